From an optimization exercise on the open Yosys and OpenROAD flow, aimed at small area; shortcuts taken in it are not production practice.
RTL that was checked went through simulation tests only; none was proved equivalent to the original.
Order is by start time. A run may have started before the one above it ended, and the first run may already hold edits.
Some runs may be left out. An edit can pass the tests and still lose a function that they never use.
No functional check of the RTL was part of runs 3 to 8, 11 and 12.
The flow treats the clock pin as an ideal source, which a real chip does not have.
Power is estimated from default activity; no workload was simulated.

<file path="flow/design.v">
module bcd_to_binary (
    input logic [3:0] bcd,   
    output logic [6:0] bin   
);
    always_comb begin
        case (bcd)
            4'b0000: bin = 7'b0111111;  
            4'b0001: bin = 7'b0000110;  
            4'b0010: bin = 7'b1011011;  
            4'b0011: bin = 7'b1001111;  
            4'b0100: bin = 7'b1100110;  
            4'b0101: bin = 7'b1101101;  
            4'b0110: bin = 7'b1111101;  
            4'b0111: bin = 7'b0000111;  
            4'b1000: bin = 7'b1111111;  
            4'b1001: bin = 7'b1101111;  
            default: bin = 7'b0000000;  
        endcase
    end
endmodule
`timescale 1ns / 1ps
module doubleDabble(
    input [13:0] bin,
    output logic [15:0] bcd,
    input clk,
    input rst,
    output logic ready
    );
    logic [29:0] scratch;
    logic [3:0] clkcnt;
    always_ff @(posedge clk)
    begin
        if(rst) begin
            scratch <= 0;
            bcd <= 0;
            ready <= 1;
            clkcnt <= 0;
        end else if(clk) begin
            if(scratch[29:26] >= 5) begin  
                    scratch[29:26] = scratch[29:26] + 3;
            end
            if(scratch[25:22] >= 5) begin
                    scratch[25:22] = scratch[25:22] + 3;
            end
            if(scratch[21:18] >= 5) begin
                    scratch[21:18]  = scratch[21:18] + 3;
            end
            if(scratch[17:14] >= 5) begin
                    scratch[17:14]  = scratch[17:14] + 3;
            end
            scratch[29:0] = {scratch[28:0], 1'b0};  
            if (clkcnt == 0) begin
                clkcnt = clkcnt + 1;
                ready <= 1;  
                bcd[15:0] <= scratch[29:14];  
                scratch[29:14] = 0;
                scratch[13:0] = bin;
            end else begin
                clkcnt = clkcnt + 1;
                ready <= 0;  
                if(clkcnt == 14) begin
                    clkcnt = 0;
                end
            end
        end
    end
endmodule
`timescale 1ns/1ps
module pwm_module
#(parameter bit_width = 8)
(
input logic clk,                          
input logic rst_n,                        
input [bit_width-1:0] duty,               
input [bit_width-1:0] max_value,          
output logic pwm_out                      
);
logic [bit_width-1:0] counter;
always_ff @(posedge clk)
begin
    if (~rst_n) begin
        counter <= (bit_width)'('d0);                
        pwm_out <= 1'b0;                             
    end else begin 
        if (counter == max_value) begin              
            counter <= (bit_width)'('d0);          
        end else begin                               
            counter <= counter + (bit_width)'('d1);
        end
        pwm_out <= (counter <= duty);                
    end
end
endmodule
`timescale 1ns / 1ps
module segment_mux (
    input logic clk,             
    input logic rst_n,            
    input logic en,               
    input logic [6:0] in0,        
    input logic [6:0] in1,        
    input logic [6:0] in2,        
    input logic [6:0] in3,        
    output logic [6:0] out_val,    
    output logic [3:0] out_sel     
);
    always_ff @(posedge clk) begin
        if (!rst_n) begin
            out_sel <= 4'b0001;    
        end else if (en) begin
            case(out_sel)
                4'b0001: out_sel <= 4'b0010;  
                4'b0010: out_sel <= 4'b0100;  
                4'b0100: out_sel <= 4'b1000;  
                4'b1000: out_sel <= 4'b0001;  
                default: out_sel <= 4'b0001;  
            endcase
        end 
    end
    always_comb begin
        case (out_sel)
            4'b0001: out_val = in0;  
            4'b0010: out_val = in1;  
            4'b0100: out_val = in2;  
            4'b1000: out_val = in3;  
            default: out_val = 7'b0000000;  
        endcase
    end
endmodule
`timescale 1ns / 1ns
module sevenseg4ddriver(
    input logic clk,  
    input logic rst_n,
    input logic [6:0] digit0_segments,
    input logic [6:0] digit1_segments,
    input logic [6:0] digit2_segments,
    input logic [6:0] digit3_segments,
    output logic [6:0] segments,
    output logic [3:0] anodes
    );
    logic clk_reduced;  
    logic clk_reduced_prev;  
    logic mux_en;  
    always_ff @(posedge clk) begin
        if (~rst_n) clk_reduced_prev <= 1'b0;
        else clk_reduced_prev <= clk_reduced;
    end
    assign mux_en = clk_reduced & ~clk_reduced_prev;
    logic [6:0] segments_mux;  
    assign segments = ~segments_mux;  
    segment_mux persistence_mux (
        .clk(clk),
        .rst_n(rst_n),
        .en(mux_en),
        .in0(digit0_segments),
        .in1(digit1_segments),
        .in2(digit2_segments),
        .in3(digit3_segments),
        .out_val(segments_mux),
        .out_sel(anodes)
    );
    pwm_module #(
        .bit_width(14)  
    ) clk_reducer (
        .clk(clk),
        .rst_n(rst_n),
        .duty(5),
        .max_value(10),
        .pwm_out(clk_reduced)
    );
endmodule
module display_driver(
    input logic clk,              
    input logic rst_n,            
    input logic [5:0] minutes,    
    input logic [5:0] seconds,    
    output logic [6:0] seg,      
    output logic [3:0] an        
    );
    logic [6:0] digit0, digit1, digit2, digit3;   
    logic [3:0] bcd0, bcd1, bcd2, bcd3;          
    logic [15:0] seconds_bcd;                     
    logic [15:0] minutes_bcd;                     
    logic seconds_ready;                          
    logic minutes_ready;                          
    logic [3:0] out_sel;                          
    logic [3:0] assigned_value;                   
    assign an = ~out_sel;                        
    bcd_to_binary digit0_bcd_to_binary (         
        .bcd(bcd0),
        .bin(digit0)
    );
    bcd_to_binary digit1_bcd_to_binary (         
        .bcd(bcd1),
        .bin(digit1)
    );
    bcd_to_binary digit2_bcd_to_binary (         
        .bcd(bcd2),
        .bin(digit2)
    );
    bcd_to_binary digit3_bcd_to_binary (         
        .bcd(bcd3),
        .bin(digit3)
    );
    doubleDabble double_dabble_seconds(          
        .bin({8'd0,seconds}),
        .bcd(seconds_bcd),
        .clk(clk),
        .rst(!rst_n),
        .ready(seconds_ready)
    );
    doubleDabble double_dabble_minutes(          
        .bin({8'd0,minutes}),
        .bcd(minutes_bcd),
        .clk(clk),
        .rst(!rst_n),
        .ready(minutes_ready)
    );
    sevenseg4ddriver seg_driver(                 
    .clk(clk),
    .rst_n(rst_n),
    .digit0_segments(digit0),
    .digit1_segments(digit1),
    .digit2_segments(digit2),
    .digit3_segments(digit3),
    .segments(seg),
    .anodes(out_sel)
    );
    always @(posedge clk) begin                  
        if(!rst_n) begin
            bcd0 <= 4'd0;                        
            bcd1 <= 4'd0;
            bcd2 <= 4'd0;
            bcd3 <= 4'd0;
        end else begin
            if(seconds_ready) begin              
                bcd0 <= seconds_bcd[3:0];
                bcd1 <= seconds_bcd[7:4];
            end
            if(minutes_ready) begin              
                bcd2 <= minutes_bcd[3:0];
                bcd3 <= minutes_bcd[7:4];
            end
        end
    end
endmodule
`timescale 1ns / 1ps
module clock_divider
(
    input logic clk_100MHz,      
    input logic rst_n,           
    output logic clk_1Hz,        
    output logic clk_1kHz        
);
    logic [25:0] counter_1Hz;
    logic [15:0] counter_1kHz;
    logic clk_1Hz_reg;
    logic clk_1kHz_reg;
    always_ff @(posedge clk_100MHz) begin
        if (!rst_n) begin                                       
            counter_1Hz <= 0;
            clk_1Hz_reg <= 0;
        end else if(counter_1Hz == 50_000 - 1) begin     
            counter_1Hz <= 0;                                
            clk_1Hz_reg <= ~clk_1Hz_reg;                     
        end else begin
            counter_1Hz <= counter_1Hz + 1;                  
        end
    end
    always_ff @(posedge clk_100MHz) begin
        if (!rst_n) begin
            counter_1kHz <= 0;
            clk_1kHz_reg <= 0;
        end else if(counter_1kHz == 50 - 1) begin    
            counter_1kHz <= 0;                           
            clk_1kHz_reg <= ~clk_1kHz_reg;               
        end else begin
            counter_1kHz <= counter_1kHz + 1;            
        end
    end
    assign clk_1Hz = clk_1Hz_reg;
    assign clk_1kHz = clk_1kHz_reg;
endmodule
`timescale 1ns / 1ps
module blinking_display (
    input logic [3:0] anode_in,   
    input logic clk,              
    input logic rst_n,            
    input logic blink,            
    input logic clk_1hz,          
    output logic [3:0] anode_out   
);
  logic blink_state;               
  logic clk_1hz_last;       
  always_ff @(posedge clk) begin
    if (!rst_n) begin
      blink_state <= 1'b0;
      anode_out <= 4'b1111;  
      clk_1hz_last <= 1'b0;
    end else begin
      if (clk_1hz && !clk_1hz_last) 
        blink_state <= ~blink_state;
      clk_1hz_last <= clk_1hz;
      if (blink && blink_state)
        anode_out <= 4'b1111;   
      else
        anode_out <= anode_in;  
    end
  end
endmodule
module debounce
 #(parameter clk_freq    = 50_000_000,  
             stable_time = 20)          
  (input  logic clk,      
                reset_n,  
                button,   
   output logic result);  
  logic ff1,ff2,ff3;
  logic ena;
  logic sclr;
  localparam int max_count = clk_freq*stable_time/1000;  
  logic [$clog2(max_count):0] count;  
  always_ff @(posedge clk, negedge reset_n)  
    if(!reset_n) begin
      ff1 <= 0;
      ff2 <= 0;
      ff3 <= 0;
    end
    else begin
      if(ena)
        ff3 <= ff2;
      ff1 <= button;
      ff2 <= ff1;  
    end
  assign result = ff3;
  assign sclr = ff1 ^ ff2;  
  always_ff @(posedge clk, negedge reset_n)
    if(!reset_n)
      count <= 0;
    else if(sclr)  
        count <= 0;
    else if (!ena)  
        count <= count + 1;
  assign ena = (count > max_count) ? 1 : 0;  
endmodule
module debounce_wrapper(
    input logic clk,                  
    input logic rst_n,                
    input logic [4:0] buttons,        
    output logic [4:0] results       
);
    generate                         
        genvar i;                    
        for (i = 0; i < 5; i = i + 1) begin: debounce_instances
            debounce #(50000,10) generic_debounce (
                .clk(clk),               
                .button(buttons[i]),     
                .reset_n(rst_n),         
                .result(results[i])      
            );
        end
    endgenerate
endmodule
`timescale 1ns / 1ps
module time_counter (
  input logic clk_1khz,        
  input logic clk_high_speed,  
  input logic rst_n,           
  input logic up_down,         
  input logic en,              
  input logic inc_sec,         
  input logic inc_min,         
  output logic [9:0] time_ms,  
  output logic [5:0] time_sec,  
  output logic [5:0] time_min   
);
logic clk_1khz_prev;    
logic inc_sec_prev;    
logic inc_min_prev;    
always @(posedge clk_high_speed) begin
    if (~rst_n) begin
      time_ms <= 32'h0;
      time_sec <= 6'h0;
      time_min <= 6'h0;
      clk_1khz_prev <= 0;
      inc_sec_prev <= 0;
      inc_min_prev <= 0;
    end else begin
        if (clk_1khz && ~clk_1khz_prev) begin  
            if (en) begin
                if (up_down) begin
                        if(time_ms < 10'h3E7) begin  
                            time_ms <= time_ms + 1;
                        end else if (time_sec < 6'h3B) begin  
                            time_ms <= 0;
                            time_sec <= time_sec + 1;
                        end else if (time_min < 6'h3B) begin  
                            time_ms <= 0;
                            time_sec <= 0;
                            time_min <= time_min + 1;
                        end
                end else begin
                        if(time_ms > 0) begin  
                            time_ms <= time_ms - 1;
                        end else if (time_sec > 0) begin  
                            time_ms <= 10'h3E7;
                            time_sec <= time_sec - 1;
                        end else if (time_min > 0) begin  
                            time_ms <= 10'h3E7;
                            time_sec <= 6'h3B;
                            time_min <= time_min - 1;
                        end  
                end
            end
        end else begin
            if(up_down) begin 
                if (inc_sec && ~inc_sec_prev) begin  
                    if(time_sec < 6'h3C) begin
                        time_sec <= time_sec + 1;
                    end else begin
                        time_sec <= 0;
                        time_min <= time_min + 1;
                    end
                end else if (inc_min && ~inc_min_prev) begin  
                    if (time_min < 6'h3C) begin
                        time_min <= time_min + 1;
                    end
                end 
            end else begin
                if (inc_sec && ~inc_sec_prev) begin  
                    if(time_sec > 0) begin
                        time_sec <= time_sec - 1;
                    end else if (time_min > 0) begin
                        time_sec <= 6'h3B;
                        time_min <= time_min - 1;
                    end
                end else if (inc_min && ~inc_min_prev) begin  
                    if(time_min > 0) begin
                        time_min <= time_min - 1;
                    end else begin
                        time_min <= 6'h3B;
                    end
                end
            end
            inc_sec_prev <= inc_sec;
            inc_min_prev <= inc_min;
        end
        clk_1khz_prev <= clk_1khz;
    end
end
endmodule
`timescale 1ns / 1ps
module timer (
  input logic clk,       
  input logic clk1k,     
  input logic rst_n,     
  input logic en,        
  input logic start,     
  input logic stop,      
  input logic reset,     
  input logic inc_min,   
  input logic inc_sec,   
  input logic inc,
  output logic [5:0] minutes,   
  output logic [5:0] seconds,   
  output logic blink           
);
  logic running;   
  logic set_time;  
  logic [9:0] time_ms;
  logic [5:0] time_sec;
  logic [5:0] time_min;
  assign minutes = time_min;
  assign seconds = time_sec;
  time_counter timer (
    .clk_1khz(clk1k),
    .clk_high_speed(clk),
    .rst_n(rst_n && !reset),
    .up_down(inc && !running),   
    .en(en && running),
    .inc_sec(inc_sec),
    .inc_min(inc_min),
    .time_ms(time_ms),
    .time_sec(time_sec),
    .time_min(time_min)
  );
  always @(posedge clk) begin
    if (~rst_n) begin
      running <= 1'b0;
      set_time <= 1'b0;
      blink <= 1'b0;
    end else if (reset) begin
      running <= 1'b0;
      set_time <= 1'b0;
      blink <= 1'b0;
    end else if (start) begin
      if (set_time) running <= 1'b1;
      blink <= 1'b0;
    end else if (stop) begin
      running <= 1'b0;
      blink <= 1'b0;
    end else if (inc_min || inc_sec) begin
      set_time <= 1'b1;  
      blink <= 1'b0;
    end
    if (time_min == 0 && time_sec == 0) begin
      if(set_time) begin
        blink <= 1'b1;   
      end else begin
        blink <= 1'b0;
      end
    end
  end
endmodule
`timescale 1ns / 1ps
module stopwatch (
  input logic clk,       
  input logic clk1k,   
  input logic rst_n,     
  input logic en,        
  input logic start,     
  input logic stop,      
  input logic reset,     
  output logic [5:0] minutes,  
  output logic [5:0] seconds  
);
  logic running;  
  logic [9:0] time_ms;
  logic [5:0] time_sec;
  logic [5:0] time_min;
  assign minutes = time_min;
  assign seconds = time_sec;
    time_counter timer (
    .clk_1khz(clk1k),
    .clk_high_speed(clk),
    .rst_n(rst_n && !reset),
    .up_down(1'b1),
    .en(en && running),
    .inc_sec(1'b0),
    .inc_min(1'b0),
    .time_ms(time_ms),
    .time_sec(time_sec),
    .time_min(time_min)
  );
  always @(posedge clk) begin
    if (~rst_n) begin
      running <= 1'b0;
    end else if (reset) begin
      running <= 1'b0;
    end else if (start) begin
      running <= 1'b1;
    end else if (stop) begin
      running <= 1'b0;
    end
  end
endmodule
`timescale 1ns / 1ps
module mux_2to1 #(
    parameter int DATA_WIDTH = 8   
) (
    input logic [DATA_WIDTH-1:0] a,   
    input logic [DATA_WIDTH-1:0] b,   
    input logic sel,                   
    output logic [DATA_WIDTH-1:0] y    
);
    always_comb begin
        if (sel == 0) begin
            y = a;
        end else begin
            y = b;
        end
    end
endmodule
`timescale 1ns / 1ps
module stopwatch_timer_wrapper (
    input logic clk,
    input logic clk_1kHz,
    input logic rst_n,
    input logic mode_sw,                 
    input logic start,
    input logic stop,
    input logic reset,
    input logic inc_min,
    input logic inc_sec,
    input logic inc_sw,
    output logic [5:0] minutes,
    output logic [5:0] seconds,
    output logic blink
);
    logic [5:0] minutes_sw;
    logic [5:0] seconds_sw;
    logic [5:0] minutes_tm;
    logic [5:0] seconds_tm;
    logic blnk;
    assign blink = blnk && !mode_sw;
    stopwatch my_stopwatch (
        .clk(clk),
        .clk1k(clk_1kHz),
        .rst_n(rst_n),
        .en(mode_sw),
        .start(start),
        .stop(stop),
        .reset(reset),
        .minutes(minutes_sw),
        .seconds(seconds_sw)
    );
    timer timer_module (                 
        .clk(clk),                       
        .clk1k(clk_1kHz),                
        .rst_n(rst_n),                   
        .en(!mode_sw),                   
        .start(start),                   
        .stop(stop),                     
        .reset(reset),                   
        .inc_min(inc_min),               
        .inc_sec(inc_sec),               
        .inc(inc_sw),                    
        .minutes(minutes_tm),            
        .seconds(seconds_tm),               
        .blink(blnk)                     
    );
    mux_2to1 #(12) mux_2to1_inst (
        .a({minutes_sw, seconds_sw}),
        .b({minutes_tm, seconds_tm}),
        .sel(!mode_sw),
        .y({minutes, seconds})
    );
endmodule
`timescale 1ns / 1ps
module top(
        input logic clk,                  
        input logic rst,                  
        input logic start_btn,            
        input logic stop_btn,             
        input logic softrst_sw,           
        input logic inc_min_btn,          
        input logic inc_sec_btn,          
        input logic inc_sw,               
        input logic mode_sw,              
        output logic [6:0] seg,           
        output logic [3:0] an             
    );
    logic clk_1Hz;
    logic clk_1kHz;
    logic blink;
    logic [5:0] minutes;
    logic [5:0] seconds;
    logic start;
    logic stop;
    logic softrst;
    logic inc_min;
    logic inc_sec;
    logic [3:0] anode_raw;
    logic rst_n;
    assign rst_n = !rst;
    clock_divider clock_divider_inst(
        .clk_100MHz(clk),
        .rst_n(rst_n ),
        .clk_1Hz(clk_1Hz),
        .clk_1kHz(clk_1kHz)
    );
    blinking_display uut (
        .anode_in(anode_raw),
        .clk(clk),
        .rst_n(rst_n),
        .blink(blink),
        .clk_1hz(clk_1Hz),
        .anode_out(an)
    );
    display_driver display_driver_inst(
        .clk(clk),
        .rst_n(rst_n),
        .minutes(minutes),
        .seconds(seconds),
        .seg(seg),
        .an(anode_raw)
    );
    stopwatch_timer_wrapper stopwatch_timer_wrapper_inst(
        .clk(clk),
        .clk_1kHz(clk_1kHz),
        .rst_n(rst_n),
        .mode_sw(mode_sw),
        .start(start),
        .stop(stop),
        .reset(softrst_sw),
        .inc_min(inc_min),
        .inc_sec(inc_sec),
        .inc_sw(inc_sw),
        .minutes(minutes),
        .seconds(seconds),
        .blink(blink)
    );
    debounce_wrapper debounce_wrapper (
        .clk(clk), 
        .rst_n(rst_n), 
        .buttons({start_btn, stop_btn, softrst_sw, inc_min_btn, inc_sec_btn}), 
        .results({start, stop, softrst, inc_min, inc_sec})
    );
endmodule
</file>
<file path="flow/run.sh">
#!/bin/bash
# synth_recipe.tcl (not shown) runs the flow's synth.tcl, then flattens the netlist and writes it again
# the make line also repeats each setting of config.mk as NAME=value (left out here)
make -C /OpenROAD-flow-scripts/flow DESIGN_CONFIG=/design/flow/config.mk WORK_HOME=/design/flow/orfs CLKGATE_MAP_FILE= SYNTH_SCRIPT=/design/flow/synth_recipe.tcl finish
</file>
<file path="flow/config.mk">
export PLATFORM = sky130hd
export DESIGN_NAME = top
export DESIGN_NICKNAME = top
export VERILOG_FILES = /design/flow/design.v
export SDC_FILE = /design/flow/constraint.sdc
export NUM_CORES = 4
export LEC_CHECK = 0
export CAP_MARGIN = 20
export CORE_MARGIN = 2
export CORE_UTILIZATION = 40
export SLEW_MARGIN = 20
</file>
<file path="flow/constraint.sdc">
create_clock -name core_clock -period 10.0 [get_ports {clk}]
set_input_delay 2.0000 -clock core_clock [delete_from_list [all_inputs] [get_ports {clk}]]
set_output_delay 2.0000 -clock core_clock [all_outputs]
set_load 0.01 [all_outputs]
</file>
==> results of run 1 <==
per-layer routing:
metal	global-route usage [%]	vias up
li1	-	5633
met1	20.7	5323
met2	25.4	243
met3	7.16	62
met4	10.6	0
met5	0	-
cell type report:
cell class / instances / area, um2 / area share (%)
tap: 448 / 561 / 3.36
multi-input combinational: 1134 / 7250 / 43.5
sequential: 287 / 6020 / 36.1
timing repair buffer: 25 / 230 / 1.38
inverter: 66 / 248 / 1.49
clock buffer: 89 / 2000 / 12.0
clock inverter: 40 / 367 / 2.20
power by group through the flow:
stage,Clock [W],Sequential (W),Combinational (W)
after global routing,0.00237,0.00128,0.000266
after global placement,0.000164,0.00129,0.000228
final,0.00222,0.00127,0.000234
after CTS,0.00228,0.00127,0.000238
after floorplan,0.000201,0.00127,0.000188
after detailed placement,0.000164,0.00129,0.000232
final timing paths:
| check | slack [ns] | endpoint | cells past startpoint | from |
|---|---|---|---|---|
| hold reg to reg | 0.39 | flip-flop | 0 | flip-flop |
| min in group asynchronous | 2.12 | async pin | 4 | rst |
| setup reg to reg | 7.24 | flip-flop | 7 | flip-flop |
| setup / recovery | 3.41 | flip-flop | 16 | clk |
| max in group asynchronous | 7.38 | async pin | 4 | rst |
| hold / removal | 0.19 | flip-flop | 7 | clk |
worst max-delay path: cells and delay by family:
kind | cells | cell delay [ns]
buffers and inverters | 12 | 1.66
AND/OR/NAND/NOR | 1 | 0.09
AO/OA/AOI/OAI | 3 | 0.32
logic make-up after synthesis:
family,Yosys count,synth area share [%]
AO/OA/AOI/OAI,327,15.8
XOR/XNOR,103,6.54
adder cells (fa/ha/maj),64,5.81
buffers and inverters,140,3.96
flip-flops,287,43.6
multiplexers,51,3.75
AND/OR/NAND/NOR,589,20.6
per-stage QoR:
step                      cells  power (W)  instance area (um2)  worst slack, ns  util [%]
after detailed placement   1961    0.00169                14300             4.00      42.4
after global routing       2089    0.00392                16700             3.32      49.5
final                      2089    0.00373                16700             3.41      49.5
after global placement     1961    0.00168                14300             4.00      42.4
after CTS                  2089    0.00379                16700             3.37      49.4
after floorplan            1561    0.00166                13800             4.06         -
synth_stat cells, types with 12 or more instances:
cell	instances
dfxtp_1	234
nor2_1	223
nand2_1	111
a21oi_1	97
ha_1	64
inv_1	62
o21ai_0	61
clkbuf_1	59
nand3_1	59
xor2_1	53
dfrtp_1	52
xnor2_1	50
mux2i_1	46
nand4_1	29
nor3_1	28
and3_1	24
a22o_1	23
o22ai_1	18
a31oi_1	16
nor2b_1	16
a22oi_1	13
nand2b_1	13
nor4_1	13
o2111ai_1	13
o31ai_1	13
or3_1	13
nor3b_1	12
==> flow_summary.toml, run 1 <==
[power_and_ir_drop]
p_int_w = 0.00273
p_switching_w = 0.000999
p_per_area_mw_per_mm2 = 224
p_leak_nw = 6.62
peakVddDrop_uv = 125
sw_frac_of_total_pct = 26.8
power_frac_clock_pct = 59.6
pwr-share-seq_pct = 34.1
combPwrFrac_pct = 6.3

[place]
io_buffers = 19
dp_hpwl_mm = 18.8
gp_congestion = 0.819

[worst_setup_path]
cpPeakStageDelay_ns = 0.20
cp_cell_sequence = "clkbuf_16, clkbuf_16, clkbuf_16, clkbuf_16, clkbuf_16, clkbuf_16, clkbuf_16, clkbuf_16, nand2_1, clkbuf_16, clkbuf_16, a31oi_1, clkbuf_16, clkbuf_16, a41oi_1, a31oi_1"
arrival_ns = 7.08
critPathMostFrequentCell = "clkbuf_16"
critPathKind = "clock port to flip-flop"
cp_slowest_cell = "a41oi_1"
cp_max_fo = 5
endpoint_kind = "flip-flop"
start_kind = "clock port"
cp_data_required_time_ns = 10.48

[grt]
gr-usage-all-layers_pct = 17.2
grt_pass1_vias = 11800
grt_pass1_wl_mm = 51.7
grt_max_degree = 74
antenna_found_initial = 0
overflow = 0

[outcome]
status = "complete, no violations"

[routing]
vias = 11300
wl_per_cell_um = 14.3
drc = 0
wl_met1_mm = 14.1
dr.max_layer_used = "met4"
wl_mm = 29.9
first_iter_violations = 646
met3_wirelength_mm = 1.54
ant_nets = 0
viasPerCell = 5.39
drt_pass1_iterations = 6
wl_met2_mm = 13.6

[floorplanning]
dieWidth_um = 190
core_region_area_mm2 = 0.0337
ioPinCount = 20
die-area_mm2 = 0.0360
die_h_um = 190
core.rowCount = 67
start_util_pct = 40.9

[cells_and_area]
nFillCells = 3086
insertedDiodeCount = 0
fin_nets = 1675
final_cell_mix = "dfxtp_1, nor2_1, nand2_1, a21oi_1, clkbuf_16"
syn_to_final_growth_pct = 20.9
top_regs = "debounce_wrapper.debounce_instances.generic_debounce.count: 40 flops, clock_divider_inst.counter_1Hz: 26 flops"
largest_reg_flops = 40
drive_gt1_share_pct = 8.71
layout_commonest_cell = "dfxtp_1"
regMostFlops = "debounce_wrapper.debounce_instances.generic_debounce.count"

[clock_tree]
cts_tree = "yes"
worstSkewPairLatency_ns = 0.62
cts_setup_buffers = 0
clkTransAtPathRegs_ns = 0.06
cts_resized = 0
hold_buffers = 0

[timing]
timing.hold.ws_ns = 0.192
slew_headroom_pct = 28.5
hold_viol_final = 0
setup_viol = 0
finClkSkew_ns = 0.0171
tns_ns = 0
slew_violations = 0
rsz0062_at_grt = "false"
tightest_slew_ns = 1.07

[logic_synthesis]
synthArstFlopShare_pct = 18.1
yosysUniqueCellTypes = 75
synthCells = 1561
synthFlopType = "dfxtp_1"
syn_area_mm2 = 0.0138
avgSynthCellArea_um2 = 8.83
synth_top_area_share_pct = 34.0
synth_area_leader_cell = "dfxtp_1"
yosysSeqAreaShare_pct = 43.6
synth_seq_cells = 287
synth_fp_nets = 1634
synth_area_leaders = "dfxtp_1, dfrtp_1, nor2_1, ha_1, a21oi_1"
ys_warn_count = 15
synth_edf_count = 1

[job]
maxCapViolCount = 0

[min_path]
hold_class = "clock port to flip-flop"
==> run 2, diff against run 1 <==
==> flow/design.v (replaced) <==
module debounce (
    input  logic clk,
    input  logic rst,
    input  logic button,
    output logic result
);
  logic ff1, ff2;
  logic [8:0] count;
  logic ena;
  assign ena = count[8] & count[7] & count[6] & count[5] & count[4] & count[2] & count[0];
  always_ff @(posedge clk) begin
    if (rst) begin
      ff1 <= 1'b0;
      ff2 <= 1'b0;
      result <= 1'b0;
      count <= 9'd0;
    end else begin
      ff1 <= button;
      ff2 <= ff1;
      if (ena) result <= ff2;
      if (ff1 ^ ff2) count <= 9'd0;
      else if (!ena) count <= count + 9'd1;
    end
  end
endmodule
module top (
    input  logic clk,
    input  logic rst,
    input  logic start_btn,
    input  logic stop_btn,
    input  logic softrst_sw,
    input  logic inc_min_btn,
    input  logic inc_sec_btn,
    input  logic inc_sw,
    input  logic mode_sw,
    output logic [6:0] seg,
    output logic [3:0] an
);
  logic start, stop, inc_min, inc_sec;
  debounce db_start (.clk(clk), .rst(rst), .button(start_btn),   .result(start));
  debounce db_stop  (.clk(clk), .rst(rst), .button(stop_btn),    .result(stop));
  debounce db_min   (.clk(clk), .rst(rst), .button(inc_min_btn), .result(inc_min));
  debounce db_sec   (.clk(clk), .rst(rst), .button(inc_sec_btn), .result(inc_sec));
  logic [5:0] lo;
  logic       ph;
  logic [9:0] hi;
  logic       bst;
  logic lo_end, hi_end;
  assign lo_end = lo[5] & lo[4] & lo[0];                        
  assign hi_end = (&hi[9:5]) & (&hi[2:0]);                      
  always_ff @(posedge clk) begin
    if (rst) begin
      lo <= 6'd0;
      ph <= 1'b0;
      hi <= 10'd0;
      bst <= 1'b0;
    end else begin
      if (lo_end) begin
        lo <= 6'd0;
        ph <= ~ph;
        if (ph) hi <= hi_end ? 10'd0 : hi + 10'd1;
      end else begin
        lo <= lo + 6'd1;
      end
      if (hi == 10'd500 && lo == 6'd0 && !ph) bst <= ~bst;
    end
  end
  logic sr_prev;
  always_ff @(posedge clk) sr_prev <= softrst_sw;
  logic tick;
  assign tick = ph & ((lo == 6'd0) | sr_prev);
  logic clr;
  assign clr = rst | softrst_sw;
  logic       run_sw;
  logic [9:0] ms_sw;
  logic [5:0] sec_sw, min_sw;
  logic ms_sw_end, sec_sw_end, min_sw_end;
  assign ms_sw_end  = (&ms_sw[9:5]) & (&ms_sw[2:0]);                           
  assign sec_sw_end = sec_sw[5] & sec_sw[4] & sec_sw[3] & sec_sw[1] & sec_sw[0];  
  assign min_sw_end = min_sw[5] & min_sw[4] & min_sw[3] & min_sw[1] & min_sw[0];  
  always_ff @(posedge clk) begin
    if (clr) begin
      run_sw <= 1'b0;
      ms_sw <= 10'd0;
      sec_sw <= 6'd0;
      min_sw <= 6'd0;
    end else begin
      if (start) run_sw <= 1'b1;
      else if (stop) run_sw <= 1'b0;
      if (tick && mode_sw && run_sw) begin
        if (!ms_sw_end) ms_sw <= ms_sw + 10'd1;
        else if (!sec_sw_end) begin
          ms_sw <= 10'd0;
          sec_sw <= sec_sw + 6'd1;
        end else if (!min_sw_end) begin
          ms_sw <= 10'd0;
          sec_sw <= 6'd0;
          min_sw <= min_sw + 6'd1;
        end
      end
    end
  end
  logic       run_tm, set_tm, blink_tm, ps, pm;
  logic [9:0] ms_tm;
  logic [5:0] sec_tm, min_tm;
  logic sec_tm_60, min_tm_ge60, up, es, em;
  assign sec_tm_60   = sec_tm[5] & sec_tm[4] & sec_tm[3] & sec_tm[2];    
  assign min_tm_ge60 = min_tm[5] & min_tm[4] & min_tm[3] & min_tm[2];
  assign up = inc_sw & ~run_tm;
  assign es = inc_sec & ~ps;
  assign em = inc_min & ~pm;
  always_ff @(posedge clk) begin
    if (clr) begin
      run_tm <= 1'b0;
      set_tm <= 1'b0;
      ms_tm <= 10'd0;
      sec_tm <= 6'd0;
      min_tm <= 6'd0;
      ps <= 1'b0;
      pm <= 1'b0;
    end else begin
      if (start) begin
        if (set_tm) run_tm <= 1'b1;
      end else if (stop) run_tm <= 1'b0;
      else if (inc_min || inc_sec) set_tm <= 1'b1;
      if (tick) begin
        if (!mode_sw && run_tm) begin
          if (ms_tm != 10'd0) ms_tm <= ms_tm - 10'd1;
          else if (sec_tm != 6'd0) begin
            ms_tm <= 10'd999;
            sec_tm <= sec_tm - 6'd1;
          end else if (min_tm != 6'd0) begin
            ms_tm <= 10'd999;
            sec_tm <= 6'd59;
            min_tm <= min_tm - 6'd1;
          end
        end
      end else begin
        if (up) begin
          if (es) begin
            if (!sec_tm_60) sec_tm <= sec_tm + 6'd1;
            else begin
              sec_tm <= 6'd0;
              min_tm <= min_tm + 6'd1;
            end
          end else if (em) begin
            if (!min_tm_ge60) min_tm <= min_tm + 6'd1;
          end
        end else begin
          if (es) begin
            if (sec_tm != 6'd0) sec_tm <= sec_tm - 6'd1;
            else if (min_tm != 6'd0) begin
              sec_tm <= 6'd59;
              min_tm <= min_tm - 6'd1;
            end
          end else if (em) begin
            if (min_tm != 6'd0) min_tm <= min_tm - 6'd1;
            else min_tm <= 6'd59;
          end
        end
        ps <= inc_sec;
        pm <= inc_min;
      end
    end
  end
  always_ff @(posedge clk) begin
    if (min_tm == 6'd0 && sec_tm == 6'd0) blink_tm <= set_tm;
    else if (clr | start | stop | inc_min | inc_sec) blink_tm <= 1'b0;
  end
  logic [2:0]  d7;
  logic [3:0]  c;           
  logic [1:0]  j;           
  logic        first;       
  logic [11:0] a, d;
  logic [3:0]  dq;
  logic        blank_q;
  logic        load;
  assign load = (d7 == 3'd0) & ~lo[0];
  logic [1:0] sel_next;
  assign sel_next = j + {1'b0, (c == 4'd1) | (c == 4'd2)};
  logic [5:0] v;
  logic [3:0] digit;
  assign v = sel_next[1] ? d[11:6] : d[5:0];
  assign digit = sel_next[0] ? 4'(v / 6'd10) : 4'(v % 6'd10);
  always_ff @(posedge clk) begin
    if (rst) begin
      d7 <= 3'd0;
      c <= 4'd0;
      j <= 2'd0;
      first <= 1'b1;
      dq <= 4'd0;
      blank_q <= 1'b1;
    end else begin
      d7 <= (d7 == 3'd6) ? 3'd0 : d7 + 3'd1;
      c <= (c == 4'd10) ? 4'd0 : c + 4'd1;
      if (c == 4'd2) j <= j + 2'd1;
      if (lo[3] & lo[2] & lo[1]) first <= 1'b0;
      dq <= first ? 4'd0 : digit;
      blank_q <= blink_tm & ~mode_sw & bst;
    end
  end
  always_ff @(posedge clk) begin
    if (load) begin
      a <= mode_sw ? {min_sw, sec_sw} : {min_tm, sec_tm};
      d <= a;
    end
  end
  always_comb begin
    case (dq)
      4'd0: seg = 7'b1000000;
      4'd1: seg = 7'b1111001;
      4'd2: seg = 7'b0100100;
      4'd3: seg = 7'b0110000;
      4'd4: seg = 7'b0011001;
      4'd5: seg = 7'b0010010;
      4'd6: seg = 7'b0000010;
      4'd7: seg = 7'b1111000;
      4'd8: seg = 7'b0000000;
      4'd9: seg = 7'b0010000;
      default: seg = 7'bxxxxxxx;
    endcase
  end
  assign an = blank_q ? 4'b1111 : ~(4'b0001 << j);
endmodule
==> run 2 against run 1 <==
- clock skew shrank 0.0063 ns
- final area shrank 47%
- clock power shrank about 70%
- critical path depth shrank 9
- combinational power shrank about 60%
- first-iteration DRC count shrank 63%
- via count shrank 49%
- die area shrank 43%
- highest routed layer unchanged
==> flow_summary.toml, run 2 <==
[routing]
viasPerCell = 5.09
wl_mm = 14.8
ant_nets = 0
drt_pass1_iterations = 4
wl_per_cell_um = 13.0
first_iter_violations = 239
vias = 5795
drc = 0

[power_and_ir_drop]
p_leak_nw = 3.21
peakVddDrop_uv = 123
p_per_area_mw_per_mm2 = 164

[cells_and_area]
drive_gt1_share_pct = 7.06
insertedDiodeCount = 0
syn_to_final_growth_pct = 12.8
instances_no_fill = 1138
layout_commonest_cell = "dfxtp_1"
nFillCells = 1841
design_area_mm2 = 0.00877
fin_nets = 911
final_cell_mix = "dfxtp_1, nor2_1, a21oi_1, nand2_1, o21ai_0"
top_regs = "a: 12 flops, d: 12 flops"

[job]
maxCapViolCount = 0

[timing]
slew_headroom_pct = 29.2
setup_slack_ns = 5.70
min_period_ns = 4.30
tightest_slew_ns = 1.06
setup_viol = 0
slew_violations = 0
hold_viol_final = 0
final.period_utilization_pct = 43.0
finClkSkew_ns = 0.0108
fmax_ghz = 0.233
tns_ns = 0
rsz0062_at_grt = "false"

[logic_synthesis]
synthArstFlopShare_pct = 0
ys_warn_count = 2
yosysSeqAreaShare_pct = 44.2
synthCells = 857
synthFlopType = "dfxtp_1"
synth_area_leader_cell = "dfxtp_1"
avgSynthCellArea_um2 = 9.07
synthTopCellsByCount = "dfxtp_1, nor2_1, a21oi_1"
synth_seq_cells = 159
synth_edf_count = 25
synth_area_leaders = "dfxtp_1, edfxtp_1, ha_1, nor2_1, a21oi_1"
synth_most_common_cell = "dfxtp_1"
synth_top_area_share_pct = 34.5
yosysUniqueCellTypes = 61
syn_area_mm2 = 0.00777
synth_fp_nets = 903

[grt]
antenna_found_initial = 0
grt_pass1_vias = 5470
grt_max_degree = 41
gr-usage-all-layers_pct = 15.3
overflow = 0
grt_pass1_wl_mm = 25.4

[clock_tree]
clock-sinks = 159
cts_root_buffer = "clkbuf_16"
hold_buffers = 0
clkTransAtPathRegs_ns = 0.06
cts_buffers = 17
worstSkewPairLatency_ns = 0.43
htreeDepth = 4
cts_resized = 0
cts_tree = "yes"
cts_setup_buffers = 0
cts_buffer_depth = 2

[outcome]
status = "complete, no violations"

[place]
detailed_place.area_mm2 = 0.00817
io_buffers = 19
dp.cells = 1106
dp_hpwl_mm = 10.4
gp_congestion = 0.841
dp_worst_setup_slack_ns = 5.24

[worst_setup_path]
r2r_cells = 15
critPathKind = "primary input to flip-flop"
rr_startpoint = "c[0]"
cp_data_required_time_ns = 10.28
cp_max_fo = 19
arrival_ns = 4.58
crit_path_start = "mode_sw"
endpoint_kind = "flip-flop"
worst-r2r-setup-slack_ns = 5.82
reg2reg_to = "seg[6]"
start_kind = "primary input"

[min_path]
whs_endpoint = "d[3]"
hp-start = "a[3]"
hold_class = "flip-flop to flip-flop"
hold_depth = 0

[floorplanning]
die-area_mm2 = 0.0206
ioPinCount = 20
core_region_area_mm2 = 0.0189
start_util_pct = 41.2
core.rowCount = 50
die_h_um = 143
dieWidth_um = 143
[run 2: changes by cell type after synthesis, moves of 29 or more]
cell,before,now
inv_1,62,33
nand2_1,111,59
clkbuf_1,59,25
a21oi_1,97,60
dfrtp_1,52,0
dfxtp_1,234,134
nor2_1,223,107
[run 2: cell type report]
type / instances / area [um2] / area share, %
clock inverter: 15 / 173 / 1.97
clock buffer: 17 / 425 / 4.85
multi-input combinational: 633 / 4090 / 46.6
tap: 260 / 325 / 3.71
inverter: 33 / 124 / 1.41
timing repair buffer: 21 / 205 / 2.34
sequential: 159 / 3430 / 39.1
[run 2: through the flow]
stage	utilization [%]	power [W]	hold WS, ns
2_1_floorplan	-	0.000769	0.400
3_3_place_gp	43.3	0.000793	0.403
3_5_place_dp	43.3	0.000794	0.408
4_1_cts	46.4	0.00146	0.423
5_1_grt	46.4	0.00150	0.429
6_report	46.4	0.00144	0.420
[run 2: cells by family after synthesis]
group                      synth area share [%]
muxes                                      4.49
buffers and inverters                      3.36
and+or+nand+nor                            22.4
DFF                                        44.2
AOI/OAI and AO/OA                          12.4
xor gates and xnor gates                   7.31
adders and majority gates                  5.95
[run 2: metal layers]
metal / part of all wire (%) / global-route usage [%] / wire (um)
met5: 0 / 0 / 0
met4: 1.6 / 6.50 / 229
met3: 2.7 / 3.43 / 393
met2: 46 / 24.5 / 6740
met1: 50 / 20.0 / 7400
[run 2: where the power goes]
| group | internal [W] | switching [W] | leakage, nW |
|---|---|---|---|
| Clock | 0.000376 | 0.000281 | 0.300 |
| Combinational | 0.0000383 | 0.0000557 | 1.58 |
| Sequential | 0.000670 | 0.0000146 | 1.33 |
| Total | 0.00109 | 0.000351 | 3.21 |
[run 2: worst max-delay path: stages]
cell and delay, ns:
clkdlybuf4s50_1 0.94, nand3_1 0.24, nor4b_1 0.83, and2_1 0.27
nand3_1 0.10, xor2_1 0.14, nor2_1 0.05
[run 2: how the worst max path moves through the flow]
stage,cells past startpoint,endpoint
final,7,min_sw[4]
after floorplan,7,min_sw[3]
after detailed placement,7,min_sw[3]
after global placement,7,min_sw[3]
after global routing,15,seg[5]
after CTS,7,min_sw[3]
==> run 3, diff against run 2 <==
==> flow/design.v (replaced) <==
module display (
    input  logic clk,
    input  logic rst,
    input  logic [11:0] bin,
    input  logic blank_in,
    output logic [6:0] seg,
    output logic [3:0] an
);
  localparam logic [7:0] D_TT = 8'd14;
  localparam logic [7:0] C_TT = 8'd7;
  logic [3:0]  d14;
  logic [3:0]  c;
  logic [1:0]  j;           
  logic        first;       
  logic [11:0] a, d;
  logic [3:0]  dq;
  logic        blank_q;
  logic        load;
  logic d_fb, c_fb, c1or2, c2, c3;
  assign d_fb  = d14[3] ^ D_TT[{d14[2], d14[1], d14[0]}];
  assign c_fb  = c[3] ^ C_TT[{c[2], c[1], c[0]}];
  assign load  = ~d14[1] & ~d14[2] & ~d14[3];       
  assign c1or2 = c[0] & ~c[2] & ~c[3];              
  assign c2    = c[0] & c[1];                       
  assign c3    = c[1] & c[2];                       
  logic [1:0] sel_next;
  assign sel_next = j + {1'b0, c1or2};
  logic [5:0] v;
  logic [3:0] digit;
  assign v = sel_next[1] ? d[11:6] : d[5:0];
  assign digit = sel_next[0] ? 4'(v / 6'd10) : 4'(v % 6'd10);
  always_ff @(posedge clk) begin
    if (rst) begin
      d14 <= 4'b0001;
      c <= 4'b0000;
      j <= 2'd0;
      first <= 1'b1;
      dq <= 4'd0;
      blank_q <= 1'b1;
    end else begin
      d14 <= {d14[2:0], d_fb};
      c <= {c[2:0], c_fb};
      if (c2) j <= j + 2'd1;
      if (load & c3) first <= 1'b0;             
      dq <= first ? 4'd0 : digit;
      blank_q <= blank_in;
    end
  end
  always_ff @(posedge clk) begin
    if (load) begin
      a <= bin;
      d <= a;
    end
  end
  always_comb begin
    case (dq)
      4'd0: seg = 7'b1000000;
      4'd1: seg = 7'b1111001;
      4'd2: seg = 7'b0100100;
      4'd3: seg = 7'b0110000;
      4'd4: seg = 7'b0011001;
      4'd5: seg = 7'b0010010;
      4'd6: seg = 7'b0000010;
      4'd7: seg = 7'b1111000;
      4'd8: seg = 7'b0000000;
      4'd9: seg = 7'b0010000;
      default: seg = 7'bxxxxxxx;
    endcase
  end
  assign an = blank_q ? 4'b1111 : ~(4'b0001 << j);
endmodule
module timebase (
    input  logic clk,
    input  logic rst,
    input  logic clr,
    output logic tick,
    output logic bst
);
  localparam logic [7:0] LO_TT = 8'd179;    
  localparam logic [7:0] HI_TT = 8'd93;     
  logic [5:0] lo;
  logic       ph, prev;
  logic [9:0] hi;
  logic lo_fb, hi_fb, lo49, lo0, hi500;
  assign lo_fb = lo[5] ^ LO_TT[{lo[3], lo[1], lo[0]}];
  assign hi_fb = hi[9] ^ HI_TT[{hi[6], hi[4], hi[1]}];
  assign lo49  = ~lo[0] & ~lo[1] & ~lo[3] & ~lo[4] & lo[5];           
  assign lo0   = ~lo[0] & ~lo[1] & ~lo[2] & ~lo[4] & ~lo[5];          
  assign hi500 = hi == 10'b1000100001;                                
  always_ff @(posedge clk) begin
    if (rst) begin
      lo <= 6'd0;
      ph <= 1'b0;
      hi <= 10'd0;
      bst <= 1'b0;
    end else begin
      lo <= {lo[4:0], lo_fb};
      if (lo49) ph <= ~ph;
      if (lo49 & ph) hi <= {hi[8:0], hi_fb};
      if (hi500 & lo0 & ~ph) bst <= ~bst;
    end
  end
  always_ff @(posedge clk) prev <= ~clr & ph;
  assign tick = ph & ~prev;
endmodule
module debounce (
    input  logic clk,
    input  logic rst,
    input  logic button,
    output logic result
);
  localparam logic [8:0] CLR = 9'b111011100;
  logic ff1, ff2;
  logic [8:0] s;
  logic ena, fb;
  assign ena = s[8] & s[7] & s[6] & s[5] & s[3] & s[2] & s[1];
  assign fb  = ~(s[8] ^ s[4]) | (s[7] & s[6] & s[5] & s[4] & s[2] & s[1] & s[0]);
  always_ff @(posedge clk) begin
    if (rst) begin
      ff1 <= 1'b0;
      ff2 <= 1'b0;
      result <= 1'b0;
      s <= CLR;
    end else begin
      ff1 <= button;
      ff2 <= ff1;
      if (ena) result <= ff2;
      if (ff1 ^ ff2) s <= CLR;
      else s <= {s[7:0], fb};
    end
  end
endmodule
module sw_counter (
    input  logic clk,
    input  logic clr,
    input  logic tick,
    input  logic mode_sw,
    input  logic start,
    input  logic stop,
    output logic [5:0] sec,
    output logic [5:0] min
);
  localparam logic [7:0] MS_TT = 8'd93;
  logic       run;
  logic [9:0] ms;
  logic ms_fb, ms_end, sec_end, min_end, step;
  assign ms_fb   = ms[9] ^ MS_TT[{ms[6], ms[4], ms[1]}];
  assign ms_end  = ms == 10'b1000000000;                           
  assign sec_end = sec[5] & sec[4] & sec[3] & sec[1] & sec[0];     
  assign min_end = min[5] & min[4] & min[3] & min[1] & min[0];     
  assign step = tick & mode_sw & run & ~(ms_end & sec_end & min_end);
  always_ff @(posedge clk) begin
    if (clr) begin
      run <= 1'b0;
      ms <= 10'd0;
      sec <= 6'd0;
      min <= 6'd0;
    end else begin
      if (start) run <= 1'b1;
      else if (stop) run <= 1'b0;
      if (step) begin
        ms <= {ms[8:0], ms_fb};
        if (ms_end) begin
          sec <= sec_end ? 6'd0 : sec + 6'd1;
          if (sec_end) min <= min + 6'd1;
        end
      end
    end
  end
endmodule
module tm_counter (
    input  logic clk,
    input  logic clr,
    input  logic tick,
    input  logic mode_sw,
    input  logic inc_sw,
    input  logic start,
    input  logic stop,
    input  logic inc_min,
    input  logic inc_sec,
    output logic [5:0] sec,
    output logic [5:0] min,
    output logic blink
);
  localparam logic [7:0] MS_TT = 8'd93;
  logic       run, set_t, ps, pm;
  logic [9:0] ms;
  logic ms_fb, ms0, sec0, min0, sec60, min_ge60, up, t_ev, es, em;
  logic sdn, sup, min_dec, min_inc, min_59;
  logic [5:0] sec_pm, min_pm;
  assign ms_fb    = ms[9] ^ MS_TT[{ms[6], ms[4], ms[1]}];
  assign ms0      = ms == 10'd0;
  assign sec0     = sec == 6'd0;
  assign min0     = min == 6'd0;
  assign sec60    = sec[5] & sec[4] & sec[3] & sec[2];    
  assign min_ge60 = min[5] & min[4] & min[3] & min[2];
  assign up   = inc_sw & ~run;                       
  assign t_ev = tick & ~mode_sw & run;
  assign es   = ~tick & inc_sec & ~ps;
  assign em   = ~tick & inc_min & ~pm & ~(inc_sec & ~ps);
  assign sdn  = (t_ev & ms0) | (es & ~up);           
  assign sup  = es & up;                             
  assign min_dec = (sdn & sec0 & ~min0) | (em & ~up & ~min0);
  assign min_inc = (sup & sec60) | (em & up & ~min_ge60);
  assign min_59  = em & ~up & min0;
  assign sec_pm = up ? sec + 6'd1 : sec - 6'd1;
  assign min_pm = up ? min + 6'd1 : min - 6'd1;
  always_ff @(posedge clk) begin
    if (clr) begin
      run <= 1'b0;
      set_t <= 1'b0;
      ms <= 10'd0;
      sec <= 6'd0;
      min <= 6'd0;
      ps <= 1'b0;
      pm <= 1'b0;
    end else begin
      if (start) begin
        if (set_t) run <= 1'b1;
      end else if (stop) run <= 1'b0;
      else if (inc_min || inc_sec) set_t <= 1'b1;
      if (t_ev & ~(ms0 & sec0 & min0)) ms <= {ms[8:0], ms_fb};
      if (sdn) begin
        if (!sec0) sec <= sec_pm;
        else if (!min0) sec <= 6'd59;
      end else if (sup) begin
        sec <= sec60 ? 6'd0 : sec_pm;
      end
      if (min_dec | min_inc) min <= min_pm;
      else if (min_59) min <= 6'd59;
      if (!tick) begin
        ps <= inc_sec;
        pm <= inc_min;
      end
    end
  end
  always_ff @(posedge clk) begin
    if (min0 && sec0) blink <= set_t;
    else if (clr | start | stop | inc_min | inc_sec) blink <= 1'b0;
  end
endmodule
module top (
    input  logic clk,
    input  logic rst,
    input  logic start_btn,
    input  logic stop_btn,
    input  logic softrst_sw,
    input  logic inc_min_btn,
    input  logic inc_sec_btn,
    input  logic inc_sw,
    input  logic mode_sw,
    output logic [6:0] seg,
    output logic [3:0] an
);
  logic start, stop, inc_min, inc_sec;
  debounce db_start (.clk(clk), .rst(rst), .button(start_btn),   .result(start));
  debounce db_stop  (.clk(clk), .rst(rst), .button(stop_btn),    .result(stop));
  debounce db_min   (.clk(clk), .rst(rst), .button(inc_min_btn), .result(inc_min));
  debounce db_sec   (.clk(clk), .rst(rst), .button(inc_sec_btn), .result(inc_sec));
  logic clr;
  assign clr = rst | softrst_sw;
  logic tick, bst;
  timebase tb (.clk(clk), .rst(rst), .clr(clr), .tick(tick), .bst(bst));
  logic [5:0] sec_sw, min_sw, sec_tm, min_tm;
  logic blink_tm;
  sw_counter swc (.clk(clk), .clr(clr), .tick(tick), .mode_sw(mode_sw), .start(start),
                  .stop(stop), .sec(sec_sw), .min(min_sw));
  tm_counter tmc (.clk(clk), .clr(clr), .tick(tick), .mode_sw(mode_sw), .inc_sw(inc_sw),
                  .start(start), .stop(stop), .inc_min(inc_min), .inc_sec(inc_sec),
                  .sec(sec_tm), .min(min_tm), .blink(blink_tm));
  display disp (.clk(clk), .rst(rst),
                .bin(mode_sw ? {min_sw, sec_sw} : {min_tm, sec_tm}),
                .blank_in(blink_tm & ~mode_sw & bst), .seg(seg), .an(an));
endmodule
==> run 3 against run 2 <==
- combinational power fell by 5.6%
- sequential share of layout area rose by 4.8 points
- still clean
- synthesized cell count fell by 20%
- clock skew barely moved
- largest power group unchanged
- sequential power rose by 1%
- critical path depth rose by 2
- final cell count fell by 17%
- largest cell class is now sequential cells
- total power barely moved
- final area fell by 10%
==> flow_summary.toml, run 3 <==
[clock_tree]
cts_root_buffer = "clkbuf_16"
worstSkewPairLatency_ns = 0.42
cts_buffer_depth = 2
cts_buffers = 17
cts_setup_buffers = 0
clkTransAtPathRegs_ns = 0.06
cts_resized = 0
hold_buffers = 0
cts_tree = "yes"
htreeDepth = 4
clock-sinks = 160

[routing]
ant_nets = 0
wl_per_cell_um = 13.2
drc = 0
vias = 4802
viasPerCell = 5.09
first_iter_violations = 321
drt_pass1_iterations = 4
wl_mm = 12.5

[worst_setup_path]
cp_max_fo = 18
cp_data_required_time_ns = 10.33
start_kind = "primary input"
worst-r2r-setup-slack_ns = 5.88
endpoint_kind = "flip-flop"
arrival_ns = 5.08
critPathKind = "primary input to flip-flop"

[timing]
tns_ns = 0
setup_viol = 0
rsz0062_at_grt = "false"
slew_headroom_pct = 45.0
finClkSkew_ns = 0.0109
hold_viol_final = 0
final.period_utilization_pct = 47.5
tightest_slew_ns = 0.825
fmax_ghz = 0.211
min_period_ns = 4.75
slew_violations = 0

[place]
gp_congestion = 0.893
detailed_place.area_mm2 = 0.00725
io_buffers = 19
dp_hpwl_mm = 8.62

[logic_synthesis]
synth_area_leader_cell = "dfxtp_1"
yosysUniqueCellTypes = 61
syn_area_mm2 = 0.00684
yosysSeqAreaShare_pct = 50.5
synth_fp_nets = 722
synthTopCellsByCount = "dfxtp_1, nor2_1, nand2_1"
synth_edf_count = 25
synthCells = 689
synthFlopType = "dfxtp_1"
synthArstFlopShare_pct = 0
synth_most_common_cell = "dfxtp_1"
avgSynthCellArea_um2 = 9.92
synth_top_area_share_pct = 39.5
synth_area_leaders = "dfxtp_1, edfxtp_1, mux2i_1, nor2_1, ha_1"
ys_warn_count = 5
synth_seq_cells = 160

[outcome]
status = "complete, no violations"

[grt]
grt_pass1_vias = 4709
grt_pass1_wl_mm = 21.7
gr-usage-all-layers_pct = 14.8
antenna_found_initial = 0
overflow = 0
grt_max_degree = 74

[cells_and_area]
fin_nets = 744
syn_to_final_growth_pct = 14.9
insertedDiodeCount = 0
layout_commonest_cell = "dfxtp_1"
multi_input_area_mm2 = 0.00322
layout.area.seq_mm2 = 0.00345
design_area_mm2 = 0.00785
final_cell_mix = "dfxtp_1, nor2_1, nand2_1, mux2i_1, a21oi_1"
top_regs = "disp.a: 12 flops, disp.d: 12 flops"
nFillCells = 1541
drive_gt1_share_pct = 8.98

[floorplanning]
start_util_pct = 41.1
ioPinCount = 20
core_region_area_mm2 = 0.0166
die-area_mm2 = 0.0181
dieWidth_um = 135
die_h_um = 135
core.rowCount = 47

[power_and_ir_drop]
p_leak_nw = 3.20
sw_frac_of_total_pct = 23.7
p_per_area_mw_per_mm2 = 183
peakVddDrop_uv = 126
pwr-share-seq_pct = 48.4
combPwrFrac_pct = 6.2
p_int_w = 0.00109
power_frac_clock_pct = 45.5
p_switching_w = 0.000341

[job]
maxCapViolCount = 0

[min_path]
hold_class = "flip-flop to flip-flop"
run 3: worst max-delay path, stage by stage:
cell             delay [ns]
clkdlybuf4s50_1        0.77
nor4bb_1               0.84
nand4_1                0.24
a21oi_1                0.27
nand2b_1               0.15
a21oi_1                0.16
o21ai_0                0.29
a21oi_1                0.14
a211oi_1               0.21
run 3: final cells by class:
cell class | instances | area share (%)
clock inverter | 14 | 2.20
clock buffer | 18 | 5.46
sequential | 160 | 44.0
tap | 220 | 3.50
multi-input combinational | 484 | 41.0
timing repair buffer | 22 | 2.64
inverter | 26 | 1.24
run 3: kinds of logic (layout without fill, tap and decap cells):
kind of cell / Yosys count / count (layout) / synth area share, %
AND/OR/NAND/NOR: 281 / 281 / 21.0
XOR/XNOR: 32 / 32 / 4.48
multiplexers: 49 / 49 / 7.51
adder cells (fa/ha/maj): 24 / 24 / 4.61
buffers and inverters: 45 / 80 / 2.47
flip-flops: 160 / 160 / 50.5
AO/OA/AOI/OAI: 98 / 98 / 9.37
run 3: stage by stage:
step	setup WS (ns)	instances	power, W	hold WS [ns]	util (%)
after floorplan	5.89	689	0.000775	0.400	-
after global placement	5.03	912	0.000794	0.406	43.6
after detailed placement	4.88	912	0.000798	0.405	43.6
after CTS	5.32	944	0.00145	0.419	47.2
after global routing	4.86	944	0.00149	0.436	47.2
final	5.25	944	0.00144	0.419	47.2
run 3: path summary, 6_finish.rpt:
check / cells after the start / start / to
max: 9 / mode_sw / tmc.min[5]
min: 0 / disp.a[11] / disp.d[11]
max reg2reg: 16 / disp.c[0] / seg[0]
min reg2reg: 0 / disp.a[11] / disp.d[11]
run 3: power by group through the flow:
stage / Sequential, W / Clock [W] / Combinational, W
2_1_floorplan: 0.000703 / 0 / 0.0000711
3_3_place_gp: 0.000707 / 0 / 0.0000865
3_5_place_dp: 0.000709 / 0 / 0.0000893
4_1_cts: 0.000694 / 0.000668 / 0.0000900
5_1_grt: 0.000698 / 0.000694 / 0.000101
6_report: 0.000694 / 0.000653 / 0.0000887
run 3: layer usage:
layer  GRT usage [%]  vias to the layer above  share of wire, %  routed length (um)
met4            5.91                        0               1.8                 224
met2            24.8                       59                49                6100
met5               0                        -                 0                   0
li1                -                     2454                 -                   -
met1            18.3                     2271                46                5800
met3            3.79                       18               2.9                 364
==> run 4, diff against run 3 <==
--- a/flow/config.mk
+++ b/flow/config.mk
@@ -8,4 +8,6 @@
 export CAP_MARGIN = 20
 export CORE_MARGIN = 2
 export CORE_UTILIZATION = 40
+export CTS_BUF_LIST = sky130_fd_sc_hd__clkbuf_8
+export CTS_CLUSTER_SIZE = 20
 export SLEW_MARGIN = 20
==> run 4 against run 3 <==
- combinational power about the same
- still clean
- sequential cell count unchanged
- via count decreased by 0.83%
- sequential share of layout area increased by 1.1 points
- maximum frequency increased by 1.2%
==> flow_summary.toml, run 4 <==
[logic_synthesis]
synth_fp_nets = 722
synthCells = 689
synthArstFlopShare_pct = 0
avgSynthCellArea_um2 = 9.92
synth_most_common_cell = "dfxtp_1"
synth_edf_count = 25
yosysSeqAreaShare_pct = 50.5
synth_area_leaders = "dfxtp_1, edfxtp_1, mux2i_1, nor2_1, ha_1"
synth_top_area_share_pct = 39.5
syn_area_mm2 = 0.00684
synthFlopType = "dfxtp_1"
yosysUniqueCellTypes = 61
synthTopCellsByCount = "dfxtp_1, nor2_1, nand2_1"
ys_warn_count = 5
synth_area_leader_cell = "dfxtp_1"
synth_seq_cells = 160

[worst_setup_path]
cp_max_fo = 18
start_kind = "primary input"
arrival_ns = 5.06
crit_path_start = "mode_sw"
rr_startpoint = "disp.c[0]"
cp_cell_sequence = "clkdlybuf4s50_1, nor4bb_1, nand4_1, a21oi_1, nand2b_1, a21oi_1, o21ai_0, a21oi_1, a211oi_1"
critPathKind = "primary input to flip-flop"
path_delay_family = "simple AND/OR/NAND/NOR gates"
cp_data_required_time_ns = 10.36
cpPeakStageDelay_ns = 0.83
critPathMostFrequentCell = "a21oi_1"
critical_path_buf_inv_count = 1
endpoint_kind = "flip-flop"
cp_slowest_cell = "nor4bb_1"

[clock_tree]
cts_resized = 0
cts_buffer_depth = 2
cts_tree = "yes"
clkTransAtPathRegs_ns = 0.08
cts_buffers = 17
hold_buffers = 0
htreeDepth = 4
cts_root_buffer = "clkbuf_8"
clock-sinks = 160
worstSkewPairLatency_ns = 0.46
cts_setup_buffers = 0

[power_and_ir_drop]
combPwrFrac_pct = 7.0
p_leak_nw = 3.12
peakVddDrop_uv = 83.9
sw_frac_of_total_pct = 25.3
p_per_area_mw_per_mm2 = 165
p_switching_w = 0.000320
power_frac_clock_pct = 38.3
p_int_w = 0.000947
pwr-share-seq_pct = 54.7

[routing]
first_iter_violations = 321
ant_nets = 0
viasPerCell = 5.04
drc = 0
vias = 4762
drt_pass1_iterations = 6
wl_per_cell_um = 13.1
wl_mm = 12.3

[grt]
grt_max_degree = 74
overflow = 0
grt_pass1_vias = 4640
grt_pass1_wl_mm = 21.4
gr-usage-all-layers_pct = 14.6
antenna_found_initial = 0

[cells_and_area]
fin_nets = 744
final_cell_mix = "dfxtp_1, nor2_1, nand2_1, mux2i_1, a21oi_1"
drive_gt1_share_pct = 8.98
design_area_mm2 = 0.00766
top_regs = "disp.a: 12 flops, disp.d: 12 flops"
insertedDiodeCount = 0
layout_commonest_cell = "dfxtp_1"
multi_input_area_mm2 = 0.00322
layout.area.seq_mm2 = 0.00345
syn_to_final_growth_pct = 12.1
nFillCells = 1572

[min_path]
hold_class = "flip-flop to flip-flop"
hp-start = "disp.a[11]"

[floorplanning]
dieWidth_um = 135
die_h_um = 135
ioPinCount = 20
start_util_pct = 41.1
core.rowCount = 47
die-area_mm2 = 0.0181
core_region_area_mm2 = 0.0166

[timing]
hold_viol_final = 0
timing.hold.ws_ns = 0.423
setup_viol = 0
slew_violations = 0
fmax_ghz = 0.213
tightest_slew_ns = 0.830
rsz0062_at_grt = "false"
tns_ns = 0
final.period_utilization_pct = 46.9
finClkSkew_ns = 0.0179
slew_headroom_pct = 44.7
min_period_ns = 4.69

[place]
gp_congestion = 0.893
io_buffers = 19
detailed_place.area_mm2 = 0.00725
dp_hpwl_mm = 8.62

[job]
maxCapViolCount = 0

[outcome]
status = "complete, no violations"
## run 4: worst paths after layout
kind              slack (ns)    endpoint  depth (start not counted)
setup / recovery        5.31  tmc.min[5]                          9
hold / removal          0.42  disp.d[11]                          0
setup reg to reg        5.87      seg[0]                         16
hold reg to reg         0.42  disp.d[11]                          0
## run 4: layout make-up
class | instances | share of cell area, %
Clock buffer | 17 | 3.05
Clock inverter | 15 | 2.30
Inverter | 26 | 1.27
Multi-Input combinational cell | 484 | 42.0
Sequential cell | 160 | 45.1
Tap cell | 220 | 3.59
Timing Repair Buffer | 22 | 2.71
## run 4: metrics by stage
| step | total power [W] | cells | util [%] | setup slack, ns |
|---|---|---|---|---|
| 6_report | 0.00127 | 944 | 46.0 | 5.31 |
| 3_5_place_dp | 0.000798 | 912 | 43.6 | 4.88 |
| 5_1_grt | 0.00132 | 944 | 46.0 | 4.90 |
| 3_3_place_gp | 0.000794 | 912 | 43.6 | 5.03 |
| 2_1_floorplan | 0.000775 | 689 | - | 5.89 |
| 4_1_cts | 0.00128 | 944 | 46.0 | 5.36 |
## run 4: metal layers
layer | GRT usage (%) | vias to the layer above | share of wire (%)
li1 | - | 2446 | -
met5 | 0 | - | 0
met1 | 18.3 | 2247 | 46
met4 | 5.09 | 0 | 1.2
met2 | 24.6 | 57 | 49
met3 | 3.53 | 12 | 3.0
## run 4: cell families (layout without fill, tap and decap cells)
family / Yosys count / in the layout / synth area share, %
simple gates: 281 / 281 / 21.0
flops: 160 / 160 / 50.5
compound gates: 98 / 98 / 9.37
mux: 49 / 49 / 7.51
buf+inv: 45 / 80 / 2.47
xor+xnor: 32 / 32 / 4.48
fa+ha+maj: 24 / 24 / 4.61
## run 4: power groups by stage
stage | clock (W) | combinational [W] | sequential, W
after floorplan | 0 | 0.0000711 | 0.000703
after global placement | 0 | 0.0000865 | 0.000707
after detailed placement | 0 | 0.0000893 | 0.000709
after CTS | 0.000499 | 0.0000899 | 0.000694
after global routing | 0.000526 | 0.000101 | 0.000697
final | 0.000485 | 0.0000886 | 0.000694
==> run 5, diff against run 4 <==
--- a/flow/config.mk
+++ b/flow/config.mk
@@ -7,7 +7,6 @@
 export LEC_CHECK = 0
 export CAP_MARGIN = 20
 export CORE_MARGIN = 2
-export CORE_UTILIZATION = 40
-export CTS_BUF_LIST = sky130_fd_sc_hd__clkbuf_8
-export CTS_CLUSTER_SIZE = 20
+export CORE_UTILIZATION = 65
+export CTS_BUF_LIST = sky130_fd_sc_hd__clkbuf_4
 export SLEW_MARGIN = 20
==> run 5 against run 4 <==
- critical path depth is the same
- final area shrank 2.4%
- total power shrank 3.9%
- still clean on timing, DRC and antenna
- synthesized cell count is the same
- non-clock buffer count is the same
- largest power group unchanged
- worst hold slack lost 0.012 ns
- critical path type unchanged
- utilization grew 27 points
- maximum frequency grew 2.3%
==> flow_summary.toml, run 5 <==
[outcome]
status = "complete, no violations"

[clock_tree]
worstSkewPairLatency_ns = 0.55
cts_resized = 0
cts_root_buffer = "clkbuf_4"
clock-sinks = 160
clkTransAtPathRegs_ns = 0.12
htreeDepth = 4
cts_tree = "yes"
cts_buffer_depth = 2
cts_setup_buffers = 0
hold_buffers = 0
cts_buffers = 17

[logic_synthesis]
synthFlopType = "dfxtp_1"
synth_compound_area_share_pct = 9.37
synth_edf_count = 25
synthTopCellsByCount = "dfxtp_1, nor2_1, nand2_1"
synth_top_family_by_area = "simple AND/OR/NAND/NOR gates"
ys_warn_count = 5
yosysUniqueCellTypes = 61
synthArstFlopShare_pct = 0
synth_fp_nets = 722
avgSynthCellArea_um2 = 9.92
synth_fa_ha_area_share_pct = 4.61
synth_most_common_cell = "dfxtp_1"
synthCells = 689
synth-xor-area-share_pct = 4.48
synthSimpleGateAreaFrac_pct = 21.0
yosysSeqAreaShare_pct = 50.5
synthMuxAreaShare_pct = 7.51
synth_area_leaders = "dfxtp_1, edfxtp_1, mux2i_1, nor2_1, ha_1"
synth_top_area_share_pct = 39.5
synth_seq_cells = 160
synth_area_leader_cell = "dfxtp_1"
syn_area_mm2 = 0.00684

[timing]
tightest_slew_ns = 0.820
min_period_ns = 4.59
slew_headroom_pct = 45.3
rsz0062_at_grt = "false"
final.period_utilization_pct = 45.9
fmax_ghz = 0.218
slew_violations = 0
hold_viol_final = 0
setup_viol = 0
setup_slack_ns = 5.41
finClkSkew_ns = 0.0157
tns_ns = 0

[routing]
first_iter_violations = 194
drt_pass1_iterations = 4
vias = 4786
drc = 0
ant_nets = 0
wl_per_cell_um = 13.8
wl_mm = 11.9
viasPerCell = 5.57

[floorplanning]
dieWidth_um = 107
ioPinCount = 20
start_util_pct = 66.5
die-area_mm2 = 0.0114
core_region_area_mm2 = 0.0103
die_h_um = 107
core.rowCount = 37

[place]
io_buffers = 19
dp_worst_setup_slack_ns = 4.88
dp_hpwl_mm = 8.30
gp_congestion = 0.874

[cells_and_area]
drive_gt1_share_pct = 8.70
layout_commonest_cell = "dfxtp_1"
top_regs = "disp.a: 12 flops, disp.d: 12 flops"
insertedDiodeCount = 0
fin_nets = 744
syn_to_final_growth_pct = 9.45
final_cell_mix = "dfxtp_1, nor2_1, nand2_1, mux2i_1, a21oi_1"

[power_and_ir_drop]
p_leak_nw = 3.10
power_w = 0.00122
peakVddDrop_uv = 102
p_per_area_mw_per_mm2 = 163

[grt]
antenna_found_initial = 0
grt_max_degree = 74
gr-usage-all-layers_pct = 23.3
grt_use_met3_pct = 6.13
grt_pass1_vias = 4762
grt-busiest-layer = "met2"
grt_use_met2_pct = 40.2
met1_usage_pct = 28.5
overflow = 0
grt_pass1_wl_mm = 21.2

[worst_setup_path]
cp_max_fo = 18
endpoint_kind = "flip-flop"
worst-r2r-setup-slack_ns = 5.91
crit_path_start = "mode_sw"
start_kind = "primary input"
cp-endpoint = "tmc.min[5]"
r2r_cells = 16
reg2reg_to = "seg[0]"
cp_data_required_time_ns = 10.47
rr_startpoint = "disp.c[0]"
critPathKind = "primary input to flip-flop"
arrival_ns = 5.06

[job]
maxCapViolCount = 0

[min_path]
hp-start = "disp.a[0]"
hold_class = "flip-flop to flip-flop"
-- run 5: worst min path at each step --
stage                end  slack [ns]  cells after the start
6_report       disp.d[0]        0.41                      0
5_1_grt        disp.d[0]        0.43                      0
4_1_cts        disp.d[0]        0.42                      0
3_5_place_dp   disp.d[5]        0.40                      0
3_3_place_gp   disp.d[0]        0.40                      0
2_1_floorplan  disp.d[0]        0.40                      0
-- run 5: layout make-up --
cell class	count	area, um2
well taps	136	170
clock inverters	13	191
inverters	26	97.6
flip-flops and latches	160	3450
repair buffers	22	208
clock buffers	19	143
multi-input cells	484	3220
fillers	790	2800
-- run 5: kinds of logic (layout without fill, tap and decap cells) --
| kind of cell | Yosys count | in the layout |
|---|---|---|
| xor gates and xnor gates | 32 | 32 |
| DFF | 160 | 160 |
| and+or+nand+nor | 281 | 281 |
| muxes | 49 | 49 |
| buffers and inverters | 45 | 80 |
| AOI/OAI and AO/OA | 98 | 98 |
| adders and majority gates | 24 | 24 |
-- run 5: power breakdown --
group / leakage, nW / switching [W] / internal (W)
clock network: 0.183 / 0.000208 / 0.000226
logic: 1.56 / 0.0000504 / 0.0000395
registers: 1.35 / 0.0000160 / 0.000678
total: 3.10 / 0.000275 / 0.000943
-- run 5: layer usage --
metal	vias to the layer above	wire (um)
met5	-	0
met4	0	143
met3	16	374
li1	2452	-
met1	2255	5510
met2	63	5870
-- run 5: worst max-delay path, cell delays in order --
cell and delay [ns]:
clkdlybuf4s50_1 0.77, nor4bb_1 0.79, nand4_1 0.24, a21oi_1 0.27
nand2b_1 0.15, a21oi_1 0.16, o21ai_0 0.31, a21oi_1 0.14
a211oi_1 0.23
-- run 5: per-stage QoR --
stage / cell area, um2 / hold slack, ns / instances / util [%]
after floorplan: 6840 / 0.400 / 689 / -
after global placement: 7150 / 0.405 / 828 / 69.5
after global routing: 7480 / 0.434 / 860 / 72.8
final: 7480 / 0.411 / 860 / 72.8
after CTS: 7480 / 0.419 / 860 / 72.8
after detailed placement: 7150 / 0.405 / 828 / 69.5
==> run 6, diff against run 5 <==
--- a/flow/config.mk
+++ b/flow/config.mk
@@ -8,5 +8,5 @@
 export CAP_MARGIN = 20
 export CORE_MARGIN = 2
 export CORE_UTILIZATION = 65
-export CTS_BUF_LIST = sky130_fd_sc_hd__clkbuf_4
+export CTS_BUF_LIST = sky130_fd_sc_hd__clkbuf_8
 export SLEW_MARGIN = 20
==> run 6 against run 5 <==
- sequential power barely moved
- die area unchanged
- highest routed layer unchanged
- via count decreased by 0.15%
- maximum frequency decreased by 2.6%
- critical path depth is the same
- clock skew is 0.0078 ns lower
- clock power grew 24%
- combinational power decreased by 0.4%
==> flow_summary.toml, run 6 <==
[outcome]
status = "complete, no violations"

[routing]
drt_pass1_iterations = 5
wl_mm = 12.0
drc = 0
viasPerCell = 5.56
wl_per_cell_um = 14.0
vias = 4779
first_iter_violations = 177
ant_nets = 0

[logic_synthesis]
synthTopCellsByCount = "dfxtp_1, nor2_1, nand2_1"
synth_edf_count = 25
synthFlopType = "dfxtp_1"
yosysSeqAreaShare_pct = 50.5
yosysUniqueCellTypes = 61
syn_area_mm2 = 0.00684
synth_seq_cells = 160
synth_top_area_share_pct = 39.5
synth_most_common_cell = "dfxtp_1"
synth_area_leaders = "dfxtp_1, edfxtp_1, mux2i_1, nor2_1, ha_1"
synth_fp_nets = 722
synthCells = 689
synthArstFlopShare_pct = 0
avgSynthCellArea_um2 = 9.92
synth_area_leader_cell = "dfxtp_1"
ys_warn_count = 5

[worst_setup_path]
arrival_ns = 5.07
cp_slowest_cell = "nor4bb_1"
critPathKind = "primary input to flip-flop"
cpPeakStageDelay_ns = 0.80
endpoint_kind = "flip-flop"
start_kind = "primary input"
cp_max_fo = 18
cp_cell_sequence = "clkdlybuf4s50_1, nor4bb_1, nand4_1, a21oi_1, nand2b_1, a21oi_1, o21ai_0, a21oi_1, a211oi_1"
critPathMostFrequentCell = "a21oi_1"
cp_data_required_time_ns = 10.36

[floorplanning]
die-area_mm2 = 0.0114
ioPinCount = 20
core.rowCount = 37
die_h_um = 107
dieWidth_um = 107
start_util_pct = 66.5
core_region_area_mm2 = 0.0103

[clock_tree]
clkTransAtPathRegs_ns = 0.08
hold_buffers = 0
cts_resized = 0
cts_root_buffer = "clkbuf_8"
worstSkewPairLatency_ns = 0.44
cts_tree = "yes"
cts_buffers = 17
cts_buffer_depth = 2
htreeDepth = 4
cts_setup_buffers = 0
clock-sinks = 160

[grt]
grt_pass1_vias = 4756
grt_pass1_wl_mm = 21.2
grt_max_degree = 74
antenna_found_initial = 0
overflow = 0
gr-usage-all-layers_pct = 23.3

[power_and_ir_drop]
p_leak_nw = 3.16
power_w = 0.00132
peakVddDrop_uv = 111
p_per_area_mw_per_mm2 = 173

[timing]
finClkSkew_ns = 0.00792
tns_ns = 0
setup_viol = 0
slew_headroom_pct = 44.0
fmax_ghz = 0.212
min_period_ns = 4.71
tightest_slew_ns = 0.834
slew_violations = 0
setup_slack_ns = 5.29
timing.hold.ws_ns = 0.420
rsz0062_at_grt = "false"
hold_viol_final = 0
final.period_utilization_pct = 47.1

[job]
maxCapViolCount = 0

[place]
dp_worst_setup_slack_ns = 4.88
gp_congestion = 0.874
io_buffers = 19
dp_hpwl_mm = 8.30

[cells_and_area]
final_cell_mix = "dfxtp_1, nor2_1, nand2_1, mux2i_1, a21oi_1"
drive_gt1_share_pct = 8.84
top_regs = "disp.a: 12 flops, disp.d: 12 flops"
insertedDiodeCount = 0
fin_nets = 744
nFillCells = 770
syn_to_final_growth_pct = 11.3
layout_commonest_cell = "dfxtp_1"

[min_path]
hold_class = "flip-flop to flip-flop"
[run 6: cell types whose count changed in the layout (fill, tap and decap cells not counted)]
cell / delta
clkbuf_4: -19
clkbuf_8: +20
clkinv_1: -3
inv_1: +2
[run 6: worst paths after layout]
kind / startpoint / end / slack (ns) / cells past startpoint
setup reg to reg: disp.c[0] / seg[0] / 5.93 / 16
hold / removal: disp.a[5] / disp.d[5] / 0.42 / 0
hold reg to reg: disp.a[5] / disp.d[5] / 0.42 / 0
setup / recovery: mode_sw / tmc.min[5] / 5.29 / 9
[run 6: layout make-up]
class | instances | area (um2) | share of cell area [%]
Clock inverter | 12 | 188 | 2.47
Timing Repair Buffer | 22 | 208 | 2.73
Multi-Input combinational cell | 484 | 3220 | 42.3
Tap cell | 136 | 170 | 2.24
Inverter | 26 | 97.6 | 1.28
Sequential cell | 160 | 3450 | 45.4
Clock buffer | 20 | 275 | 3.62
[run 6: logic make-up after synthesis]
| group | synth area share, % |
|---|---|
| compound gates | 9.37 |
| xor+xnor | 4.48 |
| fa+ha+maj | 4.61 |
| buf+inv | 2.47 |
| flops | 50.5 |
| mux | 7.51 |
| simple gates | 21.0 |
[run 6: per-layer routing]
layer / part of all wire (%) / track usage, %
met1: 46 / 28.6
met5: 0 / 0
met3: 3.1 / 5.95
met4: 1.3 / 7.88
met2: 49 / 39.9
[run 6: critical path, delay by kind of cell]
family | cells | cell delay [ns]
buf+inv | 1 | 0.78
compound gates | 5 | 1.11
simple gates | 3 | 1.18
[run 6: stage by stage]
step           instance area, um2  instances  utilization, %
3_3_place_gp                 7150        828            69.5
5_1_grt                      7610        860            74.0
2_1_floorplan                6840        689               -
4_1_cts                      7610        860            74.0
3_5_place_dp                 7150        828            69.5
6_report                     7610        860            74.0
[run 6: where the power goes]
part	leakage [nW]	internal, W	switching (W)	total, W
Sequential	1.35	0.000678	0.0000161	0.000694
Clock	0.245	0.000315	0.000221	0.000536
Combinational	1.56	0.0000395	0.0000500	0.0000895
Total	3.16	0.00103	0.000287	0.00132
==> run 7, diff against run 6 <==
==> flow/flow/run.sh (new file) <==
#!/bin/bash
# Own flow: the standard layout, with clock tree synthesis told not to add
# dummy loads and smaller port buffers.  Each tool's output goes to its own log.
set -euo pipefail
cat >> config.mk <<'EOC'
export CTS_ARGS = -sink_clustering_enable -repair_clock_nets -dont_use_dummy_load -buf_list sky130_fd_sc_hd__clkbuf_8
export BUFFER_PORTS_ARGS = -buffer_cell sky130_fd_sc_hd__buf_1
EOC
bash standard.sh > standard_flow.log 2>&1
==> flow/standard.sh (new file) <==
#!/bin/bash
# synth_recipe.tcl (not shown) runs the flow's synth.tcl, then flattens the netlist and writes it again
# the make line also repeats each setting of config.mk as NAME=value (left out here)
make -C /OpenROAD-flow-scripts/flow DESIGN_CONFIG=/design/flow/config.mk WORK_HOME=/design/flow/orfs CLKGATE_MAP_FILE= SYNTH_SCRIPT=/design/flow/synth_recipe.tcl "${@:-finish}"
--- a/flow/config.mk
+++ b/flow/config.mk
@@ -7,6 +7,7 @@
 export LEC_CHECK = 0
 export CAP_MARGIN = 20
 export CORE_MARGIN = 2
-export CORE_UTILIZATION = 65
-export CTS_BUF_LIST = sky130_fd_sc_hd__clkbuf_8
+export CORE_UTILIZATION = 40
 export SLEW_MARGIN = 20
+export CTS_ARGS = -sink_clustering_enable -repair_clock_nets -dont_use_dummy_load -buf_list sky130_fd_sc_hd__clkbuf_8
+export BUFFER_PORTS_ARGS = -buffer_cell sky130_fd_sc_hd__buf_1
removed: flow/run.sh
==> run 7 against run 6 <==
- largest power group unchanged
- total power decreased by 15%
- global-route usage is 9.0 points lower
- clock power decreased by 36%
- final area is 3.1% lower
- critical path depth did not move
- combinational power fell by 4.2%
- final cell count increased by 8.0%
==> flow_summary.toml, run 7 <==
[outcome]
status = "complete, no violations"

[logic_synthesis]
synth_seq_cells = 160
synth_area_leaders = "dfxtp_1, edfxtp_1, mux2i_1, nor2_1, ha_1"
synthTopCellsByCount = "dfxtp_1, nor2_1, nand2_1"
synth_fp_nets = 722
avgSynthCellArea_um2 = 9.92
synth_area_leader_cell = "dfxtp_1"
synthCells = 689
ys_warn_count = 5
yosysUniqueCellTypes = 61
synth_top_area_share_pct = 39.5
synthFlopType = "dfxtp_1"
yosysSeqAreaShare_pct = 50.5
syn_area_mm2 = 0.00684
synthArstFlopShare_pct = 0
synth_edf_count = 25
synth_most_common_cell = "dfxtp_1"

[grt]
gr-usage-all-layers_pct = 14.2
antenna_found_initial = 0
overflow = 0
grt_pass1_wl_mm = 21.0
grt_pass1_vias = 4640
grt_max_degree = 74

[clock_tree]
cts_tree = "yes"
cts_buffer_depth = 2
worstSkewPairLatency_ns = 0.45
cts_buffers = 17
htreeDepth = 4
cts_resized = 0
cts_root_buffer = "clkbuf_8"
hold_buffers = 0
clock-sinks = 160
cts_setup_buffers = 0
clkTransAtPathRegs_ns = 0.07

[cells_and_area]
insertedDiodeCount = 0
final_cell_mix = "dfxtp_1, nor2_1, nand2_1, mux2i_1, a21oi_1"
instances_no_fill = 929
fin_nets = 744
syn_to_final_growth_pct = 7.87
layout_commonest_cell = "dfxtp_1"
top_regs = "disp.a: 12 flops, disp.d: 12 flops"
utilization_pct = 44.3
drive_gt1_share_pct = 7.19

[timing]
timing.hold.ws_ns = 0.431
tns_ns = 0
slew_violations = 0
min_period_ns = 4.28
final.period_utilization_pct = 42.8
hold_viol_final = 0
tightest_slew_ns = 0.862
finClkSkew_ns = 0.0316
slew_headroom_pct = 42.6
rsz0062_at_grt = "false"
fmax_ghz = 0.234
setup_viol = 0

[floorplanning]
start_util_pct = 41.1
die-area_mm2 = 0.0181
die_h_um = 135
dieWidth_um = 135
core_region_area_mm2 = 0.0166
ioPinCount = 20
core.rowCount = 47

[worst_setup_path]
critPathMostFrequentCell = "a21oi_1"
cp_cell_sequence = "buf_1, nor4bb_1, nand4_1, a21oi_1, nand2b_1, a21oi_1, o21ai_0, a21oi_1, a211oi_1"
rr_startpoint = "disp.c[0]"
critical_path_buf_inv_count = 1
path_delay_family = "simple AND/OR/NAND/NOR gates"
critPathKind = "primary input to flip-flop"
cp_slowest_cell = "nor4bb_1"
cp_data_required_time_ns = 10.34
endpoint_kind = "flip-flop"
cp_max_fo = 18
cpPeakStageDelay_ns = 0.81
crit_path_start = "mode_sw"
arrival_ns = 4.62
start_kind = "primary input"

[routing]
wl_per_cell_um = 13.0
drt_pass1_iterations = 5
ant_nets = 0
first_iter_violations = 273
viasPerCell = 5.07
wl_mm = 12.1
vias = 4714
drc = 0

[place]
io_buffers = 19
dp.cells = 912
gp_congestion = 0.904
dp_hpwl_mm = 8.53

[power_and_ir_drop]
power_w = 0.00112
p_per_area_mw_per_mm2 = 152
p_leak_nw = 2.99
peakVddDrop_uv = 88.0

[min_path]
hold_class = "flip-flop to flip-flop"
hp-start = "disp.a[0]"

[job]
maxCapViolCount = 0
run 7: kinds of logic after synthesis:
kind of cell | Yosys count | synth area share [%]
and+or+nand+nor | 281 | 21.0
DFF | 160 | 50.5
AOI/OAI and AO/OA | 98 | 9.37
muxes | 49 | 7.51
buffers and inverters | 45 | 2.47
xor gates and xnor gates | 32 | 4.48
adders and majority gates | 24 | 4.61
run 7: where the power goes:
part / total [W] / switching (W) / internal [W]
combinational: 0.0000857 / 0.0000490 / 0.0000367
clock: 0.000343 / 0.000193 / 0.000150
sequential: 0.000694 / 0.0000158 / 0.000678
total: 0.00112 / 0.000258 / 0.000865
run 7: cell type report:
cell class,instances,area [um2]
tap,220,275
inverter,26,97.6
timing repair buffer,22,95.1
fill,1591,9270
sequential,160,3450
multi-input combinational,484,3220
clock buffer,17,234
run 7: routing by layer:
layer / vias to the layer above / wire (um) / part of all wire (%) / GRT usage (%)
met5: - / 0 / 0 / 0
met4: 0 / 186 / 1.5 / 5.91
met3: 22 / 404 / 3.3 / 3.87
met2: 71 / 5810 / 48 / 23.3
met1: 2198 / 5720 / 47 / 17.8
li1: 2423 / - / - / -
run 7: stage by stage:
step	setup slack [ns]	instance area, um2
6_report	5.72	7370
5_1_grt	5.34	7370
4_1_cts	5.76	7370
3_5_place_dp	5.32	7140
3_3_place_gp	5.51	7140
2_1_floorplan	5.89	6840
run 7: path summary, 6_finish.rpt:
| path | to | slack (ns) | cells after the start |
|---|---|---|---|
| setup / recovery | tmc.min[5] | 5.72 | 9 |
| hold reg to reg | disp.d[0] | 0.43 | 0 |
| hold / removal | disp.d[0] | 0.43 | 0 |
| setup reg to reg | seg[0] | 5.83 | 16 |
==> run 8, diff against run 7 <==
==> flow/flow/run.sh (replaced) <==
#!/bin/bash
# Own flow: the standard layout, with clock tree synthesis told not to add
# dummy loads and smaller port buffers.  Each tool's output goes to its own log.
set -euo pipefail
cat >> config.mk <<'EOC'
export CTS_ARGS = -sink_clustering_enable -repair_clock_nets -dont_use_dummy_load -buf_list sky130_fd_sc_hd__clkbuf_4
export BUFFER_PORTS_ARGS = -buffer_cell sky130_fd_sc_hd__buf_1
EOC
bash standard.sh > standard_flow.log 2>&1
==> flow/config.mk (replaced) <==
export PLATFORM = sky130hd
export DESIGN_NAME = top
export DESIGN_NICKNAME = top
export VERILOG_FILES = /design/flow/design.v
export SDC_FILE = /design/flow/constraint.sdc
export NUM_CORES = 4
export LEC_CHECK = 0
export CAP_MARGIN = 20
export CORE_MARGIN = 2
export CORE_UTILIZATION = 65
export SLEW_MARGIN = 20
export CTS_ARGS = -sink_clustering_enable -repair_clock_nets -dont_use_dummy_load -buf_list sky130_fd_sc_hd__clkbuf_4
export BUFFER_PORTS_ARGS = -buffer_cell sky130_fd_sc_hd__buf_1
==> run 8 against run 7 <==
- first-iteration DRC count increased by 5.9%
- global-route usage increased by 8.8 points
- clock-buffer cell count stayed put
- utilization rose by 25 points
- sequential power hardly changed
- via count grew 0.66%
- synthesized cell count is the same
- non-clock buffer count stayed put
==> flow_summary.toml, run 8 <==
[clock_tree]
clkTransAtPathRegs_ns = 0.10
cts_resized = 0
cts_setup_buffers = 0
cts_buffers = 17
htreeDepth = 4
cts_tree = "yes"
cts_buffer_depth = 2
cts_root_buffer = "clkbuf_4"
worstSkewPairLatency_ns = 0.53
hold_buffers = 0
clock-sinks = 160

[logic_synthesis]
synthCells = 689
synth_top_family_by_area = "simple AND/OR/NAND/NOR gates"
synth_area_leader_cell = "dfxtp_1"
synthFlopType = "dfxtp_1"
syn_area_mm2 = 0.00684
yosysSeqAreaShare_pct = 50.5
synth_top_area_share_pct = 39.5
synth_seq_cells = 160
yosysUniqueCellTypes = 61
synth_fa_ha_area_share_pct = 4.61
ys_warn_count = 5
synthSimpleGateAreaFrac_pct = 21.0
synth_compound_area_share_pct = 9.37
synthTopCellsByCount = "dfxtp_1, nor2_1, nand2_1"
synth_most_common_cell = "dfxtp_1"
synth_fp_nets = 722
synth_edf_count = 25
synthArstFlopShare_pct = 0
avgSynthCellArea_um2 = 9.92
synth-xor-area-share_pct = 4.48
synth_area_leaders = "dfxtp_1, edfxtp_1, mux2i_1, nor2_1, ha_1"
synthMuxAreaShare_pct = 7.51

[place]
io_buffers = 19
dp_worst_setup_slack_ns = 5.30
dp_hpwl_mm = 8.63
gp_congestion = 0.872

[floorplanning]
die_h_um = 107
core_region_area_mm2 = 0.0103
dieWidth_um = 107
die-area_mm2 = 0.0114
ioPinCount = 20
start_util_pct = 66.5
core.rowCount = 37

[timing]
timing.hold.ws_ns = 0.432
slew_headroom_pct = 40.6
final.period_utilization_pct = 42.9
setup_viol = 0
setup_slack_ns = 5.71
tightest_slew_ns = 0.891
finClkSkew_ns = 0.0314
min_period_ns = 4.29
slew_violations = 0
tns_ns = 0
rsz0062_at_grt = "false"
hold_viol_final = 0
fmax_ghz = 0.233

[routing]
ant_nets = 0
first_iter_violations = 289
wl_per_cell_um = 14.3
viasPerCell = 5.61
drt_pass1_iterations = 5
wl_mm = 12.1
drc = 0
vias = 4745

[cells_and_area]
drive_gt1_share_pct = 7.19
fin_nets = 744
syn_to_final_growth_pct = 4.81
top_regs = "disp.a: 12 flops, disp.d: 12 flops"
nFillCells = 850
final_cell_mix = "dfxtp_1, nor2_1, nand2_1, mux2i_1, a21oi_1"
layout_commonest_cell = "dfxtp_1"

[power_and_ir_drop]
p_leak_nw = 2.94
peakVddDrop_uv = 106
p_per_area_mw_per_mm2 = 145
power_w = 0.00104

[grt]
antenna_found_initial = 1
gr-usage-all-layers_pct = 23.0
grt_max_degree = 74
grt_pass1_wl_mm = 20.8
overflow = 0
grt_pass1_vias = 4663

[min_path]
hold_class = "flip-flop to flip-flop"
hp-start = "disp.a[6]"

[worst_setup_path]
critPathKind = "primary input to flip-flop"
crit_path_start = "mode_sw"
start_kind = "primary input"
arrival_ns = 4.70
cp_max_fo = 18
rr_startpoint = "disp.c[0]"
cp_data_required_time_ns = 10.41
endpoint_kind = "flip-flop"

[outcome]
status = "complete, no violations"

[job]
maxCapViolCount = 0
## run 8: cell count changes in the layout (fill, tap and decap cells not counted), sizes merged
cell / before / now
diode: 0 / 1
## run 8: cell type report
type                            instances  area (um2)  area share [%]
Antenna cell                            1        2.50          0.0349
Clock buffer                           17         128            1.78
Inverter                               26        97.6            1.36
Multi-Input combinational cell        484        3220            44.9
Sequential cell                       160        3450            48.2
Tap cell                              136         170            2.38
Timing Repair Buffer                   22        95.1            1.33
## run 8: power breakdown
part	total, W	switching, W	leakage (nW)	internal (W)
Sequential	0.000694	0.0000160	1.35	0.000678
Clock	0.000255	0.000177	0.0782	0.0000778
Combinational	0.0000861	0.0000495	1.51	0.0000366
## run 8: metal layers
layer  track usage (%)  up-vias  share of wire (%)
met5                 0        -                  0
met4              7.51        0                1.1
met3              6.56       14                3.5
met2              39.1       70                 49
met1              28.3     2238                 46
li1                  -     2423                  -
## run 8: path summary, 6_finish.rpt
path | endpoint | slack [ns] | cells after the start
setup reg to reg | seg[0] | 5.83 | 16
hold / removal | disp.d[6] | 0.43 | 0
hold reg to reg | disp.d[6] | 0.43 | 0
setup / recovery | tmc.min[5] | 5.71 | 9
## run 8: logic make-up after synthesis
kind of cell,Yosys count
AND/OR/NAND/NOR,281
multiplexers,49
flip-flops,160
buffers and inverters,45
adder cells (fa/ha/maj),24
AO/OA/AOI/OAI,98
XOR/XNOR,32
## run 8: through the flow
stage,cell area [um2],instances,utilization [%]
6_report,7160,846,69.7
5_1_grt,7160,846,69.7
4_1_cts,7160,845,69.7
3_5_place_dp,7030,828,68.4
3_3_place_gp,7030,828,68.4
2_1_floorplan,6840,689,-
## run 8: worst max-delay path: stages
cell	delay, ns
buf_1	0.36
nor4bb_1	0.84
nand4_1	0.23
a21oi_1	0.28
nand2b_1	0.16
a21oi_1	0.16
o21ai_0	0.30
a21oi_1	0.13
a211oi_1	0.22
==> run 9, diff against run 8 <==
--- a/flow/design.v
+++ b/flow/design.v
@@ -24,11 +24,19 @@
   assign c2    = c[0] & c[1];                       
   assign c3    = c[1] & c[2];                       
   logic [1:0] sel_next;
-  assign sel_next = j + {1'b0, c1or2};
+  assign sel_next = {j[1] ^ (j[0] & c1or2), j[0] ^ c1or2};
   logic [5:0] v;
   logic [3:0] digit;
   assign v = sel_next[1] ? d[11:6] : d[5:0];
-  assign digit = sel_next[0] ? 4'(v / 6'd10) : 4'(v % 6'd10);
+  logic [2:0] r2, r3, r4;  logic q2, q3, q4;
+  logic [3:0] x2, x3, x4;
+  assign x2 = {1'b0, v[5], v[4], v[3]};
+  assign q2 = x2 >= 4'd5;  assign r2 = q2 ? 3'(x2 - 4'd5) : x2[2:0];
+  assign x3 = {r2, v[2]};
+  assign q3 = x3 >= 4'd5;  assign r3 = q3 ? 3'(x3 - 4'd5) : x3[2:0];
+  assign x4 = {r3, v[1]};
+  assign q4 = x4 >= 4'd5;  assign r4 = q4 ? 3'(x4 - 4'd5) : x4[2:0];
+  assign digit = sel_next[0] ? {1'b0, q2, q3, q4} : {r4, v[0]};
   always_ff @(posedge clk) begin
     if (rst) begin
       d14 <= 4'b0001;
@@ -40,7 +48,7 @@
     end else begin
       d14 <= {d14[2:0], d_fb};
       c <= {c[2:0], c_fb};
-      if (c2) j <= j + 2'd1;
+      if (c2) j <= {j[1] ^ j[0], ~j[0]};
       if (load & c3) first <= 1'b0;             
       dq <= first ? 4'd0 : digit;
       blank_q <= blank_in;
@@ -110,24 +118,25 @@
     output logic result
 );
   localparam logic [8:0] CLR = 9'b111011100;
-  logic ff1, ff2;
-  logic [8:0] s;
-  logic ena, fb;
+  localparam logic [8:0] POL = 9'b010101010;
+  logic ff1_n, ff2;            
+  logic [8:0] r, s;
+  logic ena, fb, clr;
+  assign s   = r ^ POL;
   assign ena = s[8] & s[7] & s[6] & s[5] & s[3] & s[2] & s[1];
   assign fb  = ~(s[8] ^ s[4]) | (s[7] & s[6] & s[5] & s[4] & s[2] & s[1] & s[0]);
+  assign clr = rst | (ff1_n == ff2);
   always_ff @(posedge clk) begin
     if (rst) begin
-      ff1 <= 1'b0;
+      ff1_n <= 1'b1;
       ff2 <= 1'b0;
       result <= 1'b0;
-      s <= CLR;
-    end else begin
-      ff1 <= button;
-      ff2 <= ff1;
+    end else begin
+      ff1_n <= ~button;
+      ff2 <= ~ff1_n;
       if (ena) result <= ff2;
-      if (ff1 ^ ff2) s <= CLR;
-      else s <= {s[7:0], fb};
-    end
+    end
+    r <= clr ? (CLR ^ POL) : ({s[7:0], fb} ^ POL);
   end
 endmodule
 module sw_counter (
@@ -149,6 +158,12 @@
   assign sec_end = sec[5] & sec[4] & sec[3] & sec[1] & sec[0];     
   assign min_end = min[5] & min[4] & min[3] & min[1] & min[0];     
   assign step = tick & mode_sw & run & ~(ms_end & sec_end & min_end);
+  logic inc_s, inc_m;
+  logic [5:0] sec_t, min_t;
+  assign inc_s = step & ms_end;
+  assign inc_m = inc_s & sec_end;
+  assign sec_t = {inc_s & (&sec[4:0]), inc_s & (&sec[3:0]), inc_s & (&sec[2:0]), inc_s & (&sec[1:0]), inc_s & sec[0], inc_s};
+  assign min_t = {inc_m & (&min[4:0]), inc_m & (&min[3:0]), inc_m & (&min[2:0]), inc_m & (&min[1:0]), inc_m & min[0], inc_m};
   always_ff @(posedge clk) begin
     if (clr) begin
       run <= 1'b0;
@@ -158,13 +173,9 @@
     end else begin
       if (start) run <= 1'b1;
       else if (stop) run <= 1'b0;
-      if (step) begin
-        ms <= {ms[8:0], ms_fb};
-        if (ms_end) begin
-          sec <= sec_end ? 6'd0 : sec + 6'd1;
-          if (sec_end) min <= min + 6'd1;
-        end
-      end
+      if (step) ms <= {ms[8:0], ms_fb};
+      sec <= sec_end & inc_s ? 6'd0 : sec ^ sec_t;
+      min <= min ^ min_t;
     end
   end
 endmodule
==> flow/flow/run.sh (replaced) <==
#!/bin/bash
# Own flow: the standard layout, with clock tree synthesis told not to add
# dummy loads and smaller port buffers.  Each tool's output goes to its own log.
set -euo pipefail
cat >> config.mk <<'EOC'
export CTS_ARGS = -sink_clustering_enable -repair_clock_nets -dont_use_dummy_load -buf_list "sky130_fd_sc_hd__clkbuf_4 sky130_fd_sc_hd__clkbuf_8"
export BUFFER_PORTS_ARGS = -buffer_cell sky130_fd_sc_hd__buf_1
EOC
bash standard.sh > standard_flow.log 2>&1
==> flow/config.mk (replaced) <==
export PLATFORM = sky130hd
export DESIGN_NAME = top
export DESIGN_NICKNAME = top
export VERILOG_FILES = /design/flow/design.v
export SDC_FILE = /design/flow/constraint.sdc
export NUM_CORES = 4
export LEC_CHECK = 0
export CAP_MARGIN = 20
export CORE_MARGIN = 2
export CORE_UTILIZATION = 75
export SLEW_MARGIN = 20
export CTS_ARGS = -sink_clustering_enable -repair_clock_nets -dont_use_dummy_load -buf_list "sky130_fd_sc_hd__clkbuf_4 sky130_fd_sc_hd__clkbuf_8"
export BUFFER_PORTS_ARGS = -buffer_cell sky130_fd_sc_hd__buf_1
==> run 9 against run 8 <==
- still clean
- synthesized cell count is 3.9% lower
- wire length down 3.3%
- final cell count fell by 6.5%
- highest routed layer unchanged
==> flow_summary.toml, run 9 <==
[grt]
grt_pass1_wl_mm = 20.2
antenna_found_initial = 0
grt_max_degree = 60
grt_pass1_vias = 4512
gr-usage-all-layers_pct = 25.7
overflow = 0

[routing]
ant_nets = 0
viasPerCell = 5.98
first_iter_violations = 257
wl_mm = 11.7
drt_pass1_iterations = 5
vias = 4732
drc = 0
wl_per_cell_um = 14.8

[worst_setup_path]
cp_data_required_time_ns = 10.31
rr_startpoint = "disp.c[0]"
critPathKind = "primary input to flip-flop"
cp_slowest_cell = "nor4_1"
start_kind = "primary input"
cpPeakStageDelay_ns = 0.71
critPathMostFrequentCell = "nand3_1"
cp_cell_sequence = "buf_1, nand3_1, nor4_1, nand3_1, nand3_1, o21ai_0"
worst-r2r-setup-slack_ns = 6.01
reg2reg_to = "disp.dq[1]"
arrival_ns = 4.31
critical_path_buf_inv_count = 1
cp_max_fo = 21
path_delay_family = "simple AND/OR/NAND/NOR gates"
endpoint_kind = "flip-flop"
r2r_cells = 15

[min_path]
hp-start = "db_sec.r[1]"
whs_endpoint = "db_sec.r[2]"
hold_depth = 1
hold_class = "flip-flop to flip-flop"

[clock_tree]
htreeDepth = 4
cts_buffer_depth = 2
hold_buffers = 0
cts_tree = "yes"
worstSkewPairLatency_ns = 0.43
clkTransAtPathRegs_ns = 0.08
cts_resized = 0
cts_root_buffer = "clkbuf_8"
cts_buffers = 17
cts_setup_buffers = 0
clock-sinks = 157

[timing]
finClkSkew_ns = 0.0360
slew_violations = 0
rsz0062_at_grt = "false"
min_period_ns = 4.01
setup_slack_ns = 5.99
tns_ns = 0
final.period_utilization_pct = 40.1
fmax_ghz = 0.250
slew_headroom_pct = 37.1
tightest_slew_ns = 0.944
hold_viol_final = 0
setup_viol = 0
timing.hold.ws_ns = 0.369

[floorplanning]
start_util_pct = 76.3
core_region_area_mm2 = 0.00864
core.rowCount = 34
ioPinCount = 20
dieWidth_um = 97.7
die-area_mm2 = 0.00955
die_h_um = 97.7

[cells_and_area]
design_area_mm2 = 0.00699
layout_commonest_cell = "dfxtp_1"
instances_no_fill = 791
drive_gt1_share_pct = 6.73
fin_nets = 720
top_regs = "disp.a: 12 flops, disp.d: 12 flops"
syn_to_final_growth_pct = 6.02
nFillCells = 554
multi_input_area_mm2 = 0.00303
insertedDiodeCount = 0
layout.area.seq_mm2 = 0.00339
final_cell_mix = "dfxtp_1, nor2_1, nand2_1, mux2i_1, a21oi_1"

[outcome]
status = "complete, no violations"

[logic_synthesis]
synth_top_area_share_pct = 40.1
synth_area_leader_cell = "dfxtp_1"
synth_area_leaders = "dfxtp_1, edfxtp_1, mux2i_1, ha_1, nor2_1"
synthCells = 662
avgSynthCellArea_um2 = 9.95
synthFlopType = "dfxtp_1"
synth_seq_cells = 157
yosysUniqueCellTypes = 70
yosysSeqAreaShare_pct = 51.5
synth_fp_nets = 697
synth_most_common_cell = "dfxtp_1"
synthTopCellsByCount = "dfxtp_1, nor2_1, nand2_1"
synthArstFlopShare_pct = 0
ys_warn_count = 5
synth_edf_count = 25
syn_area_mm2 = 0.00659

[place]
dp_hpwl_mm = 8.14
dp.cells = 774
io_buffers = 19
dp_worst_setup_slack_ns = 5.71
gp_congestion = 0.879
detailed_place.area_mm2 = 0.00675

[power_and_ir_drop]
p_leak_nw = 2.77
peakVddDrop_uv = 102
p_per_area_mw_per_mm2 = 156

[job]
maxCapViolCount = 0
run 9: changes by cell type in the layout (fill, tap and decap cells not counted), sizes merged, moves of 9 or more:
cell / delta
nor2b: -12
nor2: -15
nand2b: +9
and2: -9
or3: -23
o21ai: +9
nor3: +14
run 9: how the worst max path moves through the flow:
stage / cells after the start / slack, ns / to / start
4_1_cts: 15 / 6.02 / disp.dq[1] / disp.c[0]
2_1_floorplan: 9 / 6.05 / tmc.min[5] / inc_sw
5_1_grt: 15 / 5.64 / disp.dq[0] / disp.c[0]
3_3_place_gp: 8 / 5.82 / swc.min[1] / mode_sw
3_5_place_dp: 8 / 5.71 / swc.min[1] / mode_sw
6_report: 6 / 5.99 / swc.sec[5] / mode_sw
run 9: logic make-up (layout without fill, tap and decap cells):
logic type | Yosys count | in the layout | synth area share (%)
AND/OR/NAND/NOR | 257 | 257 | 20.1
buffers and inverters | 45 | 66 | 2.64
AO/OA/AOI/OAI | 104 | 104 | 9.70
multiplexers | 45 | 45 | 7.05
adder cells (fa/ha/maj) | 26 | 26 | 5.17
flip-flops | 157 | 157 | 51.5
XOR/XNOR | 28 | 28 | 3.84
run 9: area by class of cell:
type | count | area share [%]
clock buffer | 17 | 3.35
inverter | 27 | 1.45
multi-input combinational | 460 | 43.3
sequential | 157 | 48.6
tap | 108 | 1.93
timing repair buffer | 22 | 1.36
run 9: through the flow:
| stage | power [W] | util (%) |
|---|---|---|
| global placement | 0.000765 | 78.2 |
| CTS | 0.00110 | 80.9 |
| detailed placement | 0.000770 | 78.2 |
| finish | 0.00109 | 80.9 |
| floorplan | 0.000751 | - |
| global route | 0.00114 | 80.9 |
run 9: power breakdown:
group          switching (W)  leakage, nW  internal (W)
Clock               0.000186        0.122      0.000150
Combinational      0.0000458         1.32     0.0000307
Sequential         0.0000137         1.33      0.000666
run 9: worst reg2reg max path, stage by stage, from the launching register on:
cell and delay (ns):
dfxtp_1 0.38, nor3b_1 0.25, ha_1 0.22, xor2_2 0.57, mux2_4 0.39, a21oi_1 0.21, ha_1 0.28, nand2b_1 0.11
nand3_1 0.10, o21ai_0 0.15, xnor2_1 0.29, ha_1 0.24, nand2b_1 0.06, and4b_4 0.22, or4_1 0.40, nand3_1 0.09
run 9: per-layer routing:
metal / GRT usage [%] / vias up / share of wire, %
met2: 42.9 / 104 / 49
met4: 7.16 / 0 / 1.4
met3: 6.30 / 20 / 4.5
met5: 0 / - / 0
met1: 33.9 / 2257 / 45
li1: - / 2351 / -
==> run 10, diff against run 9 <==
==> flow/flow/run.sh (replaced) <==
#!/bin/bash
# Own flow: the standard layout, with clock tree synthesis told not to add
# dummy loads and smaller port buffers.  Each tool's output goes to its own log.
set -euo pipefail
cat >> config.mk <<'EOC'
export CTS_ARGS = -sink_clustering_enable -repair_clock_nets -dont_use_dummy_load -buf_list sky130_fd_sc_hd__clkbuf_8
export BUFFER_PORTS_ARGS = -buffer_cell sky130_fd_sc_hd__buf_1
export RECOVER_POWER = 100
EOC
bash standard.sh > standard_flow.log 2>&1
--- a/flow/config.mk
+++ b/flow/config.mk
@@ -9,5 +9,6 @@
 export CORE_MARGIN = 2
 export CORE_UTILIZATION = 75
 export SLEW_MARGIN = 20
-export CTS_ARGS = -sink_clustering_enable -repair_clock_nets -dont_use_dummy_load -buf_list "sky130_fd_sc_hd__clkbuf_4 sky130_fd_sc_hd__clkbuf_8"
+export CTS_ARGS = -sink_clustering_enable -repair_clock_nets -dont_use_dummy_load -buf_list sky130_fd_sc_hd__clkbuf_8
 export BUFFER_PORTS_ARGS = -buffer_cell sky130_fd_sc_hd__buf_1
+export RECOVER_POWER = 100
==> run 10 against run 9 <==
- global-route usage did not move
- largest power group unchanged
- final area fell by 0.39%
- register-to-register slack got worse by 0.38 ns
- clock power barely moved
- critical path depth fell by 2
- maximum frequency fell by 26%
- wire length rose by 0.52%
- critical endpoint is now swc.ms[8]
- now fails the layout checks on capacitance limit, slew limit
- highest routed layer unchanged
- clock skew rose by 0.0017 ns
- first-iteration DRC count rose by 0.78%
- worst setup slack got worse by 1.4 ns
- synthesized area did not move
- via count rose by 0.30%
==> flow_summary.toml, run 10 <==
[cells_and_area]
insertedDiodeCount = 0
layout_commonest_cell = "dfxtp_1"
utilization_pct = 80.6
nFillCells = 562
syn_to_final_growth_pct = 5.60
design_area_mm2 = 0.00696
fin_nets = 720
top_regs = "disp.a: 12 flops, disp.d: 12 flops"
final_cell_mix = "dfxtp_1, nor2_1, nand2_1, mux2i_1, a21oi_1"
drive_gt1_share_pct = 5.42

[clock_tree]
cts_root_buffer = "clkbuf_8"
cts_buffer_depth = 2
cts_resized = 0
clock-sinks = 157
htreeDepth = 4
cts_tree = "yes"
clkTransAtPathRegs_ns = 0.08
worstSkewPairLatency_ns = 0.43
cts_buffers = 17
hold_buffers = 0
cts_setup_buffers = 0

[logic_synthesis]
synth_area_leaders = "dfxtp_1, edfxtp_1, mux2i_1, ha_1, nor2_1"
synthFlopType = "dfxtp_1"
synth_top_area_share_pct = 40.1
synthMuxAreaShare_pct = 7.05
synthCells = 662
synth_edf_count = 25
synth_top_family_by_area = "simple AND/OR/NAND/NOR gates"
yosysSeqAreaShare_pct = 51.5
synthSimpleGateAreaFrac_pct = 20.1
synthTopCellsByCount = "dfxtp_1, nor2_1, nand2_1"
avgSynthCellArea_um2 = 9.95
synth_compound_area_share_pct = 9.70
syn_area_mm2 = 0.00659
synth_seq_cells = 157
synth_fa_ha_area_share_pct = 5.17
yosysUniqueCellTypes = 70
synth_fp_nets = 697
synthArstFlopShare_pct = 0
synth_most_common_cell = "dfxtp_1"
synth-xor-area-share_pct = 3.84
synth_area_leader_cell = "dfxtp_1"
ys_warn_count = 5

[routing]
first_iter_violations = 259
ant_nets = 0
vias = 4746
drc = 0
wl_mm = 11.7
viasPerCell = 6.00
drt_pass1_iterations = 7
wl_per_cell_um = 14.9

[grt]
overflow = 0
grt_pass1_vias = 4512
antenna_found_initial = 0
grt_pass1_wl_mm = 20.2
grt_max_degree = 60
gr-usage-all-layers_pct = 25.7

[timing]
rsz0062_at_grt = "false"
tns_ns = 0
hold_viol_final = 0
timing.hold.ws_ns = 0.369
slew_violations = 100
finClkSkew_ns = 0.0378
fmax_ghz = 0.185
setup_slack_ns = 4.61
final.period_utilization_pct = 53.9
slew_headroom_pct = -62.3
tightest_slew_ns = 2.44
setup_viol = 0
min_period_ns = 5.39

[min_path]
hold_class = "flip-flop to flip-flop"

[power_and_ir_drop]
peakVddDrop_uv = 102
p_leak_nw = 2.76
p_per_area_mw_per_mm2 = 157

[floorplanning]
die-area_mm2 = 0.00955
core.rowCount = 34
core_region_area_mm2 = 0.00864
dieWidth_um = 97.7
ioPinCount = 20
start_util_pct = 76.3
die_h_um = 97.7

[place]
gp_congestion = 0.879
io_buffers = 19
detailed_place.area_mm2 = 0.00675
dp_hpwl_mm = 8.14
dp_worst_setup_slack_ns = 5.71

[worst_setup_path]
critPathKind = "primary input to flip-flop"
endpoint_kind = "flip-flop"
cp_max_fo = 59
cp_data_required_time_ns = 10.21
start_kind = "primary input"
arrival_ns = 5.60

[outcome]
status = "failed layout checks"
so_faults = "capacitance limit, slew limit"

[job]
maxCapViolCount = 2
run 10: changes by cell type in the layout (fill, tap and decap cells not counted), moves of 2 or more:
| cell | before | now |
|---|---|---|
| and2_1 | 4 | 2 |
| buf_4 | 3 | 1 |
| mux2_2 | 7 | 5 |
| mux2_1 | 0 | 3 |
| clkbuf_1 | 0 | 3 |
| and2_0 | 0 | 2 |
run 10: layer usage:
metal / vias to the layer above / routed length (um) / track usage (%)
li1: 2348 / - / -
met4: 0 / 189 / 7.16
met2: 121 / 5660 / 42.9
met3: 24 / 558 / 6.30
met5: - / 0 / 0
met1: 2253 / 5340 / 33.9
run 10: cell type report:
| class | instances | area [um2] | share of cell area, % |
|---|---|---|---|
| sequential | 157 | 3390 | 48.8 |
| multi-input combinational | 460 | 3010 | 43.2 |
| clock buffer | 17 | 234 | 3.36 |
| tap | 108 | 135 | 1.94 |
| inverter | 27 | 101 | 1.46 |
| timing repair buffer | 22 | 87.6 | 1.26 |
run 10: path summary, 6_finish.rpt:
| kind | cells after the start | endpoint | slack, ns | start |
|---|---|---|---|---|
| worst min register to register | 1 | db_sec.r[2] | 0.37 | db_sec.r[1] |
| worst max-delay path | 4 | swc.ms[8] | 4.61 | rst |
| worst min-delay path | 1 | db_sec.r[2] | 0.37 | db_sec.r[1] |
| worst max register to register | 15 | disp.dq[2] | 5.63 | disp.c[0] |
run 10: where the power goes:
part	switching (W)	internal, W	total [W]
logic	0.0000457	0.0000297	0.0000755
registers	0.0000135	0.000666	0.000680
clock network	0.000188	0.000150	0.000338
total	0.000247	0.000846	0.00109
run 10: kinds of logic after synthesis:
family | count (synthesis)
AND/OR/NAND/NOR | 257
XOR/XNOR | 28
AO/OA/AOI/OAI | 104
flip-flops | 157
multiplexers | 45
buffers and inverters | 45
adder cells (fa/ha/maj) | 26
run 10: worst max-delay path, cell delays in order:
cell and delay [ns]:
clkbuf_2 0.07, clkbuf_1 1.71, or2_0 1.63, nor2_1 0.17
run 10: stage by stage:
stage / power [W] / std cells
floorplan: 0.000751 / 662
CTS: 0.00110 / 791
finish: 0.00109 / 791
global placement: 0.000765 / 774
detailed placement: 0.000770 / 774
global route: 0.00114 / 791
==> run 11, diff against run 10 <==
--- a/flow/design.v
+++ b/flow/design.v
@@ -86,9 +86,13 @@
 );
   localparam logic [7:0] LO_TT = 8'd179;    
   localparam logic [7:0] HI_TT = 8'd93;     
-  logic [5:0] lo;
+  localparam logic [5:0] LO_POL = 6'b101010;
+  localparam logic [9:0] HI_POL = 10'b1010101010;
+  logic [5:0] lo, lo_q;
   logic       ph, prev;
-  logic [9:0] hi;
+  logic [9:0] hi, hi_q;
+  assign lo = lo_q ^ LO_POL;
+  assign hi = hi_q ^ HI_POL;
   logic lo_fb, hi_fb, lo49, lo0, hi500;
   assign lo_fb = lo[5] ^ LO_TT[{lo[3], lo[1], lo[0]}];
   assign hi_fb = hi[9] ^ HI_TT[{hi[6], hi[4], hi[1]}];
@@ -97,14 +101,14 @@
   assign hi500 = hi == 10'b1000100001;                                
   always_ff @(posedge clk) begin
     if (rst) begin
-      lo <= 6'd0;
+      lo_q <= LO_POL;
       ph <= 1'b0;
-      hi <= 10'd0;
+      hi_q <= HI_POL;
       bst <= 1'b0;
     end else begin
-      lo <= {lo[4:0], lo_fb};
+      lo_q <= {lo[4:0], lo_fb} ^ LO_POL;
       if (lo49) ph <= ~ph;
-      if (lo49 & ph) hi <= {hi[8:0], hi_fb};
+      if (lo49 & ph) hi_q <= {hi[8:0], hi_fb} ^ HI_POL;
       if (hi500 & lo0 & ~ph) bst <= ~bst;
     end
   end
@@ -198,7 +202,6 @@
   logic [9:0] ms;
   logic ms_fb, ms0, sec0, min0, sec60, min_ge60, up, t_ev, es, em;
   logic sdn, sup, min_dec, min_inc, min_59;
-  logic [5:0] sec_pm, min_pm;
   assign ms_fb    = ms[9] ^ MS_TT[{ms[6], ms[4], ms[1]}];
   assign ms0      = ms == 10'd0;
   assign sec0     = sec == 6'd0;
@@ -214,8 +217,16 @@
   assign min_dec = (sdn & sec0 & ~min0) | (em & ~up & ~min0);
   assign min_inc = (sup & sec60) | (em & up & ~min_ge60);
   assign min_59  = em & ~up & min0;
-  assign sec_pm = up ? sec + 6'd1 : sec - 6'd1;
-  assign min_pm = up ? min + 6'd1 : min - 6'd1;
+  logic sec_en, min_en;
+  logic [5:0] sec_t, min_t, sec_c, min_c;
+  assign sec_en = (sdn & ~sec0) | (sup & ~sec60);
+  assign min_en = min_dec | min_inc;
+  assign sec_c = sec ^ {6{~up}};
+  assign min_c = min ^ {6{~up}};
+  assign sec_t = {sec_en & (&sec_c[4:0]), sec_en & (&sec_c[3:0]), sec_en & (&sec_c[2:0]),
+                  sec_en & (&sec_c[1:0]), sec_en & sec_c[0], sec_en};
+  assign min_t = {min_en & (&min_c[4:0]), min_en & (&min_c[3:0]), min_en & (&min_c[2:0]),
+                  min_en & (&min_c[1:0]), min_en & min_c[0], min_en};
   always_ff @(posedge clk) begin
     if (clr) begin
       run <= 1'b0;
@@ -231,14 +242,11 @@
       end else if (stop) run <= 1'b0;
       else if (inc_min || inc_sec) set_t <= 1'b1;
       if (t_ev & ~(ms0 & sec0 & min0)) ms <= {ms[8:0], ms_fb};
-      if (sdn) begin
-        if (!sec0) sec <= sec_pm;
-        else if (!min0) sec <= 6'd59;
-      end else if (sup) begin
-        sec <= sec60 ? 6'd0 : sec_pm;
-      end
-      if (min_dec | min_inc) min <= min_pm;
-      else if (min_59) min <= 6'd59;
+      if (sdn & sec0 & ~min0) sec <= 6'd59;
+      else if (sup & sec60) sec <= 6'd0;
+      else sec <= sec ^ sec_t;
+      if (min_59) min <= 6'd59;
+      else min <= min ^ min_t;
       if (!tick) begin
         ps <= inc_sec;
         pm <= inc_min;
==> flow/flow/run.sh (replaced) <==
#!/bin/bash
# Own flow: the standard layout, with clock tree synthesis told not to add
# dummy loads and smaller port buffers.  Each tool's output goes to its own log.
set -euo pipefail
cat >> config.mk <<'EOC'
export CTS_ARGS = -sink_clustering_enable -repair_clock_nets -dont_use_dummy_load -buf_list "sky130_fd_sc_hd__clkbuf_4 sky130_fd_sc_hd__clkbuf_8"
export BUFFER_PORTS_ARGS = -buffer_cell sky130_fd_sc_hd__buf_1
EOC
bash standard.sh > standard_flow.log 2>&1
--- a/flow/config.mk
+++ b/flow/config.mk
@@ -9,6 +9,5 @@
 export CORE_MARGIN = 2
 export CORE_UTILIZATION = 75
 export SLEW_MARGIN = 20
-export CTS_ARGS = -sink_clustering_enable -repair_clock_nets -dont_use_dummy_load -buf_list sky130_fd_sc_hd__clkbuf_8
+export CTS_ARGS = -sink_clustering_enable -repair_clock_nets -dont_use_dummy_load -buf_list "sky130_fd_sc_hd__clkbuf_4 sky130_fd_sc_hd__clkbuf_8"
 export BUFFER_PORTS_ARGS = -buffer_cell sky130_fd_sc_hd__buf_1
-export RECOVER_POWER = 100
==> run 11 against run 10 <==
- wire length fell by 3.5%
- largest power group unchanged
- critical path type unchanged
- clock power fell by 1%
- sequential cell count did not move
- final cell count rose by 1.1%
- now clean on timing, DRC and antenna
- via count fell by 1.1%
==> flow_summary.toml, run 11 <==
[worst_setup_path]
endpoint_kind = "flip-flop"
arrival_ns = 4.48
cp_data_required_time_ns = 10.34
critPathKind = "primary input to flip-flop"
r2r_cells = 16
start_kind = "primary input"
cp_max_fo = 17

[logic_synthesis]
avgSynthCellArea_um2 = 9.66
synthCells = 675
yosysUniqueCellTypes = 56
synth_area_leaders = "dfxtp_1, edfxtp_1, nor2_1, mux2i_1, nand2_1"
synth_fp_nets = 700
synth_edf_count = 25
synth_area_leader_cell = "dfxtp_1"
synthArstFlopShare_pct = 0
ys_warn_count = 5
yosysSeqAreaShare_pct = 52.0
syn_area_mm2 = 0.00652
synth_top_area_share_pct = 40.5
synthTopCellsByCount = "dfxtp_1, nor2_1, nand2_1"
synthFlopType = "dfxtp_1"
synth_seq_cells = 157
synth_most_common_cell = "dfxtp_1"

[timing]
min_period_ns = 4.13
tightest_slew_ns = 0.844
setup_viol = 0
slew_headroom_pct = 43.7
timing.hold.ws_ns = 0.368
fmax_ghz = 0.242
setup_slack_ns = 5.87
rsz0062_at_grt = "false"
slew_violations = 0
tns_ns = 0
finClkSkew_ns = 0.0415
final.period_utilization_pct = 41.3
hold_viol_final = 0

[clock_tree]
cts_resized = 0
hold_buffers = 0
htreeDepth = 4
clkTransAtPathRegs_ns = 0.09
clock-sinks = 157
cts_buffers = 17
cts_tree = "yes"
cts_setup_buffers = 0
worstSkewPairLatency_ns = 0.43
cts_buffer_depth = 2
cts_root_buffer = "clkbuf_8"

[job]
maxCapViolCount = 0

[place]
dp.cells = 783
dp_hpwl_mm = 7.97
gp_congestion = 0.909
dp_worst_setup_slack_ns = 5.47
io_buffers = 19

[floorplanning]
core_region_area_mm2 = 0.00859
core.rowCount = 34
ioPinCount = 20
dieWidth_um = 97.2
start_util_pct = 75.9
die-area_mm2 = 0.00946
die_h_um = 97.2

[routing]
wl_per_cell_um = 14.2
drt_pass1_iterations = 5
first_iter_violations = 280
ant_nets = 0
vias = 4694
drc = 0
viasPerCell = 5.87
wl_mm = 11.3

[min_path]
hold_depth = 1
hold_class = "flip-flop to flip-flop"

[cells_and_area]
final_cell_mix = "dfxtp_1, nor2_1, nand2_1, a21oi_1, mux2i_1"
layout_commonest_cell = "dfxtp_1"
drive_gt1_share_pct = 6.36
top_regs = "disp.a: 12 flops, disp.d: 12 flops"
fin_nets = 719
insertedDiodeCount = 0
instances_no_fill = 800
syn_to_final_growth_pct = 5.66
utilization_pct = 80.2

[grt]
overflow = 0
gr-usage-all-layers_pct = 24.8
antenna_found_initial = 0
grt_pass1_vias = 4399
grt_max_degree = 57
grt_pass1_wl_mm = 19.4

[power_and_ir_drop]
p_per_area_mw_per_mm2 = 158
peakVddDrop_uv = 107
p_leak_nw = 2.67

[outcome]
status = "complete, no violations"
run 11: worst paths after layout:
kind	endpoint	slack, ns	start
worst min register to register	db_sec.r[1]	0.37	db_sec.r[0]
worst min-delay path	db_sec.r[1]	0.37	db_sec.r[0]
worst max-delay path	tmc.min[5]	5.87	mode_sw
worst max register to register	disp.dq[1]	6.31	disp.c[0]
run 11: where the power goes:
group | internal (W) | switching (W)
clock network | 0.000150 | 0.000183
logic | 0.0000301 | 0.0000475
registers | 0.000666 | 0.0000146
run 11: logic make-up after synthesis:
logic type               after synthesis  share of synthesized area [%]
AND/OR/NAND/NOR                      301                           23.7
multiplexers                          38                           6.04
flip-flops                           157                           52.0
adder cells (fa/ha/maj)               16                           3.07
XOR/XNOR                              27                           3.74
buffers and inverters                 46                           2.97
AO/OA/AOI/OAI                         90                           8.42
run 11: worst max-delay path: stages:
cell and delay, ns:
buf_1 0.62, and4bb_1 0.39, nand4_2 0.11, a211o_1 0.18, a21boi_1 0.62, mux2_2 0.42
nor3_2 0.14
run 11: through the flow:
| stage | power (W) | instance area [um2] |
|---|---|---|
| global placement | 0.000767 | 6650 |
| global route | 0.00114 | 6890 |
| CTS | 0.00110 | 6890 |
| finish | 0.00109 | 6890 |
| detailed placement | 0.000772 | 6650 |
| floorplan | 0.000753 | 6520 |
run 11: area by class of cell:
type	count	area (um2)
flip-flops and latches	157	3390
inverters	24	90.1
fillers	569	1700
multi-input cells	472	2940
repair buffers	22	95.1
clock buffers	17	234
well taps	108	135
run 11: per-layer routing:
layer | global-route usage (%) | share of wire, % | vias up | wire length, um
met5 | 0 | 0 | - | 0
met4 | 8.44 | 0.81 | 0 | 92
met3 | 5.54 | 3.7 | 10 | 421
met2 | 41.1 | 50 | 97 | 5660
met1 | 32.4 | 46 | 2208 | 5170
li1 | - | - | 2379 | -
==> run 12, diff against run 11 <==
==> flow/flow/run.sh (replaced) <==
#!/bin/bash
# Own flow: the standard layout (standard.sh), with these changes:
#  - clock tree synthesis uses clkbuf_4 and adds no dummy loads; after it,
#    flow/fix_clk.tcl upsizes the clock buffers whose flip-flop clock pins
#    would see a slow slew (POST_CTS_TCL hook);
#  - port buffers are buf_1.
# The make run's full output goes to standard_flow.log; each ORFS step keeps
# its own log under orfs/logs.
set -euo pipefail
here=$(pwd)
cat >> config.mk <<EOC
export CTS_ARGS = -sink_clustering_enable -repair_clock_nets -dont_use_dummy_load -buf_list sky130_fd_sc_hd__clkbuf_4
export BUFFER_PORTS_ARGS = -buffer_cell sky130_fd_sc_hd__buf_1
export POST_CTS_TCL = $here/flow/fix_clk.tcl
export FIX_CLK_SLEW_PS = 105
EOC
bash standard.sh > standard_flow.log 2>&1
==> flow/flow/fix_clk.tcl (new file) <==
# Upsize (clkbuf_4 -> clkbuf_8) each clock buffer that drives a flip-flop
# clock pin whose estimated slew is over FIX_CLK_SLEW_PS, then re-legalise.
estimate_parasitics -placement
set limit $::env(FIX_CLK_SLEW_PS)
set slow {}
foreach pin [all_registers -clock_pins -edge_triggered] {
  set worst 0
  foreach edge {rise fall} {
    foreach a {min max} {
      set s [get_property $pin slew_${a}_$edge]
      set ps [expr {[sta::time_ui_sta $s] * 1e12}]
      set worst [expr {max($worst, $ps)}]
    }
  }
  set net [get_nets -of_objects $pin]
  set drv [get_pins -of_objects $net -filter "direction==output"]
  set inst [get_cells -of_objects $drv]
  puts [format "fix_clk: %s %.1f ps driven by %s" [get_full_name $pin] $worst [get_full_name $inst]]
  if {$worst > $limit} { lappend slow [get_full_name $inst] }
}
foreach name [lsort -unique $slow] {
  set inst [get_cells $name]
  if {[get_property $inst ref_name] eq "sky130_fd_sc_hd__clkbuf_4"} {
    puts "fix_clk: upsizing $name"
    replace_cell $inst sky130_fd_sc_hd__clkbuf_8
  }
}
detailed_placement
check_placement -verbose
estimate_parasitics -placement
==> flow/config.mk (replaced) <==
export PLATFORM = sky130hd
export DESIGN_NAME = top
export DESIGN_NICKNAME = top
export VERILOG_FILES = /design/flow/design.v
export SDC_FILE = /design/flow/constraint.sdc
export NUM_CORES = 4
export LEC_CHECK = 0
export CAP_MARGIN = 20
export CORE_MARGIN = 2
export CORE_UTILIZATION = 65
export SLEW_MARGIN = 20
export CTS_ARGS = -sink_clustering_enable -repair_clock_nets -dont_use_dummy_load -buf_list sky130_fd_sc_hd__clkbuf_4
export BUFFER_PORTS_ARGS = -buffer_cell sky130_fd_sc_hd__buf_1
export POST_CTS_TCL = /design/flow/flow/fix_clk.tcl
export FIX_CLK_SLEW_PS = 105
==> run 12 against run 11 <==
- still clean
- sequential cell count is the same
- maximum frequency grew 4.2%
- non-clock buffer count is the same
- worst setup slack gained 0.17 ns
- clock-buffer cell count is the same
- combinational power is essentially flat
- global-route usage shrank 2.4 points
- highest routed layer unchanged
==> flow_summary.toml, run 12 <==
[worst_setup_path]
arrival_ns = 4.42
critPathKind = "primary input to flip-flop"
cp_slowest_cell = "a21boi_1"
start_kind = "primary input"
cp_cell_sequence = "buf_1, and4bb_1, nand4_2, a211o_1, a21boi_1, mux2_2, nor3_2"
rr_startpoint = "disp.c[0]"
critical_path_buf_inv_count = 1
cp_max_fo = 17
cpPeakStageDelay_ns = 0.59
reg2reg_to = "disp.dq[1]"
r2r_cells = 16
cp_data_required_time_ns = 10.45
crit_path_start = "mode_sw"
path_delay_family = "compound AO/OA/AOI/OAI gates"
worst-r2r-setup-slack_ns = 6.42
endpoint_kind = "flip-flop"

[timing]
tns_ns = 0
finClkSkew_ns = 0.0308
setup_viol = 0
slew_headroom_pct = 46.5
fmax_ghz = 0.252
rsz0062_at_grt = "false"
setup_slack_ns = 6.03
min_period_ns = 3.97
slew_violations = 0
final.period_utilization_pct = 39.7
tightest_slew_ns = 0.802
hold_viol_final = 0

[cells_and_area]
fin_nets = 719
multi_input_area_mm2 = 0.00294
final_cell_mix = "dfxtp_1, nor2_1, nand2_1, a21oi_1, mux2i_1"
layout.area.seq_mm2 = 0.00339
top_regs = "disp.a: 12 flops, disp.d: 12 flops"
syn_to_final_growth_pct = 4.99
insertedDiodeCount = 0
nFillCells = 804
layout_commonest_cell = "dfxtp_1"
drive_gt1_share_pct = 6.36

[logic_synthesis]
synthFlopType = "dfxtp_1"
synth_top_area_share_pct = 40.5
synth_area_leaders = "dfxtp_1, edfxtp_1, nor2_1, mux2i_1, nand2_1"
synth_edf_count = 25
synthTopCellsByCount = "dfxtp_1, nor2_1, nand2_1"
synthArstFlopShare_pct = 0
synth_seq_cells = 157
syn_area_mm2 = 0.00652
synth_fp_nets = 700
ys_warn_count = 5
yosysUniqueCellTypes = 56
synth_most_common_cell = "dfxtp_1"
yosysSeqAreaShare_pct = 52.0
avgSynthCellArea_um2 = 9.66
synthCells = 675
synth_area_leader_cell = "dfxtp_1"

[floorplanning]
ioPinCount = 20
die-area_mm2 = 0.0109
core.rowCount = 36
die_h_um = 104
dieWidth_um = 104
start_util_pct = 66.7
core_region_area_mm2 = 0.00977

[place]
io_buffers = 19
gp_congestion = 0.883
dp_worst_setup_slack_ns = 5.51
dp_hpwl_mm = 8.09

[min_path]
hold_class = "flip-flop to flip-flop"
hold_depth = 1
whs_endpoint = "db_sec.r[5]"
hp-start = "db_sec.r[4]"

[job]
maxCapViolCount = 0

[routing]
ant_nets = 0
wl_mm = 11.5
drt_pass1_iterations = 4
viasPerCell = 5.65
wl_per_cell_um = 13.9
first_iter_violations = 264
vias = 4662
drc = 0

[outcome]
status = "complete, no violations"

[grt]
grt_pass1_vias = 4498
antenna_found_initial = 0
overflow = 0
grt_max_degree = 56
grt_pass1_wl_mm = 19.8
gr-usage-all-layers_pct = 22.3

[clock_tree]
cts_tree = "yes"
worstSkewPairLatency_ns = 0.55
clkTransAtPathRegs_ns = 0.10
clock-sinks = 157

[power_and_ir_drop]
p_leak_nw = 2.64
p_per_area_mw_per_mm2 = 151
peakVddDrop_uv = 114
run 12: changes by cell type in the layout (fill, tap and decap cells not counted):
cell,previous run,this run
clkbuf_4,0,12
clkbuf_8,17,5
run 12: where the power goes:
part	internal, W	switching (W)	leakage (nW)
clock	0.0000984	0.000178	0.0912
combinational	0.0000300	0.0000477	1.22
sequential	0.000665	0.0000144	1.33
total	0.000794	0.000240	2.64
run 12: cells by family (layout without fill, tap and decap cells):
kind of cell	after synthesis	count (layout)	synth area share (%)
compound gates	90	90	8.42
buf+inv	46	63	2.97
mux	38	38	6.04
fa+ha+maj	16	16	3.07
simple gates	301	301	23.7
xor+xnor	27	27	3.74
flops	157	157	52.0
run 12: worst max-delay path by stage:
stage	endpoint	slack, ns	cells past startpoint
global route	tmc.min[5]	5.82	7
floorplan	tmc.min[1]	6.23	9
finish	tmc.min[5]	6.03	7
detailed placement	tmc.min[5]	5.51	7
global placement	tmc.min[5]	5.60	7
run 12: cell type report:
| class | instances | area share, % |
|---|---|---|
| timing repair buffer | 22 | 1.39 |
| multi-input combinational | 472 | 43.0 |
| clock buffer | 17 | 2.32 |
| tap | 133 | 2.43 |
| sequential | 157 | 49.6 |
| inverter | 24 | 1.32 |
run 12: per-stage QoR:
step | utilization [%] | cell area [um2] | cells | power (W) | hold slack, ns
6_report | 70.0 | 6850 | 825 | 0.00103 | 0.364
5_1_grt | 70.0 | 6850 | 825 | 0.00108 | 0.366
3_5_place_dp | 68.4 | 6680 | 808 | 0.000772 | 0.367
3_3_place_gp | 68.4 | 6680 | 808 | 0.000767 | 0.356
2_1_floorplan | - | 6520 | 675 | 0.000753 | 0.353
run 12: metal layers:
metal | part of all wire (%) | global-route usage (%)
met2 | 49 | 38.3
met1 | 47 | 26.9
met4 | 1.6 | 8.88
met3 | 2.4 | 5.58
met5 | 0 | 0
==> run 13, diff against run 12 <==
--- a/flow/design.v
+++ b/flow/design.v
@@ -162,12 +162,6 @@
   assign sec_end = sec[5] & sec[4] & sec[3] & sec[1] & sec[0];     
   assign min_end = min[5] & min[4] & min[3] & min[1] & min[0];     
   assign step = tick & mode_sw & run & ~(ms_end & sec_end & min_end);
-  logic inc_s, inc_m;
-  logic [5:0] sec_t, min_t;
-  assign inc_s = step & ms_end;
-  assign inc_m = inc_s & sec_end;
-  assign sec_t = {inc_s & (&sec[4:0]), inc_s & (&sec[3:0]), inc_s & (&sec[2:0]), inc_s & (&sec[1:0]), inc_s & sec[0], inc_s};
-  assign min_t = {inc_m & (&min[4:0]), inc_m & (&min[3:0]), inc_m & (&min[2:0]), inc_m & (&min[1:0]), inc_m & min[0], inc_m};
   always_ff @(posedge clk) begin
     if (clr) begin
       run <= 1'b0;
@@ -177,9 +171,13 @@
     end else begin
       if (start) run <= 1'b1;
       else if (stop) run <= 1'b0;
-      if (step) ms <= {ms[8:0], ms_fb};
-      sec <= sec_end & inc_s ? 6'd0 : sec ^ sec_t;
-      min <= min ^ min_t;
+      if (step) begin
+        ms <= {ms[8:0], ms_fb};
+        if (ms_end) begin
+          sec <= sec_end ? 6'd0 : sec + 6'd1;
+          if (sec_end) min <= min + 6'd1;
+        end
+      end
     end
   end
 endmodule
==> run 13 against run 12 <==
- still clean
- sequential share of layout area grew 0.31 points
- non-clock buffer count shrank 1
- sequential power is essentially flat
- clock power grew 2%
- total power grew 0.30%
- final cell count shrank 2.7%
- clock skew is essentially flat
- first-iteration DRC count grew 25%
- wire length shrank 5.3%
- critical path type is now flip-flop to flip-flop
- largest power group unchanged
- highest routed layer unchanged
==> flow_summary.toml, run 13 <==
[outcome]
status = "complete, no violations"

[cells_and_area]
nFillCells = 721
insertedDiodeCount = 0
fin_nets = 697
top_regs = "disp.a: 12 flops, disp.d: 12 flops"
final_cell_mix = "dfxtp_1, nor2_1, nand2_1, a21oi_1, mux2i_1"
syn_to_final_growth_pct = 5.41
layout_commonest_cell = "dfxtp_1"
instances_no_fill = 803
drive_gt1_share_pct = 7.31

[grt]
gr-usage-all-layers_pct = 21.7
grt_max_degree = 56
grt_pass1_wl_mm = 18.9
overflow = 0
grt_pass1_vias = 4227
antenna_found_initial = 0

[power_and_ir_drop]
p_per_area_mw_per_mm2 = 152
peakVddDrop_uv = 113
p_leak_nw = 2.63
pwr-share-seq_pct = 65.5
combPwrFrac_pct = 7.2
p_int_w = 0.000799
p_switching_w = 0.000238
power_frac_clock_pct = 27.3
sw_frac_of_total_pct = 22.9

[logic_synthesis]
ys_warn_count = 5
yosysSeqAreaShare_pct = 52.6
syn_area_mm2 = 0.00645
synth_seq_cells = 157
avgSynthCellArea_um2 = 9.89
synthCells = 653
synth_fp_nets = 678
synthSimpleGateAreaFrac_pct = 20.3
synth_area_leaders = "dfxtp_1, edfxtp_1, nor2_1, mux2i_1, ha_1"
synth_area_leader_cell = "dfxtp_1"
synthFlopType = "dfxtp_1"
synthMuxAreaShare_pct = 7.11
synth_edf_count = 25
synth_top_family_by_area = "simple AND/OR/NAND/NOR gates"
synth_top_area_share_pct = 40.9
synth_fa_ha_area_share_pct = 3.10
synthTopCellsByCount = "dfxtp_1, nor2_1, nand2_1"
synth_most_common_cell = "dfxtp_1"
synth_compound_area_share_pct = 8.97
yosysUniqueCellTypes = 54
synth-xor-area-share_pct = 5.41
synthArstFlopShare_pct = 0

[timing]
finClkSkew_ns = 0.0312
rsz0062_at_grt = "false"
tns_ns = 0
min_period_ns = 4.19
slew_violations = 0
tightest_slew_ns = 0.886
slew_headroom_pct = 40.8
final.period_utilization_pct = 41.9
fmax_ghz = 0.238
hold_viol_final = 0
setup_viol = 0

[clock_tree]
worstSkewPairLatency_ns = 0.56
clock-sinks = 157
cts_tree = "yes"
clkTransAtPathRegs_ns = 0.09

[place]
io_buffers = 19
gp_congestion = 0.819
dp_hpwl_mm = 7.60
dp.cells = 786

[floorplanning]
core_region_area_mm2 = 0.00968
ioPinCount = 20
die-area_mm2 = 0.0107
die_h_um = 104
start_util_pct = 66.7
dieWidth_um = 104
core.rowCount = 36

[worst_setup_path]
endpoint_kind = "flip-flop"
rr_startpoint = "disp.c[0]"
start_kind = "flip-flop"
arrival_ns = 4.68
cp_max_fo = 11
reg2reg_to = "disp.dq[2]"
cp_data_required_time_ns = 10.49
critPathKind = "flip-flop to flip-flop"
worst-r2r-setup-slack_ns = 5.81
r2r_cells = 14

[routing]
drt_pass1_iterations = 7
wl_per_cell_um = 13.5
first_iter_violations = 331
viasPerCell = 5.63
wl_mm = 10.8
ant_nets = 0
vias = 4524
drc = 0

[min_path]
hp-start = "db_stop.r[1]"
hold_depth = 1
hold_class = "flip-flop to flip-flop"
whs_endpoint = "db_stop.r[2]"

[job]
maxCapViolCount = 0
run 13: changes by cell type after synthesis, sizes merged, moves of 5 or more:
cell and change:
o21ai +6, nand3 -17, or4 -5, nand2 -9, buf -5, xor2 +10
run 13: cell type report:
cell class                 count  area (um2)  area share [%]
clock buffer                  17         165            2.43
inverter                      22        82.6            1.21
multi-input combinational    453        2910            42.8
sequential                   157        3390            49.9
tap                          133         166            2.45
timing repair buffer          21        87.6            1.29
run 13: how the worst max path moves through the flow:
stage	start	endpoint	slack, ns
after global placement	mode_sw	tmc.min[5]	5.52
final	disp.c[0]	disp.dq[2]	5.81
after global routing	disp.c[0]	disp.dq[2]	5.43
after detailed placement	mode_sw	tmc.min[5]	5.34
after floorplan	disp.c[0]	disp.dq[2]	6.53
run 13: metal layers:
layer | routed length [um] | track usage, %
met1 | 5070 | 26.7
met2 | 5160 | 35.1
met3 | 410 | 7.30
met4 | 198 | 8.69
met5 | 0 | 0
run 13: power groups by stage:
stage	registers [W]	clock network, W	logic (W)
5_1_grt	0.000683	0.000316	0.0000855
3_3_place_gp	0.000693	0	0.0000722
2_1_floorplan	0.000689	0	0.0000615
6_report	0.000679	0.000283	0.0000749
3_5_place_dp	0.000694	0	0.0000750
run 13: logic make-up (layout without fill, tap and decap cells):
family / Yosys count / in the layout
xor+xnor: 39 / 39
flops: 157 / 157
fa+ha+maj: 16 / 16
buf+inv: 43 / 60
compound gates: 94 / 94
simple gates: 261 / 261
mux: 43 / 43
run 13: critical path, stage by stage (launching register included):
cell	delay [ns]
dfxtp_1	0.39
nor3b_1	0.23
ha_1	0.25
xor2_1	0.70
o31ai_1	0.23
ha_1	0.25
nand2b_1	0.16
a311oi_1	0.30
a21oi_1	0.12
xnor2_1	0.24
ha_1	0.20
or2b_2	0.30
a41oi_2	0.28
mux2_1	0.35
a21oi_1	0.13
run 13: metrics by stage:
step	hold slack [ns]	utilization, %	instance area [um2]	setup slack, ns	total power [W]
after floorplan	0.353	-	6450	6.53	0.000751
after global placement	0.355	68.5	6630	5.52	0.000765
after detailed placement	0.366	68.5	6630	5.34	0.000769
after global routing	0.404	70.3	6800	5.43	0.00108
final	0.386	70.3	6800	5.81	0.00104
==> run 14, diff against run 13 <==
--- a/flow/design.v
+++ b/flow/design.v
@@ -251,10 +251,7 @@
       end
     end
   end
-  always_ff @(posedge clk) begin
-    if (min0 && sec0) blink <= set_t;
-    else if (clr | start | stop | inc_min | inc_sec) blink <= 1'b0;
-  end
+  always_ff @(posedge clk) blink <= min0 & sec0 & set_t;
 endmodule
 module top (
     input  logic clk,
--- a/flow/flow/run.sh
+++ b/flow/flow/run.sh
@@ -3,6 +3,8 @@
 #  - clock tree synthesis uses clkbuf_4 and adds no dummy loads; after it,
 #    flow/fix_clk.tcl upsizes the clock buffers whose flip-flop clock pins
 #    would see a slow slew (POST_CTS_TCL hook);
+#  - before the placement resizer, flow/downsize.tcl sets combinational
+#    cells to their smallest drive strength (PRE_RESIZE_TCL hook);
 #  - port buffers are buf_1.
 # The make run's full output goes to standard_flow.log; each ORFS step keeps
 # its own log under orfs/logs.
@@ -13,5 +15,6 @@
 export BUFFER_PORTS_ARGS = -buffer_cell sky130_fd_sc_hd__buf_1
 export POST_CTS_TCL = $here/flow/fix_clk.tcl
 export FIX_CLK_SLEW_PS = 105
+export PRE_RESIZE_TCL = $here/flow/downsize.tcl
 EOC
 bash standard.sh > standard_flow.log 2>&1
==> flow/flow/downsize.tcl (new file) <==
# Before the placement resizer: put every combinational cell at the smallest
# drive strength of its kind (synthesis maps some gates upsized); the
# resizer's repair_design that follows fixes any slew or capacitance limit.
# Flip-flops, clock cells and delay cells are left as they are.
set db [ord::get_db]
set count 0
foreach inst [[ord::get_db_block] getInsts] {
  set m [$inst getMaster]
  if {[$m getType] ne "CORE"} { continue }
  set name [$m getName]
  if {![regexp {^(sky130_fd_sc_hd__[a-z0-9]+)_([0-9]+)$} $name -> base size]} { continue }
  if {[regexp {__(df|edf|sdf|dl|clk|dly|conb|tap|fill|decap|diode)} $base]} { continue }
  set best $name
  set barea [expr {double([$m getWidth]) * [$m getHeight]}]
  foreach s {0 1 2} {
    set c [$db findMaster ${base}_$s]
    if {$c eq "NULL"} { continue }
    set a [expr {double([$c getWidth]) * [$c getHeight]}]
    if {$a < $barea} { set best ${base}_$s; set barea $a }
  }
  if {$best ne $name} {
    puts "downsize: [$inst getName] $name -> $best"
    replace_cell [get_cells [$inst getName]] $best
    incr count
  }
}
puts "downsize: $count cells"
--- a/flow/config.mk
+++ b/flow/config.mk
@@ -13,3 +13,4 @@
 export BUFFER_PORTS_ARGS = -buffer_cell sky130_fd_sc_hd__buf_1
 export POST_CTS_TCL = /design/flow/flow/fix_clk.tcl
 export FIX_CLK_SLEW_PS = 105
+export PRE_RESIZE_TCL = /design/flow/flow/downsize.tcl
==> run 14 against run 13 <==
- clock-buffer cell count unchanged
- final area down 0.28%
- non-clock buffer count up 4
- sequential share of layout area about the same
- sequential cell count unchanged
- worst hold slack worse by 0.0052 ns
- worst setup slack better by 0.32 ns
- highest routed layer unchanged
==> flow_summary.toml, run 14 <==
[floorplanning]
core_region_area_mm2 = 0.00968
die_h_um = 104
start_util_pct = 66.5
core.rowCount = 36
dieWidth_um = 104
ioPinCount = 20
die-area_mm2 = 0.0107

[cells_and_area]
fin_nets = 713
layout_commonest_cell = "dfxtp_1"
top_regs = "disp.a: 12 flops, disp.d: 12 flops"
multi_input_area_mm2 = 0.00287
layout.area.seq_mm2 = 0.00338
drive_gt1_share_pct = 5.98
syn_to_final_growth_pct = 5.30
insertedDiodeCount = 0
final_cell_mix = "dfxtp_1, nor2_1, nand2_1, a21oi_1, xnor2_1"
utilization_pct = 70.1
nFillCells = 764
instances_no_fill = 819

[grt]
overflow = 0
gr-usage-all-layers_pct = 21.5
antenna_found_initial = 0
grt_pass1_wl_mm = 18.9
grt_pass1_vias = 4296
grt_max_degree = 49

[routing]
wl_mm = 11.0
vias = 4590
drc = 0
drt_pass1_iterations = 5
viasPerCell = 5.60
ant_nets = 0
wl_per_cell_um = 13.4
first_iter_violations = 248

[logic_synthesis]
synthFlopType = "dfxtp_1"
synth_seq_cells = 157
synthArstFlopShare_pct = 0
synth_area_leaders = "dfxtp_1, edfxtp_1, nor2_1, xnor2_1, nand2_1"
yosysUniqueCellTypes = 57
synth_most_common_cell = "dfxtp_1"
synth_top_area_share_pct = 41.3
synth_edf_count = 24
ys_warn_count = 5
synthCells = 663
syn_area_mm2 = 0.00644
synth_fp_nets = 688
avgSynthCellArea_um2 = 9.72
synth_area_leader_cell = "dfxtp_1"
yosysSeqAreaShare_pct = 52.5
synthTopCellsByCount = "dfxtp_1, nor2_1, nand2_1"

[clock_tree]
worstSkewPairLatency_ns = 0.54
clkTransAtPathRegs_ns = 0.09
clock-sinks = 157
cts_tree = "yes"

[worst_setup_path]
cp_data_required_time_ns = 10.43
start_kind = "primary input"
endpoint_kind = "flip-flop"
arrival_ns = 4.31
critPathKind = "primary input to flip-flop"
cp_max_fo = 18

[timing]
setup_viol = 0
finClkSkew_ns = 0.0308
tightest_slew_ns = 0.861
rsz0062_at_grt = "false"
final.period_utilization_pct = 38.7
min_period_ns = 3.87
timing.hold.ws_ns = 0.381
fmax_ghz = 0.258
slew_headroom_pct = 42.6
slew_violations = 0
hold_viol_final = 0
tns_ns = 0

[place]
dp.cells = 802
io_buffers = 19
dp_hpwl_mm = 7.78
gp_congestion = 0.827

[power_and_ir_drop]
peakVddDrop_uv = 133
p_per_area_mw_per_mm2 = 153
p_leak_nw = 2.61

[job]
maxCapViolCount = 0

[min_path]
hold_class = "flip-flop to flip-flop"

[outcome]
status = "complete, no violations"
[run 14: worst max-delay path, cell delays in order]
cell      delay (ns)
buf_1           0.06
buf_1           0.64
nor4bb_1        0.13
buf_1           0.22
and4_1          0.20
o211ai_1        0.49
a21boi_0        0.22
xnor2_1         0.16
and3_1          0.17
[run 14: metrics by stage]
stage / power (W) / instance area [um2] / setup WS, ns
floorplan: 0.000748 / 6440 / 6.39
global placement: 0.000763 / 6640 / 6.06
detailed placement: 0.000766 / 6610 / 5.60
global route: 0.00108 / 6790 / 5.91
finish: 0.00103 / 6790 / 6.13
[run 14: path summary, 6_finish.rpt]
path | to | from | depth (start not counted) | slack, ns
worst max-delay path | tmc.min[2] | mode_sw | 9 | 6.13
worst min-delay path | tb.lo_q[3] | tb.lo_q[2] | 1 | 0.38
worst max register to register | disp.dq[1] | disp.c[0] | 15 | 6.32
worst min register to register | tb.lo_q[3] | tb.lo_q[2] | 1 | 0.38
[run 14: where the power goes]
part	switching, W	internal, W
Sequential	0.0000134	0.000665
Clock	0.000176	0.000107
Combinational	0.0000446	0.0000289
Total	0.000234	0.000801
[run 14: cells by family (layout without fill, tap and decap cells)]
kind of cell | count (synthesis) | after routing | share of synthesized area [%]
mux | 33 | 33 | 5.51
xor+xnor | 36 | 36 | 5.13
simple gates | 275 | 275 | 21.0
fa+ha+maj | 16 | 16 | 3.11
buf+inv | 41 | 64 | 2.45
compound gates | 105 | 105 | 10.3
flops | 157 | 157 | 52.5
[run 14: layout make-up]
type / count / share of cell area, %
Timing Repair Buffer: 25 / 1.70
Inverter: 22 / 1.22
Clock buffer: 17 / 2.53
Tap cell: 133 / 2.45
Multi-Input combinational cell: 465 / 42.2
Sequential cell: 157 / 49.9
[run 14: metal layers]
metal	share of wire (%)	GRT usage, %
met1	46	26.3
met2	49	36.5
met3	3.5	6.17
met4	1.1	7.43
met5	0	0
==> run 15, diff against run 14 <==
--- a/flow/flow/run.sh
+++ b/flow/flow/run.sh
@@ -11,7 +11,7 @@
 set -euo pipefail
 here=$(pwd)
 cat >> config.mk <<EOC
-export CTS_ARGS = -sink_clustering_enable -repair_clock_nets -dont_use_dummy_load -buf_list sky130_fd_sc_hd__clkbuf_4
+export CTS_ARGS = -sink_clustering_enable -repair_clock_nets -dont_use_dummy_load -buf_list sky130_fd_sc_hd__clkbuf_4 -sink_clustering_size 30 -sink_clustering_max_diameter 300 -sink_clustering_levels 1 -sink_clustering_buffer sky130_fd_sc_hd__clkbuf_8
 export BUFFER_PORTS_ARGS = -buffer_cell sky130_fd_sc_hd__buf_1
 export POST_CTS_TCL = $here/flow/fix_clk.tcl
 export FIX_CLK_SLEW_PS = 105
--- a/flow/config.mk
+++ b/flow/config.mk
@@ -9,7 +9,7 @@
 export CORE_MARGIN = 2
 export CORE_UTILIZATION = 65
 export SLEW_MARGIN = 20
-export CTS_ARGS = -sink_clustering_enable -repair_clock_nets -dont_use_dummy_load -buf_list sky130_fd_sc_hd__clkbuf_4
+export CTS_ARGS = -sink_clustering_enable -repair_clock_nets -dont_use_dummy_load -buf_list sky130_fd_sc_hd__clkbuf_4 -sink_clustering_size 30 -sink_clustering_max_diameter 300 -sink_clustering_levels 1 -sink_clustering_buffer sky130_fd_sc_hd__clkbuf_8
 export BUFFER_PORTS_ARGS = -buffer_cell sky130_fd_sc_hd__buf_1
 export POST_CTS_TCL = /design/flow/flow/fix_clk.tcl
 export FIX_CLK_SLEW_PS = 105
==> run 15 against run 14 <==
- die area stayed put
- critical path type unchanged
- sequential power hardly changed
- wire length stayed put
- clock power hardly changed
==> flow_summary.toml, run 15 <==
[timing]
final.period_utilization_pct = 38.7
finClkSkew_ns = 0.0308
tns_ns = 0
hold_viol_final = 0
setup_viol = 0
slew_headroom_pct = 42.6
slew_violations = 0
tightest_slew_ns = 0.861
fmax_ghz = 0.258
rsz0062_at_grt = "false"
min_period_ns = 3.87
timing.hold.ws_ns = 0.381

[logic_synthesis]
synth_fp_nets = 688
synth_area_leaders = "dfxtp_1, edfxtp_1, nor2_1, xnor2_1, nand2_1"
synth_most_common_cell = "dfxtp_1"
synthFlopType = "dfxtp_1"
synthCells = 663
yosysUniqueCellTypes = 57
synth_seq_cells = 157
syn_area_mm2 = 0.00644
synthTopCellsByCount = "dfxtp_1, nor2_1, nand2_1"
ys_warn_count = 5
synth_area_leader_cell = "dfxtp_1"
avgSynthCellArea_um2 = 9.72
synth_top_area_share_pct = 41.3
yosysSeqAreaShare_pct = 52.5
synthArstFlopShare_pct = 0
synth_edf_count = 24

[floorplanning]
ioPinCount = 20
start_util_pct = 66.5
dieWidth_um = 104
core_region_area_mm2 = 0.00968
die_h_um = 104
die-area_mm2 = 0.0107
core.rowCount = 36

[worst_setup_path]
critical_path_buf_inv_count = 3
cp_max_fo = 18
critPathMostFrequentCell = "buf_1"
worst-r2r-setup-slack_ns = 6.32
r2r_cells = 15
cp_data_required_time_ns = 10.43
start_kind = "primary input"
cpPeakStageDelay_ns = 0.64
path_delay_family = "buffers and inverters"
endpoint_kind = "flip-flop"
arrival_ns = 4.31
cp_slowest_cell = "buf_1"
cp_num_cells = 9
critPathKind = "primary input to flip-flop"
cp_cell_sequence = "buf_1, buf_1, nor4bb_1, buf_1, and4_1, o211ai_1, a21boi_0, xnor2_1, and3_1"

[routing]
vias = 4590
first_iter_violations = 248
drt_pass1_iterations = 5
viasPerCell = 5.60
drc = 0
wl_mm = 11.0
wl_per_cell_um = 13.4
ant_nets = 0

[outcome]
status = "complete, no violations"

[cells_and_area]
syn_to_final_growth_pct = 5.30
design_area_mm2 = 0.00679
insertedDiodeCount = 0
top_regs = "disp.a: 12 flops, disp.d: 12 flops"
drive_gt1_share_pct = 5.98
layout_commonest_cell = "dfxtp_1"
final_cell_mix = "dfxtp_1, nor2_1, nand2_1, a21oi_1, xnor2_1"
nFillCells = 764
fin_nets = 713

[power_and_ir_drop]
p_leak_nw = 2.61
p_per_area_mw_per_mm2 = 153
peakVddDrop_uv = 133
power_w = 0.00103

[place]
gp_congestion = 0.827
dp_hpwl_mm = 7.78
detailed_place.area_mm2 = 0.00661
io_buffers = 19

[clock_tree]
cts_tree = "yes"
clkTransAtPathRegs_ns = 0.09
worstSkewPairLatency_ns = 0.54
clock-sinks = 157

[grt]
grt_pass1_vias = 4296
gr-usage-all-layers_pct = 21.5
grt_pass1_wl_mm = 18.9
grt_max_degree = 49
antenna_found_initial = 0
overflow = 0

[min_path]
hold_depth = 1
hold_class = "flip-flop to flip-flop"

[job]
maxCapViolCount = 0
run 15: per-layer routing:
layer | track usage (%) | up-vias | wire, um
li1 | - | 2344 | -
met1 | 26.3 | 2148 | 5090
met2 | 36.5 | 83 | 5400
met3 | 6.17 | 15 | 383
met4 | 7.43 | 0 | 117
met5 | 0 | - | 0
run 15: per-stage QoR:
step                      setup WS (ns)  util [%]  std cells
after floorplan                    6.39         -        663
after global placement             6.06      68.6        800
after detailed placement           5.60      68.2        802
after global routing               5.91      70.1        819
final                              6.13      70.1        819
run 15: cells by family after synthesis:
| kind of cell | after synthesis | share of synthesized area (%) |
|---|---|---|
| mux | 33 | 5.51 |
| fa+ha+maj | 16 | 3.11 |
| compound gates | 105 | 10.3 |
| xor+xnor | 36 | 5.13 |
| simple gates | 275 | 21.0 |
| buf+inv | 41 | 2.45 |
| flops | 157 | 52.5 |
run 15: path summary, 6_finish.rpt:
| check | from | end |
|---|---|---|
| worst max-delay path | mode_sw | tmc.min[2] |
| worst min-delay path | tb.lo_q[2] | tb.lo_q[3] |
| worst max register to register | disp.c[0] | disp.dq[1] |
| worst min register to register | tb.lo_q[2] | tb.lo_q[3] |
run 15: final cells by class:
| class | instances | area, um2 | share of cell area (%) |
|---|---|---|---|
| Sequential cell | 157 | 3380 | 49.9 |
| Clock buffer | 17 | 171 | 2.53 |
| Timing Repair Buffer | 25 | 115 | 1.70 |
| Inverter | 22 | 82.6 | 1.22 |
| Tap cell | 133 | 166 | 2.45 |
| Multi-Input combinational cell | 465 | 2870 | 42.2 |
run 15: worst register-to-register path, delay by kind of cell (launching register included):
family	cells	cell delay, ns
simple gates	5	0.81
xor+xnor	1	0.50
buf+inv	1	0.05
flops	1	0.41
fa+ha+maj	3	0.66
compound gates	5	1.17
run 15: report_power, final:
group          internal [W]  switching (W)
combinational     0.0000289      0.0000446
clock              0.000107       0.000176
sequential         0.000665      0.0000134
==> run 16, diff against run 15 <==
--- a/flow/flow/run.sh
+++ b/flow/flow/run.sh
@@ -11,7 +11,7 @@
 set -euo pipefail
 here=$(pwd)
 cat >> config.mk <<EOC
-export CTS_ARGS = -sink_clustering_enable -repair_clock_nets -dont_use_dummy_load -buf_list sky130_fd_sc_hd__clkbuf_4 -sink_clustering_size 30 -sink_clustering_max_diameter 300 -sink_clustering_levels 1 -sink_clustering_buffer sky130_fd_sc_hd__clkbuf_8
+export CTS_ARGS = -repair_clock_nets -dont_use_dummy_load -buf_list sky130_fd_sc_hd__clkbuf_4
 export BUFFER_PORTS_ARGS = -buffer_cell sky130_fd_sc_hd__buf_1
 export POST_CTS_TCL = $here/flow/fix_clk.tcl
 export FIX_CLK_SLEW_PS = 105
==> flow/config.mk (replaced) <==
export PLATFORM = sky130hd
export DESIGN_NAME = top
export DESIGN_NICKNAME = top
export VERILOG_FILES = /design/flow/design.v
export SDC_FILE = /design/flow/constraint.sdc
export NUM_CORES = 4
export LEC_CHECK = 0
export CAP_MARGIN = 20
export CORE_MARGIN = 2
export CORE_UTILIZATION = 65
export SLEW_MARGIN = 20
export CTS_ARGS = -repair_clock_nets -dont_use_dummy_load -buf_list sky130_fd_sc_hd__clkbuf_4
export BUFFER_PORTS_ARGS = -buffer_cell sky130_fd_sc_hd__buf_1
export POST_CTS_TCL = /design/flow/flow/fix_clk.tcl
export FIX_CLK_SLEW_PS = 105
export PRE_RESIZE_TCL = /design/flow/flow/downsize.tcl
==> run 16 against run 15 <==
- critical endpoint unchanged
- sequential cell count stayed put
- first-iteration DRC count is the same
- synthesized area unchanged
==> flow_summary.toml, run 16 <==
[outcome]
status = "complete, no violations"

[logic_synthesis]
synth_top_area_share_pct = 41.3
synth_most_common_cell = "dfxtp_1"
synth_compound_area_share_pct = 10.3
synthFlopType = "dfxtp_1"
synth_edf_count = 24
synthArstFlopShare_pct = 0
synth_top_family_by_area = "simple AND/OR/NAND/NOR gates"
ys_warn_count = 5
synth_fa_ha_area_share_pct = 3.11
synth_fp_nets = 688
yosysUniqueCellTypes = 57
yosysSeqAreaShare_pct = 52.5
avgSynthCellArea_um2 = 9.72
synth_area_leader_cell = "dfxtp_1"
synthSimpleGateAreaFrac_pct = 21.0
synthMuxAreaShare_pct = 5.51
synth_seq_cells = 157
synthTopCellsByCount = "dfxtp_1, nor2_1, nand2_1"
synthCells = 663
syn_area_mm2 = 0.00644
synth-xor-area-share_pct = 5.13
synth_area_leaders = "dfxtp_1, edfxtp_1, nor2_1, xnor2_1, nand2_1"

[timing]
slew_headroom_pct = 42.6
final.period_utilization_pct = 38.7
hold_viol_final = 0
setup_slack_ns = 6.13
setup_viol = 0
rsz0062_at_grt = "false"
min_period_ns = 3.87
tightest_slew_ns = 0.861
timing.hold.ws_ns = 0.381
fmax_ghz = 0.258
finClkSkew_ns = 0.0308
slew_violations = 0
tns_ns = 0

[routing]
viasPerCell = 5.60
drc = 0
drt_pass1_iterations = 5
first_iter_violations = 248
wl_per_cell_um = 13.4
wl_mm = 11.0
ant_nets = 0
vias = 4590

[worst_setup_path]
endpoint_kind = "flip-flop"
cp-endpoint = "tmc.min[2]"
cp_data_required_time_ns = 10.43
cp_num_cells = 9
crit_path_start = "mode_sw"
critPathMostFrequentCell = "buf_1"
critical_path_buf_inv_count = 3
path_delay_family = "buffers and inverters"
r2r_cells = 15
cpPeakStageDelay_ns = 0.64
cp_cell_sequence = "buf_1, buf_1, nor4bb_1, buf_1, and4_1, o211ai_1, a21boi_0, xnor2_1, and3_1"
cp_slowest_cell = "buf_1"
cp_max_fo = 18
worst-r2r-setup-slack_ns = 6.32
start_kind = "primary input"
reg2reg_to = "disp.dq[1]"
critPathKind = "primary input to flip-flop"
arrival_ns = 4.31
rr_startpoint = "disp.c[0]"

[power_and_ir_drop]
p_int_w = 0.000801
combPwrFrac_pct = 7.1
power_frac_clock_pct = 27.3
p_leak_nw = 2.61
p_per_area_mw_per_mm2 = 153
p_switching_w = 0.000234
power_w = 0.00103
peakVddDrop_uv = 133
sw_frac_of_total_pct = 22.6
pwr-share-seq_pct = 65.5

[grt]
antenna_found_initial = 0
overflow = 0
grt_pass1_vias = 4296
grt_max_degree = 49
gr-usage-all-layers_pct = 21.5
grt_pass1_wl_mm = 18.9

[floorplanning]
dieWidth_um = 104
die_h_um = 104
die-area_mm2 = 0.0107
core_region_area_mm2 = 0.00968
start_util_pct = 66.5
core.rowCount = 36
ioPinCount = 20

[cells_and_area]
instances_no_fill = 819
final_cell_mix = "dfxtp_1, nor2_1, nand2_1, a21oi_1, xnor2_1"
nFillCells = 764
top_regs = "disp.a: 12 flops, disp.d: 12 flops"
layout_commonest_cell = "dfxtp_1"
fin_nets = 713
insertedDiodeCount = 0
drive_gt1_share_pct = 5.98
syn_to_final_growth_pct = 5.30

[place]
io_buffers = 19
dp.cells = 802
dp_hpwl_mm = 7.78
gp_congestion = 0.827
dp_worst_setup_slack_ns = 5.60

[job]
maxCapViolCount = 0

[clock_tree]
cts_tree = "yes"
clock-sinks = 157
clkTransAtPathRegs_ns = 0.09
worstSkewPairLatency_ns = 0.54

[min_path]
hold_class = "flip-flop to flip-flop"
hp-start = "tb.lo_q[2]"
hold_depth = 1
run 16: cell counts in the layout (fill, tap and decap cells not counted):
Identical to the previous run, type by type.
run 16: kinds of logic after synthesis:
group,Yosys count
buffers and inverters,41
AND/OR/NAND/NOR,275
multiplexers,33
AO/OA/AOI/OAI,105
flip-flops,157
XOR/XNOR,36
adder cells (fa/ha/maj),16
run 16: worst min path at each step:
stage                     slack (ns)            end
after floorplan                 0.35    db_min.r[4]
after global placement          0.36    db_sec.r[1]
after detailed placement        0.37  db_start.r[4]
after global routing            0.40    db_min.r[2]
final                           0.38     tb.lo_q[3]
run 16: layout make-up:
class | count | area, um2 | share of cell area, %
Clock buffer | 17 | 171 | 2.53
Inverter | 22 | 82.6 | 1.22
Multi-Input combinational cell | 465 | 2870 | 42.2
Sequential cell | 157 | 3380 | 49.9
Tap cell | 133 | 166 | 2.45
Timing Repair Buffer | 25 | 115 | 1.70
run 16: layer usage:
| metal | part of all wire (%) | track usage, % | wire (um) | vias up |
|---|---|---|---|---|
| met4 | 1.1 | 7.43 | 117 | 0 |
| met5 | 0 | 0 | 0 | - |
| li1 | - | - | - | 2344 |
| met2 | 49 | 36.5 | 5400 | 83 |
| met3 | 3.5 | 6.17 | 383 | 15 |
| met1 | 46 | 26.3 | 5090 | 2148 |
run 16: stage by stage:
| stage | cell area [um2] | utilization (%) |
|---|---|---|
| after floorplan | 6440 | - |
| after global placement | 6640 | 68.6 |
| after detailed placement | 6610 | 68.2 |
| after global routing | 6790 | 70.1 |
| final | 6790 | 70.1 |
run 16: power by group through the flow:
stage	Sequential [W]	Clock [W]	Combinational, W
floorplan	0.000689	0	0.0000582
global placement	0.000692	0	0.0000708
detailed placement	0.000693	0	0.0000735
global route	0.000682	0.000316	0.0000839
finish	0.000678	0.000283	0.0000736
==> run 17, diff against run 16 <==
--- a/flow/design.v
+++ b/flow/design.v
@@ -251,7 +251,10 @@
       end
     end
   end
-  always_ff @(posedge clk) blink <= min0 & sec0 & set_t;
+  always_ff @(posedge clk) begin
+    if (min0 && sec0) blink <= set_t;
+    else if (clr | start | stop | inc_min | inc_sec) blink <= 1'b0;
+  end
 endmodule
 module top (
     input  logic clk,
--- a/flow/flow/run.sh
+++ b/flow/flow/run.sh
@@ -11,7 +11,7 @@
 set -euo pipefail
 here=$(pwd)
 cat >> config.mk <<EOC
-export CTS_ARGS = -repair_clock_nets -dont_use_dummy_load -buf_list sky130_fd_sc_hd__clkbuf_4
+export CTS_ARGS = -sink_clustering_enable -repair_clock_nets -dont_use_dummy_load -buf_list sky130_fd_sc_hd__clkbuf_4
 export BUFFER_PORTS_ARGS = -buffer_cell sky130_fd_sc_hd__buf_1
 export POST_CTS_TCL = $here/flow/fix_clk.tcl
 export FIX_CLK_SLEW_PS = 105
--- a/flow/config.mk
+++ b/flow/config.mk
@@ -9,7 +9,7 @@
 export CORE_MARGIN = 2
 export CORE_UTILIZATION = 65
 export SLEW_MARGIN = 20
-export CTS_ARGS = -repair_clock_nets -dont_use_dummy_load -buf_list sky130_fd_sc_hd__clkbuf_4
+export CTS_ARGS = -sink_clustering_enable -repair_clock_nets -dont_use_dummy_load -buf_list sky130_fd_sc_hd__clkbuf_4
 export BUFFER_PORTS_ARGS = -buffer_cell sky130_fd_sc_hd__buf_1
 export POST_CTS_TCL = /design/flow/flow/fix_clk.tcl
 export FIX_CLK_SLEW_PS = 105
==> run 17 against run 16 <==
- combinational power down 2%
- non-clock buffer count decreased by 2
- worst setup slack lost 0.31 ns
- maximum frequency down 7.5%
- via count fell by 2.0%
- clock skew is 0.0044 ns higher
- sequential cell count unchanged
- global-route usage about the same
- worst hold slack lost 0.012 ns
- largest cell class unchanged
==> flow_summary.toml, run 17 <==
[routing]
first_iter_violations = 252
drc = 0
wl_per_cell_um = 13.4
vias = 4499
ant_nets = 0
drt_pass1_iterations = 5
wl_mm = 10.8
viasPerCell = 5.59

[grt]
grt_max_degree = 40
antenna_found_initial = 0
grt_pass1_vias = 4305
overflow = 0
gr-usage-all-layers_pct = 21.5
grt_pass1_wl_mm = 18.8

[logic_synthesis]
synthTopCellsByCount = "dfxtp_1, nor2_1, nand2_1"
syn_area_mm2 = 0.00645
synth_seq_cells = 157
synth_fp_nets = 678
ys_warn_count = 5
synthFlopType = "dfxtp_1"
avgSynthCellArea_um2 = 9.89
synth_area_leader_cell = "dfxtp_1"
synth_area_leaders = "dfxtp_1, edfxtp_1, nor2_1, mux2i_1, ha_1"
yosysSeqAreaShare_pct = 52.6
synthCells = 653
synth_top_area_share_pct = 40.9
synthArstFlopShare_pct = 0
yosysUniqueCellTypes = 54
synth_most_common_cell = "dfxtp_1"
synth_edf_count = 25

[floorplanning]
core_region_area_mm2 = 0.00968
dieWidth_um = 104
die_h_um = 104
core.rowCount = 36
die-area_mm2 = 0.0107
ioPinCount = 20
start_util_pct = 66.7

[power_and_ir_drop]
p_per_area_mw_per_mm2 = 153
peakVddDrop_uv = 147
p_leak_nw = 2.64

[cells_and_area]
final_cell_mix = "dfxtp_1, nor2_1, nand2_1, a21oi_1, mux2i_1"
drive_gt1_share_pct = 6.10
nFillCells = 741
fin_nets = 699
insertedDiodeCount = 0
layout_commonest_cell = "dfxtp_1"
syn_to_final_growth_pct = 4.90
design_area_mm2 = 0.00677
top_regs = "disp.a: 12 flops, disp.d: 12 flops"

[clock_tree]
cts_tree = "yes"
worstSkewPairLatency_ns = 0.58
clkTransAtPathRegs_ns = 0.10
clock-sinks = 157

[timing]
final.period_utilization_pct = 41.9
rsz0062_at_grt = "false"
slew_headroom_pct = 31.1
hold_viol_final = 0
tightest_slew_ns = 1.02
tns_ns = 0
setup_viol = 0
timing.hold.ws_ns = 0.369
slew_violations = 0
fmax_ghz = 0.239
min_period_ns = 4.19
finClkSkew_ns = 0.0351

[min_path]
hold_class = "flip-flop to flip-flop"

[place]
io_buffers = 19
detailed_place.area_mm2 = 0.00660
gp_congestion = 0.819
dp_hpwl_mm = 7.68

[worst_setup_path]
cp_data_required_time_ns = 10.50
cp_max_fo = 7
endpoint_kind = "flip-flop"
start_kind = "flip-flop"
critPathKind = "flip-flop to flip-flop"
worst-r2r-setup-slack_ns = 5.81
arrival_ns = 4.69

[outcome]
status = "complete, no violations"

[job]
maxCapViolCount = 0
[run 17: cell count changes in the layout (fill, tap and decap cells not counted), sizes merged, moves of 4 or more]
cell    before  now
nand3       12    8
xor2         8   16
xnor2       28   23
and3         4    8
nand2       59   51
a21oi       43   38
nand2b      20   24
mux2i       22   29
[run 17: metrics by stage]
stage / std cells / total power, W / setup slack [ns] / utilization, %
after detailed placement: 788 / 0.000766 / 5.42 / 68.2
final: 805 / 0.00104 / 5.81 / 69.9
after global routing: 805 / 0.00108 / 5.38 / 69.9
after global placement: 786 / 0.000765 / 5.52 / 68.5
after floorplan: 653 / 0.000751 / 6.53 / -
[run 17: power breakdown]
group / internal (W) / total (W) / switching [W] / leakage [nW]
sequential: 0.000666 / 0.000679 / 0.0000136 / 1.33
clock: 0.000107 / 0.000287 / 0.000180 / 0.0963
combinational: 0.0000300 / 0.0000720 / 0.0000420 / 1.22
[run 17: logic make-up (layout without fill, tap and decap cells)]
| family | Yosys count | count (layout) | share of synthesized area (%) |
|---|---|---|---|
| DFF | 157 | 157 | 52.6 |
| muxes | 43 | 43 | 7.11 |
| AOI/OAI and AO/OA | 94 | 94 | 8.97 |
| adders and majority gates | 16 | 16 | 3.10 |
| xor gates and xnor gates | 39 | 39 | 5.41 |
| buffers and inverters | 43 | 62 | 2.54 |
| and+or+nand+nor | 261 | 261 | 20.3 |
[run 17: worst paths after layout]
kind | to | cells past startpoint | from
max reg2reg | disp.dq[2] | 15 | disp.c[0]
min reg2reg | db_sec.r[8] | 1 | db_sec.r[7]
max | disp.dq[2] | 15 | disp.c[0]
min | db_sec.r[8] | 1 | db_sec.r[7]
[run 17: worst max-delay path: stages, from the launching register on]
cell and delay (ns):
dfxtp_1 0.35, nor3b_1 0.15, ha_1 0.23, xnor2_1 0.62
mux2i_1 0.34, inv_1 0.12, ha_1 0.20, nand2b_1 0.16
a311oi_1 0.29, a21oi_1 0.12, xnor2_1 0.24, ha_1 0.20
or2b_1 0.22, a41oi_1 0.36, mux2_1 0.36, a21oi_1 0.13
[run 17: area by class of cell]
type	instances	area, um2	area share, %
flip-flops and latches	157	3390	50.1
inverters	22	82.6	1.22
multi-input cells	453	2850	42.1
clock buffers	17	171	2.53
well taps	133	166	2.46
repair buffers	23	110	1.63
[run 17: per-layer routing]
layer / routed length, um / track usage (%) / part of all wire (%)
met1: 4890 / 25.7 / 45
met2: 5160 / 35.6 / 48
met3: 461 / 6.54 / 4.3
met4: 260 / 10.3 / 2.4
met5: 0 / 0 / 0
==> run 18, diff against run 17 <==
--- a/flow/design.v
+++ b/flow/design.v
@@ -216,15 +216,17 @@
   assign min_inc = (sup & sec60) | (em & up & ~min_ge60);
   assign min_59  = em & ~up & min0;
   logic sec_en, min_en;
-  logic [5:0] sec_t, min_t, sec_c, min_c;
+  logic [5:0] sec_t, min_t;
   assign sec_en = (sdn & ~sec0) | (sup & ~sec60);
   assign min_en = min_dec | min_inc;
-  assign sec_c = sec ^ {6{~up}};
-  assign min_c = min ^ {6{~up}};
-  assign sec_t = {sec_en & (&sec_c[4:0]), sec_en & (&sec_c[3:0]), sec_en & (&sec_c[2:0]),
-                  sec_en & (&sec_c[1:0]), sec_en & sec_c[0], sec_en};
-  assign min_t = {min_en & (&min_c[4:0]), min_en & (&min_c[3:0]), min_en & (&min_c[2:0]),
-                  min_en & (&min_c[1:0]), min_en & min_c[0], min_en};
+  always_comb begin
+    sec_t[0] = sec_en;
+    min_t[0] = min_en;
+    for (int i = 1; i < 6; i++) begin
+      sec_t[i] = sec_en & (up ? (&(sec | ~((6'd1 << i) - 6'd1))) : ~|(sec & ((6'd1 << i) - 6'd1)));
+      min_t[i] = min_en & (up ? (&(min | ~((6'd1 << i) - 6'd1))) : ~|(min & ((6'd1 << i) - 6'd1)));
+    end
+  end
   always_ff @(posedge clk) begin
     if (clr) begin
       run <= 1'b0;
==> run 18 against run 17 <==
- critical endpoint is now disp.dq[1]
- critical path type unchanged
- still clean
- clock power down 6%
- synthesized cell count down 1.7%
- final area down 0.46%
- total power down 1.9%
==> flow_summary.toml, run 18 <==
[cells_and_area]
top_regs = "disp.a: 12 flops, disp.d: 12 flops"
insertedDiodeCount = 0
nFillCells = 757
multi_input_area_mm2 = 0.00283
final_cell_mix = "dfxtp_1, nor2_1, nand2_1, a21oi_1, mux2i_1"
fin_nets = 687
syn_to_final_growth_pct = 4.91
layout.area.seq_mm2 = 0.00339
layout_commonest_cell = "dfxtp_1"
utilization_pct = 69.6
drive_gt1_share_pct = 6.36
design_area_mm2 = 0.00674

[timing]
slew_violations = 0
final.period_utilization_pct = 41.5
tightest_slew_ns = 0.969
min_period_ns = 4.15
finClkSkew_ns = 0.0335
timing.hold.ws_ns = 0.362
hold_viol_final = 0
fmax_ghz = 0.241
tns_ns = 0
slew_headroom_pct = 34.5
rsz0062_at_grt = "false"
setup_viol = 0

[routing]
wl_met1_mm = 5.18
viasPerCell = 5.60
ant_nets = 0
dr.max_layer_used = "met4"
wl_per_cell_um = 13.5
wl_met2_mm = 5.01
wl_mm = 10.7
drt_pass1_iterations = 5
first_iter_violations = 238
vias = 4444
met3_wirelength_um = 413
drc = 0

[worst_setup_path]
path_delay_family = "simple AND/OR/NAND/NOR gates"
start_kind = "flip-flop"
cp_cell_sequence = "nor3b_1, ha_1, xor2_2, mux2_2, a21oi_1, ha_1, and2b_1, nor3_1, a21o_1, xnor2_1, ha_1, or2b_1, and4_1, or4_1, nand3_1"
endpoint_kind = "flip-flop"
critPathKind = "flip-flop to flip-flop"
critPathMostFrequentCell = "ha_1"
cp_slowest_cell = "xor2_2"
critical_path_buf_inv_count = 0
cp_max_fo = 13
cpPeakStageDelay_ns = 0.56
cp_data_required_time_ns = 10.45
arrival_ns = 4.61
crit_path_start = "disp.c[0]"
rr_startpoint = "disp.c[0]"

[logic_synthesis]
synth_seq_cells = 157
ys_warn_count = 5
syn_area_mm2 = 0.00642
synth_top_area_share_pct = 41.1
avgSynthCellArea_um2 = 10.0
synth_area_leaders = "dfxtp_1, edfxtp_1, nor2_1, mux2i_1, ha_1"
synth_edf_count = 25
synthCells = 642
synth_most_common_cell = "dfxtp_1"
synth_fp_nets = 667
synthArstFlopShare_pct = 0
yosysSeqAreaShare_pct = 52.8
yosysUniqueCellTypes = 60
synthFlopType = "dfxtp_1"
synthTopCellsByCount = "dfxtp_1, nor2_1, nand2_1"
synth_area_leader_cell = "dfxtp_1"

[place]
gp_congestion = 0.857
io_buffers = 19
dp_hpwl_mm = 7.57
detailed_place.area_mm2 = 0.00657

[job]
maxCapViolCount = 0

[grt]
gr-usage-all-layers_pct = 21.0
overflow = 0
grt_pass1_vias = 4022
grt_pass1_wl_mm = 17.6
antenna_found_initial = 0
grt_max_degree = 40

[power_and_ir_drop]
p_leak_nw = 2.61
p_per_area_mw_per_mm2 = 151
peakVddDrop_uv = 164

[clock_tree]
clock-sinks = 157
cts_tree = "yes"
worstSkewPairLatency_ns = 0.52
clkTransAtPathRegs_ns = 0.10

[outcome]
status = "complete, no violations"

[min_path]
hold_class = "flip-flop to flip-flop"
hp-start = "tb.lo_q[2]"

[floorplanning]
die_h_um = 103
core_region_area_mm2 = 0.00968
dieWidth_um = 103
start_util_pct = 66.3
core.rowCount = 36
die-area_mm2 = 0.0107
ioPinCount = 20
## run 18: changes by cell type after synthesis, moves of 3 or more
cell	delta
nand2_1	-11
a21oi_1	-7
xnor2_1	-7
and3_1	-6
nand2b_1	-6
nand4_1	+6
nor4_1	+4
and2_1	+3
buf_1	+3
nor3_1	-3
or2b_2	+3
## run 18: worst paths after layout
check,to,cells after the start,slack (ns)
worst max-delay path,disp.dq[1],15,5.85
worst min-delay path,tb.lo_q[3],1,0.36
worst max register to register,disp.dq[1],15,5.85
worst min register to register,tb.lo_q[3],1,0.36
## run 18: cells by family after synthesis
kind of cell,Yosys count,synth area share (%)
compound gates,92,8.84
xor+xnor,33,4.62
fa+ha+maj,16,3.12
buf+inv,44,2.69
flops,157,52.8
mux,45,7.28
simple gates,255,20.6
## run 18: layout make-up
type	instances	area share, %
inverters	22	1.23
repair buffers	23	1.58
clock buffers	17	2.36
well taps	133	2.47
multi-input cells	441	42.0
flip-flops and latches	157	50.3
## run 18: per-layer routing
metal  vias to the layer above  global-route usage (%)
met5                         -                       0
met4                         0                    7.49
met3                         9                    5.98
met2                        94                    34.6
met1                      2063                    26.6
li1                       2278                       -
## run 18: power by group
part	switching (W)	leakage [nW]	internal [W]
Clock	0.000170	0.0912	0.0000986
Combinational	0.0000429	1.19	0.0000279
Sequential	0.0000134	1.33	0.000666
Total	0.000227	2.61	0.000792
## run 18: per-stage QoR
stage / cells / worst slack [ns] / total power, W
finish: 793 / 5.85 / 0.00102
global route: 793 / 5.41 / 0.00107
detailed placement: 776 / 5.55 / 0.000764
global placement: 775 / 5.65 / 0.000763
floorplan: 642 / 6.29 / 0.000748

[re-timing with driven ports]
No port has a modelled driver above. Below, the same layouts with a new extraction and two added sets of constraints. Step 1: set_driving_cell puts a clkbuf_16 on clk and a buf_2 on each other input, an assumption about the parent block. Step 2 moves the port delays by t, midway between the first and last clock arrival at a register: inputs arrive t later, outputs are due t later. That takes back most of the time a late clock gives input paths. a / b / c = ideal ports / drivers / drivers and shift; a / b = the first two.
run | t, ns | slack for setup (ns) | hold slack, ns | cell pins on the clock port's net
run 1 | 0.671 | 3.407 / 3.415 / 3.415 | 0.192 / 0.192 / 0.192 | 2
run 2 | 0.464 | 5.704 / 5.701 / 5.237 | 0.420 / 0.420 / 0.420 | 1
run 3 | 0.465 | 5.252 / 5.269 / 4.804 | 0.419 / 0.419 / 0.419 | 1
run 4 | 0.486 | 5.306 / 5.317 / 4.831 | 0.423 / 0.423 / 0.423 | 1
run 5 | 0.579 | 5.412 / 5.416 / 4.838 | 0.411 / 0.411 / 0.411 | 1
run 6 | 0.477 | 5.287 / 5.296 / 4.819 | 0.420 / 0.420 / 0.420 | 1
run 7 | 0.473 | 5.719 / 5.732 / 5.260 | 0.431 / 0.431 / 0.431 | 1
run 8 | 0.547 | 5.709 / 5.720 / 5.173 | 0.432 / 0.432 / 0.432 | 1
run 9 | 0.450 | 5.994 / 5.992 / 5.542 | 0.369 / 0.369 / 0.369 | 1
run 10 | 0.449 | 4.608 / 4.621 / 4.173 | 0.369 / 0.369 / 0.369 | 1
run 11 | 0.443 | 5.866 / 5.866 / 5.423 | 0.368 / 0.368 / 0.368 | 1
run 12 | 0.566 | 6.033 / 6.041 / 5.475 | 0.364 / 0.364 / 0.364 | 1
run 13 | 0.579 | 5.805 / 5.805 / 5.632 | 0.386 / 0.386 / 0.386 | 1
run 14 | 0.556 | 6.127 / 6.122 / 5.565 | 0.381 / 0.381 / 0.381 | 1
run 15 | 0.556 | 6.127 / 6.122 / 5.565 | 0.381 / 0.381 / 0.381 | 1
run 16 | 0.556 | 6.127 / 6.122 / 5.565 | 0.381 / 0.381 / 0.381 | 1
run 17 | 0.596 | 5.813 / 5.813 / 5.362 | 0.369 / 0.369 / 0.369 | 1
run 18 | 0.534 | 5.845 / 5.845 / 5.553 | 0.362 / 0.362 / 0.362 | 1
For run 5, which loses most, drivers alone change the setup slack by +0.004 ns; drivers and shift together by -0.574 ns.
